Context: an optimization exercise on an open-source flow, tuned for small area and a short achievable clock period. The choices shown serve that exercise and are no tape-out recipe.
RTL that was checked went through simulation tests only; none was proved equivalent to the original.
The runs stand in the order in which they began. Some may have run side by side, so a run need not build on the results above it, and the first need not be the original design.
The series may have gaps, and a smaller design here may also do less where the tests do not look.
Function not checked in runs 7 to 15, 30 and 31: the RTL went through the layout flow alone.
No activity file was given, so power comes from the tool's default toggle rates.

[flow/run.sh]
#!/bin/bash
# synth_recipe.tcl (not shown) runs the flow's synth.tcl, then flattens the netlist and writes it again
# the make line also repeats each setting of config.mk as NAME=value (left out here)
make -C /OpenROAD-flow-scripts/flow DESIGN_CONFIG=/design/flow/config.mk WORK_HOME=/design/flow/orfs CLKGATE_MAP_FILE= SYNTH_SCRIPT=/design/flow/synth_recipe.tcl finish
[flow/config.mk]
export PLATFORM = sky130hd
export DESIGN_NAME = spn_cu
export DESIGN_NICKNAME = spn_cu
export VERILOG_FILES = /design/flow/design.v
export SDC_FILE = /design/flow/constraint.sdc
export NUM_CORES = 4
export LEC_CHECK = 0
export CAP_MARGIN = 20
export CORE_MARGIN = 2
export CORE_UTILIZATION = 40
export PLACE_DENSITY = 0.6
export SLEW_MARGIN = 20
[flow/constraint.sdc]
create_clock -name core_clock -period 5.5 [get_ports {clk}]
set_input_delay 1.1000 -clock core_clock [delete_from_list [all_inputs] [get_ports {clk}]]
set_output_delay 1.1000 -clock core_clock [all_outputs]
set_load 0.01 [all_outputs]
[flow/design.v]
module spn_cu (
    input  logic        clk,
    input  logic        reset,            
    input  logic [1:0]  opcode,           
    input  logic [15:0] data_in,          
    input  logic [31:0] secret_key,       
    output logic [15:0] data_out,         
    output logic [1:0]  valid             
);
    typedef enum logic [2:0] {
        IDLE        = 3'b000,
        PROCESS     = 3'b001,
        DONE        = 3'b010,
        ERROR       = 3'b011
    } state_t;
    state_t current_state, next_state;
    logic [15:0] data_reg, result_reg;
    logic [1:0]  operation_reg;
    logic [31:0] key_reg;
    logic [1:0]  round_counter;
    logic        processing;
    function logic [3:0] sbox(input logic [3:0] x);
        case (x)
            4'h0: sbox = 4'hA; 4'h1: sbox = 4'h5; 4'h2: sbox = 4'h8; 4'h3: sbox = 4'h2;
            4'h4: sbox = 4'h6; 4'h5: sbox = 4'hC; 4'h6: sbox = 4'h4; 4'h7: sbox = 4'h3;
            4'h8: sbox = 4'h1; 4'h9: sbox = 4'h0; 4'hA: sbox = 4'hB; 4'hB: sbox = 4'h9;
            4'hC: sbox = 4'hF; 4'hD: sbox = 4'hD; 4'hE: sbox = 4'h7; default: sbox = 4'hE;
        endcase
    endfunction
    function logic [3:0] inv_sbox(input logic [3:0] x);
        case (x)
            4'h0: inv_sbox = 4'h9; 4'h1: inv_sbox = 4'h8; 4'h2: inv_sbox = 4'h3; 4'h3: inv_sbox = 4'h7;
            4'h4: inv_sbox = 4'h6; 4'h5: inv_sbox = 4'h1; 4'h6: inv_sbox = 4'h4; 4'h7: inv_sbox = 4'hE;
            4'h8: inv_sbox = 4'h2; 4'h9: inv_sbox = 4'hB; 4'hA: inv_sbox = 4'h0; 4'hB: inv_sbox = 4'hA;
            4'hC: inv_sbox = 4'h5; 4'hD: inv_sbox = 4'hD; 4'hE: inv_sbox = 4'hF; default: inv_sbox = 4'hC;
        endcase
    endfunction
    function logic [15:0] get_round_key(input logic [31:0] key, input logic [1:0] round_num);
        case (round_num)
            2'b00: get_round_key = {key[7:0], key[23:16]};       
            2'b01: get_round_key = key[15:0];                    
            2'b10: get_round_key = {key[7:0], key[31:24]};       
            default: get_round_key = 16'h0000;
        endcase
    endfunction
    function logic [15:0] apply_sbox(input logic [15:0] data_in);
        apply_sbox = {sbox(data_in[15:12]), sbox(data_in[11:8]), 
                     sbox(data_in[7:4]), sbox(data_in[3:0])};
    endfunction
    function logic [15:0] apply_inv_sbox(input logic [15:0] data_in);
        apply_inv_sbox = {inv_sbox(data_in[15:12]), inv_sbox(data_in[11:8]), 
                         inv_sbox(data_in[7:4]), inv_sbox(data_in[3:0])};
    endfunction
    function logic [15:0] apply_pbox(input logic [15:0] data_in);
        apply_pbox = {data_in[13:0], data_in[15:14]};   
    endfunction
    function logic [15:0] apply_inv_pbox(input logic [15:0] data_in);
        apply_inv_pbox = {data_in[1:0], data_in[15:2]};   
    endfunction
    function logic [15:0] encrypt_round(input logic [15:0] data, input logic [31:0] key, input logic [1:0] round_num);
        logic [15:0] temp_data;
        logic [15:0] round_key;
        round_key = get_round_key(key, round_num);
        temp_data = data ^ round_key;            
        temp_data = apply_sbox(temp_data);       
        if (round_num != 2'b10) begin           
            temp_data = apply_pbox(temp_data);   
        end
        encrypt_round = temp_data;
    endfunction
    function logic [15:0] decrypt_round(input logic [15:0] data, input logic [31:0] key, input logic [1:0] round_num);
        logic [15:0] temp_data;
        logic [15:0] round_key;
        temp_data = data;
        case (round_num)
            2'b10: begin   
                round_key = get_round_key(key, 2'b10);
                temp_data = apply_inv_sbox(temp_data);
                temp_data = temp_data ^ round_key;
            end
            2'b01: begin   
                round_key = get_round_key(key, 2'b01);
                temp_data = apply_inv_pbox(temp_data);
                temp_data = apply_inv_sbox(temp_data);
                temp_data = temp_data ^ round_key;
            end
            2'b00: begin   
                round_key = get_round_key(key, 2'b00);
                temp_data = apply_inv_pbox(temp_data);
                temp_data = apply_inv_sbox(temp_data);
                temp_data = temp_data ^ round_key;
            end
        endcase
        decrypt_round = temp_data;
    endfunction
    function logic [15:0] full_encrypt(input logic [15:0] plaintext, input logic [31:0] key);
        logic [15:0] temp_data;
        temp_data = plaintext;
        temp_data = encrypt_round(temp_data, key, 2'b00);   
        temp_data = encrypt_round(temp_data, key, 2'b01);   
        temp_data = encrypt_round(temp_data, key, 2'b10);   
        full_encrypt = temp_data;
    endfunction
    function logic [15:0] full_decrypt(input logic [15:0] ciphertext, input logic [31:0] key);
        logic [15:0] temp_data;
        temp_data = ciphertext;
        temp_data = decrypt_round(temp_data, key, 2'b10);   
        temp_data = decrypt_round(temp_data, key, 2'b01);   
        temp_data = decrypt_round(temp_data, key, 2'b00);   
        full_decrypt = temp_data;
    endfunction
    always_ff @(posedge clk or posedge reset) begin
        if (reset) begin
            current_state <= IDLE;
            data_reg <= 16'h0000;
            result_reg <= 16'h0000;
            operation_reg <= 2'b00;
            key_reg <= 32'h00000000;
            round_counter <= 2'b00;
            processing <= 1'b0;
        end else begin
            current_state <= next_state;
            case (current_state)
                IDLE: begin
                    if (opcode == 2'b01 || opcode == 2'b10) begin
                        data_reg <= data_in;
                        operation_reg <= opcode;
                        key_reg <= secret_key;
                        round_counter <= 2'b00;
                        processing <= 1'b1;
                    end
                end
                PROCESS: begin
                    if (operation_reg == 2'b01) begin
                        result_reg <= full_encrypt(data_reg, key_reg);
                    end else begin
                        result_reg <= full_decrypt(data_reg, key_reg);
                    end
                    processing <= 1'b0;
                end
                DONE: begin
                end
                ERROR: begin
                end
                default: begin
                end
            endcase
        end
    end
    always_comb begin
        case (current_state)
            IDLE: begin
                data_out = 16'h0000;
                if (opcode == 2'b11) begin
                    valid = 2'b11;   
                end else begin
                    valid = 2'b00;   
                end
            end
            PROCESS: begin
                data_out = 16'h0000;
                valid = 2'b00;
            end
            DONE: begin
                data_out = result_reg;
                valid = (operation_reg == 2'b01) ? 2'b01 : 2'b10;
            end
            ERROR: begin
                data_out = 16'h0000;
                valid = 2'b11;
            end
            default: begin
                data_out = 16'h0000;
                valid = 2'b00;
            end
        endcase
    end
    always_comb begin
        next_state = current_state;
        case (current_state)
            IDLE: begin
                if (opcode == 2'b01 || opcode == 2'b10) begin
                    next_state = PROCESS;
                end else if (opcode == 2'b11) begin
                    next_state = ERROR;
                end
            end
            PROCESS: begin
                next_state = DONE;
            end
            DONE: begin
                next_state = IDLE;
            end
            ERROR: begin
                next_state = IDLE;
            end
            default: begin
                next_state = IDLE;
            end
        endcase
    end
endmodule
==> key figures, run 1 <==
Critical path
  – Flop2flop setup slack: a little over 900 ps
  – CP required: 5730 ps
  – WS Path Type: reg -> reg
  – Worst Path Buf+Inv: 4
  – CP Capture Type: flip-flop
  – CP startpoint kind: flip-flop
  – CP most frequent cell: inv_1
  – Crit path max-delay family: multiplexers
  – Crit-path cells: inv_1 -> ha_1 -> inv_1 -> mux4_2 -> xnor2_1 -> inv_1 -> ha_1 -> mux4_2 -> xnor2_2 -> inv_1 -> ha_1 -> mux4_2 -> xnor2_1 -> a221o_1
  – Crit path DAT: slightly below 5000 ps
  – CP max stage delay: 540 ps
  – CP Max Fanout: 9
  – CP max-delay cell: xnor2_1

Synth
  – Syn Inst Count: 950
  – Synth area leader: dfrtp_1
  – Mapped cell area: slightly below 9000 um^2
  – Seq/Total Area, Yosys: around 20%
  – Top-area cell type share of the netlist area: 19.6%
  – Avg Synthesized Cell Area: 9.16 um^2
  – Main area contributors after synthesis: dfrtp_1 20%, ha_1 15%, mux2i_1 9.0%, mux2_2 7.1%, xnor2_1 3.8%
  – Post-Synth Simple-Gate Area: approximately 16%
  – Post-synth EDFFs: 0
  – Post-Synth Adder-Cell Area: 15.4%
  – Synth cell types: between 90 and 100
  – Largest family of logic cells by synthesized area: multiplexers
  – Async SR Flop Fraction: 100%
  – Top_reg_cell synth: dfrtp_1
  – Post-Synth XOR/XNOR Area: between 8 and 9%
  – Compound-Gate Fraction of Synth Area: 15.8%
  – Syn_nets: between 1000 and 1500
  – Register bit total from synthesis: between 60 and 70
  – Yosys Warn Count: 1
  – Post-synthesis mux area share: approximately a fifth

Die
  – Die H: around 150 um
  – Num ports: 70
  – Num rows: 53
  – Core ar.: 21200 um^2
  – Die W: about 150 um
  – Starting Density: about two fifths
  – Die ar.: 22900 um^2

Job
  – Max-cap violations: 0

Clock tree
  – Hold Buf Count CTS: 0
  – Worst-skew pair later-pin latency: 340 ps
  – Num CTS Buffers: 9
  – PostCTS Resize Cnt: 0
  – Clk pin slew, worst setup/hold paths: approximately 60 ps
  – Htree depth: 3
  – CTS tree: yes
  – Clk sink count: 68
  – CTS root buf: clkbuf_16
  – Post-CTS setup buffer count: 0
  – CTS max path bufs: 2

Hold path
  – Hold Crit Class: reg -> reg

Global route
  – Initial antenna violation count: 0
  – First-pass GRT wire length: approximately 37 mm
  – Total gr overflow: 0
  – All-Layer GR Usage: 20.4%
  – Pin count of the biggest net entering global routing: 42
  – Vias in the first global route: just under 7000

Layout
  – Commonest non-fill, non-tap cells in the layout: 106 x ha_1, 79 x inv_1, 78 x mux2i_1
  – Finished Core Util: a little under half
  – Reg area: between 1500 and 2000 um^2
  – Max FFs per register: 32
  – Multi-input logic area: around 6500 um^2
  – Commonest non-fill, non-tap cell in the layout: ha_1
  – P&R area growth vs syn: 13.6%
  – # fillers: 2031
  – Antenna Cells: 0
  – Layout cells sized above 1: approximately 14%
  – Final nets: 1155

Route
  – Routed Antenna Nets: 0
  – # DRC: 0
  – Routed len/inst: roughly 18 um
  – Routed vias/inst: ~5.6
  – Drt first-iter violations: about 390
  – TritonRoute pass-1 iters: 4
  – WL final: between 20 and 25 mm
  – Via count: roughly 7000

STA
  – Final setup fails: 0
  – Max Clock Skew: approximately 8.1 ps
  – Fin crit share: between 80% and 90%
  – Rel. slew slack: between 40% and 50%
  – Worst Tran Pin Value: around 860 ps
  – Post-layout min period: about 4600 ps
  – Unrepaired setup endpoints after global routing: false
  – WHS: between 400 and 500 ps
  – Final hold violation count: 0
  – Setup_tns: 0 ps
  – Max frequency: 218 MHz
  – Final Max Tran Viols: 0

Placed design
  – Placer Congestion: around 0.86
  – PortBufs: between 60 and 70
  – Post-DP HPWL: 17.2 mm

Run status
  – Status: finished clean
[tightest hold or removal path, cell delays in order (launching register included)]
cell	delay (ps)
dfrtp_1	340
nand2_1	40
o21ai_0	60
[logic make-up (layout without fill, tap and decap cells)]
family | Yosys count | in the layout
simple gates | 247 | 247
compound gates | 187 | 187
mux | 144 | 144
buf+inv | 126 | 178
fa+ha+maj | 107 | 107
xor+xnor | 71 | 71
flops | 68 | 68
[synthesized netlist by cell type (13+ instances only)]
cell type and number:
mux2i_1 78, nand2b_1 16, ha_1 106, o21ai_0 41
a21oi_1 26, nor3_1 15, nand2_1 46, xor2_1 21
clkbuf_1 17, nand3_1 22, inv_1 80, and2_1 26
o211ai_1 19, mux2_2 55, xnor2_1 38, dfrtp_1 68
nor2_1 38, buf_2 13
[area by class of cell]
| type | count | area share (%) |
|---|---|---|
| Timing Repair Buffer | 76 | 7.52 |
| Multi-Input combinational cell | 756 | 65.5 |
| Clock inverter | 7 | 0.734 |
| Inverter | 86 | 3.28 |
| Clock buffer | 9 | 2.28 |
| Tap cell | 275 | 3.48 |
| Sequential cell | 68 | 17.2 |
[final timing paths]
kind / startpoint / endpoint / cells after the start
min in group asynchronous: reset / key_reg[21]$_DFFE_PP0P_ / 2
max in group asynchronous: reset / current_state[0]$_DFFE_PP0P_ / 3
worst min register to register: result_reg[6]$_DFFE_PP0P_ / result_reg[6]$_DFFE_PP0P_ / 2
worst min-delay path: result_reg[6]$_DFFE_PP0P_ / result_reg[6]$_DFFE_PP0P_ / 2
worst max-delay path: data_reg[0]$_DFFE_PP0P_ / result_reg[1]$_DFFE_PP0P_ / 14
worst max register to register: data_reg[0]$_DFFE_PP0P_ / result_reg[1]$_DFFE_PP0P_ / 14
[metrics by stage]
step	setup WS, ps	cell area (um^2)	instances
floorplan	1370	8700	950
global placement	1080	9580	1261
detailed placement	958	9580	1261
CTS	956	9880	1277
global route	635	9880	1277
finish	911	9880	1277
[metal layers]
layer / vias to the layer above / global-route usage, % / share of wire (%)
li1: 3509 / - / -
met1: 3476 / 28.4 / 49
met2: 120 / 33.9 / 47
met3: 18 / 2.57 / 3.1
met4: 0 / 4.30 / 1.1
met5: - / 0 / 0
Power of run 1 is left out: the tool's default activity adds up to more than one toggle a clock period on the data nets, which glitch-free logic cannot reach.
==> run 2, diff against run 1 <==
==> flow/design.v (replaced) <==
module spn_cu (
    input  logic        clk,
    input  logic        reset,            
    input  logic [1:0]  opcode,           
    input  logic [15:0] data_in,          
    input  logic [31:0] secret_key,       
    output logic [15:0] data_out,         
    output logic [1:0]  valid             
);
    localparam logic [15:0] S0 = 16'h7d82, S1 = 16'hd499, S2 = 16'hf072, S3 = 16'hbc25;
    localparam logic [15:0] I0 = 16'h722d, I1 = 16'h4b9c, I2 = 16'hf0d8, I3 = 16'hea83;
    function automatic logic [3:0] sbox(input logic [3:0] x);
        sbox = {S3[x], S2[x], S1[x], S0[x]};
    endfunction
    function automatic logic [3:0] inv_sbox(input logic [3:0] x);
        inv_sbox = {I3[x], I2[x], I1[x], I0[x]};
    endfunction
    function automatic logic [15:0] s16(input logic [15:0] x);
        s16 = {sbox(x[15:12]), sbox(x[11:8]), sbox(x[7:4]), sbox(x[3:0])};
    endfunction
    function automatic logic [15:0] si16(input logic [15:0] x);
        si16 = {inv_sbox(x[15:12]), inv_sbox(x[11:8]), inv_sbox(x[7:4]), inv_sbox(x[3:0])};
    endfunction
    logic [1:0]  v;
    logic        p;
    logic [15:0] d_reg, k_reg;
    logic [7:0]  x_reg;
    logic        idle, done, err_in, enc;
    logic [15:0] x, rk, u;
    assign idle   = (v == 2'b00);
    assign done   = !p && (v[0] ^ v[1]);
    assign err_in = idle && (opcode == 2'b11);
    assign enc    = idle ? opcode[0] : v[0];
    assign x  = idle ? data_in : d_reg;
    assign rk = idle ? {secret_key[7:0], opcode[0] ? secret_key[23:16] : secret_key[31:24]}
                     : k_reg;
    assign u  = enc ? s16(x ^ rk) : (si16(x) ^ rk);
    always_ff @(posedge clk or posedge reset) begin
        if (reset) begin
            v <= 2'b00;
            p <= 1'b0;
        end else begin
            v <= idle ? opcode : (p ? v : 2'b00);
            p <= idle && (opcode[0] ^ opcode[1]);
        end
    end
    always_ff @(posedge clk) begin
        d_reg <= enc ? {u[13:0], u[15:14]} : {u[1:0], u[15:2]};
        k_reg <= idle ? secret_key[15:0] : {k_reg[7:0], x_reg};
        x_reg <= opcode[0] ? secret_key[31:24] : secret_key[23:16];
    end
    assign data_out = done ? u : 16'h0000;
    assign valid    = (p ? 2'b00 : v) | {err_in, err_in};
endmodule
==> key figures, run 2 <==
Die
  – Num rows: 37
  – Core ar.: 10300 um^2
  – Num ports: 70
  – Die ar.: about 12000 um^2
  – Die H: between 100 and 150 um
  – Starting Density: a little over 40%
  – Die W: about 110 um

Synth
  – Yosys Warn Count: 1
  – Seq/Total Area, Yosys: 20.5%
  – Synth area leader: dfxtp_1
  – Top_reg_cell synth: dfxtp_1
  – Post-Synth XOR/XNOR Area: under 10%
  – Main area contributors after synthesis: dfxtp_1 19%, ha_1 14%, mux2i_1 11%, mux2_2 9.5%, xnor2_1 5.8%
  – Post-synth EDFFs: 0
  – Top-area cell type share of the netlist area: 18.8%
  – Async SR Flop Fraction: about 7.0%
  – Avg Synthesized Cell Area: between 9 and 10 um^2
  – Compound-Gate Fraction of Synth Area: between 10% and 20%
  – Syn Inst Count: between 400 and 500
  – Post-Synth Adder-Cell Area: 13.8%
  – Post-synthesis mux area share: between 20% and 30%
  – Post-Synth Simple-Gate Area: 10.5%
  – Register bit total from synthesis: 43
  – Mapped cell area: ~4300 um^2
  – Synth cell types: between 50 and 60
  – Most common cell in the netlist: ha_1
  – Syn_nets: roughly 560
  – Synth cell count leaders: 47 x ha_1, 46 x mux2i_1, 41 x nand2_1
  – Largest family of logic cells by synthesized area: multiplexers

Layout
  – P&R area growth vs syn: 21.5%
  – Finished Core Util: 50.2%
  – Layout cells sized above 1: ~16%
  – Commonest non-fill, non-tap cells in the layout: 69 x clkdlybuf4s50_1, 46 x mux2i_1, 46 x ha_1
  – Antenna Cells: 0
  – Fin area: ~5200 um^2
  – Final Non-Filler Cells: roughly 670
  – Commonest non-fill, non-tap cell in the layout: clkdlybuf4s50_1
  – Final nets: 631

Placed design
  – Placed insts: 661
  – Post-DP Area: 5090 um^2
  – Post-DP HPWL: 8.63 mm
  – Placer Congestion: 0.879
  – PortBufs: 69

STA
  – Unrepaired setup endpoints after global routing: false
  – Final Max Tran Viols: 0
  – Post-layout min period: around 5300 ps
  – Max frequency: about 190 MHz
  – Final setup fails: 0
  – Setup_tns: 0 ps
  – Max Clock Skew: approximately 2.7 ps
  – Final hold violation count: 0
  – Fin crit share: 96.0%
  – Rel. slew slack: 48.8%
  – Worst Tran Pin Value: between 700 and 800 ps

Clock tree
  – Num CTS Buffers: 5
  – Hold Buf Count CTS: 0
  – CTS max path bufs: 2
  – Clk sink count: 43
  – Post-CTS setup buffer count: 0
  – Clk pin slew, worst setup/hold paths: approximately 90 ps
  – PostCTS Resize Cnt: 0
  – Htree depth: 2
  – CTS tree: yes
  – Worst-skew pair later-pin latency: between 200 and 300 ps
  – CTS root buf: clkbuf_8

Route
  – Routed Antenna Nets: 0
  – TritonRoute pass-1 iters: 4
  – Routed vias/inst: slightly above 5
  – # DRC: 0
  – Routed len/inst: 16.0 um
  – Via count: roughly 3400
  – Drt first-iter violations: ~120
  – WL final: between 10 and 15 mm

Critical path
  – Crit path DAT: around 4200 ps
  – Worst R2R End: d_reg[9]$_DFF_P_
  – CP Capture Type: output port
  – Worst Reg2Reg Path Length in Cells: 11
  – CP startpoint kind: flip-flop
  – RR Startpoint: v[0]$_DFFE_PP0P_
  – CP Max Fanout: 19
  – Flop2flop setup slack: 1950 ps
  – WS Path Type: reg -> out
  – CP endpoint: data_out[11]
  – Worst Setup SP: v[0]$_DFFE_PP0P_
  – CP required: 4400 ps

Global route
  – Initial antenna violation count: 0
  – Total gr overflow: 0
  – All-Layer GR Usage: 19.0%
  – Vias in the first global route: roughly 3500
  – Pin count of the biggest net entering global routing: 21
  – First-pass GRT wire length: 17.3 mm

Hold path
  – Hold Crit Class: reg -> reg

Job
  – Max-cap violations: 0

Run status
  – Status: finished clean
run 2: changes by cell type in the layout (fill, tap and decap cells not counted), moves of 30 or more:
| cell | change |
|---|---|
| dfrtp_1 | -65 |
| dfxtp_1 | +40 |
| ha_1 | -60 |
| inv_1 | -46 |
| mux2i_1 | -32 |
| o21ai_0 | -30 |
run 2: how the worst min path moves through the flow:
stage                        to  slack (ps)  depth (start not counted)              from
5_1_grt        k_reg[3]$_DFF_P_         460                          2  x_reg[3]$_DFF_P_
2_1_floorplan  k_reg[3]$_DFF_P_         420                          2  x_reg[3]$_DFF_P_
3_5_place_dp   k_reg[3]$_DFF_P_         440                          2  x_reg[3]$_DFF_P_
6_report       k_reg[3]$_DFF_P_         450                          2  x_reg[3]$_DFF_P_
3_3_place_gp   k_reg[3]$_DFF_P_         430                          2  x_reg[3]$_DFF_P_
4_1_cts        k_reg[3]$_DFF_P_         450                          2  x_reg[3]$_DFF_P_
run 2: stage by stage:
step                hold WS, ps  setup slack, ps
finish                      445              222
global route                457             53.0
CTS                         452              241
detailed placement          440              256
global placement            426              338
floorplan                   415             1370
run 2: critical path, stage by stage (launching register included):
cell and delay, ps:
dfrtp_1 420, inv_1 150, ha_2 550, buf_4 380, mux2_2 430, inv_1 130
ha_1 170, nor2_1 50, a211oi_1 330, nor3_1 100, o21ai_0 510, a21oi_1 150
clkdlybuf4s50_1 510
run 2: metal layers:
layer | wire, um | global-route usage [%] | vias to the layer above
li1 | - | - | 1746
met1 | 5090 | 25.5 | 1603
met2 | 4960 | 32.1 | 76
met3 | 496 | 3.03 | 12
met4 | 160 | 4.45 | 0
met5 | 0 | 0 | -
run 2: logic make-up after synthesis:
group | Yosys count
and+or+nand+nor | 103
muxes | 98
AOI/OAI and AO/OA | 78
buffers and inverters | 50
adders and majority gates | 47
DFF | 43
xor gates and xnor gates | 39
run 2: final cells by class:
cell class / count / area [um^2]
clock inverter: 2 / 12.5
tap: 136 / 170
fill: 969 / 5140
timing repair buffer: 82 / 788
inverter: 35 / 131
multi-input combinational: 365 / 3130
clock buffer: 6 / 72.6
sequential: 43 / 876
Power of run 2 is not shown: the default activity estimate is doubtful for this run.
==> run 3, diff against run 2 <==
--- a/flow/config.mk
+++ b/flow/config.mk
@@ -9,4 +9,5 @@
 export CORE_MARGIN = 2
 export CORE_UTILIZATION = 40
 export PLACE_DENSITY = 0.6
+export SETUP_SLACK_MARGIN = 2.0
 export SLEW_MARGIN = 20
==> key figures, run 3 <==
STA
  – Worst Tran Pin Value: 985 ps
  – Fin worst setup slack: 1250 ps
  – Final setup fails: 0
  – Fin crit share: between 70 and 80%
  – Post-layout min period: roughly 4300 ps
  – Rel. slew slack: roughly a third
  – Setup_tns: 0 ps
  – Max frequency: 235 MHz
  – WHS: approximately 440 ps
  – Max Clock Skew: 11.1 ps
  – Final Max Tran Viols: 0
  – Unrepaired setup endpoints after global routing: true
  – Final hold violation count: 0

Synth
  – Top-area cell type share of the netlist area: between 10% and 20%
  – Syn_nets: 557
  – Top_reg_cell synth: dfxtp_1
  – Yosys Warn Count: 1
  – Syn Inst Count: 458
  – Register bit total from synthesis: 43
  – Synth cell count leaders: 47 x ha_1, 46 x mux2i_1, 41 x nand2_1
  – Async SR Flop Fraction: under 10%
  – Most common cell in the netlist: ha_1
  – Mapped cell area: about 4300 um^2
  – Seq/Total Area, Yosys: about a fifth
  – Main area contributors after synthesis: dfxtp_1 19%, ha_1 14%, mux2i_1 11%, mux2_2 9.5%, xnor2_1 5.8%
  – Avg Synthesized Cell Area: between 9 and 10 um^2
  – Post-synth EDFFs: 0
  – Synth cell types: between 50 and 60
  – Synth area leader: dfxtp_1

Layout
  – Commonest non-fill, non-tap cells in the layout: 89 x buf_4, 40 x dfxtp_1, 34 x nand2_1
  – Final nets: between 700 and 800
  – Layout cells sized above 1: 50.2%
  – Multi-input logic area: 3960 um^2
  – Antenna Cells: 0
  – Reg area: 876 um^2
  – Commonest non-fill, non-tap cell in the layout: buf_4
  – # fillers: between 700 and 800
  – P&R area growth vs syn: 62.5%

Clock tree
  – CTS max path bufs: 2
  – Clk sink count: 43
  – Clk pin slew, worst setup/hold paths: ~100 ps
  – CTS tree: yes
  – CTS root buf: clkbuf_8
  – Worst-skew pair later-pin latency: 310 ps
  – Hold Buf Count CTS: 0
  – Htree depth: 2
  – Num CTS Buffers: 5

Global route
  – Met3 Usage GRT: 3.87%
  – Initial antenna violation count: 0
  – Vias in the first global route: 4173
  – GR Util met2: between 40% and 50%
  – All-Layer GR Usage: a little under a quarter
  – GR peak layer: met2
  – Total gr overflow: 0
  – Met1 Use GR: 31.0%
  – First-pass GRT wire length: around 21 mm
  – Pin count of the biggest net entering global routing: 17

Placed design
  – Post-DP HPWL: slightly below 9 mm
  – Setup WS pre-CTS: 369 ps
  – PortBufs: 69
  – Placer Congestion: 0.832

Route
  – Routed Antenna Nets: 0
  – Routed vias/inst: between 5 and 6
  – Drt first-iter violations: 250
  – Via count: between 4000 and 5000
  – # DRC: 0
  – WL final: around 14 mm
  – Routed len/inst: 17.8 um
  – TritonRoute pass-1 iters: 4

Die
  – Core ar.: about 10000 um^2
  – Die ar.: 11500 um^2
  – Num ports: 70
  – Die W: 107 um
  – Num rows: 37
  – Starting Density: between 40% and 50%
  – Die H: roughly 110 um

Critical path
  – Crit path DAT: between 3000 and 4000 ps
  – Worst Reg2Reg Path Length in Cells: 24
  – CP max stage delay: roughly 480 ps
  – CP Max Fanout: 5
  – CP required: approximately 4400 ps
  – CP startpoint kind: input port
  – RR Startpoint: v[0]$_DFFE_PP0P_
  – Worst Path Buf+Inv: 4
  – Crit-path cells: buf_8 -> buf_12 -> mux2_4 -> mux2i_4 -> xnor2_2 -> inv_2 -> ha_4 -> mux4_2 -> nand2_2 -> a21oi_2 -> buf_2
  – CP max-delay cell: mux4_2
  – CP Capture Type: output port
  – Worst R2R End: d_reg[13]$_DFF_P_
  – WS Path Type: in -> out
  – Crit path max-delay family: multiplexers
  – Flop2flop setup slack: 1860 ps
  – Worst Setup SP: opcode[0]
  – Critical path depth: 11

Hold path
  – Worst Min Path Start: x_reg[3]$_DFF_P_
  – Hold Crit Class: reg -> reg
  – WHS Path Cells: 2
  – WHS Endpoint: k_reg[3]$_DFF_P_

Job
  – Max-cap violations: 0

Run status
  – Status: finished clean
[run 3: cell counts after synthesis]
Identical to the previous run, type by type.
[run 3: kinds of logic after synthesis]
group	count (synthesis)	synth area share, %
AND/OR/NAND/NOR	103	10.5
flip-flops	43	20.5
AO/OA/AOI/OAI	78	12.9
XOR/XNOR	39	8.54
buffers and inverters	50	6.13
adder cells (fa/ha/maj)	47	13.8
multiplexers	98	27.6
[run 3: worst max path at each step]
stage	slack, ps	endpoint
after floorplan	1570	data_out[7]
after global placement	400	data_out[0]
after detailed placement	370	data_out[0]
after CTS	1290	data_out[7]
after global routing	1200	data_out[0]
final	1250	data_out[0]
[run 3: worst register-to-register path, stage by stage, from the launching register on]
cell,delay (ps)
dfrtp_1,400
inv_2,130
ha_4,200
buf_12,160
inv_12,90
mux2_4,370
inv_6,90
ha_4,130
mux2i_1,60
mux2i_1,190
nand2_1,130
buf_4,180
buf_4,120
buf_4,120
buf_4,120
buf_4,120
buf_4,120
buf_4,120
buf_4,120
buf_4,120
buf_4,120
buf_4,120
buf_4,120
buf_6,110
nand2_4,50
[run 3: cell type report]
cell class | instances | area share [%]
multi-input combinational | 366 | 57.1
timing repair buffer | 183 | 24.0
sequential | 43 | 12.6
tap | 136 | 2.46
inverter | 35 | 2.33
clock buffer | 6 | 1.19
clock inverter | 2 | 0.235
[run 3: layer usage]
layer	part of all wire, %	vias up
met5	0	-
met4	2.5	0
met3	5.2	26
met2	49	122
met1	44	1995
li1	-	1950
[run 3: timing repair]
item / 4_1_cts / 5_1_grt
buffers inserted: 88 / 14
gates resized for setup: 278 / 39
hold endpoints to repair: 0 / 0
gates cloned: 3 / 1
setup endpoints to repair: 18 / 17
pin swaps: 41 / 14
[run 3: metrics by stage]
stage | instances | instance area [um^2] | utilization [%]
after floorplan | 458 | 4430 | -
after global placement | 657 | 5230 | 50.6
after detailed placement | 657 | 5230 | 50.6
after CTS | 756 | 6660 | 64.5
after global routing | 771 | 6930 | 67.1
final | 771 | 6930 | 67.1
Power of run 3 is not shown: the default activity estimate is doubtful for this run.
==> run 4, diff against run 3 <==
--- a/flow/config.mk
+++ b/flow/config.mk
@@ -9,5 +9,5 @@
 export CORE_MARGIN = 2
 export CORE_UTILIZATION = 40
 export PLACE_DENSITY = 0.6
-export SETUP_SLACK_MARGIN = 2.0
+export SETUP_SLACK_MARGIN = 3.0
 export SLEW_MARGIN = 20
==> key figures, run 4 <==
Placed design
  – Post-DP HPWL: 9.33 mm
  – PortBufs: 69
  – Post-DP Area: approximately 5500 um^2
  – Placer Congestion: roughly 0.83

Layout
  – Finished Core Util: 77.5%
  – P&R area growth vs syn: 87.6%
  – Commonest non-fill, non-tap cells in the layout: 117 x buf_4, 62 x buf_6, 40 x dfxtp_1
  – Commonest non-fill, non-tap cell in the layout: buf_4
  – Fin area: roughly 8000 um^2
  – Antenna Cells: 0
  – Final nets: between 800 and 900
  – # fillers: roughly 630
  – Layout cells sized above 1: ~62%

Global route
  – Pin count of the biggest net entering global routing: 18
  – Total gr overflow: 0
  – Vias in the first global route: ~4600
  – All-Layer GR Usage: a little over a quarter
  – Initial antenna violation count: 0
  – First-pass GRT wire length: roughly 24 mm

Route
  – Drt first-iter violations: between 200 and 250
  – Routed vias/inst: between 5 and 6
  – TritonRoute pass-1 iters: 4
  – Routed len/inst: approximately 20 um
  – # DRC: 0
  – WL final: 16.8 mm
  – Via count: 4590
  – Routed Antenna Nets: 0

Synth
  – Avg Synthesized Cell Area: 9.31 um^2
  – Seq/Total Area, Yosys: a little over 20%
  – Async SR Flop Fraction: under 10%
  – Top-area cell type share of the netlist area: 18.8%
  – Yosys Warn Count: 1
  – Mapped cell area: between 4000 and 5000 um^2
  – Most common cell in the netlist: ha_1
  – Syn_nets: 557
  – Main area contributors after synthesis: dfxtp_1 19%, ha_1 14%, mux2i_1 11%, mux2_2 9.5%, xnor2_1 5.8%
  – Post-synth EDFFs: 0
  – Synth cell count leaders: 47 x ha_1, 46 x mux2i_1, 41 x nand2_1
  – Register bit total from synthesis: between 40 and 50
  – Syn Inst Count: about 460
  – Synth area leader: dfxtp_1
  – Top_reg_cell synth: dfxtp_1
  – Synth cell types: 58

Clock tree
  – CTS root buf: clkbuf_8
  – Htree depth: 2
  – CTS tree: yes
  – Clk pin slew, worst setup/hold paths: ~90 ps
  – Worst-skew pair later-pin latency: roughly 320 ps
  – Clk sink count: 43
  – Hold Buf Count CTS: 0
  – Num CTS Buffers: 5
  – CTS max path bufs: 2

STA
  – Final setup fails: 0
  – Unrepaired setup endpoints after global routing: true
  – Max Clock Skew: roughly 12 ps
  – Final Max Tran Viols: 0
  – Setup_tns: 0 ps
  – Rel. slew slack: between 60% and 70%
  – Max frequency: 232 MHz
  – Post-layout min period: approximately 4300 ps
  – Fin crit share: 78.2%
  – Worst Tran Pin Value: approximately 560 ps
  – Final hold violation count: 0
  – WHS: between 400 and 500 ps

Die
  – Die ar.: around 12000 um^2
  – Core ar.: 10300 um^2
  – Num rows: 37
  – Die H: about 110 um
  – Starting Density: around two fifths
  – Die W: ~110 um
  – Num ports: 70

Run status
  – Status: finished clean

Critical path
  – CP required: 4400 ps
  – Crit path DAT: roughly 3200 ps
  – WS Path Type: in -> out
  – CP Max Fanout: 5
  – CP Capture Type: output port
  – CP startpoint kind: input port

Hold path
  – Hold Crit Class: reg -> reg

Job
  – Max-cap violations: 0
## run 4: metrics by stage
| stage | setup slack [ps] | instances |
|---|---|---|
| after CTS | 1330 | 822 |
| after detailed placement | 345 | 661 |
| after floorplan | 1580 | 458 |
| after global routing | 1160 | 850 |
| after global placement | 397 | 661 |
| final | 1200 | 850 |
## run 4: timing repair
| item | CTS | global route |
|---|---|---|
| gates resized for setup | 321 | 55 |
| gates cloned | 1 | 0 |
| setup buffers | 153 | 28 |
| endpoints found under the hold margin | 0 | 0 |
| endpoints found under the setup margin | 34 | 32 |
| pin swaps | 52 | 38 |
## run 4: cell type report
type / instances / area [um^2] / area share (%)
clock buffer: 7 / 97.6 / 1.22
inverter: 35 / 166 / 2.08
multi-input combinational: 365 / 4230 / 52.9
sequential: 43 / 876 / 11.0
tap: 136 / 170 / 2.13
timing repair buffer: 264 / 2450 / 30.7
## run 4: cells by family after synthesis
logic type | Yosys count | synth area share, %
compound gates | 78 | 12.9
xor+xnor | 39 | 8.54
fa+ha+maj | 47 | 13.8
buf+inv | 50 | 6.13
flops | 43 | 20.5
mux | 98 | 27.6
simple gates | 103 | 10.5
## run 4: final timing paths
check	startpoint	end	slack [ps]	cells past startpoint
max	opcode[0]	data_out[4]	1200	12
min	x_reg[5]$_DFF_P_	k_reg[5]$_DFF_P_	460	1
min reg2reg	x_reg[5]$_DFF_P_	k_reg[5]$_DFF_P_	460	1
max in group asynchronous	reset	v[0]$_DFFE_PP0P_	4420	2
max reg2reg	v[0]$_DFFE_PP0P_	d_reg[6]$_DFF_P_	1340	27
min in group asynchronous	reset	p$_DFF_PP0_	960	2
## run 4: routing by layer
metal  vias up  routed length (um)  GRT usage, %
met5         -                   0             0
li1       2113                   -             -
met1      2263                6950          33.7
met3        46                 759          3.57
met4         0                 666          8.35
met2       168                8390          49.9
## run 4: worst max-delay path, cell delays in order
cell,delay [ps]
buf_8,100
buf_6,120
mux2_4,310
mux2i_4,220
xnor2_4,180
clkinv_4,140
buf_6,140
ha_4,140
mux4_2,450
nand2_2,100
a21oi_2,60
buf_2,150
Power of run 4 is not shown: the default activity estimate is doubtful for this run.
==> run 5, diff against run 4 <==
==> flow/flow/run.sh (new file) <==
#!/bin/bash
bash standard.sh "BUFFER_PORTS_ARGS=-buffer_cell sky130_fd_sc_hd__buf_1" finish > standard.log 2>&1
==> flow/standard.sh (new file) <==
#!/bin/bash
# synth_recipe.tcl (not shown) runs the flow's synth.tcl, then flattens the netlist and writes it again
# the make line also repeats each setting of config.mk as NAME=value (left out here)
make -C /OpenROAD-flow-scripts/flow DESIGN_CONFIG=/design/flow/config.mk WORK_HOME=/design/flow/orfs CLKGATE_MAP_FILE= SYNTH_SCRIPT=/design/flow/synth_recipe.tcl "${@:-finish}"
--- a/flow/config.mk
+++ b/flow/config.mk
@@ -9,5 +9,4 @@
 export CORE_MARGIN = 2
 export CORE_UTILIZATION = 40
 export PLACE_DENSITY = 0.6
-export SETUP_SLACK_MARGIN = 3.0
 export SLEW_MARGIN = 20
removed: flow/run.sh
==> key figures, run 5 <==
Clock tree
  – CTS root buf: clkbuf_8
  – Clk pin slew, worst setup/hold paths: around 90 ps
  – PostCTS Resize Cnt: 0
  – Clk sink count: 43
  – Num CTS Buffers: 5
  – Htree depth: 2
  – CTS max path bufs: 2
  – Hold Buf Count CTS: 0
  – Post-CTS setup buffer count: 0
  – CTS tree: yes
  – Worst-skew pair later-pin latency: around 300 ps

Synth
  – Main area contributors after synthesis: dfxtp_1 19%, ha_1 14%, mux2i_1 11%, mux2_2 9.5%, xnor2_1 5.8%
  – Top-area cell type share of the netlist area: between 10% and 20%
  – Mapped cell area: between 4000 and 5000 um^2
  – Seq/Total Area, Yosys: 20.5%
  – Top_reg_cell synth: dfxtp_1
  – Most common cell in the netlist: ha_1
  – Synth cell types: 58
  – Synth area leader: dfxtp_1
  – Syn Inst Count: between 400 and 500
  – Post-Synth Adder-Cell Area: about 14%
  – Syn_nets: around 560
  – Post-synth EDFFs: 0
  – Post-Synth XOR/XNOR Area: roughly 8.5%
  – Post-synthesis mux area share: between 20% and 30%
  – Largest family of logic cells by synthesized area: multiplexers
  – Avg Synthesized Cell Area: 9.31 um^2
  – Compound-Gate Fraction of Synth Area: 12.9%
  – Post-Synth Simple-Gate Area: between 10% and 20%
  – Register bit total from synthesis: between 40 and 50
  – Async SR Flop Fraction: approximately 7.0%
  – Synth cell count leaders: 47 x ha_1, 46 x mux2i_1, 41 x nand2_1
  – Yosys Warn Count: 1

Critical path
  – Worst Reg2Reg Path Length in Cells: 10
  – CP Capture Type: output port
  – RR Startpoint: v[0]$_DFFE_PP0P_
  – CP required: 4400 ps
  – CP Max Fanout: 9
  – Crit-path cells: inv_1 -> ha_2 -> mux2i_1 -> inv_2 -> xnor2_1 -> inv_1 -> ha_1 -> mux4_2 -> nand2_1 -> a31oi_1 -> buf_1
  – Flop2flop setup slack: a little over 2000 ps
  – Crit path DAT: between 3000 and 4000 ps
  – Worst R2R End: d_reg[9]$_DFF_P_
  – CP most frequent cell: inv_1
  – CP max-delay cell: mux2i_1
  – WS Path Type: reg -> out
  – CP startpoint kind: flip-flop
  – CP max stage delay: between 600 and 700 ps

STA
  – Rel. slew slack: between 30% and 40%
  – Setup_tns: 0 ps
  – Final hold violation count: 0
  – Worst Tran Pin Value: approximately 900 ps
  – Final Max Tran Viols: 0
  – Final setup fails: 0
  – Unrepaired setup endpoints after global routing: false
  – Fin crit share: 88.9%
  – Post-layout min period: roughly 5000 ps
  – Max Clock Skew: 5.15 ps
  – Max frequency: a little over 200 MHz

Global route
  – Vias in the first global route: 3300
  – First-pass GRT wire length: 16.6 mm
  – Initial antenna violation count: 0
  – Total gr overflow: 0
  – All-Layer GR Usage: 18.3%
  – Pin count of the biggest net entering global routing: 43

Die
  – Num rows: 37
  – Starting Density: between 40% and 50%
  – Num ports: 70
  – Die ar.: approximately 12000 um^2
  – Die W: ~110 um
  – Die H: ~110 um
  – Core ar.: just over 10000 um^2

Route
  – TritonRoute pass-1 iters: 5
  – WL final: a little over 10 mm
  – Routed vias/inst: 5.21
  – Drt first-iter violations: roughly 140
  – Via count: between 3000 and 4000
  – Routed Antenna Nets: 0
  – Routed len/inst: 15.7 um
  – # DRC: 0

Layout
  – P&R area growth vs syn: 10.6%
  – Layout cells sized above 1: 14.9%
  – Commonest non-fill, non-tap cell in the layout: buf_1
  – Reg area: approximately 880 um^2
  – Commonest non-fill, non-tap cells in the layout: 69 x buf_1, 46 x mux2i_1, 46 x ha_1
  – # fillers: 1003
  – Multi-input logic area: between 3000 and 4000 um^2
  – Antenna Cells: 0
  – Final nets: between 600 and 700

Hold path
  – WHS Endpoint: k_reg[7]$_DFF_P_
  – Hold Crit Class: reg -> reg
  – Worst Min Path Start: x_reg[7]$_DFF_P_
  – WHS Path Cells: 1

Placed design
  – Placer Congestion: roughly 0.89
  – Post-DP HPWL: roughly 8.4 mm
  – PortBufs: slightly below 70

Job
  – Max-cap violations: 0

Run status
  – Status: finished clean
## run 5: layout make-up
class | count | area share, %
multi-input cells | 365 | 66.4
flip-flops and latches | 43 | 18.6
repair buffers | 74 | 6.56
well taps | 136 | 3.61
inverters | 35 | 2.79
clock buffers | 6 | 1.75
clock inverters | 2 | 0.345
## run 5: metrics by stage
step	worst slack (ps)	instances	cell area (um^2)	hold WS, ps	utilization [%]
2_1_floorplan	1370	458	4260	415	-
3_3_place_gp	922	653	4620	425	44.7
3_5_place_dp	834	653	4620	446	44.7
4_1_cts	611	661	4710	468	45.7
5_1_grt	352	661	4710	476	45.7
6_report	610	661	4710	461	45.7
## run 5: layer usage
metal / share of wire [%] / track usage (%) / vias up / wire, um
met1: 47 / 24.6 / 1630 / 4880
met3: 4.0 / 3.15 / 14 / 418
met5: 0 / 0 / - / 0
li1: - / - / 1726 / -
met2: 47 / 30.6 / 74 / 4910
met4: 1.6 / 4.27 / 0 / 170
## run 5: worst max-delay path by stage
stage                             end  cells past startpoint              from
after floorplan           data_out[7]                      9         opcode[0]
after detailed placement  data_out[0]                     11         opcode[0]
after CTS                 data_out[3]                     12  v[0]$_DFFE_PP0P_
after global routing      data_out[7]                     11  v[0]$_DFFE_PP0P_
after global placement    data_out[4]                     11         opcode[0]
final                     data_out[7]                     11  v[0]$_DFFE_PP0P_
## run 5: cell families after synthesis
| logic type | count (synthesis) |
|---|---|
| DFF | 43 |
| buffers and inverters | 50 |
| xor gates and xnor gates | 39 |
| adders and majority gates | 47 |
| muxes | 98 |
| AOI/OAI and AO/OA | 78 |
| and+or+nand+nor | 103 |
## run 5: worst max-delay path: cells and delay by family, from the launching register on
| kind | cells | cell delay (ps) |
|---|---|---|
| multiplexers | 2 | 1060 |
| buffers and inverters | 4 | 650 |
| flip-flops | 1 | 420 |
| adder cells (fa/ha/maj) | 2 | 670 |
| AO/OA/AOI/OAI | 1 | 110 |
| XOR/XNOR | 1 | 480 |
| AND/OR/NAND/NOR | 1 | 100 |
Power of run 5 is not shown: the default activity estimate is doubtful for this run.
==> run 6, diff against run 5 <==
==> flow/flow/run.sh (replaced) <==
#!/bin/bash
bash standard.sh "BUFFER_PORTS_ARGS=-buffer_cell sky130_fd_sc_hd__buf_1" "ADDER_MAP_FILE=" finish > standard.log 2>&1
==> key figures, run 6 <==
Critical path
  – Crit path DAT: between 3000 and 4000 ps
  – Critical path depth: 7
  – Worst Path Buf+Inv: 1
  – WS Path Type: reg -> out
  – Worst Reg2Reg Path Length in Cells: 6
  – RR Startpoint: v[1]$_DFFE_PP0P_
  – Flop2flop setup slack: between 2000 and 3000 ps
  – CP Capture Type: output port
  – CP required: approximately 4400 ps
  – Worst Setup SP: v[1]$_DFFE_PP0P_
  – CP max-delay cell: or2_4
  – CP Max Fanout: 69
  – CP startpoint kind: flip-flop
  – CP endpoint: data_out[13]
  – Worst R2R End: d_reg[9]$_DFF_P_
  – CP max stage delay: between 800 and 900 ps
  – Crit path max-delay family: simple AND/OR/NAND/NOR gates
  – Crit-path cells: or2_4 -> mux2i_4 -> xnor2_1 -> o221ai_2 -> and4bb_2 -> or3_1 -> buf_1

Job
  – Max-cap violations: 0

Placed design
  – Post-DP Area: around 4200 um^2
  – Placer Congestion: 0.831
  – Post-DP HPWL: 8.36 mm
  – PortBufs: between 60 and 70

STA
  – Unrepaired setup endpoints after global routing: false
  – WHS: between 400 and 500 ps
  – Final Max Tran Viols: 0
  – Fin crit share: between 80% and 90%
  – Max frequency: 227 MHz
  – Final setup fails: 0
  – Setup_tns: 0 ps
  – Final hold violation count: 0
  – Max Clock Skew: slightly above 7 ps
  – Rel. slew slack: 29.9%
  – Worst Tran Pin Value: around 1100 ps
  – Post-layout min period: around 4400 ps

Synth
  – Synth cell types: 63
  – Largest family of logic cells by synthesized area: compound AO/OA/AOI/OAI gates
  – Top_reg_cell synth: dfxtp_1
  – Post-synthesis mux area share: between 10% and 20%
  – Most common cell in the netlist: nand2_1
  – Seq/Total Area, Yosys: roughly 23%
  – Syn_nets: roughly 530
  – Async SR Flop Fraction: 6.98%
  – Yosys Warn Count: 1
  – Post-synth EDFFs: 0
  – Synth cell count leaders: 74 x nand2_1, 40 x dfxtp_1, 29 x xnor2_1
  – Syn Inst Count: 475
  – Mapped cell area: approximately 3900 um^2
  – Register bit total from synthesis: 43
  – Synth area leader: dfxtp_1
  – Post-Synth Simple-Gate Area: between 20 and 25%
  – Post-Synth XOR/XNOR Area: between 10% and 20%
  – Main area contributors after synthesis: dfxtp_1 21%, nand2_1 7.2%, mux2i_1 6.7%, xnor2_1 6.6%, xor2_1 5.0%
  – Post-Synth Adder-Cell Area: 0.291%
  – Avg Synthesized Cell Area: slightly above 8 um^2
  – Top-area cell type share of the netlist area: approximately 21%
  – Compound-Gate Fraction of Synth Area: 22.7%

Die
  – Die H: between 100 and 150 um
  – Die W: ~100 um
  – Core ar.: between 9000 and 10000 um^2
  – Num rows: 35
  – Num ports: 70
  – Starting Density: 41.5%
  – Die ar.: ~10000 um^2

Clock tree
  – CTS tree: yes
  – CTS max path bufs: 2
  – PostCTS Resize Cnt: 0
  – Post-CTS setup buffer count: 0
  – Clk sink count: 43
  – Worst-skew pair later-pin latency: 300 ps
  – Num CTS Buffers: 5
  – Htree depth: 2
  – CTS root buf: clkbuf_8
  – Hold Buf Count CTS: 0
  – Clk pin slew, worst setup/hold paths: about 90 ps

Layout
  – Antenna Cells: 0
  – Finished Core Util: roughly 46%
  – # fillers: between 900 and 1000
  – Fin area: 4330 um^2
  – Layout cells sized above 1: ~11%
  – Commonest non-fill, non-tap cells in the layout: 74 x nand2_1, 69 x buf_1, 40 x dfxtp_1
  – P&R area growth vs syn: 11.9%
  – Commonest non-fill, non-tap cell in the layout: nand2_1
  – Final nets: between 500 and 600

Global route
  – All-Layer GR Usage: 20.9%
  – Total gr overflow: 0
  – Vias in the first global route: between 3000 and 4000
  – Pin count of the biggest net entering global routing: 70
  – Initial antenna violation count: 0
  – First-pass GRT wire length: 17.0 mm

Route
  – WL final: ~11 mm
  – Drt first-iter violations: roughly 150
  – Via count: 3663
  – Routed len/inst: 16.2 um
  – Routed Antenna Nets: 0
  – Routed vias/inst: 5.54
  – TritonRoute pass-1 iters: 4
  – # DRC: 0

Run status
  – Status: finished clean

Hold path
  – Hold Crit Class: reg -> reg
## run 6: cell count changes after synthesis, moves of 8 or more
cell     change
buf_2        +9
ha_1        -47
inv_1       -22
mux2_2      -25
mux2i_1     -20
nand2_1     +33
nand3_1     +11
o21ai_0      +8
xor2_1      +14
## run 6: worst min-delay path, cell delays in order (launching register included)
cell and delay [ps]:
dfxtp_1 300, nand2_1 50, nand2_1 40
## run 6: cell families (layout without fill, tap and decap cells)
group                    after synthesis  after routing
AND/OR/NAND/NOR                      169            169
AO/OA/AOI/OAI                        122            122
XOR/XNOR                              51             51
multiplexers                          51             51
flip-flops                            43             43
buffers and inverters                 38             95
adder cells (fa/ha/maj)                1              1
## run 6: cell type report
cell class,instances,area [um^2],share of cell area [%]
tap,129,161,3.73
sequential,43,876,20.2
timing repair buffer,76,312,7.20
clock buffer,5,68.8,1.59
clock inverter,3,67.6,1.56
inverter,11,41.3,0.954
multi-input combinational,394,2800,64.7
## run 6: per-layer routing
metal	wire length (um)	vias up	part of all wire (%)	global-route usage, %
met5	0	-	0	0
met4	137	0	1.3	5.03
met3	513	10	4.8	2.87
met2	4800	99	45	34.5
met1	5280	1735	49	28.9
li1	-	1819	-	-
## run 6: worst min-delay path by stage
stage                     slack (ps)              from               end  cells after the start
after floorplan                  400  x_reg[0]$_DFF_P_  k_reg[0]$_DFF_P_                      2
after global placement           410  x_reg[7]$_DFF_P_  k_reg[7]$_DFF_P_                      2
after detailed placement         410  x_reg[5]$_DFF_P_  k_reg[5]$_DFF_P_                      2
after CTS                        430  x_reg[7]$_DFF_P_  k_reg[7]$_DFF_P_                      2
after global routing             440  x_reg[7]$_DFF_P_  k_reg[7]$_DFF_P_                      2
final                            430  x_reg[4]$_DFF_P_  k_reg[4]$_DFF_P_                      2
## run 6: through the flow
| stage | instances | setup slack (ps) |
|---|---|---|
| 5_1_grt | 661 | 842 |
| 2_1_floorplan | 475 | 1590 |
| 3_5_place_dp | 653 | 1200 |
| 3_3_place_gp | 653 | 1240 |
| 6_report | 661 | 1090 |
| 4_1_cts | 661 | 1080 |
Power of run 6 is not shown: the default activity estimate is doubtful for this run.
==> run 7, diff against run 6 <==
==> flow/design.v (replaced) <==
module spn_cu (
    input  logic        clk,
    input  logic        reset,            
    input  logic [1:0]  opcode,           
    input  logic [15:0] data_in,          
    input  logic [31:0] secret_key,       
    output logic [15:0] data_out,         
    output logic [1:0]  valid             
);
    function automatic logic [3:0] sbox(input logic [3:0] x);
        logic w;
        w = ~(x[1] ^ x[2]);
        sbox[0] = x[3] ^ (x[0] & w);
        sbox[1] = ~(x[0] ^ x[1]) ^ (x[3] & ((~x[0] & ~x[2]) | (x[1] & (x[0] ^ x[2]))));
        sbox[2] = x[2] ^ (x[0] & w & ~x[3]);
        sbox[3] = ~(x[0] ^ (x[2] & ~(x[0] & x[1])) ^ (x[3] & ~(x[0] ^ x[1])));
    endfunction
    function automatic logic [3:0] inv_sbox(input logic [3:0] x);
        inv_sbox[0] = ~(x[2] ^ x[3] ^ (x[0] & ~(x[1] ^ (x[2] & x[3]))));
        inv_sbox[1] = x[1] ^ x[2] ^ x[3] ^ (x[0] & (x[3] ? x[1] : x[2]));
        inv_sbox[2] = x[2] ^ (x[0] & ~x[3] & (x[1] ^ x[2]));
        inv_sbox[3] = (~(x[1] | x[2]) | (x[0] & x[1] & x[2])) ^ (x[3] & ~(x[0] ^ x[1] ^ x[2]));
    endfunction
    function automatic logic [15:0] s16(input logic [15:0] x);
        s16 = {sbox(x[15:12]), sbox(x[11:8]), sbox(x[7:4]), sbox(x[3:0])};
    endfunction
    function automatic logic [15:0] si16(input logic [15:0] x);
        si16 = {inv_sbox(x[15:12]), inv_sbox(x[11:8]), inv_sbox(x[7:4]), inv_sbox(x[3:0])};
    endfunction
    logic        st_idle, st_pe, st_pd, st_de, st_dd, st_err;
    logic [15:0] d_reg, k_reg;
    logic [7:0]  x_reg;
    logic        err_in, enc;
    logic [15:0] x, rk, u_enc, u_dec, u;
    assign err_in = st_idle && (opcode == 2'b11);
    assign enc    = st_idle ? opcode[0] : (st_pe | st_de);
    assign x     = st_idle ? data_in : d_reg;
    assign rk    = st_idle ? {secret_key[7:0], opcode[0] ? secret_key[23:16] : secret_key[31:24]}
                           : k_reg;
    assign u_enc = s16(x ^ rk);
    assign u_dec = si16(x) ^ rk;
    assign u     = enc ? u_enc : u_dec;
    always_ff @(posedge clk or posedge reset) begin
        if (reset) begin
            st_idle <= 1'b1;
            st_pe   <= 1'b0;
            st_pd   <= 1'b0;
            st_de   <= 1'b0;
            st_dd   <= 1'b0;
            st_err  <= 1'b0;
        end else begin
            st_idle <= st_de | st_dd | st_err | (st_idle && opcode == 2'b00);
            st_pe   <= st_idle && opcode == 2'b01;
            st_pd   <= st_idle && opcode == 2'b10;
            st_de   <= st_pe;
            st_dd   <= st_pd;
            st_err  <= err_in;
        end
    end
    always_ff @(posedge clk) begin
        d_reg <= enc ? {u[13:0], u[15:14]} : {u[1:0], u[15:2]};
        k_reg <= st_idle ? secret_key[15:0] : {k_reg[7:0], x_reg};
        x_reg <= opcode[0] ? secret_key[31:24] : secret_key[23:16];
    end
    assign data_out = ({16{st_de}} & u_enc) | ({16{st_dd}} & u_dec);
    assign valid    = {st_dd | st_err | err_in, st_de | st_err | err_in};
endmodule
==> flow/flow/run.sh (replaced) <==
#!/bin/bash
bash standard.sh "BUFFER_PORTS_ARGS=-buffer_cell sky130_fd_sc_hd__buf_1" "ADDER_MAP_FILE=" "SETUP_SLACK_MARGIN=1.0" finish > standard.log 2>&1
==> key figures, run 7 <==
Die
  – Die ar.: 10300 um^2
  – Core ar.: roughly 9000 um^2
  – Num rows: 35
  – Starting Density: between 40% and 50%
  – Die W: 101 um
  – Die H: 101 um
  – Num ports: 70

Pwr
  – Sw Pwr: 1240 uW
  – Clock share of power: 8.3%
  – P_int: roughly 1300 uW
  – Pleak: between 0.0015 and 0.002 uW
  – Sw frac: between 40% and 50%
  – Combinational share of power: between 60% and 70%
  – Maximum vdd ir drop: 0.000228 V
  – Sequential share of power: roughly 22%
  – Power Dens Cells: ~610 nW/um^2

Placed design
  – Setup WS pre-CTS: 1200 ps
  – PortBufs: 69
  – Post-DP HPWL: 7.84 mm
  – Placer Congestion: 0.887

Route
  – # DRC: 0
  – Drt first-iter violations: ~160
  – WL final: 10.0 mm
  – Routed Antenna Nets: 0
  – Routed len/inst: 17.3 um
  – TritonRoute pass-1 iters: 4
  – Via count: roughly 3200
  – Routed vias/inst: about 5.5

Critical path
  – CP most frequent cell: mux2_2
  – CP required: approximately 4400 ps
  – CP Max Fanout: 31
  – CP startpoint kind: flip-flop
  – WS Path Type: reg -> out
  – RR Startpoint: st_idle$_DFF_PP1_
  – CP max-delay cell: dfstp_4
  – Flop2flop setup slack: approximately 2700 ps
  – Crit path DAT: roughly 3200 ps
  – Crit-path cells: buf_4 -> mux2_2 -> mux2_2 -> a22oi_1 -> o31ai_2 -> xnor2_1 -> a32o_1 -> buf_1
  – CP Capture Type: output port
  – Worst R2R End: d_reg[7]$_DFF_P_
  – CP max stage delay: between 800 and 900 ps
  – Worst Reg2Reg Path Length in Cells: 7

Global route
  – Pin count of the biggest net entering global routing: 57
  – Total gr overflow: 0
  – Vias in the first global route: between 3000 and 4000
  – First-pass GRT wire length: 15.5 mm
  – All-Layer GR Usage: approximately a fifth
  – Initial antenna violation count: 0

Layout
  – Antenna Cells: 0
  – Final nets: 517
  – Multi-input logic area: ~2700 um^2
  – P&R area growth vs syn: 10.0%
  – Commonest non-fill, non-tap cells in the layout: 69 x buf_1, 43 x mux2i_1, 41 x mux2_2
  – Reg area: about 960 um^2
  – Layout cells sized above 1: 16.1%
  – Commonest non-fill, non-tap cell in the layout: buf_1
  – # fillers: 901

STA
  – Worst Tran Pin Value: around 800 ps
  – Fin crit share: about four fifths
  – Setup_tns: 0 ps
  – Unrepaired setup endpoints after global routing: false
  – WHS: 356 ps
  – Max Clock Skew: between 7 and 8 ps
  – Post-layout min period: between 4000 and 5000 ps
  – Final Max Tran Viols: 0
  – Final hold violation count: 0
  – Rel. slew slack: 47.6%
  – Fin worst setup slack: approximately 1200 ps
  – Final setup fails: 0
  – Max frequency: roughly 230 MHz

Hold path
  – WHS Path Cells: 0
  – Hold Crit Class: reg -> reg
  – Worst Min Path Start: st_pd$_DFF_PP0_
  – WHS Endpoint: st_dd$_DFF_PP0_

Synth
  – Top-area cell type share of the netlist area: approximately a fifth
  – Yosys Warn Count: 1
  – Avg Synthesized Cell Area: approximately 9.4 um^2
  – Synth cell types: 54
  – Async SR Flop Fraction: a little over an eighth
  – Syn Inst Count: between 400 and 500
  – Syn_nets: 455
  – Synth area leader: dfxtp_1
  – Seq/Total Area, Yosys: 25.1%
  – Post-synth EDFFs: 0
  – Mapped cell area: about 3800 um^2
  – Register bit total from synthesis: 46
  – Top_reg_cell synth: dfxtp_1
  – Most common cell in the netlist: mux2i_1
  – Main area contributors after synthesis: dfxtp_1 21%, mux2_2 12%, mux2i_1 11%, xnor2_1 7.4%, xor2_1 5.8%
  – Synth cell count leaders: 43 x mux2i_1, 41 x mux2_2, 40 x dfxtp_1

Clock tree
  – PostCTS Resize Cnt: 0
  – Worst-skew pair later-pin latency: roughly 300 ps
  – CTS tree: yes
  – Hold Buf Count CTS: 0
  – Num CTS Buffers: 5
  – Post-CTS setup buffer count: 0
  – CTS root buf: clkbuf_8
  – Clk sink count: 46
  – CTS max path bufs: 2
  – Htree depth: 2
  – Clk pin slew, worst setup/hold paths: 90 ps

Job
  – Max-cap violations: 0

Run status
  – Status: finished clean
-- run 7: changes by cell type after synthesis, sizes merged, moves of 10 or more --
| cell | before | now |
|---|---|---|
| mux2 | 14 | 43 |
| nor2 | 27 | 38 |
| o21ai | 22 | 12 |
| nand2 | 74 | 24 |
| mux2i | 37 | 53 |
-- run 7: kinds of logic (layout without fill, tap and decap cells) --
logic type	Yosys count	in the layout	synth area share, %
xor+xnor	58	58	13.6
buf+inv	22	85	4.36
simple gates	96	96	11.3
compound gates	83	83	16.6
mux	96	96	28.5
fa+ha+maj	2	2	0.529
flops	46	46	25.1
-- run 7: worst max path at each step --
stage,depth (start not counted),slack [ps],to,startpoint
after global routing,8,1000,data_out[9],st_idle$_DFF_PP1_
after global placement,9,1250,data_out[7],opcode[0]
final,8,1180,data_out[9],st_idle$_DFF_PP1_
after CTS,8,1160,data_out[9],st_idle$_DFF_PP1_
after floorplan,7,1840,data_out[7],opcode[0]
after detailed placement,9,1200,data_out[7],opcode[0]
-- run 7: power groups by stage --
stage / registers (uW) / logic [uW] / clock network (uW)
2_1_floorplan: 516 / 1450 / 0
3_3_place_gp: 568 / 1740 / 0
3_5_place_dp: 567 / 1760 / 0
4_1_cts: 561 / 1770 / 222
5_1_grt: 571 / 1960 / 232
6_report: 560 / 1780 / 212
-- run 7: critical path: cells and delay by family (launching register included) --
family / cells / cell delay, ps
multiplexers: 2 / 680
XOR/XNOR: 1 / 290
flip-flops: 1 / 890
AO/OA/AOI/OAI: 3 / 530
buffers and inverters: 2 / 510
-- run 7: final cells by class --
class / instances / share of cell area (%)
Sequential cell: 46 / 22.9
Inverter: 4 / 0.360
Tap cell: 111 / 3.33
Clock buffer: 6 / 1.74
Clock inverter: 2 / 0.330
Timing Repair Buffer: 73 / 7.24
Multi-Input combinational cell: 335 / 64.1
-- run 7: routing by layer --
| metal | vias up | wire length, um | track usage [%] |
|---|---|---|---|
| met4 | 0 | 173 | 5.30 |
| met1 | 1497 | 4420 | 26.5 |
| met2 | 93 | 4820 | 32.1 |
| li1 | 1595 | - | - |
| met5 | - | 0 | 0 |
| met3 | 14 | 588 | 2.76 |
-- run 7: metrics by stage --
stage	cells	instance area [um^2]	power, uW	utilization, %
2_1_floorplan	403	3790	1970	-
3_3_place_gp	569	4080	2310	44.4
3_5_place_dp	569	4080	2330	44.4
4_1_cts	577	4170	2560	45.3
5_1_grt	577	4170	2760	45.3
6_report	577	4170	2550	45.3
==> run 8, diff against run 7 <==
==> flow/flow/run.sh (replaced) <==
#!/bin/bash
bash standard.sh "BUFFER_PORTS_ARGS=-buffer_cell sky130_fd_sc_hd__buf_1" "ADDER_MAP_FILE=" finish > standard.log 2>&1
==> key figures, run 8 <==
STA
  – Final hold violation count: 0
  – Final Max Tran Viols: 0
  – Final setup fails: 0
  – Max Clock Skew: around 7.4 ps
  – Fin crit share: between 70% and 80%
  – Max frequency: approximately 230 MHz
  – Worst Tran Pin Value: 787 ps
  – Rel. slew slack: 47.6%
  – Setup_tns: 0 ps
  – Fin worst setup slack: 1180 ps
  – Unrepaired setup endpoints after global routing: false
  – Post-layout min period: about 4300 ps

Global route
  – GR Util met2: about a third
  – First-pass GRT wire length: 15.5 mm
  – All-Layer GR Usage: around a fifth
  – Initial antenna violation count: 0
  – Total gr overflow: 0
  – GR peak layer: met2
  – Met1 Use GR: a little over a quarter
  – Vias in the first global route: 3017
  – Pin count of the biggest net entering global routing: between 50 and 60
  – Met3 Usage GRT: 2.76%

Clock tree
  – Clk pin slew, worst setup/hold paths: 90 ps
  – CTS tree: yes
  – Clk sink count: 46
  – Hold Buf Count CTS: 0
  – CTS root buf: clkbuf_8
  – Worst-skew pair later-pin latency: 300 ps
  – Htree depth: 2
  – PostCTS Resize Cnt: 0
  – Num CTS Buffers: 5
  – CTS max path bufs: 2
  – Post-CTS setup buffer count: 0

Route
  – Drt first-iter violations: ~160
  – Routed Antenna Nets: 0
  – TritonRoute pass-1 iters: 4
  – Routed vias/inst: about 5.5
  – Routed len/inst: 17.3 um
  – WL final: approximately 10 mm
  – # DRC: 0
  – Via count: roughly 3200

Placed design
  – Setup WS pre-CTS: approximately 1200 ps
  – Placed insts: roughly 570
  – PortBufs: 69
  – Post-DP Area: 4080 um^2
  – Post-DP HPWL: 7.84 mm
  – Placer Congestion: between 0.8 and 0.9

Job
  – Max-cap violations: 0

Synth
  – Top_reg_cell synth: dfxtp_1
  – Syn_nets: between 400 and 500
  – Most common cell in the netlist: mux2i_1
  – Synth cell count leaders: 43 x mux2i_1, 41 x mux2_2, 40 x dfxtp_1
  – Post-synth EDFFs: 0
  – Syn Inst Count: roughly 400
  – Avg Synthesized Cell Area: between 9 and 10 um^2
  – Top-area cell type share of the netlist area: 21.2%
  – Synth cell types: 54
  – Seq/Total Area, Yosys: 25.1%
  – Yosys Warn Count: 1
  – Async SR Flop Fraction: a little over an eighth
  – Synth area leader: dfxtp_1
  – Main area contributors after synthesis: dfxtp_1 21%, mux2_2 12%, mux2i_1 11%, xnor2_1 7.4%, xor2_1 5.8%
  – Mapped cell area: around 3800 um^2
  – Register bit total from synthesis: 46

Layout
  – Antenna Cells: 0
  – Reg area: around 960 um^2
  – Final Non-Filler Cells: ~580
  – Fin area: roughly 4200 um^2
  – Layout cells sized above 1: 16.1%
  – Commonest non-fill, non-tap cell in the layout: buf_1
  – # fillers: approximately 900
  – P&R area growth vs syn: 10.0%
  – Multi-input logic area: roughly 2700 um^2
  – Final nets: slightly above 500
  – Commonest non-fill, non-tap cells in the layout: 69 x buf_1, 43 x mux2i_1, 41 x mux2_2

Die
  – Num rows: 35
  – Die ar.: 10300 um^2
  – Core ar.: 9200 um^2
  – Die H: 101 um
  – Num ports: 70
  – Die W: ~100 um
  – Starting Density: between 40% and 50%

Run status
  – Status: finished clean

Critical path
  – CP most frequent cell: mux2_2
  – Crit path DAT: 3220 ps
  – CP Max Fanout: 31
  – CP max-delay cell: dfstp_4
  – CP startpoint kind: flip-flop
  – CP Capture Type: output port
  – Crit-path cells: buf_4 -> mux2_2 -> mux2_2 -> a22oi_1 -> o31ai_2 -> xnor2_1 -> a32o_1 -> buf_1
  – Crit path max-delay family: flip-flops
  – WS Path Type: reg -> out
  – Worst Path Buf+Inv: 2
  – CP required: between 4000 and 5000 ps
  – CP max stage delay: a little under 900 ps

Hold path
  – Hold Crit Class: reg -> reg

Pwr
  – Pleak: approximately 0.0016 uW
  – Maximum vdd ir drop: ~0.00023 V
  – Power Dens Cells: 613 nW/um^2
==> run 8: cell counts in the layout (fill, tap and decap cells not counted) <==
No cell type changed its count.
==> run 8: worst paths after layout <==
check | from | end | slack [ps] | depth (start not counted)
min in group asynchronous | reset | st_err$_DFF_PP0_ | 670 | 2
max in group asynchronous | reset | st_idle$_DFF_PP1_ | 4560 | 2
min | st_pd$_DFF_PP0_ | st_dd$_DFF_PP0_ | 360 | 0
min reg2reg | st_pd$_DFF_PP0_ | st_dd$_DFF_PP0_ | 360 | 0
max | st_idle$_DFF_PP1_ | data_out[9] | 1180 | 8
max reg2reg | st_idle$_DFF_PP1_ | d_reg[7]$_DFF_P_ | 2680 | 7
==> run 8: metrics by stage <==
stage / hold slack, ps / util [%] / power, uW
floorplan: 331 / - / 1970
global placement: 334 / 44.4 / 2310
detailed placement: 338 / 44.4 / 2330
CTS: 358 / 45.3 / 2560
global route: 362 / 45.3 / 2760
finish: 356 / 45.3 / 2550
==> run 8: area by class of cell <==
type,instances,area share (%)
tap,111,3.33
clock buffer,6,1.74
multi-input combinational,335,64.1
clock inverter,2,0.330
sequential,46,22.9
timing repair buffer,73,7.24
inverter,4,0.360
==> run 8: kinds of logic after synthesis <==
logic type / count (synthesis) / synth area share [%]
simple gates: 96 / 11.3
fa+ha+maj: 2 / 0.529
mux: 96 / 28.5
xor+xnor: 58 / 13.6
flops: 46 / 25.1
buf+inv: 22 / 4.36
compound gates: 83 / 16.6
==> run 8: per-layer routing <==
layer	vias to the layer above	wire (um)
met5	-	0
met4	0	173
met3	14	588
met2	93	4820
met1	1497	4420
li1	1595	-
==> run 8: report_power, final <==
| group | switching (uW) | internal (uW) |
|---|---|---|
| Combinational | 1010 | 775 |
| Clock | 122 | 90.0 |
| Sequential | 114 | 446 |
==> run 8: worst reg2reg max path, cell delays in order, from the launching register on <==
cell and delay [ps]:
dfstp_4 890, buf_4 360, mux2_2 420, mux2_2 270, a22oi_1 210, o31ai_2 110
xnor2_1 190, mux2_2 280
==> run 9, diff against run 8 <==
--- a/flow/design.v
+++ b/flow/design.v
@@ -30,16 +30,16 @@
     logic        st_idle, st_pe, st_pd, st_de, st_dd, st_err;
     logic [15:0] d_reg, k_reg;
     logic [7:0]  x_reg;
-    logic        err_in, enc;
-    logic [15:0] x, rk, u_enc, u_dec, u;
+    logic        err_in, go_e, go_d;
+    logic [15:0] x, rk, u_enc, u_dec;
     assign err_in = st_idle && (opcode == 2'b11);
-    assign enc    = st_idle ? opcode[0] : (st_pe | st_de);
-    assign x     = st_idle ? data_in : d_reg;
-    assign rk    = st_idle ? {secret_key[7:0], opcode[0] ? secret_key[23:16] : secret_key[31:24]}
-                           : k_reg;
+    assign go_e   = (st_idle && opcode == 2'b01) || st_pe;
+    assign go_d   = (st_idle && opcode == 2'b10) || st_pd;
+    assign x     = d_reg | ({16{st_idle}} & data_in);
+    assign rk    = k_reg | ({16{st_idle}} &
+                   {secret_key[7:0], opcode[0] ? secret_key[23:16] : secret_key[31:24]});
     assign u_enc = s16(x ^ rk);
     assign u_dec = si16(x) ^ rk;
-    assign u     = enc ? u_enc : u_dec;
     always_ff @(posedge clk or posedge reset) begin
         if (reset) begin
             st_idle <= 1'b1;
@@ -48,6 +48,8 @@
             st_de   <= 1'b0;
             st_dd   <= 1'b0;
             st_err  <= 1'b0;
+            d_reg   <= 16'h0000;
+            k_reg   <= 16'h0000;
         end else begin
             st_idle <= st_de | st_dd | st_err | (st_idle && opcode == 2'b00);
             st_pe   <= st_idle && opcode == 2'b01;
@@ -55,11 +57,17 @@
             st_de   <= st_pe;
             st_dd   <= st_pd;
             st_err  <= err_in;
+            d_reg   <= ({16{go_e}} & {u_enc[13:0], u_enc[15:14]})
+                     | ({16{go_d}} & {u_dec[1:0], u_dec[15:2]});
+            if (st_idle)
+                k_reg <= (opcode[0] ^ opcode[1]) ? secret_key[15:0] : 16'h0000;
+            else if (st_pe || st_pd)
+                k_reg <= {k_reg[7:0], x_reg};
+            else
+                k_reg <= 16'h0000;
         end
     end
     always_ff @(posedge clk) begin
-        d_reg <= enc ? {u[13:0], u[15:14]} : {u[1:0], u[15:2]};
-        k_reg <= st_idle ? secret_key[15:0] : {k_reg[7:0], x_reg};
         x_reg <= opcode[0] ? secret_key[31:24] : secret_key[23:16];
     end
     assign data_out = ({16{st_de}} & u_enc) | ({16{st_dd}} & u_dec);
==> flow/flow/run.sh (replaced) <==
#!/bin/bash
set -u
here=$(pwd)
sed "s#SYNTH_SCRIPT=[^ ]*#SYNTH_SCRIPT=$here/flow/my_synth.tcl#" standard.sh > my_standard.sh
export MY_ABC_SCRIPT=$here/flow/abc.scr
export FLOW_SYNTH_TCL=$here/synth_recipe.tcl
extra=()
if [[ -f flow/make_args ]]; then mapfile -t extra < flow/make_args; fi
bash my_standard.sh "BUFFER_PORTS_ARGS=-buffer_cell sky130_fd_sc_hd__buf_1" "ADDER_MAP_FILE=" "${extra[@]}" finish > standard.log 2>&1
==> flow/flow/abc.scr (new file) <==
strash; &get -n; &fraig -x; &put; scorr; dc2; strash; &get -n; &dch -f; &nf; &put
==> flow/flow/my_synth.tcl (new file) <==
# Run the standard flow's synthesis script, but map with the ABC script in MY_ABC_SCRIPT.
proc abc {args} {
  set i [lsearch -exact $args -script]
  if { $i >= 0 } { lset args [expr {$i + 1}] $::env(MY_ABC_SCRIPT) }
  yosys abc {*}$args
}
source $::env(FLOW_SYNTH_TCL)
==> key figures, run 9 <==
Route
  – Drt first-iter violations: ~210
  – Via count: between 3000 and 4000
  – Routed Antenna Nets: 0
  – # DRC: 0
  – Routed vias/inst: between 5 and 6
  – WL final: ~9.1 mm
  – TritonRoute pass-1 iters: 6
  – Routed len/inst: between 15 and 20 um

Synth
  – Post-synth EDFFs: 0
  – Yosys Warn Count: 1
  – Most common cell in the netlist: a21oi_1
  – Register bit total from synthesis: 46
  – Synth cell types: 43
  – Synth area leader: dfrtp_1
  – Seq/Total Area, Yosys: a little over a third
  – Syn Inst Count: approximately 350
  – Top-area cell type share of the netlist area: 29.6%
  – Async SR Flop Fraction: a little over 80%
  – Synth cell count leaders: 38 x a21oi_1, 37 x dfrtp_1, 32 x nand2_1
  – Top_reg_cell synth: dfrtp_1
  – Avg Synthesized Cell Area: around 8.8 um^2
  – Mapped cell area: between 3000 and 4000 um^2
  – Main area contributors after synthesis: dfrtp_1 30%, xnor2_1 6.4%, xor2_1 6.4%, a21oi_1 6.1%, dfxtp_1 5.1%
  – Syn_nets: 406

STA
  – Worst Tran Pin Value: around 800 ps
  – Final Max Tran Viols: 0
  – Setup_tns: 0 ps
  – Final hold violation count: 0
  – Final setup fails: 0
  – Max Clock Skew: about 9 ps
  – Post-layout min period: ~4700 ps
  – Fin worst setup slack: approximately 820 ps
  – Rel. slew slack: between 40% and 50%
  – Unrepaired setup endpoints after global routing: false
  – Fin crit share: between 80 and 90%
  – Max frequency: around 210 MHz

Die
  – Die W: 92.4 um
  – Die H: just over 90 um
  – Core ar.: 7650 um^2
  – Num rows: 32
  – Num ports: 70
  – Starting Density: 40.9%
  – Die ar.: 8540 um^2

Critical path
  – WS Path Type: in -> out
  – CP required: roughly 4400 ps
  – CP Capture Type: output port
  – CP Max Fanout: 15
  – Crit-path cells: buf_1 -> nor2b_1 -> a221o_1 -> xnor2_1 -> xor2_1 -> a21boi_0 -> o31ai_1 -> buf_1
  – Crit path DAT: ~3600 ps
  – CP max stage delay: roughly 480 ps
  – CP most frequent cell: buf_1
  – CP max-delay cell: buf_1
  – CP startpoint kind: input port

Placed design
  – PortBufs: 69
  – Placer Congestion: roughly 0.89
  – Post-DP HPWL: 6.86 mm
  – Placed insts: 530
  – Setup WS pre-CTS: between 800 and 900 ps
  – Post-DP Area: 3550 um^2

Clock tree
  – PostCTS Resize Cnt: 0
  – Num CTS Buffers: 5
  – Post-CTS setup buffer count: 0
  – Hold Buf Count CTS: 0
  – CTS root buf: clkbuf_8
  – CTS max path bufs: 2
  – Htree depth: 2
  – Clk sink count: 46
  – Clk pin slew, worst setup/hold paths: about 90 ps
  – CTS tree: yes
  – Worst-skew pair later-pin latency: between 300 and 400 ps

Layout
  – P&R area growth vs syn: 16.5%
  – Final Non-Filler Cells: between 500 and 600
  – # fillers: 779
  – Final nets: between 400 and 500
  – Antenna Cells: 0
  – Fin area: approximately 3600 um^2
  – Commonest non-fill, non-tap cells in the layout: 69 x buf_1, 38 x a21oi_1, 37 x dfrtp_1
  – Commonest non-fill, non-tap cell in the layout: buf_1
  – Layout cells sized above 1: under 10%

Run status
  – Status: finished clean

Global route
  – Vias in the first global route: between 2000 and 3000
  – Total gr overflow: 0
  – First-pass GRT wire length: around 14 mm
  – Initial antenna violation count: 0
  – Pin count of the biggest net entering global routing: 39
  – All-Layer GR Usage: around 21%

Pwr
  – Overall Power: between 1500 and 2000 uW
  – Maximum vdd ir drop: ~0.00015 V
  – Power Dens Cells: between 400 and 500 nW/um^2
  – Pleak: around 0.0014 uW

Job
  – Max-cap violations: 0

Hold path
  – Hold Crit Class: reg -> reg
[run 9: changes by cell type after synthesis, moves of 20 or more]
| cell | change |
|---|---|
| a21oi_1 | +24 |
| dfrtp_1 | +32 |
| dfxtp_1 | -32 |
| mux2_2 | -41 |
| mux2i_1 | -38 |
| nor2_1 | -20 |
[run 9: kinds of logic (layout without fill, tap and decap cells)]
group / Yosys count / count (layout) / synth area share [%]
mux: 13 / 13 / 4.48
buf+inv: 15 / 97 / 1.80
flops: 46 / 46 / 35.6
compound gates: 137 / 137 / 29.6
xor+xnor: 46 / 46 / 12.9
simple gates: 97 / 97 / 15.7
[run 9: layout make-up]
| class | instances | area, um^2 | share of cell area (%) |
|---|---|---|---|
| clock buffer | 7 | 86.3 | 2.37 |
| sequential | 46 | 1110 | 30.5 |
| multi-input combinational | 293 | 1960 | 53.7 |
| clock inverter | 1 | 5.00 | 0.137 |
| tap | 102 | 128 | 3.51 |
| inverter | 15 | 56.3 | 1.55 |
| timing repair buffer | 74 | 297 | 8.14 |
[run 9: path summary, 6_finish.rpt]
check / startpoint / end / slack (ps) / cells after the start
max in group asynchronous: reset / st_idle$_DFF_PP1_ / 4250 / 3
worst max-delay path: opcode[0] / data_out[7] / 820 / 8
min in group asynchronous: reset / k_reg[6]$_DFF_PP0_ / 870 / 3
worst min register to register: st_pd$_DFF_PP0_ / st_dd$_DFF_PP0_ / 450 / 0
worst max register to register: st_idle$_DFF_PP1_ / d_reg[9]$_DFF_PP0_ / 2520 / 7
worst min-delay path: st_pd$_DFF_PP0_ / st_dd$_DFF_PP0_ / 450 / 0
[run 9: metal layers]
layer,track usage (%),wire length (um)
met1,30.4,4170
met3,3.34,553
met2,34.4,4250
met5,0,0
met4,4.98,105
[run 9: worst max-delay path: cells and delay by family]
kind	cells	cell delay, ps
XOR/XNOR	2	700
AO/OA/AOI/OAI	3	880
buffers and inverters	2	670
AND/OR/NAND/NOR	1	230
[run 9: report_power, final]
group	internal (uW)	switching [uW]	total, uW
Clock	102	120	222
Combinational	418	699	1120
Sequential	393	37.2	430
[run 9: metrics by stage]
stage          utilization (%)  hold slack [ps]
2_1_floorplan                -              402
3_3_place_gp              46.4              420
3_5_place_dp              46.4              430
4_1_cts                   47.6              440
5_1_grt                   47.6              451
6_report                  47.6              446
==> run 10, diff against run 9 <==
==> flow/flow/abc.scr (replaced) <==
strash; &get -n; &fraig -x; &put; scorr; dc2; strash; &get -n; &dch -f; &nf -R 1000 -C 32; &put
==> key figures, run 10 <==
Run status
  – Status: finished clean

Pwr
  – Sw Pwr: ~840 uW
  – Pleak: 0.00131 uW
  – Maximum vdd ir drop: about 0.00017 V
  – Combinational share of power: a little under two thirds
  – Sequential share of power: around a quarter
  – Power Dens Cells: 519 nW/um^2
  – Sw frac: 48.0%
  – P_int: 912 uW
  – Clock share of power: roughly 12%

Die
  – Starting Density: 41.8%
  – Num rows: 30
  – Die H: approximately 89 um
  – Num ports: 70
  – Core ar.: approximately 7000 um^2
  – Die W: about 89 um
  – Die ar.: around 7900 um^2

Clock tree
  – Hold Buf Count CTS: 0
  – Num CTS Buffers: 5
  – Clk sink count: between 40 and 50
  – CTS tree: yes
  – Clk pin slew, worst setup/hold paths: around 90 ps
  – Post-CTS setup buffer count: 0
  – PostCTS Resize Cnt: 0
  – Htree depth: 2
  – CTS max path bufs: 2
  – Worst-skew pair later-pin latency: approximately 300 ps
  – CTS root buf: clkbuf_8

Global route
  – Initial antenna violation count: 0
  – Total gr overflow: 0
  – All-Layer GR Usage: 20.9%
  – Vias in the first global route: 2528
  – First-pass GRT wire length: between 10 and 15 mm
  – Pin count of the biggest net entering global routing: 39

Synth
  – Synth cell count leaders: 39 x a21oi_1, 39 x o22ai_1, 37 x dfrtp_1
  – Syn Inst Count: between 300 and 400
  – Avg Synthesized Cell Area: slightly below 9 um^2
  – Seq/Total Area, Yosys: between 30% and 40%
  – Synth area leader: dfrtp_1
  – Main area contributors after synthesis: dfrtp_1 32%, xnor2_1 11%, o22ai_1 8.4%, a21oi_1 6.8%, xor2_1 5.8%
  – Top_reg_cell synth: dfrtp_1
  – Yosys Warn Count: 1
  – Syn_nets: about 380
  – Top-area cell type share of the netlist area: around a third
  – Register bit total from synthesis: 46
  – Mapped cell area: just under 3000 um^2
  – Async SR Flop Fraction: 82.6%
  – Synth cell types: 30
  – Post-synth EDFFs: 0

STA
  – Worst Tran Pin Value: 1080 ps
  – Fin crit share: between 80% and 90%
  – Rel. slew slack: around 28%
  – Post-layout min period: 4590 ps
  – Unrepaired setup endpoints after global routing: false
  – Max frequency: approximately 220 MHz
  – Final setup fails: 0
  – Setup_tns: 0 ps
  – Max Clock Skew: roughly 11 ps
  – Final Max Tran Viols: 0
  – Final hold violation count: 0

Route
  – Routed vias/inst: around 5.4
  – TritonRoute pass-1 iters: 4
  – Via count: about 2800
  – Routed len/inst: between 15 and 20 um
  – Drt first-iter violations: approximately 130
  – Routed Antenna Nets: 0
  – # DRC: 0
  – WL final: 8.02 mm

Critical path
  – Worst R2R End: d_reg[4]$_DFF_PP0_
  – Worst Reg2Reg Path Length in Cells: 8
  – Crit-path cells: buf_1 -> nor2b_1 -> a221o_1 -> xnor2_1 -> a21oi_1 -> o21ai_0 -> nor2_1 -> xnor2_1 -> o22ai_1 -> buf_1
  – Crit path DAT: 3490 ps
  – Flop2flop setup slack: 2580 ps
  – CP required: 4400 ps
  – CP startpoint kind: input port
  – CP Capture Type: output port
  – CP max-delay cell: buf_1
  – WS Path Type: in -> out
  – RR Startpoint: st_idle$_DFF_PP1_
  – CP max stage delay: around 440 ps
  – CP Max Fanout: 12

Layout
  – Commonest non-fill, non-tap cell in the layout: buf_1
  – P&R area growth vs syn: 17.0%
  – Antenna Cells: 0
  – Commonest non-fill, non-tap cells in the layout: 69 x buf_1, 39 x o22ai_1, 39 x a21oi_1
  – Layout cells sized above 1: approximately 3.2%
  – Final nets: 462
  – Finished Core Util: 49.0%

Hold path
  – WHS Path Cells: 0
  – Worst Min Path Start: st_pe$_DFF_PP0_
  – WHS Endpoint: st_de$_DFF_PP0_
  – Hold Crit Class: reg -> reg

Placed design
  – Post-DP HPWL: around 6.2 mm
  – PortBufs: between 60 and 70
  – Placer Congestion: about 0.92

Job
  – Max-cap violations: 0
==> run 10: cell types whose count changed in the layout (fill, tap and decap cells not counted), sizes merged, moves of 5 or more <==
cell,previous run,this run
o22ai,18,39
a22o,16,0
xnor2,23,35
or2,9,1
o2bb2ai,6,0
a221o,3,8
a31oi,8,3
==> run 10: how the worst max path moves through the flow <==
stage	startpoint	end
2_1_floorplan	opcode[0]	data_out[2]
3_3_place_gp	opcode[0]	data_out[2]
3_5_place_dp	opcode[0]	data_out[6]
4_1_cts	opcode[0]	data_out[6]
5_1_grt	opcode[0]	data_out[2]
6_report	opcode[0]	data_out[2]
==> run 10: kinds of logic after synthesis <==
family                 share of synthesized area, %
multiplexers                                   3.81
AO/OA/AOI/OAI                                  26.9
flip-flops                                     38.5
AND/OR/NAND/NOR                                12.1
buffers and inverters                          2.34
XOR/XNOR                                       16.4
==> run 10: layout make-up <==
cell class | instances | area, um^2
Fill cell | 734 | 3520
Multi-Input combinational cell | 267 | 1710
Sequential cell | 46 | 1110
Timing Repair Buffer | 72 | 282
Tap cell | 96 | 120
Clock buffer | 5 | 68.8
Inverter | 18 | 67.6
Clock inverter | 3 | 18.8
==> run 10: worst max-delay path, delay by kind of cell <==
kind / cells / cell delay, ps
AO/OA/AOI/OAI: 4 / 810
XOR/XNOR: 2 / 580
buffers and inverters: 2 / 590
AND/OR/NAND/NOR: 2 / 390
==> run 10: layer usage <==
layer  wire length [um]  GRT usage, %  vias to the layer above
met1               3880          30.8                     1295
met2               3640          31.9                       84
met5                  0             0                        -
li1                   -             -                     1373
met4                 89          5.97                        0
met3                403          3.05                        9
==> run 10: power groups by stage <==
stage | clock [uW] | combinational (uW) | sequential (uW)
floorplan | 0 | 858 | 434
global placement | 0 | 1090 | 434
detailed placement | 0 | 1110 | 435
CTS | 216 | 1110 | 428
global route | 233 | 1250 | 432
finish | 212 | 1120 | 427
==> run 10: metrics by stage <==
step                      area (um^2)  instances  total power, uW  hold slack, ps  setup slack, ps
after floorplan                  2890        331             1290             389             1660
after global placement           3290        499             1520             400             1010
after detailed placement         3290        499             1540             412              911
after CTS                        3380        507             1750             434              915
after global routing             3380        507             1910             464              603
final                            3380        507             1750             448              915
==> run 11, diff against run 10 <==
--- a/flow/design.v
+++ b/flow/design.v
@@ -30,16 +30,16 @@
     logic        st_idle, st_pe, st_pd, st_de, st_dd, st_err;
     logic [15:0] d_reg, k_reg;
     logic [7:0]  x_reg;
-    logic        err_in, go_e, go_d;
-    logic [15:0] x, rk, u_enc, u_dec;
+    logic        err_in;
+    logic [15:0] rk_a, a_enc, a_dec, b_enc, b_dec, a_next, b_next;
     assign err_in = st_idle && (opcode == 2'b11);
-    assign go_e   = (st_idle && opcode == 2'b01) || st_pe;
-    assign go_d   = (st_idle && opcode == 2'b10) || st_pd;
-    assign x     = d_reg | ({16{st_idle}} & data_in);
-    assign rk    = k_reg | ({16{st_idle}} &
-                   {secret_key[7:0], opcode[0] ? secret_key[23:16] : secret_key[31:24]});
-    assign u_enc = s16(x ^ rk);
-    assign u_dec = si16(x) ^ rk;
+    assign rk_a  = {secret_key[7:0], opcode[0] ? secret_key[23:16] : secret_key[31:24]};
+    assign a_enc = s16(data_in ^ rk_a);
+    assign a_dec = si16(data_in) ^ rk_a;
+    assign a_next = opcode[0] ? {a_enc[13:0], a_enc[15:14]} : {a_dec[1:0], a_dec[15:2]};
+    assign b_enc = s16(d_reg ^ k_reg);
+    assign b_dec = si16(d_reg) ^ k_reg;
+    assign b_next = st_pe ? {b_enc[13:0], b_enc[15:14]} : {b_dec[1:0], b_dec[15:2]};
     always_ff @(posedge clk or posedge reset) begin
         if (reset) begin
             st_idle <= 1'b1;
@@ -48,8 +48,6 @@
             st_de   <= 1'b0;
             st_dd   <= 1'b0;
             st_err  <= 1'b0;
-            d_reg   <= 16'h0000;
-            k_reg   <= 16'h0000;
         end else begin
             st_idle <= st_de | st_dd | st_err | (st_idle && opcode == 2'b00);
             st_pe   <= st_idle && opcode == 2'b01;
@@ -57,19 +55,13 @@
             st_de   <= st_pe;
             st_dd   <= st_pd;
             st_err  <= err_in;
-            d_reg   <= ({16{go_e}} & {u_enc[13:0], u_enc[15:14]})
-                     | ({16{go_d}} & {u_dec[1:0], u_dec[15:2]});
-            if (st_idle)
-                k_reg <= (opcode[0] ^ opcode[1]) ? secret_key[15:0] : 16'h0000;
-            else if (st_pe || st_pd)
-                k_reg <= {k_reg[7:0], x_reg};
-            else
-                k_reg <= 16'h0000;
         end
     end
     always_ff @(posedge clk) begin
+        d_reg <= st_idle ? a_next : b_next;
+        k_reg <= st_idle ? secret_key[15:0] : {k_reg[7:0], x_reg};
         x_reg <= opcode[0] ? secret_key[31:24] : secret_key[23:16];
     end
-    assign data_out = ({16{st_de}} & u_enc) | ({16{st_dd}} & u_dec);
+    assign data_out = ({16{st_de}} & b_enc) | ({16{st_dd}} & b_dec);
     assign valid    = {st_dd | st_err | err_in, st_de | st_err | err_in};
 endmodule
==> flow/flow/abc.scr (replaced) <==
strash; &get -n; &fraig -x; &put; scorr; dc2; strash; &get -n; &dch -f; &nf; &put
==> key figures, run 11 <==
Die
  – Die ar.: 10500 um^2
  – Num ports: 70
  – Core ar.: 9330 um^2
  – Starting Density: 41.7%
  – Die H: about 100 um
  – Num rows: 35
  – Die W: 103 um

STA
  – Fin crit share: approximately 64%
  – Final Max Tran Viols: 0
  – Unrepaired setup endpoints after global routing: false
  – Setup_tns: 0 ps
  – Post-layout min period: between 3000 and 4000 ps
  – Final hold violation count: 0
  – Final setup fails: 0
  – Max Clock Skew: slightly above 7 ps
  – Rel. slew slack: between 40% and 50%
  – Max frequency: around 280 MHz
  – Worst Tran Pin Value: a little under 900 ps

Synth
  – Post-synthesis mux area share: around an eighth
  – Register bit total from synthesis: 46
  – Post-Synth Simple-Gate Area: 14.3%
  – Main area contributors after synthesis: dfxtp_1 21%, xnor2_1 16%, xor2_1 8.6%, mux2_1 7.2%, o21ai_0 6.2%
  – Post-Synth XOR/XNOR Area: 24.6%
  – Yosys Warn Count: 1
  – Most common cell in the netlist: xnor2_1
  – Largest family of logic cells by synthesized area: XOR/XNOR gates
  – Post-synth EDFFs: 0
  – Synth area leader: dfxtp_1
  – Top_reg_cell synth: dfxtp_1
  – Syn Inst Count: 473
  – Top-area cell type share of the netlist area: between 20% and 30%
  – Async SR Flop Fraction: 13.0%
  – Syn_nets: around 530
  – Compound-Gate Fraction of Synth Area: 22.2%
  – Synth cell types: 38
  – Avg Synthesized Cell Area: 8.22 um^2
  – Mapped cell area: around 3900 um^2
  – Synth cell count leaders: 71 x xnor2_1, 48 x o21ai_0, 40 x dfxtp_1
  – Seq/Total Area, Yosys: 24.5%
  – Post-Synth Adder-Cell Area: 0%

Layout
  – Layout cells sized above 1: ~1.8%
  – Final nets: ~600
  – # fillers: about 970
  – Antenna Cells: 0
  – Fin area: approximately 4400 um^2
  – Commonest non-fill, non-tap cell in the layout: xnor2_1
  – Commonest non-fill, non-tap cells in the layout: 71 x xnor2_1, 68 x buf_1, 48 x o21ai_0
  – P&R area growth vs syn: 13.4%

Global route
  – Vias in the first global route: between 3000 and 4000
  – Initial antenna violation count: 0
  – All-Layer GR Usage: 20.0%
  – First-pass GRT wire length: between 15 and 20 mm
  – Total gr overflow: 0
  – Pin count of the biggest net entering global routing: 41

Critical path
  – CP startpoint kind: input port
  – CP required: 4400 ps
  – Crit path max-delay family: simple AND/OR/NAND/NOR gates
  – Crit-path cells: clkbuf_2 -> and3_1 -> or3_1 -> buf_1
  – CP max stage delay: between 400 and 500 ps
  – WS Path Type: in -> out
  – CP Capture Type: output port
  – CP Max Fanout: 40
  – Crit path DAT: between 2000 and 2500 ps
  – CP max-delay cell: clkbuf_2
  – Worst Path Buf+Inv: 2

Clock tree
  – PostCTS Resize Cnt: 0
  – Htree depth: 2
  – Num CTS Buffers: 5
  – Worst-skew pair later-pin latency: ~300 ps
  – Clk pin slew, worst setup/hold paths: around 90 ps
  – Hold Buf Count CTS: 0
  – Clk sink count: between 40 and 50
  – CTS max path bufs: 2
  – CTS root buf: clkbuf_8
  – CTS tree: yes
  – Post-CTS setup buffer count: 0

Hold path
  – Hold Crit Class: reg -> reg

Run status
  – Status: finished clean

Job
  – Max-cap violations: 0

Pwr
  – Sw Pwr: approximately 1100 uW
  – Maximum vdd ir drop: around 0.0002 V
  – Combinational share of power: around 63%
  – Clock share of power: about a tenth
  – Sw frac: 49.6%
  – P_int: around 1200 uW
  – Sequential share of power: roughly 28%
  – Power Dens Cells: around 520 nW/um^2
  – Pleak: between 0.0015 and 0.002 uW

Placed design
  – PortBufs: 69
  – Post-DP Area: 4320 um^2
  – Post-DP HPWL: about 8.2 mm
  – Placer Congestion: approximately 0.9

Route
  – WL final: about 10 mm
  – TritonRoute pass-1 iters: 5
  – Drt first-iter violations: around 140
  – Routed vias/inst: about 5.4
  – # DRC: 0
  – Routed Antenna Nets: 0
  – Via count: 3670
  – Routed len/inst: ~15 um
-- run 11: stage by stage --
stage                     hold WS, ps  setup WS, ps  std cells  utilization, %  power (uW)
after global routing              369          1880        680            47.2        2480
after CTS                         355          1970        680            47.2        2290
after global placement            337          1900        672            46.3        2030
after floorplan                   331          2750        473               -        1680
final                             354          1980        680            47.2        2290
after detailed placement          335          1840        672            46.3        2070
-- run 11: path summary, 6_finish.rpt --
path | slack (ps) | startpoint | cells after the start | end
worst min-delay path | 350 | st_pd$_DFF_PP0_ | 0 | st_dd$_DFF_PP0_
min in group asynchronous | 640 | reset | 2 | st_err$_DFF_PP0_
worst max-delay path | 1980 | opcode[0] | 4 | valid[0]
worst min register to register | 350 | st_pd$_DFF_PP0_ | 0 | st_dd$_DFF_PP0_
max in group asynchronous | 4640 | reset | 2 | st_idle$_DFF_PP1_
worst max register to register | 3170 | st_idle$_DFF_PP1_ | 3 | d_reg[8]$_DFF_P_
-- run 11: worst register-to-register path, stage by stage (launching register included) --
cell and delay, ps:
dfstp_2 1040, clkinv_1 710, a221o_1 450, o21ai_0 70
-- run 11: cell type report --
cell class	count	area (um^2)	area share, %
clock buffer	7	86.3	1.96
sequential	46	952	21.6
multi-input combinational	413	2880	65.4
tap	129	161	3.66
inverter	14	52.6	1.19
timing repair buffer	70	268	6.08
clock inverter	1	5.00	0.114
-- run 11: logic make-up (layout without fill, tap and decap cells) --
family / after synthesis / in the layout
compound gates: 138 / 138
simple gates: 118 / 118
xor+xnor: 109 / 109
mux: 48 / 48
flops: 46 / 46
buf+inv: 14 / 92
-- run 11: per-layer routing --
layer  routed length, um  part of all wire, %  GRT usage (%)  up-vias
met5                   0                    0              0        -
met4                 149                  1.5           4.72        0
met3                 502                  4.9           2.58       13
met2                4720                   46           32.4      112
met1                4880                   48           28.3     1700
li1                    -                    -              -     1845
-- run 11: power groups by stage --
stage | combinational, uW | sequential [uW] | clock, uW
finish | 1440 | 635 | 218
global route | 1590 | 658 | 236
floorplan | 1100 | 581 | 0
CTS | 1430 | 633 | 222
detailed placement | 1430 | 642 | 0
global placement | 1400 | 635 | 0
==> run 12, diff against run 11 <==
==> flow/flow/abc.scr (replaced) <==
strash; &get -n; &fraig -x; &put; scorr; dc2; strash; &get -n; &dch -f; &nf -R 1000 -C 32; &put
==> key figures, run 12 <==
Placed design
  – Placed insts: 678
  – Post-DP HPWL: between 8 and 9 mm
  – Placer Congestion: about 0.85
  – Post-DP Area: ~4300 um^2
  – PortBufs: ~70

Synth
  – Yosys Warn Count: 1
  – Syn Inst Count: approximately 480
  – Seq/Total Area, Yosys: 24.6%
  – Main area contributors after synthesis: dfxtp_1 21%, xnor2_1 13%, xor2_1 10%, mux2_1 7.0%, o21ai_0 6.5%
  – Async SR Flop Fraction: 13.0%
  – Synth cell count leaders: 59 x xnor2_1, 50 x o21ai_0, 48 x nor2_1
  – Most common cell in the netlist: xnor2_1
  – Post-synth EDFFs: 0
  – Syn_nets: 531
  – Top-area cell type share of the netlist area: between 20% and 30%
  – Synth area leader: dfxtp_1
  – Synth cell types: 41
  – Mapped cell area: around 3900 um^2
  – Register bit total from synthesis: 46
  – Avg Synthesized Cell Area: between 8 and 9 um^2
  – Top_reg_cell synth: dfxtp_1

Route
  – Routed Antenna Nets: 0
  – Routed vias/inst: about 5.3
  – Drt first-iter violations: ~110
  – # DRC: 0
  – Routed len/inst: around 15 um
  – Via count: ~3700
  – WL final: ~10 mm
  – TritonRoute pass-1 iters: 5

Critical path
  – Crit path DAT: around 2400 ps
  – Worst R2R End: d_reg[8]$_DFF_P_
  – CP max-delay cell: clkbuf_2
  – Crit-path cells: clkbuf_2 -> and3_1 -> or3_1 -> buf_1
  – CP Capture Type: output port
  – CP max stage delay: 480 ps
  – CP Max Fanout: 40
  – WS Path Type: in -> out
  – RR Startpoint: st_idle$_DFF_PP1_
  – Flop2flop setup slack: between 3000 and 4000 ps
  – CP required: between 4000 and 5000 ps
  – CP startpoint kind: input port
  – Worst Reg2Reg Path Length in Cells: 3

Die
  – Die H: around 100 um
  – Die W: 102 um
  – Num rows: 35
  – Num ports: 70
  – Starting Density: around 42%
  – Die ar.: 10500 um^2
  – Core ar.: roughly 9300 um^2

Layout
  – Final Non-Filler Cells: approximately 690
  – Layout cells sized above 1: 1.97%
  – Antenna Cells: 0
  – P&R area growth vs syn: 14.6%
  – Final nets: just over 600
  – Commonest non-fill, non-tap cells in the layout: 68 x buf_1, 59 x xnor2_1, 50 x o21ai_0
  – Commonest non-fill, non-tap cell in the layout: buf_1
  – # fillers: between 900 and 1000
  – Fin area: 4440 um^2

STA
  – Fin crit share: 63.6%
  – Rel. slew slack: between 40% and 50%
  – Final hold violation count: 0
  – Setup_tns: 0 ps
  – Final setup fails: 0
  – Post-layout min period: between 3000 and 4000 ps
  – Unrepaired setup endpoints after global routing: false
  – Max frequency: roughly 290 MHz
  – Max Clock Skew: roughly 7.4 ps
  – Worst Tran Pin Value: 872 ps
  – WHS: about 360 ps
  – Final Max Tran Viols: 0

Clock tree
  – PostCTS Resize Cnt: 0
  – Clk pin slew, worst setup/hold paths: roughly 90 ps
  – Htree depth: 2
  – Post-CTS setup buffer count: 0
  – CTS max path bufs: 2
  – Hold Buf Count CTS: 0
  – CTS tree: yes
  – Num CTS Buffers: 5
  – Worst-skew pair later-pin latency: roughly 300 ps
  – CTS root buf: clkbuf_8
  – Clk sink count: 46

Global route
  – Total gr overflow: 0
  – Initial antenna violation count: 0
  – Vias in the first global route: approximately 3400
  – All-Layer GR Usage: about a fifth
  – Pin count of the biggest net entering global routing: 41
  – First-pass GRT wire length: between 15 and 20 mm

Pwr
  – Maximum vdd ir drop: between 0.00015 and 0.0002 V
  – Power Dens Cells: about 530 nW/um^2
  – Overall Power: between 2000 and 2500 uW
  – Pleak: around 0.0016 uW

Hold path
  – WHS Endpoint: st_dd$_DFF_PP0_
  – Worst Min Path Start: st_pd$_DFF_PP0_
  – WHS Path Cells: 0
  – Hold Crit Class: reg -> reg

Run status
  – Status: finished clean

Job
  – Max-cap violations: 0
run 12: cell types whose count changed after synthesis, sizes merged, moves of 3 or more:
cell	before	now
mux2i	23	16
nor2	37	48
xnor2	71	59
xor2	38	46
a31oi	4	1
nand2	38	41
o31ai	2	6
run 12: worst max-delay path, delay by kind of cell:
| kind | cells | cell delay (ps) |
|---|---|---|
| AND/OR/NAND/NOR | 2 | 660 |
| buffers and inverters | 2 | 620 |
run 12: stage by stage:
step	util, %	setup slack (ps)
detailed placement	46.1	1860
global placement	46.1	1910
global route	47.6	1880
CTS	47.6	2000
finish	47.6	2000
floorplan	-	2780
run 12: worst max-delay path by stage:
| stage | from | to | slack, ps | cells past startpoint |
|---|---|---|---|---|
| CTS | opcode[0] | valid[0] | 2000 | 4 |
| floorplan | opcode[0] | d_reg[7]$_DFF_P_ | 2780 | 8 |
| detailed placement | opcode[0] | d_reg[7]$_DFF_P_ | 1860 | 9 |
| global placement | opcode[0] | d_reg[7]$_DFF_P_ | 1910 | 9 |
| global route | opcode[0] | valid[0] | 1880 | 4 |
| finish | opcode[0] | valid[0] | 2000 | 4 |
run 12: kinds of logic (layout without fill, tap and decap cells):
family	after synthesis	after routing	synth area share (%)
buf+inv	12	90	1.16
flops	46	46	24.6
compound gates	144	144	23.6
xor+xnor	105	105	23.7
mux	40	40	11.1
simple gates	132	132	15.9
run 12: area by class of cell:
class	count	area (um^2)	share of cell area (%)
clock buffers	5	68.8	1.55
clock inverters	3	68.8	1.55
inverters	12	45.0	1.01
multi-input cells	421	2880	64.8
flip-flops and latches	46	952	21.4
well taps	129	161	3.63
repair buffers	70	268	6.03
run 12: routing by layer:
metal | share of wire, % | global-route usage [%] | up-vias | wire (um)
li1 | - | - | 1870 | -
met1 | 45 | 27.8 | 1683 | 4680
met2 | 49 | 34.9 | 107 | 5070
met3 | 4.9 | 2.39 | 7 | 509
met4 | 0.84 | 4.00 | 0 | 87
met5 | 0 | 0 | - | 0
run 12: power by group:
part           internal [uW]  switching (uW)  total, uW
Combinational            601             817       1420
Sequential               441             186        627
Clock                    182             124        306
==> run 13, diff against run 12 <==
==> flow/flow/abc.scr (replaced) <==
strash; &get -n; &fraig -x; &put; scorr; dc2; strash; &get -n; &dch -f; &nf; &put
==> flow/flow/make_args (new file) <==
SETUP_SLACK_MARGIN=2.5
==> key figures, run 13 <==
Run status
  – Status: finished clean

Clock tree
  – CTS root buf: clkbuf_8
  – Worst-skew pair later-pin latency: 300 ps
  – Hold Buf Count CTS: 0
  – Clk pin slew, worst setup/hold paths: roughly 90 ps
  – Htree depth: 2
  – CTS max path bufs: 2
  – Clk sink count: between 40 and 50
  – Num CTS Buffers: 5
  – CTS tree: yes

Critical path
  – CP Max Fanout: 20
  – CP max stage delay: ~300 ps
  – CP startpoint kind: input port
  – CP required: approximately 4400 ps
  – WS Path Type: in -> out
  – Worst Reg2Reg Path Length in Cells: 3
  – CP Capture Type: output port
  – Crit path DAT: about 1900 ps
  – CP max-delay cell: or3_1
  – Crit-path cells: clkbuf_16 -> and3_4 -> or3_1 -> clkbuf_2

Synth
  – Synth cell types: 38
  – Top_reg_cell synth: dfxtp_1
  – Synth area leader: dfxtp_1
  – Top-area cell type share of the netlist area: approximately a fifth
  – Register bit total from synthesis: between 40 and 50
  – Seq/Total Area, Yosys: 24.5%
  – Mapped cell area: slightly below 4000 um^2
  – Syn_nets: 525
  – Main area contributors after synthesis: dfxtp_1 21%, xnor2_1 16%, xor2_1 8.6%, mux2_1 7.2%, o21ai_0 6.2%
  – Post-synth EDFFs: 0
  – Avg Synthesized Cell Area: between 8 and 9 um^2
  – Yosys Warn Count: 1
  – Most common cell in the netlist: xnor2_1
  – Syn Inst Count: 473
  – Async SR Flop Fraction: 13.0%
  – Synth cell count leaders: 71 x xnor2_1, 48 x o21ai_0, 40 x dfxtp_1

Die
  – Die H: a little over 100 um
  – Die ar.: 10500 um^2
  – Num ports: 70
  – Die W: 103 um
  – Core ar.: between 9000 and 10000 um^2
  – Num rows: 35
  – Starting Density: a little over two fifths

Layout
  – Reg area: 1000 um^2
  – Commonest non-fill, non-tap cells in the layout: 64 x buf_1, 62 x xnor2_1, 42 x o21ai_0
  – Multi-input logic area: roughly 3100 um^2
  – Finished Core Util: 52.5%
  – Final nets: 623
  – Layout cells sized above 1: 15.0%
  – Fin area: between 4000 and 5000 um^2
  – # fillers: 928
  – Commonest non-fill, non-tap cell in the layout: buf_1
  – Antenna Cells: 0
  – P&R area growth vs syn: 26.0%

Hold path
  – Hold Crit Class: reg -> reg
  – WHS Path Cells: 0

Placed design
  – Placer Congestion: 0.899
  – Post-DP HPWL: 8.18 mm
  – Post-DP Area: approximately 4300 um^2
  – PortBufs: slightly below 70
  – Setup WS pre-CTS: 1840 ps

Route
  – WL final: about 11 mm
  – Routed vias/inst: ~5.4
  – Routed len/inst: roughly 15 um
  – # DRC: 0
  – Routed Antenna Nets: 0
  – Via count: about 3800
  – TritonRoute pass-1 iters: 5
  – Drt first-iter violations: around 140

STA
  – Final hold violation count: 0
  – Setup_tns: 0 ps
  – Unrepaired setup endpoints after global routing: true
  – Max Clock Skew: 5.64 ps
  – Rel. slew slack: between 40% and 50%
  – Fin worst setup slack: between 2000 and 3000 ps
  – Worst Tran Pin Value: 769 ps
  – Final Max Tran Viols: 0
  – Fin crit share: about 54%
  – Max frequency: between 300 and 400 MHz
  – Final setup fails: 0
  – Post-layout min period: ~3000 ps

Pwr
  – Power Dens Cells: roughly 570 nW/um^2
  – Maximum vdd ir drop: 0.000290 V
  – Pleak: about 0.0018 uW
  – Overall Power: approximately 2800 uW

Global route
  – Initial antenna violation count: 0
  – Pin count of the biggest net entering global routing: 38
  – All-Layer GR Usage: between 20% and 30%
  – Vias in the first global route: 3381
  – Total gr overflow: 0
  – First-pass GRT wire length: between 15 and 20 mm

Job
  – Max-cap violations: 0
run 13: final cells by class:
class                      instances  area share (%)
tap                              129            3.30
inverter                          14            1.07
multi-input combinational        413            64.0
clock inverter                     1           0.102
timing repair buffer              91            9.32
clock buffer                       7            1.76
sequential                        46            20.5
run 13: routing by layer:
| metal | GRT usage [%] | share of wire [%] | vias to the layer above |
|---|---|---|---|
| met5 | 0 | 0 | - |
| met1 | 28.7 | 46 | 1748 |
| li1 | - | - | 1882 |
| met2 | 33.6 | 47 | 119 |
| met3 | 3.19 | 4.9 | 18 |
| met4 | 5.95 | 1.9 | 0 |
run 13: metrics by stage:
step	instances	hold slack (ps)
final	701	354
after global routing	701	369
after CTS	689	355
after detailed placement	672	335
after global placement	672	337
after floorplan	473	331
run 13: logic make-up (layout without fill, tap and decap cells):
kind of cell / after synthesis / after routing / synth area share, %
compound gates: 138 / 138 / 22.2
simple gates: 118 / 118 / 14.3
buf+inv: 14 / 113 / 1.35
flops: 46 / 46 / 24.5
xor+xnor: 109 / 109 / 24.6
mux: 48 / 48 / 13.2
run 13: critical path, delay by kind of cell:
| kind | cells | cell delay, ps |
|---|---|---|
| and+or+nand+nor | 2 | 460 |
| buffers and inverters | 2 | 300 |
run 13: worst paths after layout:
path,from,endpoint,slack (ps)
hold / removal,st_pd$_DFF_PP0_,st_dd$_DFF_PP0_,350
setup reg to reg,st_idle$_DFF_PP1_,d_reg[8]$_DFF_P_,3450
hold reg to reg,st_pd$_DFF_PP0_,st_dd$_DFF_PP0_,350
setup / recovery,opcode[0],valid[0],2520
min in group asynchronous,reset,st_err$_DFF_PP0_,640
max in group asynchronous,reset,st_idle$_DFF_PP1_,4640
run 13: power breakdown:
part / leakage (uW) / internal, uW / switching [uW]
clock: 0.0000482 / 102 / 117
combinational: 0.00131 / 922 / 929
sequential: 0.000420 / 471 / 239
run 13: repair_timing:
action,4_1_cts,5_1_grt
setup buffers,8,12
gates cloned,1,0
endpoints found under the hold margin,0,0
gates resized for setup,34,49
endpoints found under the setup margin,22,18
pin swaps,7,17
==> run 14, diff against run 13 <==
==> flow/flow/make_args (replaced) <==
SETUP_SLACK_MARGIN=3.0
==> key figures, run 14 <==
STA
  – Max frequency: around 340 MHz
  – Unrepaired setup endpoints after global routing: true
  – Fin crit share: 54.0%
  – Fin worst setup slack: 2530 ps
  – Rel. slew slack: a little under half
  – Final setup fails: 0
  – Worst Tran Pin Value: approximately 820 ps
  – Max Clock Skew: ~11 ps
  – Setup_tns: 0 ps
  – Final Max Tran Viols: 0
  – Final hold violation count: 0
  – Post-layout min period: a little under 3000 ps

Die
  – Die ar.: around 11000 um^2
  – Die H: a little over 100 um
  – Die W: 103 um
  – Core ar.: about 9300 um^2
  – Num ports: 70
  – Num rows: 35
  – Starting Density: between 40% and 50%

Route
  – TritonRoute pass-1 iters: 5
  – Drt first-iter violations: 157
  – # DRC: 0
  – Via count: 3985
  – Routed Antenna Nets: 0
  – Routed vias/inst: 5.38
  – WL final: ~13 mm
  – Routed len/inst: about 17 um

Global route
  – Met1 Use GR: a little under 30%
  – All-Layer GR Usage: a little under a quarter
  – First-pass GRT wire length: ~19 mm
  – Total gr overflow: 0
  – GR Util met2: between 40% and 50%
  – Initial antenna violation count: 0
  – Vias in the first global route: 3809
  – Pin count of the biggest net entering global routing: 38
  – Met3 Usage GRT: 3.73%
  – GR peak layer: met2

Layout
  – P&R area growth vs syn: 52.7%
  – Antenna Cells: 0
  – Final nets: 664
  – # fillers: slightly below 800
  – Multi-input logic area: between 3000 and 4000 um^2
  – Reg area: 1040 um^2
  – Commonest non-fill, non-tap cells in the layout: 47 x buf_1, 47 x buf_4, 42 x xnor2_1
  – Layout cells sized above 1: 35.5%

Pwr
  – Power Dens Cells: ~600 nW/um^2
  – Overall Power: approximately 3600 uW
  – Pleak: approximately 0.0023 uW
  – Maximum vdd ir drop: around 0.00032 V

Placed design
  – Setup WS pre-CTS: 1870 ps
  – Post-DP HPWL: about 8 mm
  – Placer Congestion: a little under 0.9
  – PortBufs: roughly 70

Critical path
  – CP Max Fanout: 4
  – Crit path DAT: 1870 ps
  – Worst Setup SP: opcode[1]
  – CP max-delay cell: or3_4
  – Crit-path cells: buf_4 -> and3_4 -> or3_4 -> buf_6
  – CP max stage delay: approximately 320 ps
  – CP required: ~4400 ps
  – CP startpoint kind: input port
  – WS Path Type: in -> out
  – CP Capture Type: output port
  – RR Startpoint: st_idle$_DFF_PP1_

Synth
  – Avg Synthesized Cell Area: between 8 and 9 um^2
  – Yosys Warn Count: 1
  – Largest family of logic cells by synthesized area: XOR/XNOR gates
  – Post-synthesis mux area share: between 10% and 20%
  – Top-area cell type share of the netlist area: around a fifth
  – Mapped cell area: 3890 um^2
  – Syn_nets: between 500 and 600
  – Post-synth EDFFs: 0
  – Synth area leader: dfxtp_1
  – Syn Inst Count: about 470
  – Synth cell types: 38
  – Most common cell in the netlist: xnor2_1
  – Register bit total from synthesis: between 40 and 50
  – Synth cell count leaders: 71 x xnor2_1, 48 x o21ai_0, 40 x dfxtp_1
  – Main area contributors after synthesis: dfxtp_1 21%, xnor2_1 16%, xor2_1 8.6%, mux2_1 7.2%, o21ai_0 6.2%
  – Seq/Total Area, Yosys: between 20% and 30%
  – Post-Synth Adder-Cell Area: 0%
  – Post-Synth XOR/XNOR Area: 24.6%
  – Compound-Gate Fraction of Synth Area: between 20% and 30%
  – Post-Synth Simple-Gate Area: 14.3%
  – Top_reg_cell synth: dfxtp_1
  – Async SR Flop Fraction: 13.0%

Job
  – Max-cap violations: 0

Clock tree
  – CTS max path bufs: 2
  – Clk sink count: 46
  – CTS tree: yes
  – Worst-skew pair later-pin latency: 300 ps
  – Clk pin slew, worst setup/hold paths: ~90 ps
  – Htree depth: 2
  – Hold Buf Count CTS: 0
  – Num CTS Buffers: 5
  – CTS root buf: clkbuf_8

Hold path
  – Hold Crit Class: reg -> reg
  – Worst Min Path Start: st_pd$_DFF_PP0_

Run status
  – Status: finished clean
[run 14: cell counts after synthesis]
No cell type changed its count.
[run 14: per-stage QoR]
| step | utilization (%) | hold WS [ps] | instance area, um^2 | cells |
|---|---|---|---|---|
| after floorplan | - | 331 | 3950 | 473 |
| after global placement | 47.0 | 332 | 4380 | 672 |
| after detailed placement | 47.0 | 339 | 4380 | 672 |
| after CTS | 58.8 | 358 | 5490 | 725 |
| after global routing | 63.6 | 366 | 5930 | 741 |
| final | 63.6 | 356 | 5930 | 741 |
[run 14: final cells by class]
| class | instances | area share (%) |
|---|---|---|
| flip-flops and latches | 46 | 17.5 |
| multi-input cells | 413 | 62.5 |
| well taps | 129 | 2.72 |
| clock buffers | 7 | 1.46 |
| inverters | 14 | 0.886 |
| repair buffers | 132 | 14.8 |
[run 14: routing by layer]
layer  routed length, um  share of wire (%)
met5                   0                  0
met4                 194                1.6
met3                 855                6.8
met2                6350                 51
met1                5110                 41
[run 14: critical path: cells and delay by family]
kind	cells	cell delay, ps
buf+inv	2	260
simple gates	2	510
[run 14: repair_timing]
item	CTS	global route
endpoints found under the setup margin	28	30
resized for setup	172	67
cloned	2	0
buffers inserted	44	16
pin swaps	35	31
[run 14: cell families (layout without fill, tap and decap cells)]
logic type	after synthesis	count (layout)
compound gates	138	138
xor+xnor	109	109
buf+inv	14	153
flops	46	46
mux	48	48
simple gates	118	118
[run 14: power breakdown]
part           internal [uW]  switching (uW)
clock network            100             113
registers                488             255
logic                   1390            1240
total                   1980            1600
[run 14: worst paths after layout]
kind                                     endpoint  slack, ps  depth (start not counted)
max in group asynchronous       st_idle$_DFF_PP1_       4630                          2
worst max register to register   d_reg[8]$_DFF_P_       3460                          3
worst min-delay path              st_dd$_DFF_PP0_        360                          0
min in group asynchronous         st_de$_DFF_PP0_        640                          2
worst max-delay path                     valid[0]       2530                          4
worst min register to register    st_dd$_DFF_PP0_        360                          0
==> run 15, diff against run 14 <==
==> flow/design.v: back to that of run 9 <==
==> flow/flow/abc.scr (replaced) <==
strash; &get -n; &fraig -x; &put; scorr; dc2; strash; &get -n; &dch -f; &nf -R 1000 -C 32; &put
==> flow/flow/make_args (replaced) <==
SETUP_SLACK_MARGIN=1.8
==> key figures, run 15 <==
Run status
  – Status: finished clean

Global route
  – Initial antenna violation count: 0
  – Pin count of the biggest net entering global routing: 40
  – GR peak layer: met2
  – Vias in the first global route: roughly 3000
  – GR Util met2: ~42%
  – First-pass GRT wire length: around 15 mm
  – Met1 Use GR: roughly a third
  – All-Layer GR Usage: between 20% and 30%
  – Met3 Usage GRT: approximately 4.1%
  – Total gr overflow: 0

Layout
  – Layout cells sized above 1: between 20% and 30%
  – Antenna Cells: 0
  – # fillers: ~600
  – Commonest non-fill, non-tap cell in the layout: buf_1
  – P&R area growth vs syn: 46.8%
  – Final nets: approximately 510
  – Commonest non-fill, non-tap cells in the layout: 57 x buf_1, 44 x buf_4, 37 x o22ai_1, 37 x dfrtp_1, 32 x nand2_1
  – Finished Core Util: between 60% and 70%
  – Final Non-Filler Cells: 551

Synth
  – Mapped cell area: 2890 um^2
  – Syn_nets: roughly 380
  – Largest family of logic cells by synthesized area: compound AO/OA/AOI/OAI gates
  – Avg Synthesized Cell Area: just under 9 um^2
  – Post-Synth Simple-Gate Area: around 12%
  – Post-synth EDFFs: 0
  – Post-Synth Adder-Cell Area: 0%
  – Synth cell count leaders: 39 x a21oi_1, 39 x o22ai_1, 37 x dfrtp_1
  – Top_reg_cell synth: dfrtp_1
  – Compound-Gate Fraction of Synth Area: 26.9%
  – Yosys Warn Count: 1
  – Synth cell types: 30
  – Top-area cell type share of the netlist area: 32.0%
  – Register bit total from synthesis: 46
  – Post-Synth XOR/XNOR Area: between 10% and 20%
  – Async SR Flop Fraction: about 83%
  – Main area contributors after synthesis: dfrtp_1 32%, xnor2_1 11%, o22ai_1 8.4%, a21oi_1 6.8%, xor2_1 5.8%
  – Post-synthesis mux area share: 3.81%
  – Synth area leader: dfrtp_1
  – Seq/Total Area, Yosys: about two fifths
  – Syn Inst Count: around 330

Clock tree
  – Clk sink count: 46
  – CTS max path bufs: 2
  – CTS root buf: clkbuf_8
  – Htree depth: 2
  – CTS tree: yes
  – Worst-skew pair later-pin latency: roughly 300 ps
  – Num CTS Buffers: 5
  – Clk pin slew, worst setup/hold paths: around 90 ps
  – Hold Buf Count CTS: 0

Critical path
  – Worst Path Buf+Inv: 3
  – CP max-delay cell: a221o_1
  – CP Capture Type: output port
  – WS Path Type: in -> out
  – CP Max Fanout: 5
  – Crit-path cells: buf_6 -> buf_6 -> and2_4 -> a221o_1 -> xnor2_2 -> nor2_2 -> nand3b_1 -> xnor2_2 -> o22ai_1 -> buf_2
  – Crit path DAT: approximately 3000 ps
  – CP startpoint kind: input port
  – CP required: between 4000 and 5000 ps
  – Crit path max-delay family: compound AO/OA/AOI/OAI gates
  – CP max stage delay: about 410 ps

Placed design
  – Placer Congestion: slightly above 0.9
  – Post-DP HPWL: 6.33 mm
  – PortBufs: 69
  – Placed insts: between 500 and 600

Pwr
  – Power Dens Cells: 583 nW/um^2
  – Pleak: approximately 0.0017 uW
  – Maximum vdd ir drop: between 0.00015 and 0.0002 V

Route
  – # DRC: 0
  – Routed vias/inst: ~5.7
  – Routed Antenna Nets: 0
  – Via count: around 3100
  – TritonRoute pass-1 iters: 5
  – Drt first-iter violations: between 200 and 300
  – Routed len/inst: ~18 um
  – WL final: between 9 and 10 mm

STA
  – Setup_tns: 0 ps
  – Max frequency: roughly 240 MHz
  – Post-layout min period: a little over 4000 ps
  – Final Max Tran Viols: 0
  – Max Clock Skew: roughly 6.6 ps
  – Rel. slew slack: roughly 48%
  – Worst Tran Pin Value: ~780 ps
  – Unrepaired setup endpoints after global routing: true
  – Fin crit share: about three quarters
  – Final hold violation count: 0
  – Final setup fails: 0

Die
  – Starting Density: a little over two fifths
  – Die H: between 80 and 90 um
  – Die ar.: between 7000 and 8000 um^2
  – Num ports: 70
  – Num rows: 30
  – Core ar.: about 6900 um^2
  – Die W: roughly 89 um

Job
  – Max-cap violations: 0

Hold path
  – Hold Crit Class: reg -> reg
[run 15: cell types whose count changed after synthesis, moves of 21 or more]
cell,delta
dfrtp_1,+32
dfxtp_1,-32
mux2i_1,-21
o21ai_0,-31
o22ai_1,+34
xnor2_1,-36
[run 15: layout make-up]
type	instances	area, um^2	share of cell area, %
Clock inverter	2	37.5	0.885
Inverter	18	67.6	1.59
Sequential cell	46	1120	26.3
Tap cell	96	120	2.83
Clock buffer	6	72.6	1.71
Multi-Input combinational cell	268	2190	51.5
Timing Repair Buffer	115	642	15.1
[run 15: worst min-delay path, cell delays in order, from the launching register on]
cell	delay, ps
dfxtp_1	310
clkinv_1	40
o32ai_1	70
[run 15: worst paths after layout]
path | start | to | slack [ps] | cells past startpoint
max in group asynchronous | reset | st_idle$_DFF_PP1_ | 4250 | 3
worst min-delay path | x_reg[3]$_DFF_P_ | k_reg[3]$_DFF_PP0_ | 450 | 2
worst max register to register | st_idle$_DFF_PP1_ | d_reg[4]$_DFF_PP0_ | 2570 | 12
worst max-delay path | opcode[0] | data_out[3] | 1400 | 10
worst min register to register | x_reg[3]$_DFF_P_ | k_reg[3]$_DFF_PP0_ | 450 | 2
min in group asynchronous | reset | k_reg[3]$_DFF_PP0_ | 890 | 3
[run 15: metrics by stage]
step	worst slack (ps)	power, uW	area [um^2]	hold slack (ps)
floorplan	1820	1320	2940	389
global placement	1270	1570	3370	428
detailed placement	1230	1580	3370	432
CTS	1510	2170	3840	455
global route	1330	2620	4240	472
finish	1400	2470	4240	451
[run 15: timing repair]
action,in CTS,in global routing
cloned,1,0
setup endpoints to repair,16,16
setup buffers,25,15
pin swaps,25,26
resized for setup,44,52
[run 15: cells by family after synthesis]
| logic type | after synthesis |
|---|---|
| compound gates | 125 |
| simple gates | 78 |
| xor+xnor | 54 |
| flops | 46 |
| buf+inv | 18 |
| mux | 10 |
[run 15: report_power, final]
part / switching, uW / internal (uW) / total, uW
clock: 121 / 136 / 257
sequential: 36.4 / 397 / 433
combinational: 940 / 842 / 1780
[run 15: routing by layer]
layer	wire length [um]	vias up
met2	4740	146
met4	318	0
li1	-	1464
met1	4250	1494
met3	531	34
met5	0	-
==> run 16, diff against run 15 <==
==> flow/design.v (replaced) <==
module spn_cu (
    input  logic        clk,
    input  logic        reset,            
    input  logic [1:0]  opcode,           
    input  logic [15:0] data_in,          
    input  logic [31:0] secret_key,       
    output logic [15:0] data_out,         
    output logic [1:0]  valid             
);
    function automatic logic [3:0] sbox(input logic [3:0] x);
        logic w;
        w = ~(x[1] ^ x[2]);
        sbox[0] = x[3] ^ (x[0] & w);
        sbox[1] = ~(x[0] ^ x[1]) ^ (x[3] & ((~x[0] & ~x[2]) | (x[1] & (x[0] ^ x[2]))));
        sbox[2] = x[2] ^ (x[0] & w & ~x[3]);
        sbox[3] = ~(x[0] ^ (x[2] & ~(x[0] & x[1])) ^ (x[3] & ~(x[0] ^ x[1])));
    endfunction
    function automatic logic [3:0] inv_sbox(input logic [3:0] x);
        inv_sbox[0] = ~(x[2] ^ x[3] ^ (x[0] & ~(x[1] ^ (x[2] & x[3]))));
        inv_sbox[1] = x[1] ^ x[2] ^ x[3] ^ (x[0] & (x[3] ? x[1] : x[2]));
        inv_sbox[2] = x[2] ^ (x[0] & ~x[3] & (x[1] ^ x[2]));
        inv_sbox[3] = (~(x[1] | x[2]) | (x[0] & x[1] & x[2])) ^ (x[3] & ~(x[0] ^ x[1] ^ x[2]));
    endfunction
    function automatic logic [15:0] s16(input logic [15:0] x);
        s16 = {sbox(x[15:12]), sbox(x[11:8]), sbox(x[7:4]), sbox(x[3:0])};
    endfunction
    function automatic logic [15:0] si16(input logic [15:0] x);
        si16 = {inv_sbox(x[15:12]), inv_sbox(x[11:8]), inv_sbox(x[7:4]), inv_sbox(x[3:0])};
    endfunction
    logic        st_idle, st_pe, st_pd, st_de, st_dd;
    logic [1:0]  vo;
    logic [15:0] d_reg, k_reg;
    logic [7:0]  x_reg;
    logic        err_in;
    logic [15:0] rk_a, a_enc, a_dec, b_enc, b_dec, a_next, b_next;
    assign err_in = st_idle && (opcode == 2'b11);
    assign st_de  = vo[0] && !vo[1];
    assign st_dd  = vo[1] && !vo[0];
    assign rk_a  = {secret_key[7:0], opcode[1] ? secret_key[31:24] : secret_key[23:16]};
    assign a_enc = s16(data_in ^ rk_a);
    assign a_dec = si16(data_in) ^ rk_a;
    assign a_next = opcode[0] ? {a_enc[13:0], a_enc[15:14]} : {a_dec[1:0], a_dec[15:2]};
    assign b_enc = s16(d_reg ^ k_reg);
    assign b_dec = si16(d_reg) ^ k_reg;
    assign b_next = st_pe ? {b_enc[13:0], b_enc[15:14]} : {b_dec[1:0], b_dec[15:2]};
    always_ff @(posedge clk or posedge reset) begin
        if (reset) begin
            st_idle <= 1'b1;
            st_pe   <= 1'b0;
            st_pd   <= 1'b0;
            vo      <= 2'b00;
        end else begin
            st_idle <= vo[0] | vo[1] | (st_idle && opcode == 2'b00);
            st_pe   <= st_idle && opcode == 2'b01;
            st_pd   <= st_idle && opcode == 2'b10;
            vo      <= {st_pd | err_in, st_pe | err_in};
        end
    end
    always_ff @(posedge clk) begin
        d_reg <= st_idle ? a_next : b_next;
        k_reg <= st_idle ? secret_key[15:0] : {k_reg[7:0], x_reg};
        x_reg <= opcode[0] ? secret_key[31:24] : secret_key[23:16];
    end
    assign data_out = ({16{st_de}} & b_enc) | ({16{st_dd}} & b_dec);
    assign valid    = vo | {err_in, err_in};
endmodule
==> flow/flow/abc.scr (replaced) <==
strash; &get -n; &fraig -x; &put; scorr; dc2; strash; &get -n; &dch -f; &nf; &put
==> flow/flow/make_args (replaced) <==
SETUP_SLACK_MARGIN=2.5
==> key figures, run 16 <==
Run status
  – Status: finished clean

Die
  – Die W: ~100 um
  – Num ports: 70
  – Core ar.: slightly above 9000 um^2
  – Die ar.: around 10000 um^2
  – Num rows: 35
  – Die H: around 100 um
  – Starting Density: approximately two fifths

Clock tree
  – CTS tree: yes
  – CTS root buf: clkbuf_8
  – Htree depth: 2
  – Clk sink count: between 40 and 50
  – Num CTS Buffers: 5
  – CTS max path bufs: 2
  – Clk pin slew, worst setup/hold paths: about 80 ps
  – Worst-skew pair later-pin latency: around 300 ps

Critical path
  – CP max stage delay: 370 ps
  – CP required: 4400 ps
  – Flop2flop setup slack: 3560 ps
  – CP max-delay cell: dfxtp_2
  – WS Path Type: reg -> out
  – Worst Setup SP: d_reg[12]$_DFF_P_
  – Worst Reg2Reg Path Length in Cells: 3
  – Crit-path cells: xnor2_2 -> nor2_1 -> or2_1 -> a21oi_2 -> xnor2_1 -> o22ai_1 -> clkbuf_2
  – Crit path DAT: about 1900 ps
  – Crit path max-delay family: XOR/XNOR gates
  – Worst R2R End: d_reg[8]$_DFF_P_
  – Worst Path Buf+Inv: 1
  – CP startpoint kind: flip-flop
  – CP Max Fanout: 6
  – CP Capture Type: output port
  – RR Startpoint: st_pe$_DFF_PP0_

STA
  – Worst Tran Pin Value: roughly 650 ps
  – Final setup fails: 0
  – Final Max Tran Viols: 0
  – Setup_tns: 0 ps
  – Final hold violation count: 0
  – Post-layout min period: between 2000 and 3000 ps
  – Unrepaired setup endpoints after global routing: true
  – Max frequency: 335 MHz
  – Fin crit share: roughly 54%
  – WHS: 453 ps
  – Rel. slew slack: between 50% and 60%
  – Max Clock Skew: 6.77 ps

Hold path
  – Worst Min Path Start: st_pd$_DFF_PP0_
  – WHS Path Cells: 1
  – WHS Endpoint: vo[1]$_DFF_PP0_
  – Hold Crit Class: reg -> reg

Synth
  – Synth area leader: dfxtp_1
  – Most common cell in the netlist: xnor2_1
  – Seq/Total Area, Yosys: ~24%
  – Synth cell types: 39
  – Avg Synthesized Cell Area: 8.01 um^2
  – Async SR Flop Fraction: between 10 and 15%
  – Post-synth EDFFs: 0
  – Synth cell count leaders: 68 x xnor2_1, 45 x nand2_1, 40 x a21oi_1, 40 x dfxtp_1, 40 x o21ai_0
  – Syn Inst Count: between 400 and 500
  – Main area contributors after synthesis: dfxtp_1 21%, xnor2_1 16%, xor2_1 8.3%, mux2_1 7.7%, a21oi_1 5.2%
  – Top_reg_cell synth: dfxtp_1
  – Register bit total from synthesis: 45
  – Top-area cell type share of the netlist area: 21.0%
  – Syn_nets: between 500 and 600
  – Mapped cell area: 3820 um^2
  – Yosys Warn Count: 1

Route
  – WL final: roughly 11 mm
  – Routed Antenna Nets: 0
  – Via count: around 3800
  – TritonRoute pass-1 iters: 4
  – Routed len/inst: between 15 and 20 um
  – Drt first-iter violations: between 100 and 150
  – # DRC: 0
  – Routed vias/inst: 5.45

Pwr
  – Combinational share of power: 66.1%
  – Sw Pwr: between 1000 and 1500 uW
  – P_int: between 1000 and 1500 uW
  – Sw frac: between 40% and 50%
  – Clock share of power: a little under 8%
  – Pleak: 0.00164 uW
  – Sequential share of power: approximately a quarter
  – Maximum vdd ir drop: ~0.0003 V
  – Power Dens Cells: ~580 nW/um^2

Global route
  – Pin count of the biggest net entering global routing: between 40 and 50
  – Initial antenna violation count: 0
  – All-Layer GR Usage: 20.3%
  – Total gr overflow: 0
  – Vias in the first global route: 3415
  – First-pass GRT wire length: roughly 16 mm

Layout
  – Commonest non-fill, non-tap cell in the layout: xnor2_1
  – Finished Core Util: between 50% and 60%
  – Final nets: 612
  – # fillers: 922
  – Antenna Cells: 0
  – P&R area growth vs syn: 23.0%
  – Fin area: roughly 4700 um^2
  – Layout cells sized above 1: 11.9%
  – Commonest non-fill, non-tap cells in the layout: 64 x xnor2_1, 63 x buf_1, 45 x nand2_1

Placed design
  – Placer Congestion: around 0.84
  – Post-DP HPWL: roughly 8 mm
  – PortBufs: slightly below 70
  – Post-DP Area: around 4200 um^2

Job
  – Max-cap violations: 0
run 16: changes by cell type after synthesis, sizes merged, moves of 17 or more:
cell,previous run,this run
o22ai,39,17
dfrtp,37,4
dfxtp,8,40
xnor2,35,68
o21ai,17,40
mux2,8,26
xor2,19,36
run 16: kinds of logic after synthesis:
| family | share of synthesized area, % |
|---|---|
| AOI/OAI and AO/OA | 24.1 |
| muxes | 10.8 |
| DFF | 24.3 |
| and+or+nand+nor | 14.6 |
| adders and majority gates | 0.524 |
| xor gates and xnor gates | 23.8 |
| buffers and inverters | 1.87 |
run 16: worst reg2reg max path, delay by kind of cell, from the launching register on:
family                 cells  cell delay [ps]
buffers and inverters      1              550
DFF                        1              690
AOI/OAI and AO/OA          2              620
run 16: worst max-delay path by stage:
stage | end | slack (ps) | depth (start not counted)
floorplan | data_out[6] | 2930 | 5
global placement | valid[1] | 2160 | 4
detailed placement | d_reg[8]$_DFF_P_ | 2080 | 8
CTS | valid[1] | 2500 | 5
global route | data_out[13] | 2430 | 7
finish | data_out[13] | 2510 | 7
run 16: timing repair:
item	CTS	global route
pin swaps	2	6
hold buffers	0	0
gates cloned	0	1
setup endpoints to repair	18	18
setup buffers	3	2
gates resized for setup	31	48
run 16: routing by layer:
metal	up-vias	track usage (%)	share of wire [%]
met2	103	34.8	49
met5	-	0	0
met3	13	2.97	5.1
li1	1869	-	-
met4	0	6.86	1.8
met1	1776	25.9	44
run 16: power by group through the flow:
stage | clock (uW) | combinational (uW) | sequential [uW]
after floorplan | 0 | 1200 | 575
after global placement | 0 | 1530 | 625
after detailed placement | 0 | 1560 | 629
after CTS | 218 | 1640 | 652
after global routing | 227 | 1950 | 729
final | 212 | 1790 | 705
run 16: cell type report:
cell class              instances  area [um^2]  share of cell area, %
clock buffers                   8         90.1                   1.92
well taps                     129          161                   3.43
flip-flops and latches         45          976                   20.8
inverters                      19         71.3                   1.52
repair buffers                 76          352                   7.48
multi-input cells             413         3050                   64.9
run 16: per-stage QoR:
step	total power [uW]	worst slack, ps	instances
4_1_cts	2510	2500	687
2_1_floorplan	1770	2930	477
5_1_grt	2900	2430	690
6_report	2700	2510	690
3_5_place_dp	2180	2080	676
3_3_place_gp	2160	2160	676
==> run 17, diff against run 16 <==
==> flow/flow/make_args (replaced) <==
SETUP_SLACK_MARGIN=2.5
CTS_CLUSTER_SIZE=100
CTS_CLUSTER_DIAMETER=500
==> key figures, run 17 <==
Clock tree
  – CTS max path bufs: 2
  – Num CTS Buffers: 5
  – Clk pin slew, worst setup/hold paths: 80 ps
  – Clk sink count: 45
  – Htree depth: 2
  – CTS root buf: clkbuf_8
  – Worst-skew pair later-pin latency: 300 ps
  – CTS tree: yes

Synth
  – Main area contributors after synthesis: dfxtp_1 21%, xnor2_1 16%, xor2_1 8.3%, mux2_1 7.7%, a21oi_1 5.2%
  – Syn Inst Count: ~480
  – Seq/Total Area, Yosys: 24.3%
  – Yosys Warn Count: 1
  – Top-area cell type share of the netlist area: roughly a fifth
  – Most common cell in the netlist: xnor2_1
  – Register bit total from synthesis: 45
  – Synth cell count leaders: 68 x xnor2_1, 45 x nand2_1, 40 x a21oi_1, 40 x dfxtp_1, 40 x o21ai_0
  – Post-synth EDFFs: 0
  – Synth area leader: dfxtp_1
  – Synth cell types: 39
  – Async SR Flop Fraction: approximately 11%
  – Syn_nets: 529
  – Mapped cell area: roughly 3800 um^2
  – Avg Synthesized Cell Area: 8.01 um^2
  – Top_reg_cell synth: dfxtp_1

Layout
  – # fillers: between 900 and 1000
  – P&R area growth vs syn: 23.0%
  – Commonest non-fill, non-tap cell in the layout: xnor2_1
  – Multi-input logic area: roughly 3000 um^2
  – Layout cells sized above 1: approximately an eighth
  – Final nets: slightly above 600
  – Reg area: 976 um^2
  – Antenna Cells: 0
  – Commonest non-fill, non-tap cells in the layout: 64 x xnor2_1, 63 x buf_1, 45 x nand2_1

Global route
  – Initial antenna violation count: 0
  – Vias in the first global route: 3415
  – All-Layer GR Usage: around a fifth
  – Total gr overflow: 0
  – Pin count of the biggest net entering global routing: 45
  – First-pass GRT wire length: 16.4 mm

Critical path
  – RR Startpoint: st_pe$_DFF_PP0_
  – Flop2flop setup slack: about 3600 ps
  – Worst Path Buf+Inv: 1
  – Critical path depth: 7
  – Worst Setup SP: d_reg[12]$_DFF_P_
  – CP startpoint kind: flip-flop
  – Crit path DAT: 1890 ps
  – CP required: between 4000 and 5000 ps
  – CP max-delay cell: dfxtp_2
  – Crit path max-delay family: XOR/XNOR gates
  – CP Capture Type: output port
  – Worst Reg2Reg Path Length in Cells: 3
  – Worst R2R End: d_reg[8]$_DFF_P_
  – Crit-path cells: xnor2_2 -> nor2_1 -> or2_1 -> a21oi_2 -> xnor2_1 -> o22ai_1 -> clkbuf_2
  – CP Max Fanout: 6
  – CP endpoint: data_out[13]
  – CP max stage delay: between 300 and 400 ps
  – WS Path Type: reg -> out

Die
  – Starting Density: about two fifths
  – Core ar.: 9240 um^2
  – Die H: ~100 um
  – Die W: just over 100 um
  – Num ports: 70
  – Num rows: 35
  – Die ar.: 10300 um^2

Placed design
  – PortBufs: 69
  – Post-DP HPWL: 8.17 mm
  – Placer Congestion: ~0.84
  – Setup WS pre-CTS: ~2100 ps

Route
  – Routed Antenna Nets: 0
  – # DRC: 0
  – WL final: roughly 11 mm
  – TritonRoute pass-1 iters: 4
  – Via count: 3761
  – Drt first-iter violations: around 130
  – Routed len/inst: around 15 um
  – Routed vias/inst: 5.45

Hold path
  – Hold Crit Class: reg -> reg
  – WHS Path Cells: 1

STA
  – Max frequency: between 300 and 400 MHz
  – Final hold violation count: 0
  – Worst Tran Pin Value: around 650 ps
  – Fin worst setup slack: 2510 ps
  – Max Clock Skew: roughly 6.8 ps
  – Unrepaired setup endpoints after global routing: true
  – Final Max Tran Viols: 0
  – Rel. slew slack: 56.7%
  – Fin crit share: around 54%
  – Final setup fails: 0
  – Post-layout min period: 2990 ps
  – Setup_tns: 0 ps

Pwr
  – Pleak: around 0.0016 uW
  – Power Dens Cells: 576 nW/um^2
  – Maximum vdd ir drop: just under 0.0003 V

Run status
  – Status: finished clean

Job
  – Max-cap violations: 0
## run 17: cell counts after synthesis
Identical to the previous run, type by type.
## run 17: cells by family (layout without fill, tap and decap cells)
kind of cell	Yosys count	in the layout	share of synthesized area [%]
flip-flops	45	45	24.3
adder cells (fa/ha/maj)	2	2	0.524
AO/OA/AOI/OAI	149	149	24.1
multiplexers	38	38	10.8
AND/OR/NAND/NOR	120	120	14.6
buffers and inverters	19	103	1.87
XOR/XNOR	104	104	23.8
## run 17: what timing repair did
| item | in CTS | in global routing |
|---|---|---|
| hold buffers | 0 | 0 |
| pin swaps | 2 | 6 |
| gates cloned | 0 | 1 |
| buffers inserted | 3 | 2 |
| gates resized for setup | 31 | 48 |
| setup endpoints to repair | 18 | 18 |
## run 17: cell type report
class / count / area share, %
inverters: 19 / 1.52
well taps: 129 / 3.43
flip-flops and latches: 45 / 20.8
clock buffers: 8 / 1.92
multi-input cells: 413 / 64.9
repair buffers: 76 / 7.48
## run 17: routing by layer
layer,GRT usage (%),vias to the layer above,wire length (um)
li1,-,1869,-
met1,25.9,1776,4680
met2,34.8,103,5200
met3,2.97,13,542
met4,6.86,0,192
met5,0,-,0
## run 17: power breakdown
group,switching [uW],internal (uW),leakage (uW)
registers,242,463,0.000404
clock network,110,103,0.0000455
logic,969,818,0.00119
total,1320,1380,0.00164
## run 17: per-stage QoR
step                utilization [%]  hold slack, ps  cells  cell area (um^2)  total power (uW)
CTS                            48.5             455    687              4480              2510
global placement               46.0             424    676              4250              2160
floorplan                         -             408    477              3820              1770
global route                   50.9             481    690              4700              2900
detailed placement             46.0             435    676              4250              2180
finish                         50.9             453    690              4700              2700
## run 17: worst min-delay path by stage
stage | endpoint | from | slack (ps)
after detailed placement | vo[1]$_DFF_PP0_ | st_pd$_DFF_PP0_ | 430
after global routing | k_reg[2]$_DFF_P_ | x_reg[2]$_DFF_P_ | 480
final | vo[1]$_DFF_PP0_ | st_pd$_DFF_PP0_ | 450
after CTS | vo[1]$_DFF_PP0_ | st_pd$_DFF_PP0_ | 450
after floorplan | vo[1]$_DFF_PP0_ | st_pd$_DFF_PP0_ | 410
after global placement | vo[1]$_DFF_PP0_ | st_pd$_DFF_PP0_ | 420
## run 17: worst reg2reg max path: stages (launching register included)
cell	delay, ps
dfrtp_1	690
clkinv_1	550
o211ai_1	410
a21boi_0	210
==> run 18, diff against run 17 <==
==> flow/flow/make_args (replaced) <==
SETUP_SLACK_MARGIN=2.2
==> key figures, run 18 <==
Run status
  – Status: finished clean

Die
  – Num ports: 70
  – Starting Density: 41.3%
  – Die H: 102 um
  – Die ar.: between 10000 and 15000 um^2
  – Num rows: 35
  – Die W: 102 um
  – Core ar.: 9240 um^2

Layout
  – Commonest non-fill, non-tap cell in the layout: buf_1
  – Layout cells sized above 1: 2.88%
  – # fillers: 943
  – Commonest non-fill, non-tap cells in the layout: 68 x buf_1, 66 x xnor2_1, 45 x nand2_1
  – Final nets: roughly 610
  – Final Non-Filler Cells: about 680
  – P&R area growth vs syn: 15.0%
  – Antenna Cells: 0

Hold path
  – WHS Path Cells: 1
  – Worst Min Path Start: st_pd$_DFF_PP0_
  – Hold Crit Class: reg -> reg
  – WHS Endpoint: vo[1]$_DFF_PP0_

Placed design
  – PortBufs: slightly below 70
  – Post-DP HPWL: ~8.2 mm
  – Placer Congestion: 0.840
  – Placed insts: 676

Critical path
  – CP Max Fanout: 7
  – Crit path max-delay family: compound AO/OA/AOI/OAI gates
  – Worst Path Buf+Inv: 1
  – Flop2flop setup slack: about 3400 ps
  – Crit-path cells: xor2_2 -> o21ai_1 -> o31ai_1 -> o31ai_1 -> o22ai_1 -> buf_1
  – RR Startpoint: st_idle$_DFF_PP1_
  – CP Capture Type: output port
  – CP required: 4400 ps
  – CP max-delay cell: dfxtp_1
  – CP startpoint kind: flip-flop
  – CP most frequent cell: o31ai_1
  – CP max stage delay: about 480 ps
  – Worst Reg2Reg Path Length in Cells: 3
  – WS Path Type: reg -> out
  – Crit path DAT: slightly above 2000 ps
  – Worst R2R End: d_reg[8]$_DFF_P_

STA
  – Max Clock Skew: approximately 4.5 ps
  – Post-layout min period: 3150 ps
  – WHS: 457 ps
  – Max frequency: 317 MHz
  – Final setup fails: 0
  – Fin crit share: between 50 and 60%
  – Final hold violation count: 0
  – Unrepaired setup endpoints after global routing: true
  – Setup_tns: 0 ps
  – Final Max Tran Viols: 0
  – Worst Tran Pin Value: slightly below 900 ps
  – Rel. slew slack: between 40% and 50%

Route
  – # DRC: 0
  – TritonRoute pass-1 iters: 4
  – Via count: between 3000 and 4000
  – WL final: about 10 mm
  – Routed len/inst: about 15 um
  – Routed vias/inst: 5.38
  – Drt first-iter violations: 125
  – Routed Antenna Nets: 0

Synth
  – Top_reg_cell synth: dfxtp_1
  – Synth cell count leaders: 68 x xnor2_1, 45 x nand2_1, 40 x a21oi_1, 40 x dfxtp_1, 40 x o21ai_0
  – Synth cell types: 39
  – Syn_nets: 529
  – Yosys Warn Count: 1
  – Top-area cell type share of the netlist area: 21.0%
  – Async SR Flop Fraction: between 10% and 20%
  – Post-synth EDFFs: 0
  – Syn Inst Count: 477
  – Most common cell in the netlist: xnor2_1
  – Main area contributors after synthesis: dfxtp_1 21%, xnor2_1 16%, xor2_1 8.3%, mux2_1 7.7%, a21oi_1 5.2%
  – Avg Synthesized Cell Area: 8.01 um^2
  – Seq/Total Area, Yosys: between 20 and 25%
  – Register bit total from synthesis: 45
  – Synth area leader: dfxtp_1
  – Mapped cell area: ~3800 um^2

Global route
  – All-Layer GR Usage: about 20%
  – Pin count of the biggest net entering global routing: 45
  – Initial antenna violation count: 0
  – Vias in the first global route: 3379
  – Total gr overflow: 0
  – First-pass GRT wire length: 16.3 mm

Clock tree
  – CTS tree: yes
  – Post-CTS setup buffer count: 0
  – Worst-skew pair later-pin latency: ~300 ps
  – Htree depth: 2
  – Clk sink count: 45
  – Num CTS Buffers: 5
  – PostCTS Resize Cnt: 2
  – CTS root buf: clkbuf_8
  – Clk pin slew, worst setup/hold paths: roughly 80 ps
  – CTS max path bufs: 2
  – Hold Buf Count CTS: 0

Pwr
  – Maximum vdd ir drop: ~0.00028 V
  – Power Dens Cells: 559 nW/um^2
  – Pleak: roughly 0.0015 uW

Job
  – Max-cap violations: 0
==> run 18: layout make-up <==
type                    instances  area (um^2)  share of cell area (%)
multi-input cells             413         2870                    65.4
flip-flops and latches         45          927                    21.1
repair buffers                 70          268                    6.10
well taps                     129          161                    3.68
clock buffers                   8         90.1                    2.05
inverters                      19         71.3                    1.62
==> run 18: cells by family (layout without fill, tap and decap cells) <==
group,count (synthesis),in the layout,share of synthesized area (%)
fa+ha+maj,2,2,0.524
flops,45,45,24.3
compound gates,149,149,24.1
buf+inv,19,97,1.87
xor+xnor,104,104,23.8
mux,38,38,10.8
simple gates,120,120,14.6
==> run 18: per-stage QoR <==
step                total power [uW]  utilization (%)  area, um^2  worst slack, ps
floorplan                       1770                -        3820             2930
global placement                2160             46.0        4250             2160
detailed placement              2180             46.0        4250             2080
CTS                             2410             47.0        4350             2260
global route                    2650             47.5        4390             2200
finish                          2450             47.5        4390             2350
==> run 18: per-layer routing <==
layer  track usage, %  vias to the layer above  part of all wire, %
met4             6.86                        0                  1.9
met2             34.1                       88                   48
met5                0                        -                    0
met1             26.1                     1718                   44
met3             2.97                       14                  5.6
li1                 -                     1862                    -
==> run 18: worst max path at each step <==
stage | from | end | cells after the start
2_1_floorplan | d_reg[5]$_DFF_P_ | data_out[6] | 5
3_3_place_gp | opcode[1] | valid[1] | 4
3_5_place_dp | opcode[1] | d_reg[8]$_DFF_P_ | 8
4_1_cts | d_reg[5]$_DFF_P_ | data_out[6] | 6
5_1_grt | d_reg[9]$_DFF_P_ | data_out[11] | 6
6_report | d_reg[1]$_DFF_P_ | data_out[2] | 6
==> run 18: where the power goes <==
group	switching, uW	total [uW]	internal [uW]
sequential	199	633	434
combinational	923	1610	686
clock	110	213	103
total	1230	2450	1220
==> run 19, diff against run 18 <==
==> flow/flow/make_args (replaced) <==
SETUP_SLACK_MARGIN=2.5
CORE_UTILIZATION=65
PLACE_DENSITY=0.8
==> key figures, run 19 <==
Clock tree
  – Htree depth: 2
  – CTS tree: yes
  – CTS max path bufs: 2
  – Clk sink count: 45
  – CTS root buf: clkbuf_8
  – Num CTS Buffers: 5
  – Hold Buf Count CTS: 0
  – Clk pin slew, worst setup/hold paths: 90 ps
  – Worst-skew pair later-pin latency: 310 ps

Synth
  – Async SR Flop Fraction: 11.1%
  – Top-area cell type share of the netlist area: between 20% and 30%
  – Syn Inst Count: 477
  – Register bit total from synthesis: 45
  – Mapped cell area: between 3000 and 4000 um^2
  – Avg Synthesized Cell Area: roughly 8 um^2
  – Synth cell types: 39
  – Synth cell count leaders: 68 x xnor2_1, 45 x nand2_1, 40 x a21oi_1, 40 x dfxtp_1, 40 x o21ai_0
  – Most common cell in the netlist: xnor2_1
  – Syn_nets: 529
  – Post-synth EDFFs: 0
  – Top_reg_cell synth: dfxtp_1
  – Yosys Warn Count: 1
  – Seq/Total Area, Yosys: 24.3%
  – Synth area leader: dfxtp_1
  – Main area contributors after synthesis: dfxtp_1 21%, xnor2_1 16%, xor2_1 8.3%, mux2_1 7.7%, a21oi_1 5.2%

STA
  – Final hold violation count: 0
  – Max Clock Skew: ~8.3 ps
  – Setup_tns: 0 ps
  – Worst Tran Pin Value: 700 ps
  – Post-layout min period: approximately 3100 ps
  – Final Max Tran Viols: 0
  – Final setup fails: 0
  – Max frequency: 325 MHz
  – Rel. slew slack: a little over half
  – Fin crit share: between 50 and 60%
  – Unrepaired setup endpoints after global routing: true

Critical path
  – CP Capture Type: output port
  – CP required: 4400 ps
  – CP Max Fanout: 6
  – WS Path Type: reg -> out
  – CP startpoint kind: flip-flop
  – Crit path DAT: 1980 ps

Layout
  – # fillers: 363
  – Multi-input logic area: approximately 3100 um^2
  – Finished Core Util: ~84%
  – Final nets: between 600 and 700
  – Reg area: about 980 um^2
  – Layout cells sized above 1: approximately an eighth
  – Antenna Cells: 0
  – Commonest non-fill, non-tap cell in the layout: buf_1
  – P&R area growth vs syn: 23.2%
  – Commonest non-fill, non-tap cells in the layout: 65 x buf_1, 60 x xnor2_1, 45 x nand2_1

Global route
  – Pin count of the biggest net entering global routing: between 40 and 50
  – First-pass GRT wire length: between 15 and 20 mm
  – All-Layer GR Usage: approximately a third
  – Initial antenna violation count: 0
  – Vias in the first global route: around 3500
  – Total gr overflow: 0

Pwr
  – Pleak: between 0.0015 and 0.002 uW
  – Maximum vdd ir drop: between 0.0004 and 0.0005 V
  – Power Dens Cells: between 600 and 700 nW/um^2

Job
  – Max-cap violations: 0

Die
  – Die ar.: around 6500 um^2
  – Core ar.: 5610 um^2
  – Die W: 80.7 um
  – Num ports: 70
  – Die H: between 80 and 90 um
  – Num rows: 27
  – Starting Density: between 60% and 70%

Route
  – WL final: between 10 and 15 mm
  – Drt first-iter violations: around 290
  – # DRC: 0
  – TritonRoute pass-1 iters: 7
  – Routed len/inst: 18.0 um
  – Routed vias/inst: 6.36
  – Via count: about 4000
  – Routed Antenna Nets: 0

Placed design
  – Post-DP HPWL: between 7 and 8 mm
  – Placer Congestion: 0.919
  – PortBufs: 69

Hold path
  – Hold Crit Class: reg -> reg

Run status
  – Status: finished clean
## run 19: where the power goes
group | internal, uW | switching [uW]
logic | 816 | 1010
clock network | 183 | 127
registers | 464 | 262
total | 1460 | 1400
## run 19: metal layers
metal | track usage [%] | part of all wire [%]
met3 | 6.18 | 6.9
met5 | 0 | 0
met2 | 58.0 | 50
met1 | 41.3 | 40
met4 | 12.7 | 3.3
## run 19: worst paths after layout
path,end,slack [ps],cells after the start,start
max in group asynchronous,st_idle$_DFF_PP1_,4660,2,reset
max,data_out[2],2420,6,k_reg[2]$_DFF_P_
min in group asynchronous,vo[1]$_DFF_PP0_,620,2,reset
max reg2reg,d_reg[8]$_DFF_P_,3480,3,st_pe$_DFF_PP0_
min,k_reg[4]$_DFF_P_,450,1,x_reg[4]$_DFF_P_
min reg2reg,k_reg[4]$_DFF_P_,450,1,x_reg[4]$_DFF_P_
## run 19: logic make-up after synthesis
logic type	Yosys count	synth area share, %
AOI/OAI and AO/OA	149	24.1
and+or+nand+nor	120	14.6
xor gates and xnor gates	104	23.8
DFF	45	24.3
muxes	38	10.8
buffers and inverters	19	1.87
adders and majority gates	2	0.524
## run 19: critical path, cell delays in order (launching register included)
cell and delay [ps]:
dfxtp_1 380, xnor2_2 360, o21ai_2 140, o31ai_1 290
o31ai_1 170, o22ai_1 150, buf_1 190
## run 19: what timing repair did
item,CTS,global route
buffers inserted,1,1
pin swaps,2,6
endpoints found under the setup margin,18,18
gates resized for setup,28,60
gates cloned,0,1
## run 19: per-stage QoR
stage | power, uW | instance area, um^2 | instances | hold WS [ps] | setup slack [ps]
4_1_cts | 2540 | 4440 | 628 | 451 | 2500
2_1_floorplan | 1770 | 3820 | 477 | 408 | 2930
3_5_place_dp | 2140 | 4180 | 619 | 422 | 2100
5_1_grt | 3020 | 4710 | 630 | 472 | 2370
6_report | 2860 | 4710 | 630 | 454 | 2420
3_3_place_gp | 2100 | 4180 | 619 | 418 | 2170
## run 19: final cells by class
| class | instances | share of cell area, % |
|---|---|---|
| clock buffer | 5 | 1.46 |
| clock inverter | 3 | 1.46 |
| inverter | 19 | 1.52 |
| multi-input combinational | 413 | 65.9 |
| sequential | 45 | 20.8 |
| tap | 72 | 1.91 |
| timing repair buffer | 73 | 6.94 |
==> run 20, diff against run 19 <==
==> flow/flow/make_args (replaced) <==
SETUP_SLACK_MARGIN=2.0
==> key figures, run 20 <==
Run status
  – Status: finished clean

Layout
  – Finished Core Util: 46.9%
  – P&R area growth vs syn: 13.6%
  – Fin area: 4340 um^2
  – Final nets: 606
  – Commonest non-fill, non-tap cell in the layout: buf_1
  – Commonest non-fill, non-tap cells in the layout: 69 x buf_1, 68 x xnor2_1, 45 x nand2_1
  – Layout cells sized above 1: about 1.4%
  – Antenna Cells: 0
  – # fillers: 947
  – Multi-input logic area: 2820 um^2
  – Reg area: between 900 and 1000 um^2

STA
  – Unrepaired setup endpoints after global routing: false
  – Rel. slew slack: roughly 42%
  – Post-layout min period: around 3300 ps
  – Fin crit share: between 60% and 70%
  – Max Clock Skew: 7.62 ps
  – Final hold violation count: 0
  – Setup_tns: 0 ps
  – Worst Tran Pin Value: roughly 860 ps
  – Max frequency: ~300 MHz
  – Final setup fails: 0
  – Final Max Tran Viols: 0
  – Fin worst setup slack: 2160 ps

Global route
  – Initial antenna violation count: 0
  – Total gr overflow: 0
  – All-Layer GR Usage: a little over 20%
  – First-pass GRT wire length: about 16 mm
  – Pin count of the biggest net entering global routing: 45
  – Vias in the first global route: roughly 3400

Route
  – WL final: 10.2 mm
  – Routed Antenna Nets: 0
  – # DRC: 0
  – Via count: roughly 3700
  – Routed len/inst: 15.0 um
  – Routed vias/inst: roughly 5.4
  – TritonRoute pass-1 iters: 4
  – Drt first-iter violations: between 100 and 150

Synth
  – Seq/Total Area, Yosys: 24.3%
  – Register bit total from synthesis: 45
  – Post-synth EDFFs: 0
  – Largest family of logic cells by synthesized area: compound AO/OA/AOI/OAI gates
  – Post-synthesis mux area share: roughly 11%
  – Syn Inst Count: about 480
  – Post-Synth Adder-Cell Area: less than 1%
  – Synth area leader: dfxtp_1
  – Mapped cell area: around 3800 um^2
  – Top_reg_cell synth: dfxtp_1
  – Avg Synthesized Cell Area: 8.01 um^2
  – Yosys Warn Count: 1
  – Async SR Flop Fraction: 11.1%
  – Syn_nets: 529
  – Most common cell in the netlist: xnor2_1
  – Top-area cell type share of the netlist area: a little over a fifth
  – Main area contributors after synthesis: dfxtp_1 21%, xnor2_1 16%, xor2_1 8.3%, mux2_1 7.7%, a21oi_1 5.2%
  – Synth cell count leaders: 68 x xnor2_1, 45 x nand2_1, 40 x a21oi_1, 40 x dfxtp_1, 40 x o21ai_0
  – Post-Synth Simple-Gate Area: between 10 and 15%
  – Post-Synth XOR/XNOR Area: a little under a quarter
  – Compound-Gate Fraction of Synth Area: roughly 24%
  – Synth cell types: 39

Critical path
  – RR Startpoint: st_idle$_DFF_PP1_
  – CP Max Fanout: 7
  – CP max stage delay: between 400 and 500 ps
  – CP max-delay cell: dfxtp_1
  – Flop2flop setup slack: 3400 ps
  – Worst Reg2Reg Path Length in Cells: 3
  – WS Path Type: reg -> out
  – CP most frequent cell: o31ai_1
  – CP startpoint kind: flip-flop
  – Crit path DAT: 2240 ps
  – CP Capture Type: output port
  – Crit-path cells: xor2_1 -> o21ai_0 -> o31ai_1 -> o31ai_1 -> o22ai_1 -> buf_1
  – Worst R2R End: d_reg[8]$_DFF_P_
  – CP required: 4400 ps

Pwr
  – Sequential share of power: 25.8%
  – Pleak: roughly 0.0015 uW
  – Power Dens Cells: 556 nW/um^2
  – Combinational share of power: roughly two thirds
  – Sw frac: roughly half
  – Clock share of power: under 10%
  – Sw Pwr: between 1000 and 1500 uW
  – Maximum vdd ir drop: 0.000262 V
  – P_int: around 1200 uW

Clock tree
  – Clk pin slew, worst setup/hold paths: 80 ps
  – Clk sink count: 45
  – Worst-skew pair later-pin latency: around 300 ps
  – Post-CTS setup buffer count: 0
  – CTS tree: yes
  – CTS max path bufs: 2
  – Htree depth: 2
  – CTS root buf: clkbuf_8
  – Num CTS Buffers: 5
  – Hold Buf Count CTS: 0
  – PostCTS Resize Cnt: 0

Die
  – Die ar.: roughly 10000 um^2
  – Num ports: 70
  – Die H: between 100 and 150 um
  – Die W: between 100 and 150 um
  – Num rows: 35
  – Starting Density: 41.3%
  – Core ar.: 9240 um^2

Hold path
  – Worst Min Path Start: st_pd$_DFF_PP0_
  – Hold Crit Class: reg -> reg
  – WHS Endpoint: vo[1]$_DFF_PP0_
  – WHS Path Cells: 1

Placed design
  – PortBufs: a little under 70
  – Setup WS pre-CTS: ~2100 ps
  – Post-DP Area: 4250 um^2
  – Post-DP HPWL: approximately 8.2 mm
  – Placer Congestion: 0.840

Job
  – Max-cap violations: 0
## run 20: area by class of cell
type | count | area share, %
Clock buffer | 8 | 2.08
Inverter | 19 | 1.64
Multi-Input combinational cell | 413 | 65.0
Sequential cell | 45 | 21.4
Tap cell | 129 | 3.72
Timing Repair Buffer | 70 | 6.14
## run 20: worst max-delay path: cells and delay by family (launching register included)
kind | cells | cell delay, ps
AO/OA/AOI/OAI | 4 | 900
buffers and inverters | 1 | 190
flip-flops | 1 | 460
XOR/XNOR | 1 | 400
## run 20: routing by layer
layer  share of wire (%)  GRT usage [%]
met5                   0              0
met4                 1.8           6.86
met3                 6.0           2.97
met2                  48           34.1
met1                  45           26.1
## run 20: power groups by stage
stage,Clock (uW),Sequential (uW),Combinational (uW)
floorplan,0,575,1200
global placement,0,625,1530
detailed placement,0,629,1560
CTS,218,621,1570
global route,227,646,1740
finish,212,622,1580
## run 20: cell families (layout without fill, tap and decap cells)
| group | Yosys count | count (layout) |
|---|---|---|
| AOI/OAI and AO/OA | 149 | 149 |
| xor gates and xnor gates | 104 | 104 |
| adders and majority gates | 2 | 2 |
| buffers and inverters | 19 | 97 |
| DFF | 45 | 45 |
| muxes | 38 | 38 |
| and+or+nand+nor | 120 | 120 |
## run 20: stage by stage
stage	cells	hold slack (ps)	total power [uW]
floorplan	477	408	1770
global placement	676	424	2160
detailed placement	676	435	2180
CTS	684	455	2410
global route	684	481	2610
finish	684	455	2410
## run 20: worst max-delay path by stage
stage,to,startpoint,depth (start not counted),slack [ps]
finish,data_out[2],d_reg[1]$_DFF_P_,6,2160
global placement,valid[1],opcode[1],4,2160
detailed placement,d_reg[8]$_DFF_P_,opcode[1],8,2080
CTS,valid[1],opcode[1],4,2140
global route,data_out[11],d_reg[9]$_DFF_P_,6,2000
floorplan,data_out[6],d_reg[5]$_DFF_P_,5,2930
==> run 21, diff against run 20 <==
==> flow/flow/abc.scr (replaced) <==
strash; &get -n; &fraig -x; &put; scorr; dc2; strash; &get -n; &dch -f; &nf -R 1000 -C 32; &put
==> flow/flow/make_args (replaced) <==
SETUP_SLACK_MARGIN=2.2
==> key figures, run 21 <==
Synth
  – Yosys Warn Count: 1
  – Post-Synth Simple-Gate Area: between 10% and 20%
  – Most common cell in the netlist: xnor2_1
  – Top-area cell type share of the netlist area: 21.1%
  – Top_reg_cell synth: dfxtp_1
  – Register bit total from synthesis: 45
  – Main area contributors after synthesis: dfxtp_1 21%, xnor2_1 14%, xor2_1 9.7%, mux2_1 8.0%, a21oi_1 5.3%
  – Synth cell count leaders: 60 x xnor2_1, 50 x nand2_1, 42 x xor2_1
  – Async SR Flop Fraction: between 10 and 15%
  – Synth cell types: 35
  – Synth area leader: dfxtp_1
  – Compound-Gate Fraction of Synth Area: a little under a quarter
  – Seq/Total Area, Yosys: 24.4%
  – Syn Inst Count: roughly 470
  – Avg Synthesized Cell Area: ~8 um^2
  – Post-synthesis mux area share: between 10% and 20%
  – Syn_nets: between 500 and 600
  – Post-Synth XOR/XNOR Area: 23.5%
  – Post-synth EDFFs: 0
  – Post-Synth Adder-Cell Area: 0%
  – Largest family of logic cells by synthesized area: XOR/XNOR gates
  – Mapped cell area: ~3800 um^2

Layout
  – Fin area: ~4400 um^2
  – P&R area growth vs syn: 15.8%
  – # fillers: around 950
  – Antenna Cells: 0
  – Final Non-Filler Cells: just under 700
  – Layout cells sized above 1: 3.26%
  – Commonest non-fill, non-tap cells in the layout: 68 x buf_1, 58 x xnor2_1, 50 x nand2_1
  – Multi-input logic area: 2850 um^2
  – Commonest non-fill, non-tap cell in the layout: buf_1
  – Reg area: approximately 930 um^2
  – Finished Core Util: a little under half
  – Final nets: roughly 600

STA
  – Worst Tran Pin Value: approximately 670 ps
  – Rel. slew slack: 55.2%
  – Fin crit share: between 50% and 60%
  – Setup_tns: 0 ps
  – Final hold violation count: 0
  – Final Max Tran Viols: 0
  – Post-layout min period: 3160 ps
  – Max frequency: approximately 320 MHz
  – Max Clock Skew: approximately 5.8 ps
  – Unrepaired setup endpoints after global routing: true
  – Final setup fails: 0

Global route
  – Pin count of the biggest net entering global routing: 49
  – Total gr overflow: 0
  – First-pass GRT wire length: about 17 mm
  – Vias in the first global route: 3395
  – Initial antenna violation count: 0
  – All-Layer GR Usage: between 20% and 30%

Critical path
  – CP required: 4400 ps
  – WS Path Type: reg -> out
  – CP most frequent cell: o21ai_0
  – Worst Path Buf+Inv: 1
  – CP Max Fanout: 7
  – Crit-path cells: xor2_1 -> o21ai_0 -> o21ai_0 -> xor2_1 -> nand2b_1 -> o21ai_0 -> buf_1
  – CP Capture Type: output port
  – CP max-delay cell: dfxtp_1
  – CP max stage delay: ~470 ps
  – CP startpoint kind: flip-flop
  – Crit path max-delay family: XOR/XNOR gates
  – Crit path DAT: 2060 ps

Route
  – Routed Antenna Nets: 0
  – Via count: about 3600
  – # DRC: 0
  – Drt first-iter violations: approximately 180
  – TritonRoute pass-1 iters: 4
  – Routed vias/inst: about 5.3
  – WL final: around 10 mm
  – Routed len/inst: 15.2 um

Placed design
  – Placed insts: approximately 670
  – PortBufs: 69
  – Post-DP HPWL: between 8 and 9 mm
  – Post-DP Area: 4220 um^2
  – Placer Congestion: 0.826

Hold path
  – Hold Crit Class: reg -> reg

Clock tree
  – CTS max path bufs: 2
  – Num CTS Buffers: 5
  – Clk pin slew, worst setup/hold paths: about 90 ps
  – Clk sink count: 45
  – CTS root buf: clkbuf_8
  – Htree depth: 2
  – Worst-skew pair later-pin latency: roughly 300 ps
  – CTS tree: yes

Job
  – Max-cap violations: 0

Die
  – Num rows: 35
  – Core ar.: between 9000 and 10000 um^2
  – Die ar.: 10300 um^2
  – Num ports: 70
  – Starting Density: between 40% and 50%
  – Die H: 101 um
  – Die W: slightly above 100 um

Pwr
  – Pleak: 0.00158 uW
  – Power Dens Cells: 563 nW/um^2
  – Maximum vdd ir drop: around 0.00020 V
  – Overall Power: around 2500 uW

Run status
  – Status: finished clean
-- run 21: changes by cell type after synthesis, moves of 3 or more --
cell       change
a22o_1         +3
mux2i_1        +5
o2bb2ai_1      -4
nand2_1        +5
nor2_1         +3
xor2_1         +6
xnor2_1        -8
-- run 21: logic make-up (layout without fill, tap and decap cells) --
logic type | after synthesis | count (layout)
xor gates and xnor gates | 102 | 102
muxes | 44 | 44
AOI/OAI and AO/OA | 144 | 144
and+or+nand+nor | 122 | 122
DFF | 45 | 45
buffers and inverters | 17 | 95
-- run 21: metal layers --
metal,vias to the layer above,track usage (%),part of all wire (%)
met5,-,0,0
met4,0,5.30,1.3
met3,8,2.28,4.1
met2,90,33.8,48
met1,1640,28.8,47
li1,1849,-,-
-- run 21: where the power goes --
part / leakage (uW) / switching, uW / internal [uW]
Clock: 0.0000574 / 117 / 148
Sequential: 0.000402 / 204 / 437
Combinational: 0.00112 / 897 / 670
-- run 21: final cells by class --
type | count | area share [%]
Tap cell | 129 | 3.67
Clock inverter | 2 | 0.854
Sequential cell | 45 | 21.2
Multi-Input combinational cell | 412 | 64.8
Clock buffer | 6 | 1.88
Timing Repair Buffer | 70 | 6.09
Inverter | 17 | 1.45
-- run 21: what timing repair did --
action | CTS | global route
endpoints found under the hold margin | 0 | 0
resized for setup | 1 | 9
endpoints found under the setup margin | 2 | 9
setup buffers | 0 | 0
hold buffers | 0 | 0
-- run 21: per-stage QoR --
stage,worst slack (ps),hold slack (ps)
after floorplan,2930,408
after global placement,2120,417
after detailed placement,2110,423
after CTS,2240,441
after global routing,2130,454
final,2340,436
-- run 21: worst paths after layout --
kind | from | endpoint | slack (ps) | cells after the start
worst max-delay path | d_reg[14]$_DFF_P_ | data_out[15] | 2340 | 7
worst min-delay path | st_pd$_DFF_PP0_ | vo[1]$_DFF_PP0_ | 440 | 1
worst max register to register | d_reg[8]$_DFF_P_ | d_reg[13]$_DFF_P_ | 3580 | 6
worst min register to register | st_pd$_DFF_PP0_ | vo[1]$_DFF_PP0_ | 440 | 1
max in group asynchronous | reset | st_idle$_DFF_PP1_ | 4660 | 2
min in group asynchronous | reset | vo[1]$_DFF_PP0_ | 630 | 2
==> run 22, diff against run 21 <==
==> flow/flow/abc.scr (replaced) <==
strash; &get -n; &fraig -x; &put; scorr; dc2; strash; &get -n; &dch -f; &nf; &put
==> flow/flow/make_args (replaced) <==
SETUP_SLACK_MARGIN=2.4
==> key figures, run 22 <==
Global route
  – Vias in the first global route: roughly 3400
  – Total gr overflow: 0
  – Initial antenna violation count: 0
  – All-Layer GR Usage: around a fifth
  – First-pass GRT wire length: roughly 16 mm
  – Pin count of the biggest net entering global routing: 45

Synth
  – Main area contributors after synthesis: dfxtp_1 21%, xnor2_1 16%, xor2_1 8.3%, mux2_1 7.7%, a21oi_1 5.2%
  – Mapped cell area: about 3800 um^2
  – Avg Synthesized Cell Area: ~8.0 um^2
  – Synth area leader: dfxtp_1
  – Most common cell in the netlist: xnor2_1
  – Async SR Flop Fraction: approximately 11%
  – Syn Inst Count: 477
  – Synth cell types: 39
  – Seq/Total Area, Yosys: about a quarter
  – Top-area cell type share of the netlist area: around a fifth
  – Syn_nets: 529
  – Post-synth EDFFs: 0
  – Top_reg_cell synth: dfxtp_1
  – Yosys Warn Count: 1
  – Register bit total from synthesis: 45
  – Synth cell count leaders: 68 x xnor2_1, 45 x nand2_1, 40 x a21oi_1, 40 x dfxtp_1, 40 x o21ai_0

Clock tree
  – CTS tree: yes
  – Num CTS Buffers: 5
  – Htree depth: 2
  – Hold Buf Count CTS: 0
  – Post-CTS setup buffer count: 0
  – CTS max path bufs: 2
  – Clk sink count: 45
  – Worst-skew pair later-pin latency: around 300 ps
  – Clk pin slew, worst setup/hold paths: ~80 ps
  – CTS root buf: clkbuf_8

Layout
  – # fillers: between 900 and 1000
  – Final Non-Filler Cells: approximately 700
  – Commonest non-fill, non-tap cells in the layout: 68 x buf_1, 64 x xnor2_1, 45 x nand2_1
  – Antenna Cells: 0
  – Final nets: between 600 and 700
  – Layout cells sized above 1: between 6 and 7%
  – P&R area growth vs syn: 18.3%
  – Commonest non-fill, non-tap cell in the layout: buf_1

Pwr
  – P_int: about 1300 uW
  – Power Dens Cells: roughly 560 nW/um^2
  – Maximum vdd ir drop: approximately 0.00028 V
  – Overall Power: ~2500 uW
  – Sw Pwr: 1260 uW
  – Clock share of power: ~8.4%
  – Sequential share of power: a little over a quarter
  – Sw frac: between 40% and 50%
  – Combinational share of power: 65.1%
  – Pleak: 0.00157 uW

Critical path
  – Worst R2R End: d_reg[8]$_DFF_P_
  – WS Path Type: reg -> out
  – Critical path depth: 6
  – CP Capture Type: output port
  – CP endpoint: data_out[6]
  – CP required: ~4400 ps
  – Flop2flop setup slack: about 3600 ps
  – CP max-delay cell: dfxtp_1
  – Worst Reg2Reg Path Length in Cells: 3
  – Worst Setup SP: k_reg[4]$_DFF_P_
  – CP startpoint kind: flip-flop
  – Crit path DAT: around 2000 ps
  – CP max stage delay: between 400 and 500 ps
  – Crit-path cells: xor2_1 -> o21ai_2 -> o31ai_1 -> o31ai_1 -> o22ai_1 -> buf_1
  – Crit path max-delay family: compound AO/OA/AOI/OAI gates
  – RR Startpoint: st_pe$_DFF_PP0_
  – Worst Path Buf+Inv: 1
  – CP most frequent cell: o31ai_1
  – CP Max Fanout: 4

Die
  – Num ports: 70
  – Core ar.: between 9000 and 10000 um^2
  – Starting Density: about two fifths
  – Die H: slightly above 100 um
  – Die W: between 100 and 150 um
  – Die ar.: just over 10000 um^2
  – Num rows: 35

Route
  – WL met3: 545 um
  – WL met1: ~4.6 mm
  – # DRC: 0
  – Routed vias/inst: approximately 5.4
  – Via count: 3691
  – Met2 WL: 5.14 mm
  – Routed len/inst: 15.2 um
  – Max layer used: met4
  – TritonRoute pass-1 iters: 4
  – WL final: 10.4 mm
  – Routed Antenna Nets: 0
  – Drt first-iter violations: ~150

Hold path
  – Worst Min Path Start: st_pd$_DFF_PP0_
  – Hold Crit Class: reg -> reg

STA
  – Post-layout min period: between 3000 and 4000 ps
  – Unrepaired setup endpoints after global routing: true
  – Rel. slew slack: 57.5%
  – Setup_tns: 0 ps
  – Max Clock Skew: 4.91 ps
  – Worst Tran Pin Value: ~640 ps
  – Final Max Tran Viols: 0
  – Max frequency: between 300 and 400 MHz
  – Fin crit share: a little under three fifths
  – Final setup fails: 0
  – Final hold violation count: 0

Placed design
  – Placed insts: ~680
  – Placer Congestion: 0.840
  – Post-DP HPWL: 8.17 mm
  – PortBufs: 69

Job
  – Max-cap violations: 0

Run status
  – Status: finished clean
run 22: cell count changes after synthesis, moves of 3 or more:
cell       previous run  this run
a22o_1                7         4
xor2_1               42        36
nor2_1               34        31
mux2i_1              17        12
xnor2_1              60        68
o2bb2ai_1             0         4
nand2_1              50        45
run 22: power groups by stage:
| stage | Clock (uW) | Sequential (uW) | Combinational, uW |
|---|---|---|---|
| after floorplan | 0 | 575 | 1200 |
| after global placement | 0 | 625 | 1530 |
| after detailed placement | 0 | 629 | 1560 |
| after CTS | 218 | 638 | 1600 |
| after global routing | 227 | 693 | 1800 |
| final | 213 | 669 | 1650 |
run 22: layer usage:
| layer | track usage (%) | vias up |
|---|---|---|
| li1 | - | 1851 |
| met1 | 26.1 | 1733 |
| met2 | 34.3 | 96 |
| met5 | 0 | - |
| met3 | 2.97 | 11 |
| met4 | 6.86 | 0 |
run 22: final cells by class:
cell class / count / area [um^2] / share of cell area (%)
Clock buffer: 8 / 90.1 / 1.99
Multi-Input combinational cell: 413 / 2970 / 65.7
Sequential cell: 45 / 947 / 21.0
Tap cell: 129 / 161 / 3.57
Timing Repair Buffer: 70 / 280 / 6.20
Inverter: 19 / 71.3 / 1.58
run 22: logic make-up (layout without fill, tap and decap cells):
kind of cell | Yosys count | in the layout | share of synthesized area (%)
adder cells (fa/ha/maj) | 2 | 2 | 0.524
AND/OR/NAND/NOR | 120 | 120 | 14.6
multiplexers | 38 | 38 | 10.8
XOR/XNOR | 104 | 104 | 23.8
flip-flops | 45 | 45 | 24.3
AO/OA/AOI/OAI | 149 | 149 | 24.1
buffers and inverters | 19 | 97 | 1.87
run 22: per-stage QoR:
stage	util [%]	setup WS, ps	cell area (um^2)	hold slack (ps)
finish	48.9	2450	4520	455
global route	48.9	2370	4520	481
CTS	47.7	2410	4410	455
detailed placement	46.0	2080	4250	435
global placement	46.0	2160	4250	424
floorplan	-	2930	3820	408
run 22: timing repair:
action	in CTS	in global routing
endpoints found under the setup margin	13	17
pin swaps	0	3
resized for setup	17	25
run 22: how the worst min path moves through the flow:
stage,endpoint,slack (ps),depth (start not counted)
6_report,vo[1]$_DFF_PP0_,460,1
5_1_grt,k_reg[2]$_DFF_P_,480,1
4_1_cts,vo[1]$_DFF_PP0_,450,1
3_5_place_dp,vo[1]$_DFF_PP0_,430,1
3_3_place_gp,vo[1]$_DFF_PP0_,420,1
2_1_floorplan,vo[1]$_DFF_PP0_,410,1
run 22: worst reg2reg max path, stage by stage (launching register included):
cell      delay [ps]
dfrtp_1          680
clkinv_1         540
o211ai_1         420
a21boi_0         210
==> run 23, diff against run 22 <==
==> flow/flow/make_args (replaced) <==
SETUP_SLACK_MARGIN=2.3
==> key figures, run 23 <==
STA
  – Worst Tran Pin Value: 650 ps
  – Max Clock Skew: between 6 and 7 ps
  – Final setup fails: 0
  – Max frequency: 323 MHz
  – Final Max Tran Viols: 0
  – Rel. slew slack: a little under three fifths
  – Unrepaired setup endpoints after global routing: true
  – Setup_tns: 0 ps
  – Post-layout min period: around 3100 ps
  – Fin crit share: 56.2%
  – Final hold violation count: 0

Synth
  – Synth cell count leaders: 68 x xnor2_1, 45 x nand2_1, 40 x a21oi_1, 40 x dfxtp_1, 40 x o21ai_0
  – Synth area leader: dfxtp_1
  – Post-synth EDFFs: 0
  – Async SR Flop Fraction: 11.1%
  – Most common cell in the netlist: xnor2_1
  – Register bit total from synthesis: 45
  – Top_reg_cell synth: dfxtp_1
  – Top-area cell type share of the netlist area: 21.0%
  – Mapped cell area: 3820 um^2
  – Syn_nets: roughly 530
  – Seq/Total Area, Yosys: ~24%
  – Main area contributors after synthesis: dfxtp_1 21%, xnor2_1 16%, xor2_1 8.3%, mux2_1 7.7%, a21oi_1 5.2%
  – Synth cell types: 39
  – Avg Synthesized Cell Area: 8.01 um^2
  – Yosys Warn Count: 1
  – Syn Inst Count: around 480

Critical path
  – CP max-delay cell: dfxtp_1
  – CP Max Fanout: 6
  – Crit-path cells: clkinv_1 -> o21ai_0 -> o31a_1 -> xor2_1 -> o22ai_1 -> buf_1
  – Crit path DAT: between 1500 and 2000 ps
  – CP max stage delay: roughly 500 ps
  – CP startpoint kind: flip-flop
  – CP Capture Type: output port
  – CP required: roughly 4400 ps
  – WS Path Type: reg -> out

Global route
  – GR peak layer: met2
  – Met1 Use GR: 26.1%
  – Vias in the first global route: roughly 3400
  – First-pass GRT wire length: 16.4 mm
  – Pin count of the biggest net entering global routing: between 40 and 50
  – All-Layer GR Usage: between 20% and 30%
  – Met3 Usage GRT: 2.97%
  – GR Util met2: about a third
  – Total gr overflow: 0
  – Initial antenna violation count: 0

Placed design
  – PortBufs: 69
  – Placer Congestion: between 0.8 and 0.9
  – Post-DP HPWL: 8.17 mm

Clock tree
  – Hold Buf Count CTS: 0
  – CTS tree: yes
  – Clk pin slew, worst setup/hold paths: about 80 ps
  – CTS root buf: clkbuf_8
  – CTS max path bufs: 2
  – Htree depth: 2
  – Worst-skew pair later-pin latency: about 300 ps
  – Post-CTS setup buffer count: 0
  – Clk sink count: between 40 and 50
  – Num CTS Buffers: 5

Route
  – TritonRoute pass-1 iters: 4
  – Via count: between 3000 and 4000
  – WL final: about 10 mm
  – # DRC: 0
  – Routed len/inst: 15.0 um
  – Routed Antenna Nets: 0
  – Drt first-iter violations: roughly 130
  – Routed vias/inst: 5.46

Pwr
  – Power Dens Cells: approximately 560 nW/um^2
  – Pleak: ~0.0016 uW
  – Maximum vdd ir drop: 0.000273 V

Layout
  – Final nets: 606
  – Commonest non-fill, non-tap cell in the layout: buf_1
  – Layout cells sized above 1: under 10%
  – P&R area growth vs syn: 15.9%
  – Finished Core Util: 47.9%
  – Commonest non-fill, non-tap cells in the layout: 68 x buf_1, 64 x xnor2_1, 45 x nand2_1
  – Antenna Cells: 0

Die
  – Core ar.: ~9000 um^2
  – Die W: around 100 um
  – Num ports: 70
  – Die H: a little over 100 um
  – Die ar.: just over 10000 um^2
  – Starting Density: around two fifths
  – Num rows: 35

Job
  – Max-cap violations: 0

Hold path
  – Hold Crit Class: reg -> reg

Run status
  – Status: finished clean
[run 23: cell counts after synthesis]
Identical to the previous run, type by type.
[run 23: logic make-up (layout without fill, tap and decap cells)]
| family | after synthesis | after routing | synth area share, % |
|---|---|---|---|
| muxes | 38 | 38 | 10.8 |
| DFF | 45 | 45 | 24.3 |
| and+or+nand+nor | 120 | 120 | 14.6 |
| buffers and inverters | 19 | 97 | 1.87 |
| xor gates and xnor gates | 104 | 104 | 23.8 |
| AOI/OAI and AO/OA | 149 | 149 | 24.1 |
| adders and majority gates | 2 | 2 | 0.524 |
[run 23: where the power goes]
group	switching (uW)	internal (uW)
logic	926	696
registers	202	440
clock network	112	103
[run 23: worst paths after layout]
kind	start	end	slack (ps)	cells after the start
max in group asynchronous	reset	st_idle$_DFF_PP1_	4650	2
min in group asynchronous	reset	vo[1]$_DFF_PP0_	630	2
setup / recovery	d_reg[4]$_DFF_P_	data_out[6]	2410	6
setup reg to reg	d_reg[4]$_DFF_P_	d_reg[4]$_DFF_P_	3570	7
hold / removal	st_pd$_DFF_PP0_	vo[1]$_DFF_PP0_	450	1
hold reg to reg	st_pd$_DFF_PP0_	vo[1]$_DFF_PP0_	450	1
[run 23: layer usage]
metal | wire, um | up-vias
met5 | 0 | -
met4 | 185 | 0
met3 | 655 | 14
met2 | 4980 | 114
met1 | 4470 | 1740
li1 | - | 1866
[run 23: final cells by class]
type,instances,area [um^2]
inverters,19,71.3
fillers,940,4810
repair buffers,70,272
flip-flops and latches,45,936
clock buffers,8,90.1
well taps,129,161
multi-input cells,413,2900
[run 23: per-stage QoR]
step / worst slack [ps] / power [uW] / cells / hold slack, ps / instance area [um^2]
after CTS: 2310 / 2420 / 684 / 455 / 4370
after global routing: 2300 / 2670 / 684 / 481 / 4430
after detailed placement: 2080 / 2180 / 676 / 435 / 4250
final: 2410 / 2480 / 684 / 454 / 4430
after global placement: 2160 / 2160 / 676 / 424 / 4250
after floorplan: 2930 / 1770 / 477 / 408 / 3820
[run 23: worst max-delay path, delay by kind of cell, from the launching register on]
| family | cells | cell delay, ps |
|---|---|---|
| compound gates | 3 | 620 |
| flops | 1 | 500 |
| buf+inv | 2 | 340 |
| xor+xnor | 1 | 240 |
[run 23: repair_timing]
| item | 4_1_cts | 5_1_grt |
|---|---|---|
| endpoints found under the setup margin | 7 | 12 |
| gates resized for setup | 6 | 17 |
| pin swaps | 0 | 0 |
==> run 24, diff against run 23 <==
==> flow/flow/make_args (replaced) <==
SETUP_SLACK_MARGIN=2.3
CTS_ARGS=-sink_clustering_enable -repair_clock_nets -buf_list sky130_fd_sc_hd__clkbuf_16 -sink_clustering_size 60 -sink_clustering_max_diameter 500
==> key figures, run 24 <==
Synth
  – Mapped cell area: between 3000 and 4000 um^2
  – Syn_nets: between 500 and 600
  – Post-synthesis mux area share: between 10% and 20%
  – Yosys Warn Count: 1
  – Most common cell in the netlist: xnor2_1
  – Post-Synth XOR/XNOR Area: about a quarter
  – Post-Synth Adder-Cell Area: less than 1%
  – Main area contributors after synthesis: dfxtp_1 21%, xnor2_1 16%, xor2_1 8.3%, mux2_1 7.7%, a21oi_1 5.2%
  – Post-Synth Simple-Gate Area: between 10 and 15%
  – Synth cell count leaders: 68 x xnor2_1, 45 x nand2_1, 40 x a21oi_1, 40 x dfxtp_1, 40 x o21ai_0
  – Synth cell types: 39
  – Async SR Flop Fraction: 11.1%
  – Register bit total from synthesis: 45
  – Compound-Gate Fraction of Synth Area: about 24%
  – Top_reg_cell synth: dfxtp_1
  – Seq/Total Area, Yosys: between 20% and 30%
  – Avg Synthesized Cell Area: 8.01 um^2
  – Syn Inst Count: approximately 480
  – Largest family of logic cells by synthesized area: compound AO/OA/AOI/OAI gates
  – Post-synth EDFFs: 0
  – Top-area cell type share of the netlist area: between 20% and 30%
  – Synth area leader: dfxtp_1

Critical path
  – CP Capture Type: output port
  – Worst R2R End: d_reg[4]$_DFF_P_
  – RR Startpoint: d_reg[4]$_DFF_P_
  – WS Path Type: reg -> out
  – Flop2flop setup slack: about 3600 ps
  – Crit path DAT: roughly 2000 ps
  – CP max stage delay: between 400 and 500 ps
  – CP required: between 4000 and 5000 ps
  – Worst Reg2Reg Path Length in Cells: 7
  – CP max-delay cell: dfxtp_1
  – Crit path max-delay family: compound AO/OA/AOI/OAI gates
  – CP most frequent cell: o31ai_1
  – CP startpoint kind: flip-flop
  – CP Max Fanout: 7
  – Crit-path cells: xor2_2 -> o21ai_1 -> o31ai_1 -> o31ai_1 -> o22ai_1 -> buf_1
  – Worst Path Buf+Inv: 1

STA
  – Final Max Tran Viols: 0
  – Rel. slew slack: between 50% and 60%
  – Final hold violation count: 0
  – WHS: ~450 ps
  – Unrepaired setup endpoints after global routing: false
  – Fin crit share: 57.1%
  – Setup_tns: 0 ps
  – Final setup fails: 0
  – Worst Tran Pin Value: between 600 and 700 ps
  – Post-layout min period: about 3100 ps
  – Max Clock Skew: 5.47 ps
  – Max frequency: around 320 MHz

Global route
  – First-pass GRT wire length: 16.4 mm
  – Vias in the first global route: around 3400
  – Initial antenna violation count: 0
  – Pin count of the biggest net entering global routing: between 40 and 50
  – All-Layer GR Usage: between 20% and 30%
  – Total gr overflow: 0

Die
  – Num rows: 35
  – Core ar.: around 9200 um^2
  – Starting Density: 41.3%
  – Die ar.: 10300 um^2
  – Num ports: 70
  – Die H: 102 um
  – Die W: ~100 um

Run status
  – Status: finished clean

Pwr
  – P_int: between 1000 and 1500 uW
  – Sw Pwr: ~1300 uW
  – Clock share of power: 11.1%
  – Power Dens Cells: between 500 and 600 nW/um^2
  – Sequential share of power: 25.1%
  – Pleak: roughly 0.0016 uW
  – Maximum vdd ir drop: 0.000264 V
  – Combinational share of power: 63.8%
  – Sw frac: 49.1%

Hold path
  – WHS Path Cells: 1
  – WHS Endpoint: vo[1]$_DFF_PP0_
  – Worst Min Path Start: st_pd$_DFF_PP0_
  – Hold Crit Class: reg -> reg

Placed design
  – Placer Congestion: between 0.8 and 0.9
  – PortBufs: about 70
  – Post-DP Area: 4250 um^2
  – Placed insts: between 600 and 700
  – Post-DP HPWL: between 8 and 9 mm

Layout
  – Final nets: slightly above 600
  – Final Non-Filler Cells: roughly 680
  – Layout cells sized above 1: 3.60%
  – Commonest non-fill, non-tap cells in the layout: 68 x buf_1, 64 x xnor2_1, 45 x nand2_1
  – Antenna Cells: 0
  – P&R area growth vs syn: 17.0%
  – Fin area: 4470 um^2
  – Commonest non-fill, non-tap cell in the layout: buf_1

Clock tree
  – Clk sink count: between 40 and 50
  – CTS tree: yes
  – Worst-skew pair later-pin latency: around 280 ps
  – Clk pin slew, worst setup/hold paths: ~60 ps
  – CTS max path bufs: 2
  – CTS root buf: clkbuf_16
  – Post-CTS setup buffer count: 0
  – Num CTS Buffers: 5
  – Htree depth: 2
  – PostCTS Resize Cnt: 5
  – Hold Buf Count CTS: 0

Route
  – Routed vias/inst: 5.42
  – Routed Antenna Nets: 0
  – Drt first-iter violations: 132
  – Routed len/inst: roughly 15 um
  – TritonRoute pass-1 iters: 4
  – Via count: between 3000 and 4000
  – # DRC: 0
  – WL final: roughly 10 mm

Job
  – Max-cap violations: 0
==> run 24: worst max-delay path by stage <==
stage / startpoint / endpoint / slack [ps] / cells past startpoint
2_1_floorplan: d_reg[5]$_DFF_P_ / data_out[6] / 2930 / 5
3_3_place_gp: opcode[1] / valid[1] / 2160 / 4
3_5_place_dp: opcode[1] / d_reg[8]$_DFF_P_ / 2080 / 8
4_1_cts: opcode[0] / valid[1] / 2330 / 5
5_1_grt: d_reg[9]$_DFF_P_ / data_out[10] / 2300 / 6
6_report: d_reg[1]$_DFF_P_ / data_out[2] / 2360 / 6
==> run 24: area by class of cell <==
type,count,area [um^2]
Timing Repair Buffer,70,272
Tap cell,129,161
Sequential cell,45,932
Clock buffer,5,125
Clock inverter,3,11.3
Inverter,19,71.3
Fill cell,930,4770
Multi-Input combinational cell,413,2900
==> run 24: through the flow <==
stage	util (%)	total power, uW	setup slack, ps
6_report	48.4	2550	2360
5_1_grt	48.4	2740	2300
4_1_cts	47.7	2490	2330
3_5_place_dp	46.0	2180	2080
3_3_place_gp	46.0	2160	2160
2_1_floorplan	-	1770	2930
==> run 24: worst reg2reg max path: stages, from the launching register on <==
cell and delay (ps):
dfxtp_1 490, clkinv_1 170, o21ai_0 280, o31a_1 200, xor2_1 240, or2_0 150, o211ai_1 130, a21boi_0 150
==> run 24: cell families (layout without fill, tap and decap cells) <==
kind of cell               Yosys count  after routing
adders and majority gates            2              2
muxes                               38             38
buffers and inverters               19             97
and+or+nand+nor                    120            120
xor gates and xnor gates           104            104
DFF                                 45             45
AOI/OAI and AO/OA                  149            149
==> run 24: per-layer routing <==
layer	up-vias	part of all wire (%)	GRT usage [%]
met2	97	48	34.3
li1	1866	-	-
met4	0	1.9	6.55
met1	1729	45	26.2
met5	-	0	0
met3	15	5.3	2.76
==> run 24: power groups by stage <==
stage	Clock, uW	Sequential [uW]	Combinational, uW
after floorplan	0	575	1200
after CTS	286	627	1570
final	284	639	1630
after detailed placement	0	629	1560
after global placement	0	625	1530
after global routing	297	664	1780
==> run 25, diff against run 24 <==
==> flow/flow/abc.scr (replaced) <==
strash; &get -n; &fraig -x; &put; scorr; dc2; strash; &get -n; &dch -f; &nf -R 1000 -C 32; &put
==> flow/flow/make_args (replaced) <==
SETUP_SLACK_MARGIN=2.3
==> key figures, run 25 <==
Critical path
  – Crit path max-delay family: compound AO/OA/AOI/OAI gates
  – CP max stage delay: between 400 and 500 ps
  – CP Capture Type: output port
  – Crit path DAT: 1970 ps
  – Worst Path Buf+Inv: 2
  – Crit-path cells: clkinv_1 -> o21ai_0 -> o31a_1 -> xor2_1 -> o22ai_1 -> buf_1
  – CP required: about 4400 ps
  – CP max-delay cell: dfxtp_1
  – CP Max Fanout: 5
  – WS Path Type: reg -> out
  – CP startpoint kind: flip-flop

Die
  – Num ports: 70
  – Core ar.: just over 9000 um^2
  – Die ar.: between 10000 and 15000 um^2
  – Die H: 101 um
  – Die W: 101 um
  – Num rows: 35
  – Starting Density: roughly 41%

Synth
  – Synth cell count leaders: 60 x xnor2_1, 50 x nand2_1, 42 x xor2_1
  – Post-synth EDFFs: 0
  – Yosys Warn Count: 1
  – Top-area cell type share of the netlist area: roughly a fifth
  – Register bit total from synthesis: 45
  – Synth cell types: 35
  – Syn_nets: around 530
  – Most common cell in the netlist: xnor2_1
  – Syn Inst Count: between 400 and 500
  – Async SR Flop Fraction: 11.1%
  – Seq/Total Area, Yosys: between 20% and 30%
  – Avg Synthesized Cell Area: around 8.0 um^2
  – Mapped cell area: ~3800 um^2
  – Synth area leader: dfxtp_1
  – Main area contributors after synthesis: dfxtp_1 21%, xnor2_1 14%, xor2_1 9.7%, mux2_1 8.0%, a21oi_1 5.3%
  – Top_reg_cell synth: dfxtp_1

STA
  – Setup_tns: 0 ps
  – Unrepaired setup endpoints after global routing: true
  – Post-layout min period: approximately 3100 ps
  – WHS: roughly 430 ps
  – Fin crit share: between 50 and 60%
  – Max Clock Skew: ~6.9 ps
  – Max frequency: approximately 330 MHz
  – Final hold violation count: 0
  – Final setup fails: 0
  – Rel. slew slack: between 50% and 60%
  – Final Max Tran Viols: 0
  – Worst Tran Pin Value: around 650 ps

Clock tree
  – Clk sink count: 45
  – CTS tree: yes
  – Htree depth: 2
  – Post-CTS setup buffer count: 0
  – CTS max path bufs: 2
  – Worst-skew pair later-pin latency: 300 ps
  – CTS root buf: clkbuf_8
  – Clk pin slew, worst setup/hold paths: ~90 ps
  – Num CTS Buffers: 5

Hold path
  – Hold Crit Class: reg -> reg

Placed design
  – PortBufs: 69
  – Post-DP HPWL: 8.12 mm
  – Placer Congestion: 0.826

Pwr
  – Overall Power: 2510 uW
  – Maximum vdd ir drop: just over 0.0002 V
  – Power Dens Cells: roughly 560 nW/um^2
  – Pleak: 0.00159 uW

Layout
  – P&R area growth vs syn: 17.0%
  – Antenna Cells: 0
  – Layout cells sized above 1: around 4.5%
  – Commonest non-fill, non-tap cell in the layout: buf_1
  – Final nets: 603
  – Commonest non-fill, non-tap cells in the layout: 68 x buf_1, 56 x xnor2_1, 50 x nand2_1

Global route
  – Initial antenna violation count: 0
  – All-Layer GR Usage: between 20% and 30%
  – Total gr overflow: 0
  – Pin count of the biggest net entering global routing: between 40 and 50
  – First-pass GRT wire length: ~17 mm
  – Vias in the first global route: ~3400

Route
  – # DRC: 0
  – WL final: about 10 mm
  – Routed len/inst: about 15 um
  – Drt first-iter violations: 158
  – Routed vias/inst: around 5.2
  – TritonRoute pass-1 iters: 4
  – Via count: 3568
  – Routed Antenna Nets: 0

Job
  – Max-cap violations: 0

Run status
  – Status: finished clean
## run 25: cell count changes after synthesis, sizes merged, moves of 3 or more
| cell | delta |
|---|---|
| a22o | +3 |
| mux2i | +5 |
| nand2 | +5 |
| nor2 | +3 |
| o2bb2ai | -4 |
| xnor2 | -8 |
| xor2 | +6 |
## run 25: power breakdown
| group | total [uW] | switching (uW) | leakage [uW] | internal [uW] |
|---|---|---|---|---|
| clock | 266 | 119 | 0.0000574 | 148 |
| sequential | 650 | 212 | 0.000402 | 438 |
| combinational | 1590 | 901 | 0.00114 | 688 |
## run 25: cell type report
cell class / count / area, um^2
inverter: 17 / 63.8
tap: 129 / 161
timing repair buffer: 70 / 272
fill: 946 / 4800
multi-input combinational: 412 / 2890
sequential: 45 / 933
clock buffer: 6 / 82.6
clock inverter: 2 / 37.5
## run 25: worst register-to-register path, stage by stage, from the launching register on
cell	delay [ps]
dfrtp_1	740
clkinv_1	540
mux2i_1	230
mux2_1	280
## run 25: kinds of logic after synthesis
group / share of synthesized area, %
flops: 24.4
buf+inv: 1.68
xor+xnor: 23.5
simple gates: 14.6
mux: 12.5
compound gates: 23.2
## run 25: path summary, 6_finish.rpt
path                             startpoint                 to  slack [ps]  depth (start not counted)
max                        d_reg[8]$_DFF_P_       data_out[10]        2430                          6
min                         st_pd$_DFF_PP0_    vo[1]$_DFF_PP0_         430                          1
max reg2reg                 st_pe$_DFF_PP0_  d_reg[13]$_DFF_P_        3590                          3
min reg2reg                 st_pd$_DFF_PP0_    vo[1]$_DFF_PP0_         430                          1
max in group asynchronous             reset  st_idle$_DFF_PP1_        4660                          2
min in group asynchronous             reset    vo[1]$_DFF_PP0_         630                          2
## run 25: layer usage
layer  up-vias  part of all wire [%]  global-route usage (%)
li1       1844                     -                       -
met1      1624                    46                    28.6
met2        85                    47                    33.8
met3        15                   4.4                    2.28
met4         0                   2.2                    5.72
met5         -                     0                       0
## run 25: per-stage QoR
step	cell area (um^2)	std cells	setup slack, ps	utilization, %
floorplan	3790	474	2930	-
global placement	4220	673	2120	45.7
detailed placement	4220	673	2110	45.7
CTS	4360	681	2330	47.1
global route	4440	681	2250	48.1
finish	4440	681	2430	48.1
## run 25: what timing repair did
| item | 4_1_cts | 5_1_grt |
|---|---|---|
| gates resized for setup | 4 | 18 |
| hold buffers | 0 | 0 |
| endpoints found under the setup margin | 4 | 14 |
==> run 26, diff against run 25 <==
==> flow/flow/abc.scr (replaced) <==
&get -n
&st
&dch
&nf
&st
&syn2
&if -g -K 6
&synch2
&nf
&st
&syn2
&if -g -K 6
&synch2
&nf
&st
&syn2
&if -g -K 6
&synch2
&nf
&st
&syn2
&if -g -K 6
&synch2
&nf
&st
&syn2
&if -g -K 6
&synch2
&nf
&put
buffer -c
topo
stime -c
upsize -c
dnsize -c
==> key figures, run 26 <==
Run status
  – Status: finished clean

Clock tree
  – Worst-skew pair later-pin latency: around 300 ps
  – CTS tree: yes
  – Clk pin slew, worst setup/hold paths: about 90 ps
  – Clk sink count: 45
  – Num CTS Buffers: 5
  – CTS max path bufs: 2
  – CTS root buf: clkbuf_8
  – Htree depth: 2
  – Hold Buf Count CTS: 0

Synth
  – Yosys Warn Count: 1
  – Compound-Gate Fraction of Synth Area: between 10% and 20%
  – Syn_nets: 595
  – Post-synthesis mux area share: between 10% and 20%
  – Synth cell count leaders: 53 x nor2_1, 45 x xnor2_1, 42 x xor2_1
  – Mapped cell area: roughly 4400 um^2
  – Post-synth EDFFs: 0
  – Top_reg_cell synth: dfxtp_1
  – Syn Inst Count: between 500 and 600
  – Post-Synth XOR/XNOR Area: between 10% and 20%
  – Top-area cell type share of the netlist area: between 10% and 20%
  – Post-Synth Simple-Gate Area: around 18%
  – Async SR Flop Fraction: 11.1%
  – Synth area leader: dfxtp_1
  – Synth cell types: 62
  – Seq/Total Area, Yosys: approximately a fifth
  – Most common cell in the netlist: nor2_1
  – Largest family of logic cells by synthesized area: compound AO/OA/AOI/OAI gates
  – Register bit total from synthesis: 45
  – Avg Synthesized Cell Area: 8.10 um^2
  – Main area contributors after synthesis: dfxtp_1 18%, xnor2_1 9.0%, xor2_1 8.4%, mux2_2 7.9%, mux2i_1 5.7%
  – Post-Synth Adder-Cell Area: less than 1%

STA
  – Setup_tns: 0 ps
  – Max Clock Skew: 5.51 ps
  – Fin crit share: 57.3%
  – Max frequency: approximately 320 MHz
  – Final hold violation count: 0
  – Post-layout min period: roughly 3100 ps
  – Final setup fails: 0
  – Final Max Tran Viols: 0
  – Rel. slew slack: between 50% and 60%
  – Worst Tran Pin Value: approximately 630 ps
  – Unrepaired setup endpoints after global routing: true
  – Fin worst setup slack: ~2400 ps

Route
  – Via count: about 4000
  – Routed vias/inst: 5.57
  – Routed len/inst: ~16 um
  – TritonRoute pass-1 iters: 5
  – WL final: between 10 and 15 mm
  – Routed Antenna Nets: 0
  – # DRC: 0
  – Drt first-iter violations: around 340

Die
  – Die W: 109 um
  – Num rows: 38
  – Die H: 109 um
  – Num ports: 70
  – Die ar.: roughly 12000 um^2
  – Starting Density: between 40% and 50%
  – Core ar.: around 11000 um^2

Placed design
  – PortBufs: 69
  – Placer Congestion: between 0.8 and 0.9
  – Post-DP HPWL: 9.18 mm
  – Setup WS pre-CTS: between 1500 and 2000 ps

Layout
  – Commonest non-fill, non-tap cell in the layout: buf_1
  – Layout cells sized above 1: approximately 14%
  – Antenna Cells: 0
  – Final nets: approximately 630
  – P&R area growth vs syn: 11.0%
  – Commonest non-fill, non-tap cells in the layout: 68 x buf_1, 53 x nor2_1, 40 x xnor2_1

Global route
  – Total gr overflow: 0
  – Vias in the first global route: roughly 3700
  – First-pass GRT wire length: around 19 mm
  – All-Layer GR Usage: between 20% and 30%
  – Pin count of the biggest net entering global routing: 39
  – Initial antenna violation count: 0

Critical path
  – CP Capture Type: output port
  – Crit path DAT: between 2000 and 2500 ps
  – CP Max Fanout: 6
  – CP startpoint kind: flip-flop
  – WS Path Type: reg -> out
  – CP required: roughly 4400 ps

Hold path
  – Hold Crit Class: reg -> reg

Pwr
  – Power Dens Cells: around 540 nW/um^2
  – Maximum vdd ir drop: ~0.00033 V
  – Pleak: 0.00185 uW

Job
  – Max-cap violations: 0
==> run 26: cell types whose count changed after synthesis, moves of 14 or more <==
cell,before,now
mux2_2,0,31
mux2_1,27,1
nand2_1,50,25
buf_2,0,19
nor2_1,34,53
clkbuf_1,0,16
clkinv_1,17,1
o21ai_0,39,24
xnor2_1,60,45
a21oi_1,40,26
nor3_1,1,15
==> run 26: metrics by stage <==
step | util [%] | instances | hold slack (ps) | instance area [um^2] | power, uW
after global routing | 45.3 | 723 | 467 | 4880 | 2820
after floorplan | - | 543 | 408 | 4400 | 1880
after CTS | 44.3 | 721 | 433 | 4780 | 2500
final | 45.3 | 723 | 433 | 4880 | 2620
after global placement | 43.2 | 713 | 412 | 4660 | 2220
after detailed placement | 43.2 | 713 | 418 | 4660 | 2250
==> run 26: cell type report <==
| type | instances | area [um^2] |
|---|---|---|
| Multi-Input combinational cell | 448 | 3340 |
| Inverter | 10 | 37.5 |
| Clock buffer | 7 | 96.3 |
| Fill cell | 1057 | 5910 |
| Sequential cell | 45 | 945 |
| Clock inverter | 1 | 5.00 |
| Timing Repair Buffer | 72 | 283 |
| Tap cell | 140 | 175 |
==> run 26: path summary, 6_finish.rpt <==
path,slack [ps],startpoint,to,depth (start not counted)
worst min-delay path,430,st_pd$_DFF_PP0_,vo[1]$_DFF_PP0_,1
max in group asynchronous,4590,reset,st_idle$_DFF_PP1_,2
min in group asynchronous,660,reset,vo[1]$_DFF_PP0_,2
worst max-delay path,2350,d_reg[4]$_DFF_P_,data_out[7],6
worst max register to register,3410,st_pe$_DFF_PP0_,d_reg[6]$_DFF_P_,5
worst min register to register,430,st_pd$_DFF_PP0_,vo[1]$_DFF_PP0_,1
==> run 26: where the power goes <==
group	internal, uW	leakage, uW	total (uW)	switching, uW
Sequential	445	0.000401	707	262
Combinational	747	0.00140	1680	930
Clock	114	0.0000542	233	119
Total	1310	0.00185	2620	1310
==> run 26: layer usage <==
layer	wire [um]	vias up	global-route usage [%]
met2	5480	130	33.2
met3	591	20	1.85
met1	5370	1887	27.7
met4	293	0	6.59
li1	-	1993	-
met5	0	-	0
==> run 26: logic make-up after synthesis <==
family,count (synthesis)
AND/OR/NAND/NOR,160
flip-flops,45
multiplexers,62
buffers and inverters,50
AO/OA/AOI/OAI,132
XOR/XNOR,93
adder cells (fa/ha/maj),1
==> run 26: repair_timing <==
| item | in CTS | in global routing |
|---|---|---|
| gates resized for setup | 8 | 20 |
| endpoints found under the setup margin | 5 | 14 |
| setup buffers | 0 | 2 |
==> run 26: critical path, stage by stage (launching register included) <==
cell and delay [ps]:
dfxtp_1 480, xnor2_2 200, nand2b_1 190, a21boi_0 280, a221oi_2 120, o22ai_1 280
buf_1 190
==> run 27, diff against run 26 <==
==> flow/flow/abc.scr (replaced) <==
strash; &get -n; &fraig -x; &put; scorr; dc2; strash; &get -n; &dch -f; &nf -R 1000 -C 32; &put
==> flow/flow/make_args (replaced) <==
SETUP_SLACK_MARGIN=2.3
GPL_TIMING_DRIVEN=1
==> key figures, run 27 <==
Critical path
  – Worst Reg2Reg Path Length in Cells: 3
  – Flop2flop setup slack: 3590 ps
  – Worst R2R End: d_reg[13]$_DFF_P_
  – CP required: about 4400 ps
  – Crit path DAT: between 1500 and 2000 ps
  – CP Max Fanout: 5
  – CP startpoint kind: flip-flop
  – CP Capture Type: output port
  – WS Path Type: reg -> out
  – RR Startpoint: st_pe$_DFF_PP0_

Layout
  – P&R area growth vs syn: 17.0%
  – Multi-input logic area: 2890 um^2
  – Layout cells sized above 1: between 4 and 5%
  – Finished Core Util: between 40 and 50%
  – Commonest non-fill, non-tap cell in the layout: buf_1
  – # fillers: 946
  – Commonest non-fill, non-tap cells in the layout: 68 x buf_1, 56 x xnor2_1, 50 x nand2_1
  – Reg area: a little over 900 um^2
  – Final Non-Filler Cells: between 600 and 700
  – Final nets: between 600 and 700
  – Antenna Cells: 0

Clock tree
  – Worst-skew pair later-pin latency: 300 ps
  – Num CTS Buffers: 5
  – Clk pin slew, worst setup/hold paths: around 90 ps
  – Htree depth: 2
  – Hold Buf Count CTS: 0
  – CTS max path bufs: 2
  – CTS root buf: clkbuf_8
  – CTS tree: yes
  – Clk sink count: 45

Hold path
  – WHS Endpoint: vo[1]$_DFF_PP0_
  – WHS Path Cells: 1
  – Hold Crit Class: reg -> reg
  – Worst Min Path Start: st_pd$_DFF_PP0_

Placed design
  – PortBufs: slightly below 70
  – Post-DP HPWL: between 8 and 9 mm
  – Placer Congestion: just over 0.8
  – Placed insts: approximately 670

Synth
  – Post-Synth Adder-Cell Area: 0%
  – Compound-Gate Fraction of Synth Area: 23.2%
  – Most common cell in the netlist: xnor2_1
  – Main area contributors after synthesis: dfxtp_1 21%, xnor2_1 14%, xor2_1 9.7%, mux2_1 8.0%, a21oi_1 5.3%
  – Top_reg_cell synth: dfxtp_1
  – Post-Synth Simple-Gate Area: 14.6%
  – Mapped cell area: between 3000 and 4000 um^2
  – Synth cell count leaders: 60 x xnor2_1, 50 x nand2_1, 42 x xor2_1
  – Syn Inst Count: 474
  – Register bit total from synthesis: between 40 and 50
  – Synth cell types: 35
  – Top-area cell type share of the netlist area: a little over a fifth
  – Largest family of logic cells by synthesized area: XOR/XNOR gates
  – Syn_nets: 526
  – Post-Synth XOR/XNOR Area: between 20% and 30%
  – Seq/Total Area, Yosys: between 20% and 30%
  – Synth area leader: dfxtp_1
  – Yosys Warn Count: 1
  – Post-synthesis mux area share: between 10 and 15%
  – Post-synth EDFFs: 0
  – Avg Synthesized Cell Area: between 8 and 9 um^2
  – Async SR Flop Fraction: between 10% and 20%

STA
  – Max frequency: 326 MHz
  – Post-layout min period: between 3000 and 4000 ps
  – Rel. slew slack: 56.6%
  – Fin crit share: 55.7%
  – Final hold violation count: 0
  – Worst Tran Pin Value: roughly 650 ps
  – Unrepaired setup endpoints after global routing: true
  – Setup_tns: 0 ps
  – Final setup fails: 0
  – Final Max Tran Viols: 0
  – Max Clock Skew: just under 7 ps
  – WHS: roughly 430 ps

Global route
  – All-Layer GR Usage: between 20 and 25%
  – Vias in the first global route: approximately 3400
  – Initial antenna violation count: 0
  – Pin count of the biggest net entering global routing: 49
  – First-pass GRT wire length: about 17 mm
  – Total gr overflow: 0

Route
  – TritonRoute pass-1 iters: 4
  – Routed len/inst: 15.1 um
  – Drt first-iter violations: around 160
  – # DRC: 0
  – Routed Antenna Nets: 0
  – WL final: 10.3 mm
  – Routed vias/inst: approximately 5.2
  – Via count: between 3000 and 4000

Die
  – Die W: about 100 um
  – Starting Density: roughly two fifths
  – Num ports: 70
  – Die ar.: 10300 um^2
  – Core ar.: about 9200 um^2
  – Num rows: 35
  – Die H: ~100 um

Run status
  – Status: finished clean

Job
  – Max-cap violations: 0

Pwr
  – Maximum vdd ir drop: between 0.0002 and 0.00025 V
  – Overall Power: between 2000 and 3000 uW
  – Pleak: ~0.0016 uW
  – Power Dens Cells: between 500 and 600 nW/um^2
-- run 27: cell count changes in the layout (fill, tap and decap cells not counted), moves of 16 or more --
cell / previous run / this run
nand2_1: 25 / 50
xnor2_1: 40 / 56
clkinv_1: 1 / 17
mux2_1: 1 / 27
mux2_2: 31 / 0
nor2_1: 53 / 34
-- run 27: where the power goes --
| part | switching [uW] | internal (uW) |
|---|---|---|
| logic | 901 | 688 |
| clock network | 119 | 148 |
| registers | 212 | 438 |
-- run 27: per-stage QoR --
stage	cell area [um^2]	worst slack [ps]
after detailed placement	4220	2110
after CTS	4360	2330
final	4440	2430
after global routing	4440	2250
after global placement	4220	2120
after floorplan	3790	2930
-- run 27: metal layers --
| metal | track usage (%) | share of wire [%] | routed length, um |
|---|---|---|---|
| met1 | 28.6 | 46 | 4760 |
| met2 | 33.8 | 47 | 4840 |
| met3 | 2.28 | 4.4 | 455 |
| met4 | 5.72 | 2.2 | 224 |
| met5 | 0 | 0 | 0 |
-- run 27: cell families (layout without fill, tap and decap cells) --
kind of cell / after synthesis / in the layout
compound gates: 144 / 144
flops: 45 / 45
simple gates: 122 / 122
xor+xnor: 102 / 102
buf+inv: 17 / 95
mux: 44 / 44
-- run 27: worst max-delay path, cell delays in order (launching register included) --
cell and delay, ps:
dfxtp_1 490, clkinv_1 150, o21ai_0 290, o31a_1 210, xor2_1 230, o22ai_1 120, buf_1 170
-- run 27: worst max path at each step --
stage                               to  cells after the start               from  slack [ps]
after floorplan           data_out[10]                      5   d_reg[9]$_DFF_P_        2930
after global placement        valid[1]                      4          opcode[1]        2120
after detailed placement      valid[0]                      4          opcode[1]        2110
after CTS                 data_out[15]                      8  d_reg[13]$_DFF_P_        2330
after global routing      data_out[10]                      6   d_reg[8]$_DFF_P_        2250
final                     data_out[10]                      6   d_reg[8]$_DFF_P_        2430
-- run 27: final cells by class --
cell class	instances	share of cell area, %
Tap cell	129	3.63
Sequential cell	45	21.0
Timing Repair Buffer	70	6.11
Multi-Input combinational cell	412	65.1
Clock buffer	6	1.86
Clock inverter	2	0.845
Inverter	17	1.44
-- run 27: what timing repair did --
item / in CTS / in global routing
endpoints found under the setup margin: 4 / 14
buffers inserted: 0 / 0
resized for setup: 4 / 18
==> run 28, diff against run 27 <==
==> flow/flow/abc.scr (replaced) <==
strash; &get -n; &fraig -x; &put; scorr; dc2; strash; &get -n; &synch2; &nf -R 1000; &put
==> flow/flow/make_args (replaced) <==
SETUP_SLACK_MARGIN=2.3
==> key figures, run 28 <==
Critical path
  – RR Startpoint: st_idle$_DFF_PP1_
  – Worst Setup SP: d_reg[10]$_DFF_P_
  – WS Path Type: reg -> out
  – CP Max Fanout: 5
  – Crit path DAT: roughly 2000 ps
  – Crit-path cells: xor2_2 -> clkinv_1 -> o21ai_0 -> xor2_1 -> o22ai_1 -> buf_1
  – CP max stage delay: between 400 and 500 ps
  – CP startpoint kind: flip-flop
  – CP required: 4400 ps
  – CP max-delay cell: dfxtp_1
  – CP Capture Type: output port

Placed design
  – Setup WS pre-CTS: 2010 ps
  – Placer Congestion: between 0.8 and 0.9
  – PortBufs: between 60 and 70
  – Post-DP HPWL: 7.92 mm
  – Placed insts: 672

Synth
  – Mapped cell area: between 3000 and 4000 um^2
  – Seq/Total Area, Yosys: roughly 24%
  – Synth cell count leaders: 58 x xnor2_1, 45 x xor2_1, 44 x nand2_1
  – Main area contributors after synthesis: dfxtp_1 21%, xnor2_1 13%, xor2_1 10%, mux2_1 8.8%, mux2i_1 7.3%
  – Top_reg_cell synth: dfxtp_1
  – Async SR Flop Fraction: between 10% and 20%
  – Syn Inst Count: approximately 470
  – Avg Synthesized Cell Area: approximately 8.1 um^2
  – Register bit total from synthesis: between 40 and 50
  – Top-area cell type share of the netlist area: a little over a fifth
  – Yosys Warn Count: 1
  – Synth area leader: dfxtp_1
  – Post-synth EDFFs: 0
  – Most common cell in the netlist: xnor2_1
  – Syn_nets: ~530
  – Synth cell types: 33

Global route
  – Total gr overflow: 0
  – Met3 Usage GRT: under 10%
  – All-Layer GR Usage: about a fifth
  – GR Util met2: 31.3%
  – Initial antenna violation count: 0
  – Pin count of the biggest net entering global routing: 45
  – Met1 Use GR: a little over a quarter
  – First-pass GRT wire length: 15.8 mm
  – GR peak layer: met2
  – Vias in the first global route: about 3300

Layout
  – Commonest non-fill, non-tap cells in the layout: 67 x buf_1, 56 x xnor2_1, 44 x nand2_1
  – Reg area: 935 um^2
  – Final Non-Filler Cells: just under 700
  – Final nets: ~600
  – P&R area growth vs syn: 16.1%
  – Commonest non-fill, non-tap cell in the layout: buf_1
  – Layout cells sized above 1: 3.99%
  – Multi-input logic area: slightly below 3000 um^2
  – # fillers: 965
  – Antenna Cells: 0

Route
  – Drt first-iter violations: roughly 190
  – Routed len/inst: between 10 and 15 um
  – Routed vias/inst: 5.25
  – TritonRoute pass-1 iters: 4
  – Via count: about 3600
  – Routed Antenna Nets: 0
  – # DRC: 0
  – WL final: 9.91 mm

Clock tree
  – PostCTS Resize Cnt: 4
  – Worst-skew pair later-pin latency: slightly below 300 ps
  – Htree depth: 2
  – Num CTS Buffers: 5
  – CTS max path bufs: 2
  – CTS root buf: clkbuf_8
  – CTS tree: yes
  – Clk pin slew, worst setup/hold paths: roughly 90 ps
  – Hold Buf Count CTS: 0
  – Post-CTS setup buffer count: 0
  – Clk sink count: 45

Die
  – Starting Density: ~41%
  – Core ar.: roughly 9300 um^2
  – Die H: 102 um
  – Num ports: 70
  – Die ar.: roughly 10000 um^2
  – Num rows: 35
  – Die W: between 100 and 150 um

STA
  – Final Max Tran Viols: 0
  – Post-layout min period: 3100 ps
  – Unrepaired setup endpoints after global routing: true
  – Fin worst setup slack: 2400 ps
  – Max frequency: approximately 320 MHz
  – Final setup fails: 0
  – Final hold violation count: 0
  – Setup_tns: 0 ps
  – Max Clock Skew: roughly 2.6 ps
  – Rel. slew slack: between 40% and 50%
  – Fin crit share: a little under three fifths
  – WHS: 435 ps
  – Worst Tran Pin Value: slightly above 800 ps

Hold path
  – Worst Min Path Start: st_pd$_DFF_PP0_
  – Hold Crit Class: reg -> reg

Pwr
  – Maximum vdd ir drop: 0.000181 V
  – Power Dens Cells: approximately 560 nW/um^2
  – Pleak: about 0.0016 uW

Run status
  – Status: finished clean

Job
  – Max-cap violations: 0
-- run 28: cell count changes in the layout (fill, tap and decap cells not counted), moves of 6 or more --
cell      change
mux2i_1      +11
nor3_1       +10
o211ai_1      +7
a22o_1        -6
nand2_1       -6
nand3_1       +6
-- run 28: critical path, delay by kind of cell, from the launching register on --
family	cells	cell delay, ps
XOR/XNOR	2	560
AO/OA/AOI/OAI	2	360
buffers and inverters	2	320
flip-flops	1	460
-- run 28: where the power goes --
part,internal [uW],switching (uW)
logic,685,921
clock network,148,117
registers,440,197
-- run 28: final timing paths --
check                                          to  slack, ps  cells past startpoint
worst max-delay path                 data_out[11]       2400                      6
worst min-delay path              vo[1]$_DFF_PP0_        440                      1
worst max register to register   d_reg[4]$_DFF_P_       3560                      3
worst min register to register    vo[1]$_DFF_PP0_        440                      1
max in group asynchronous       st_idle$_DFF_PP1_       4650                      2
min in group asynchronous         st_pd$_DFF_PP0_        630                      2
-- run 28: kinds of logic after synthesis --
| group | Yosys count | share of synthesized area [%] |
|---|---|---|
| AO/OA/AOI/OAI | 124 | 19.1 |
| XOR/XNOR | 103 | 23.5 |
| buffers and inverters | 16 | 1.57 |
| flip-flops | 45 | 24.2 |
| multiplexers | 58 | 16.1 |
| AND/OR/NAND/NOR | 128 | 15.5 |
-- run 28: layout make-up --
cell class	instances	area share [%]
Inverter	16	1.35
Tap cell	129	3.62
Clock buffer	6	1.85
Clock inverter	2	0.843
Sequential cell	45	21.0
Timing Repair Buffer	69	6.01
Multi-Input combinational cell	413	65.3
-- run 28: metrics by stage --
stage / instance area, um^2 / utilization, % / power, uW
2_1_floorplan: 3840 / - / 1760
3_3_place_gp: 4260 / 45.9 / 2160
3_5_place_dp: 4260 / 45.9 / 2190
4_1_cts: 4400 / 47.4 / 2460
5_1_grt: 4450 / 48.0 / 2710
6_report: 4450 / 48.0 / 2510
-- run 28: layer usage --
metal	vias up	share of wire [%]	wire, um
li1	1827	-	-
met1	1627	46	4570
met2	104	46	4580
met3	11	6.1	600
met4	0	1.6	161
met5	-	0	0
==> run 29, diff against run 28 <==
==> flow/flow/abc.scr (replaced) <==
strash; &get -n; &fraig -x; &put; scorr; dc2; strash; &get -n; &dch -f; &nf -R 1000 -C 32; &put
==> flow/flow/make_args (replaced) <==
SETUP_SLACK_MARGIN=2.4
==> key figures, run 29 <==
Die
  – Die W: 101 um
  – Num ports: 70
  – Die ar.: roughly 10000 um^2
  – Starting Density: between 40% and 50%
  – Num rows: 35
  – Core ar.: slightly above 9000 um^2
  – Die H: 101 um

Global route
  – Total gr overflow: 0
  – GR Util met2: about a third
  – Met3 Usage GRT: around 2.3%
  – Initial antenna violation count: 0
  – Pin count of the biggest net entering global routing: 49
  – GR peak layer: met2
  – Met1 Use GR: between 20% and 30%
  – Vias in the first global route: 3412
  – All-Layer GR Usage: around a fifth
  – First-pass GRT wire length: 16.8 mm

Synth
  – Yosys Warn Count: 1
  – Post-synth EDFFs: 0
  – Synth area leader: dfxtp_1
  – Register bit total from synthesis: between 40 and 50
  – Mapped cell area: approximately 3800 um^2
  – Synth cell types: 35
  – Avg Synthesized Cell Area: 8.01 um^2
  – Seq/Total Area, Yosys: between 20% and 30%
  – Synth cell count leaders: 60 x xnor2_1, 50 x nand2_1, 42 x xor2_1
  – Async SR Flop Fraction: 11.1%
  – Most common cell in the netlist: xnor2_1
  – Top_reg_cell synth: dfxtp_1
  – Top-area cell type share of the netlist area: between 20% and 30%
  – Syn Inst Count: 474
  – Syn_nets: between 500 and 600
  – Main area contributors after synthesis: dfxtp_1 21%, xnor2_1 14%, xor2_1 9.7%, mux2_1 8.0%, a21oi_1 5.3%

Route
  – TritonRoute pass-1 iters: 5
  – Drt first-iter violations: 157
  – Via count: approximately 3600
  – Routed len/inst: roughly 15 um
  – WL final: just over 10 mm
  – Routed vias/inst: 5.30
  – Routed Antenna Nets: 0
  – # DRC: 0

Layout
  – P&R area growth vs syn: 19.7%
  – Layout cells sized above 1: under 10%
  – Commonest non-fill, non-tap cell in the layout: buf_1
  – Finished Core Util: about half
  – Antenna Cells: 0
  – Final nets: 605
  – Commonest non-fill, non-tap cells in the layout: 68 x buf_1, 56 x xnor2_1, 50 x nand2_1

Clock tree
  – Hold Buf Count CTS: 0
  – Htree depth: 2
  – Clk pin slew, worst setup/hold paths: approximately 90 ps
  – Num CTS Buffers: 5
  – CTS max path bufs: 2
  – Clk sink count: 45
  – Worst-skew pair later-pin latency: approximately 300 ps
  – CTS tree: yes
  – CTS root buf: clkbuf_8

Critical path
  – CP most frequent cell: xnor2_1
  – CP required: roughly 4400 ps
  – Crit path DAT: 1900 ps
  – WS Path Type: reg -> out
  – Crit-path cells: xor2_2 -> xnor2_1 -> nand2b_1 -> xnor2_1 -> o22ai_1 -> buf_1
  – RR Startpoint: st_pe$_DFF_PP0_
  – CP startpoint kind: flip-flop
  – CP max-delay cell: dfxtp_1
  – Worst Setup SP: k_reg[5]$_DFF_P_
  – Worst Path Buf+Inv: 1
  – CP Capture Type: output port
  – Crit path max-delay family: XOR/XNOR gates
  – CP max stage delay: between 400 and 500 ps
  – CP Max Fanout: 4

Pwr
  – Power Dens Cells: 567 nW/um^2
  – Pleak: 0.00162 uW
  – Maximum vdd ir drop: between 0.00015 and 0.0002 V

STA
  – Max Clock Skew: 5.28 ps
  – Setup_tns: 0 ps
  – Max frequency: roughly 330 MHz
  – Post-layout min period: roughly 3000 ps
  – Final setup fails: 0
  – Fin worst setup slack: about 2500 ps
  – Unrepaired setup endpoints after global routing: false
  – Worst Tran Pin Value: ~650 ps
  – Fin crit share: between 50% and 60%
  – Final hold violation count: 0
  – Final Max Tran Viols: 0
  – Rel. slew slack: between 50% and 60%

Run status
  – Status: finished clean

Job
  – Max-cap violations: 0

Hold path
  – Hold Crit Class: reg -> reg
  – Worst Min Path Start: st_pd$_DFF_PP0_

Placed design
  – Setup WS pre-CTS: about 2100 ps
  – Placer Congestion: between 0.8 and 0.9
  – Post-DP HPWL: around 8.1 mm
  – PortBufs: 69
==> run 29: per-stage QoR <==
step | hold slack, ps | power (uW) | std cells | area (um^2)
final | 433 | 2580 | 683 | 4540
after global routing | 457 | 2800 | 683 | 4540
after CTS | 441 | 2470 | 681 | 4390
after detailed placement | 423 | 2170 | 673 | 4220
after global placement | 417 | 2130 | 673 | 4220
after floorplan | 408 | 1760 | 474 | 3790
==> run 29: layer usage <==
metal / wire length [um] / share of wire [%] / vias up
met1: 4710 / 45 / 1661
met3: 488 / 4.7 / 13
li1: - / - / 1849
met4: 189 / 1.8 / 0
met5: 0 / 0 / -
met2: 4970 / 48 / 94
==> run 29: layout make-up <==
type | instances | area (um^2)
inverters | 17 | 63.8
fillers | 933 | 4700
multi-input cells | 412 | 2950
clock inverters | 2 | 37.5
clock buffers | 6 | 82.6
repair buffers | 72 | 295
flip-flops and latches | 45 | 953
well taps | 129 | 161
==> run 29: logic make-up (layout without fill, tap and decap cells) <==
kind of cell / count (synthesis) / after routing / synth area share (%)
buffers and inverters: 17 / 97 / 1.68
XOR/XNOR: 102 / 102 / 23.5
multiplexers: 44 / 44 / 12.5
AND/OR/NAND/NOR: 122 / 122 / 14.6
AO/OA/AOI/OAI: 144 / 144 / 23.2
flip-flops: 45 / 45 / 24.4
==> run 29: path summary, 6_finish.rpt <==
path | endpoint | slack [ps] | depth (start not counted)
max in group asynchronous | st_idle$_DFF_PP1_ | 4660 | 2
min in group asynchronous | vo[1]$_DFF_PP0_ | 630 | 2
max | data_out[7] | 2500 | 6
min | vo[1]$_DFF_PP0_ | 430 | 1
min reg2reg | vo[1]$_DFF_PP0_ | 430 | 1
max reg2reg | d_reg[13]$_DFF_P_ | 3600 | 3
==> run 29: what timing repair did <==
| action | 4_1_cts | 5_1_grt |
|---|---|---|
| resized for setup | 11 | 37 |
| setup buffers | 0 | 2 |
| gates cloned | 0 | 0 |
| endpoints found under the setup margin | 12 | 18 |
| pin swaps | 0 | 1 |
==> run 29: power breakdown <==
part	leakage [uW]	switching (uW)	internal (uW)
combinational	0.00116	915	720
sequential	0.000403	224	451
clock	0.0000574	117	148
==> run 30, diff against run 29 <==
--- a/flow/design.v
+++ b/flow/design.v
@@ -36,10 +36,10 @@
     assign err_in = st_idle && (opcode == 2'b11);
     assign st_de  = vo[0] && !vo[1];
     assign st_dd  = vo[1] && !vo[0];
-    assign rk_a  = {secret_key[7:0], opcode[1] ? secret_key[31:24] : secret_key[23:16]};
+    assign rk_a  = {secret_key[7:0], opcode[0] ? secret_key[23:16] : secret_key[31:24]};
     assign a_enc = s16(data_in ^ rk_a);
     assign a_dec = si16(data_in) ^ rk_a;
-    assign a_next = opcode[0] ? {a_enc[13:0], a_enc[15:14]} : {a_dec[1:0], a_dec[15:2]};
+    assign a_next = opcode[1] ? {a_dec[1:0], a_dec[15:2]} : {a_enc[13:0], a_enc[15:14]};
     assign b_enc = s16(d_reg ^ k_reg);
     assign b_dec = si16(d_reg) ^ k_reg;
     assign b_next = st_pe ? {b_enc[13:0], b_enc[15:14]} : {b_dec[1:0], b_dec[15:2]};
==> flow/flow/make_args (replaced) <==
SETUP_SLACK_MARGIN=2.5
==> key figures, run 30 <==
Clock tree
  – CTS max path bufs: 2
  – Clk pin slew, worst setup/hold paths: approximately 80 ps
  – Clk sink count: 45
  – Htree depth: 2
  – Num CTS Buffers: 5
  – Hold Buf Count CTS: 0
  – CTS root buf: clkbuf_8
  – Worst-skew pair later-pin latency: approximately 300 ps
  – CTS tree: yes

Layout
  – Commonest non-fill, non-tap cell in the layout: buf_1
  – Commonest non-fill, non-tap cells in the layout: 64 x buf_1, 55 x nand2_1, 54 x xnor2_1
  – Final nets: approximately 620
  – P&R area growth vs syn: 22.8%
  – Antenna Cells: 0
  – Multi-input logic area: between 3000 and 4000 um^2
  – # fillers: between 900 and 1000
  – Reg area: 975 um^2
  – Layout cells sized above 1: between 10% and 20%

Synth
  – Post-synth EDFFs: 0
  – Seq/Total Area, Yosys: roughly 24%
  – Register bit total from synthesis: 45
  – Synth area leader: dfxtp_1
  – Syn Inst Count: 480
  – Async SR Flop Fraction: 11.1%
  – Yosys Warn Count: 1
  – Avg Synthesized Cell Area: just under 8 um^2
  – Syn_nets: roughly 530
  – Main area contributors after synthesis: dfxtp_1 21%, xnor2_1 13%, xor2_1 9.5%, mux2_1 8.0%, o21ai_0 6.9%
  – Top_reg_cell synth: dfxtp_1
  – Mapped cell area: between 3000 and 4000 um^2
  – Synth cell types: 34
  – Most common cell in the netlist: xnor2_1
  – Top-area cell type share of the netlist area: 21.1%
  – Synth cell count leaders: 58 x xnor2_1, 55 x nand2_1, 52 x o21ai_0

Critical path
  – Worst R2R End: d_reg[4]$_DFF_P_
  – Crit-path cells: xor2_4 -> o21ai_2 -> o31ai_1 -> o31ai_1 -> o22ai_1 -> clkbuf_2
  – CP Capture Type: output port
  – Crit path max-delay family: compound AO/OA/AOI/OAI gates
  – CP most frequent cell: o31ai_1
  – Flop2flop setup slack: ~3700 ps
  – Crit path DAT: 1820 ps
  – CP max-delay cell: dfxtp_4
  – Worst Path Buf+Inv: 1
  – Worst Reg2Reg Path Length in Cells: 6
  – CP Max Fanout: 7
  – RR Startpoint: d_reg[4]$_DFF_P_
  – WS Path Type: reg -> out
  – CP required: roughly 4400 ps
  – CP startpoint kind: flip-flop
  – CP max stage delay: between 400 and 500 ps

STA
  – Rel. slew slack: a little under three fifths
  – Final hold violation count: 0
  – Final setup fails: 0
  – Post-layout min period: 2920 ps
  – Max frequency: 342 MHz
  – Worst Tran Pin Value: ~640 ps
  – Unrepaired setup endpoints after global routing: true
  – Max Clock Skew: 6.18 ps
  – Fin crit share: between 50% and 60%
  – Setup_tns: 0 ps
  – WHS: between 400 and 500 ps
  – Final Max Tran Viols: 0

Hold path
  – WHS Path Cells: 1
  – Worst Min Path Start: st_pd$_DFF_PP0_
  – Hold Crit Class: reg -> reg
  – WHS Endpoint: vo[1]$_DFF_PP0_

Global route
  – Vias in the first global route: about 3300
  – First-pass GRT wire length: around 16 mm
  – Initial antenna violation count: 0
  – Pin count of the biggest net entering global routing: 52
  – All-Layer GR Usage: approximately 20%
  – Total gr overflow: 0

Die
  – Core ar.: 9200 um^2
  – Die W: 101 um
  – Num ports: 70
  – Starting Density: between 40% and 50%
  – Die ar.: roughly 10000 um^2
  – Die H: approximately 100 um
  – Num rows: 35

Route
  – Via count: 3658
  – Routed len/inst: approximately 15 um
  – TritonRoute pass-1 iters: 4
  – Drt first-iter violations: between 150 and 200
  – Routed Antenna Nets: 0
  – # DRC: 0
  – Routed vias/inst: 5.37
  – WL final: roughly 10 mm

Run status
  – Status: finished clean

Pwr
  – Maximum vdd ir drop: about 0.00022 V
  – Power Dens Cells: 569 nW/um^2
  – Pleak: approximately 0.0017 uW

Placed design
  – Post-DP HPWL: between 7 and 8 mm
  – Placer Congestion: 0.889
  – PortBufs: roughly 70

Job
  – Max-cap violations: 0
[run 30: cell types whose count changed after synthesis, sizes merged, moves of 3 or more]
cell / previous run / this run
a21oi: 40 / 37
and2: 0 / 3
and3b: 1 / 4
nand2: 50 / 55
nor2: 34 / 37
nor2b: 10 / 7
nor3: 1 / 4
o21a: 1 / 4
o21ai: 39 / 52
o221ai: 3 / 0
o31ai: 6 / 2
or2: 4 / 0
[run 30: routing by layer]
layer | wire, um | share of wire [%] | global-route usage (%) | vias to the layer above
li1 | - | - | - | 1884
met1 | 4530 | 45 | 25.6 | 1688
met4 | 89 | 0.88 | 4.05 | 0
met5 | 0 | 0 | 0 | -
met3 | 499 | 4.9 | 3.31 | 6
met2 | 4960 | 49 | 34.3 | 80
[run 30: worst reg2reg max path: stages (launching register included)]
cell and delay, ps:
dfxtp_4 410, clkinv_1 120, o21ai_1 220, o31a_1 190
xor2_1 270, mux2i_1 150, mux2_1 310
[run 30: area by class of cell]
type,count,area share [%]
clock buffers,7,1.64
clock inverters,1,0.108
inverters,15,1.21
multi-input cells,420,64.8
flip-flops and latches,45,20.9
well taps,111,2.98
repair buffers,82,8.28
[run 30: where the power goes]
part / internal, uW / switching, uW
Sequential: 463 / 240
Clock: 89.3 / 113
Combinational: 812 / 932
Total: 1360 / 1280
[run 30: what timing repair did]
| item | CTS | global route |
|---|---|---|
| resized for setup | 28 | 49 |
| pin swaps | 2 | 7 |
| setup endpoints to repair | 17 | 18 |
| setup buffers | 5 | 6 |
[run 30: cell families (layout without fill, tap and decap cells)]
| kind of cell | count (synthesis) | in the layout | synth area share, % |
|---|---|---|---|
| and+or+nand+nor | 131 | 131 | 15.6 |
| DFF | 45 | 45 | 24.5 |
| buffers and inverters | 15 | 105 | 1.49 |
| AOI/OAI and AO/OA | 148 | 148 | 23.5 |
| xor gates and xnor gates | 99 | 99 | 22.9 |
| muxes | 42 | 42 | 12.0 |
[run 30: worst max path at each step]
stage	start	endpoint	slack [ps]	cells past startpoint
after floorplan	opcode[0]	d_reg[4]$_DFF_P_	2830	8
after global placement	opcode[0]	d_reg[4]$_DFF_P_	1740	9
after detailed placement	opcode[0]	d_reg[8]$_DFF_P_	2040	10
after CTS	d_reg[1]$_DFF_P_	data_out[2]	2450	6
after global routing	d_reg[5]$_DFF_P_	data_out[6]	2460	7
final	d_reg[1]$_DFF_P_	data_out[2]	2580	6
[run 30: per-stage QoR]
step	instance area [um^2]	power [uW]	setup slack, ps	util [%]	std cells
finish	4650	2650	2580	50.6	681
floorplan	3790	1750	2830	-	480
global route	4650	2860	2460	50.6	681
CTS	4430	2460	2450	48.2	675
global placement	4200	2110	1740	45.6	661
detailed placement	4210	2140	2040	45.7	662
==> run 31, diff against run 30 <==
==> flow/flow/make_args (replaced) <==
SETUP_SLACK_MARGIN=2.3
==> key figures, run 31 <==
Synth
  – Largest family of logic cells by synthesized area: compound AO/OA/AOI/OAI gates
  – Synth area leader: dfxtp_1
  – Mapped cell area: about 3800 um^2
  – Synth cell types: 34
  – Synth cell count leaders: 58 x xnor2_1, 55 x nand2_1, 52 x o21ai_0
  – Post-synthesis mux area share: between 10% and 20%
  – Yosys Warn Count: 1
  – Most common cell in the netlist: xnor2_1
  – Post-Synth Adder-Cell Area: 0%
  – Main area contributors after synthesis: dfxtp_1 21%, xnor2_1 13%, xor2_1 9.5%, mux2_1 8.0%, o21ai_0 6.9%
  – Register bit total from synthesis: 45
  – Post-Synth XOR/XNOR Area: between 20% and 30%
  – Avg Synthesized Cell Area: roughly 8 um^2
  – Post-synth EDFFs: 0
  – Syn Inst Count: 480
  – Seq/Total Area, Yosys: between 20% and 30%
  – Syn_nets: roughly 530
  – Post-Synth Simple-Gate Area: around 16%
  – Async SR Flop Fraction: 11.1%
  – Top_reg_cell synth: dfxtp_1
  – Top-area cell type share of the netlist area: a little over a fifth
  – Compound-Gate Fraction of Synth Area: about a quarter

Pwr
  – Pleak: 0.00159 uW
  – Maximum vdd ir drop: about 0.00017 V
  – Power Dens Cells: between 500 and 600 nW/um^2

Clock tree
  – Worst-skew pair later-pin latency: 300 ps
  – CTS max path bufs: 2
  – Clk pin slew, worst setup/hold paths: around 90 ps
  – Hold Buf Count CTS: 0
  – CTS tree: yes
  – Htree depth: 2
  – CTS root buf: clkbuf_8
  – Clk sink count: between 40 and 50
  – Num CTS Buffers: 5

Placed design
  – Placer Congestion: 0.889
  – Post-DP HPWL: between 7 and 8 mm
  – PortBufs: 69
  – Setup WS pre-CTS: ~2000 ps

STA
  – Unrepaired setup endpoints after global routing: true
  – Setup_tns: 0 ps
  – Final Max Tran Viols: 0
  – Rel. slew slack: 57.1%
  – Final hold violation count: 0
  – Post-layout min period: approximately 3200 ps
  – Max frequency: between 300 and 400 MHz
  – Final setup fails: 0
  – Fin crit share: 57.4%
  – Fin worst setup slack: between 2000 and 2500 ps
  – Max Clock Skew: 7.92 ps
  – Worst Tran Pin Value: approximately 640 ps

Global route
  – Pin count of the biggest net entering global routing: 52
  – All-Layer GR Usage: between 15 and 20%
  – Total gr overflow: 0
  – Initial antenna violation count: 0
  – Vias in the first global route: around 3200
  – First-pass GRT wire length: 15.7 mm

Route
  – Drt first-iter violations: 139
  – Routed Antenna Nets: 0
  – TritonRoute pass-1 iters: 4
  – # DRC: 0
  – Routed len/inst: 14.5 um
  – WL final: roughly 10 mm
  – Routed vias/inst: approximately 5.4
  – Via count: 3595

Die
  – Num rows: 35
  – Die W: approximately 100 um
  – Die H: approximately 100 um
  – Num ports: 70
  – Starting Density: about two fifths
  – Core ar.: just over 9000 um^2
  – Die ar.: just over 10000 um^2

Critical path
  – CP startpoint kind: flip-flop
  – CP Max Fanout: 7
  – Worst R2R End: d_reg[8]$_DFF_P_
  – RR Startpoint: d_reg[5]$_DFF_P_
  – WS Path Type: reg -> out
  – Worst Reg2Reg Path Length in Cells: 8
  – CP endpoint: data_out[6]
  – Flop2flop setup slack: approximately 3500 ps
  – CP required: 4400 ps
  – CP Capture Type: output port
  – Worst Setup SP: d_reg[5]$_DFF_P_
  – Crit path DAT: a little over 2000 ps

Layout
  – # fillers: ~940
  – Antenna Cells: 0
  – Commonest non-fill, non-tap cells in the layout: 68 x buf_1, 56 x xnor2_1, 55 x nand2_1
  – P&R area growth vs syn: 15.4%
  – Final nets: just over 600
  – Layout cells sized above 1: under 10%
  – Commonest non-fill, non-tap cell in the layout: buf_1
  – Reg area: around 940 um^2
  – Finished Core Util: 47.6%
  – Multi-input logic area: a little under 3000 um^2

Job
  – Max-cap violations: 0

Run status
  – Status: finished clean

Hold path
  – Hold Crit Class: reg -> reg
[run 31: cell types whose count changed in the layout (fill, tap and decap cells not counted), sizes merged]
| cell | change |
|---|---|
| buf | -8 |
| clkbuf | -3 |
| clkinv | +1 |
| inv | -1 |
[run 31: per-stage QoR]
step	power (uW)	hold slack, ps	std cells	cell area [um^2]
after floorplan	1750	408	480	3790
after global placement	2110	417	661	4200
after detailed placement	2140	421	662	4210
after CTS	2360	445	670	4310
after global routing	2610	457	670	4370
final	2400	443	670	4370
[run 31: logic make-up after synthesis]
family                 after synthesis
flip-flops                          45
XOR/XNOR                            99
AO/OA/AOI/OAI                      148
AND/OR/NAND/NOR                    131
buffers and inverters               15
multiplexers                        42
[run 31: worst min-delay path by stage]
stage,start,to,cells after the start
2_1_floorplan,st_pd$_DFF_PP0_,vo[1]$_DFF_PP0_,1
3_3_place_gp,st_pd$_DFF_PP0_,vo[1]$_DFF_PP0_,1
3_5_place_dp,st_pd$_DFF_PP0_,vo[1]$_DFF_PP0_,1
4_1_cts,st_pd$_DFF_PP0_,vo[1]$_DFF_PP0_,1
5_1_grt,st_pd$_DFF_PP0_,vo[1]$_DFF_PP0_,1
6_report,st_pd$_DFF_PP0_,vo[1]$_DFF_PP0_,1
[run 31: layer usage]
metal	track usage (%)	wire, um
met5	0	0
met3	3.24	560
met4	4.05	89
met1	25.4	4470
met2	33.4	4590
[run 31: repair_timing]
item,4_1_cts,5_1_grt
endpoints found under the setup margin,7,8
pin swaps,0,2
buffers inserted,0,0
resized for setup,6,12
[run 31: final cells by class]
type                       instances  share of cell area [%]
sequential                        45                    21.4
clock inverter                     1                   0.114
clock buffer                       7                    1.74
timing repair buffer              71                    6.38
multi-input combinational        420                    65.9
tap                              111                    3.18
inverter                          15                    1.29
[run 31: critical path, stage by stage, from the launching register on]
cell	delay [ps]
dfxtp_1	500
xor2_2	240
o21ai_0	140
a21oi_1	200
nor2b_1	180
xor2_1	190
o22ai_1	130
buf_1	170
[run 31: power breakdown]
part | internal (uW) | leakage, uW | total, uW | switching [uW]
Combinational | 671 | 0.00115 | 1540 | 873
Clock | 89.4 | 0.0000422 | 204 | 115
Sequential | 442 | 0.000402 | 650 | 208
==> run 32, diff against run 31 <==
--- a/flow/design.v
+++ b/flow/design.v
@@ -36,10 +36,10 @@
     assign err_in = st_idle && (opcode == 2'b11);
     assign st_de  = vo[0] && !vo[1];
     assign st_dd  = vo[1] && !vo[0];
-    assign rk_a  = {secret_key[7:0], opcode[0] ? secret_key[23:16] : secret_key[31:24]};
+    assign rk_a  = {secret_key[7:0], opcode[1] ? secret_key[31:24] : secret_key[23:16]};
     assign a_enc = s16(data_in ^ rk_a);
     assign a_dec = si16(data_in) ^ rk_a;
-    assign a_next = opcode[1] ? {a_dec[1:0], a_dec[15:2]} : {a_enc[13:0], a_enc[15:14]};
+    assign a_next = opcode[0] ? {a_enc[13:0], a_enc[15:14]} : {a_dec[1:0], a_dec[15:2]};
     assign b_enc = s16(d_reg ^ k_reg);
     assign b_dec = si16(d_reg) ^ k_reg;
     assign b_next = st_pe ? {b_enc[13:0], b_enc[15:14]} : {b_dec[1:0], b_dec[15:2]};
==> flow/flow/make_args (replaced) <==
SETUP_SLACK_MARGIN=2.3
CORE_UTILIZATION=50
PLACE_DENSITY=0.7
==> key figures, run 32 <==
Synth
  – Mapped cell area: between 3000 and 4000 um^2
  – Post-Synth Simple-Gate Area: between 10% and 20%
  – Most common cell in the netlist: xnor2_1
  – Top-area cell type share of the netlist area: 21.1%
  – Largest family of logic cells by synthesized area: XOR/XNOR gates
  – Post-synth EDFFs: 0
  – Main area contributors after synthesis: dfxtp_1 21%, xnor2_1 14%, xor2_1 9.7%, mux2_1 8.0%, a21oi_1 5.3%
  – Top_reg_cell synth: dfxtp_1
  – Synth cell count leaders: 60 x xnor2_1, 50 x nand2_1, 42 x xor2_1
  – Yosys Warn Count: 1
  – Compound-Gate Fraction of Synth Area: 23.2%
  – Seq/Total Area, Yosys: 24.4%
  – Post-synthesis mux area share: between 10% and 20%
  – Synth cell types: 35
  – Post-Synth XOR/XNOR Area: 23.5%
  – Register bit total from synthesis: 45
  – Synth area leader: dfxtp_1
  – Syn Inst Count: between 400 and 500
  – Syn_nets: between 500 and 600
  – Post-Synth Adder-Cell Area: 0%
  – Async SR Flop Fraction: 11.1%
  – Avg Synthesized Cell Area: about 8.0 um^2

STA
  – Rel. slew slack: 57.5%
  – Fin worst setup slack: between 2000 and 2500 ps
  – Final hold violation count: 0
  – Max Clock Skew: ~6.5 ps
  – Post-layout min period: about 3100 ps
  – Final setup fails: 0
  – Worst Tran Pin Value: about 640 ps
  – Fin crit share: a little under three fifths
  – Max frequency: between 300 and 400 MHz
  – Final Max Tran Viols: 0
  – Unrepaired setup endpoints after global routing: true
  – WHS: approximately 440 ps
  – Setup_tns: 0 ps

Critical path
  – RR Startpoint: st_pe$_DFF_PP0_
  – Flop2flop setup slack: about 3700 ps
  – Worst R2R End: d_reg[13]$_DFF_P_
  – Crit path DAT: ~2000 ps
  – Worst Reg2Reg Path Length in Cells: 3
  – CP Capture Type: output port
  – CP required: 4400 ps
  – Worst Setup SP: d_reg[7]$_DFF_P_
  – CP Max Fanout: 9
  – CP startpoint kind: flip-flop
  – Crit-path cells: xor2_1 -> nand2b_1 -> xnor2_1 -> o22ai_1 -> buf_1
  – WS Path Type: reg -> out
  – CP max stage delay: 490 ps
  – CP max-delay cell: dfxtp_1

Layout
  – P&R area growth vs syn: 14.5%
  – Antenna Cells: 0
  – Commonest non-fill, non-tap cells in the layout: 68 x buf_1, 57 x xnor2_1, 50 x nand2_1
  – Multi-input logic area: 2870 um^2
  – Final nets: about 600
  – Final Non-Filler Cells: around 650
  – Reg area: about 930 um^2
  – # fillers: 727
  – Finished Core Util: approximately three fifths
  – Commonest non-fill, non-tap cell in the layout: buf_1
  – Layout cells sized above 1: under 10%

Global route
  – Initial antenna violation count: 0
  – All-Layer GR Usage: between 20% and 30%
  – Total gr overflow: 0
  – Vias in the first global route: between 3000 and 4000
  – Pin count of the biggest net entering global routing: 49
  – First-pass GRT wire length: around 16 mm

Pwr
  – Pleak: 0.00157 uW
  – Maximum vdd ir drop: approximately 0.00016 V
  – Power Dens Cells: roughly 560 nW/um^2

Placed design
  – Placer Congestion: approximately 0.92
  – Post-DP HPWL: about 7.6 mm
  – Placed insts: between 600 and 700
  – PortBufs: 69
  – Setup WS pre-CTS: 2110 ps

Clock tree
  – Clk pin slew, worst setup/hold paths: approximately 80 ps
  – CTS root buf: clkbuf_8
  – Num CTS Buffers: 5
  – CTS tree: yes
  – Htree depth: 2
  – Worst-skew pair later-pin latency: approximately 300 ps
  – Clk sink count: 45
  – Post-CTS setup buffer count: 0
  – CTS max path bufs: 2

Run status
  – Status: finished clean

Route
  – Via count: 3641
  – # DRC: 0
  – Routed len/inst: approximately 15 um
  – Drt first-iter violations: 241
  – Routed vias/inst: 5.59
  – WL final: just under 10 mm
  – TritonRoute pass-1 iters: 5
  – Routed Antenna Nets: 0

Die
  – Num rows: 31
  – Die ar.: 8300 um^2
  – Die W: ~91 um
  – Core ar.: around 7300 um^2
  – Die H: between 90 and 100 um
  – Starting Density: a little over half
  – Num ports: 70

Job
  – Max-cap violations: 0

Hold path
  – Hold Crit Class: reg -> reg
  – Worst Min Path Start: st_pd$_DFF_PP0_
  – WHS Endpoint: vo[1]$_DFF_PP0_
  – WHS Path Cells: 1
==> run 32: cell types whose count changed after synthesis, sizes merged, moves of 4 or more <==
| cell | delta |
|---|---|
| o31ai | +4 |
| or2 | +4 |
| nand2 | -5 |
| o21ai | -13 |
==> run 32: where the power goes <==
part | switching, uW | internal [uW] | total (uW)
Sequential | 209 | 438 | 647
Clock | 111 | 90.0 | 201
Combinational | 897 | 678 | 1570
==> run 32: repair_timing <==
item                       CTS  global route
setup endpoints to repair    4            16
pin swaps                    0             0
gates resized for setup      2            15
hold buffers                 0             0
==> run 32: metal layers <==
metal	vias to the layer above	GRT usage, %	part of all wire [%]
li1	1848	-	-
met1	1673	31.5	45
met2	104	39.0	48
met3	16	3.40	5.4
met4	0	6.19	1.8
met5	-	0	0
==> run 32: worst max path at each step <==
stage	to	slack, ps	cells after the start
after global routing	data_out[15]	2250	8
final	data_out[7]	2400	5
after CTS	data_out[11]	2310	6
after global placement	valid[0]	2150	4
after detailed placement	d_reg[9]$_DFF_P_	2110	9
after floorplan	data_out[10]	2930	5
==> run 32: worst max-delay path, delay by kind of cell (launching register included) <==
kind | cells | cell delay (ps)
compound gates | 1 | 150
xor+xnor | 2 | 730
flops | 1 | 490
buf+inv | 1 | 180
simple gates | 1 | 150
==> run 32: area by class of cell <==
class	count	share of cell area (%)
well taps	99	2.85
multi-input cells	412	66.1
clock buffers	7	1.76
inverters	17	1.47
repair buffers	70	6.16
clock inverters	1	0.173
flip-flops and latches	45	21.5
==> run 32: through the flow <==
stage                     power [uW]  cell area [um^2]
after CTS                       2370              4280
final                           2420              4340
after detailed placement        2150              4190
after floorplan                 1760              3790
after global routing            2620              4340
after global placement          2120              4190
==> run 32: logic make-up after synthesis <==
kind of cell | after synthesis
xor gates and xnor gates | 102
and+or+nand+nor | 122
muxes | 44
DFF | 45
buffers and inverters | 17
AOI/OAI and AO/OA | 144
==> run 33, diff against run 32 <==
==> flow/flow/make_args (replaced) <==
SETUP_SLACK_MARGIN=2.3
CORE_UTILIZATION=30
PLACE_DENSITY=0.5
==> key figures, run 33 <==
Run status
  – Status: finished clean

Critical path
  – CP startpoint kind: flip-flop
  – CP Max Fanout: 6
  – Worst R2R End: d_reg[13]$_DFF_P_
  – Crit-path cells: xor2_2 -> nor2_1 -> or2_0 -> a21oi_1 -> xnor2_1 -> o22ai_1 -> buf_1
  – Crit path max-delay family: flip-flops
  – Worst Reg2Reg Path Length in Cells: 3
  – CP max-delay cell: dfxtp_1
  – Critical path depth: 7
  – CP max stage delay: approximately 450 ps
  – CP required: about 4400 ps
  – Crit path DAT: about 2000 ps
  – Flop2flop setup slack: approximately 3600 ps
  – Worst Path Buf+Inv: 1
  – RR Startpoint: st_pe$_DFF_PP0_
  – WS Path Type: reg -> out
  – CP Capture Type: output port

STA
  – Max frequency: roughly 330 MHz
  – Setup_tns: 0 ps
  – Worst Tran Pin Value: just under 700 ps
  – Post-layout min period: between 3000 and 4000 ps
  – Final setup fails: 0
  – Final Max Tran Viols: 0
  – Rel. slew slack: around 55%
  – Unrepaired setup endpoints after global routing: true
  – Final hold violation count: 0
  – Max Clock Skew: ~2.1 ps
  – Fin crit share: 55.9%

Route
  – WL final: 11.0 mm
  – Via count: roughly 3600
  – Drt first-iter violations: about 160
  – Routed len/inst: between 15 and 20 um
  – Routed Antenna Nets: 0
  – TritonRoute pass-1 iters: 4
  – # DRC: 0
  – Routed vias/inst: ~5.0

Synth
  – Most common cell in the netlist: xnor2_1
  – Mapped cell area: roughly 3800 um^2
  – Top_reg_cell synth: dfxtp_1
  – Syn Inst Count: approximately 470
  – Seq/Total Area, Yosys: between 20% and 30%
  – Async SR Flop Fraction: between 10 and 15%
  – Synth area leader: dfxtp_1
  – Post-synth EDFFs: 0
  – Top-area cell type share of the netlist area: about a fifth
  – Synth cell types: 35
  – Syn_nets: 526
  – Register bit total from synthesis: 45
  – Main area contributors after synthesis: dfxtp_1 21%, xnor2_1 14%, xor2_1 9.7%, mux2_1 8.0%, a21oi_1 5.3%
  – Yosys Warn Count: 1
  – Synth cell count leaders: 60 x xnor2_1, 50 x nand2_1, 42 x xor2_1
  – Avg Synthesized Cell Area: approximately 8.0 um^2

Die
  – Core ar.: ~12000 um^2
  – Num ports: 70
  – Die ar.: 13600 um^2
  – Die W: 116 um
  – Die H: 116 um
  – Starting Density: around 30%
  – Num rows: about 40

Global route
  – Vias in the first global route: approximately 3500
  – Initial antenna violation count: 0
  – GR peak layer: met2
  – Met1 Use GR: a little under a quarter
  – Pin count of the biggest net entering global routing: 49
  – GR Util met2: roughly 29%
  – First-pass GRT wire length: about 18 mm
  – All-Layer GR Usage: approximately 17%
  – Total gr overflow: 0
  – Met3 Usage GRT: around 2.1%

Clock tree
  – Clk pin slew, worst setup/hold paths: approximately 60 ps
  – CTS tree: yes
  – Num CTS Buffers: 5
  – Clk sink count: 45
  – Hold Buf Count CTS: 0
  – CTS max path bufs: 2
  – CTS root buf: clkbuf_16
  – Htree depth: 2
  – Worst-skew pair later-pin latency: 280 ps

Hold path
  – Hold Crit Class: reg -> reg
  – WHS Path Cells: 1
  – WHS Endpoint: vo[1]$_DFF_PP0_
  – Worst Min Path Start: st_pd$_DFF_PP0_

Layout
  – P&R area growth vs syn: 19.7%
  – Multi-input logic area: 2900 um^2
  – # fillers: ~1300
  – Final nets: approximately 600
  – Final Non-Filler Cells: between 700 and 800
  – Layout cells sized above 1: ~4.2%
  – Commonest non-fill, non-tap cells in the layout: 68 x buf_1, 57 x xnor2_1, 50 x nand2_1
  – Reg area: just over 900 um^2
  – Antenna Cells: 0
  – Commonest non-fill, non-tap cell in the layout: buf_1

Job
  – Max-cap violations: 0

Pwr
  – Pleak: between 0.0015 and 0.002 uW
  – Power Dens Cells: 567 nW/um^2
  – Maximum vdd ir drop: about 0.00017 V

Placed design
  – Placed insts: 716
  – Placer Congestion: between 0.8 and 0.9
  – PortBufs: 69
  – Post-DP HPWL: 8.90 mm
[run 33: where the power goes]
group          switching [uW]  internal [uW]
clock                     123            192
sequential                220            438
combinational             914            690
[run 33: per-layer routing]
layer / up-vias / routed length (um)
li1: 1840 / -
met1: 1664 / 5290
met2: 80 / 5100
met3: 10 / 477
met4: 0 / 144
met5: - / 0
[run 33: repair_timing]
item                       CTS  global route
setup endpoints to repair    5            14
resized for setup            5            18
setup buffers                0             0
[run 33: worst max-delay path by stage]
stage / from / endpoint / slack, ps
floorplan: d_reg[9]$_DFF_P_ / data_out[10] / 2930
global placement: opcode[1] / valid[1] / 2090
detailed placement: opcode[1] / valid[1] / 2070
CTS: d_reg[13]$_DFF_P_ / data_out[15] / 2310
global route: d_reg[13]$_DFF_P_ / data_out[15] / 2280
finish: d_reg[13]$_DFF_P_ / data_out[13] / 2420
[run 33: logic make-up after synthesis]
kind of cell | count (synthesis) | synth area share (%)
compound gates | 144 | 23.2
xor+xnor | 102 | 23.5
buf+inv | 17 | 1.68
flops | 45 | 24.4
mux | 44 | 12.5
simple gates | 122 | 14.6
[run 33: area by class of cell]
type                       count  share of cell area [%]
timing repair buffer          70                    5.98
sequential                    45                    20.5
clock inverter                 1                   0.110
clock buffer                   7                    3.36
multi-input combinational    412                    63.9
inverter                      17                    1.40
tap                          172                    4.74
[run 33: per-stage QoR]
stage                     worst slack (ps)  area (um^2)  power, uW  hold WS, ps  utilization, %
after floorplan                       2930         3790       1760          408               -
after global placement                2090         4280       2170          418            34.3
after detailed placement              2070         4280       2190          429            34.3
after CTS                             2310         4450       2530          446            35.7
after global routing                  2280         4540       2810          458            36.4
final                                 2420         4540       2580          436            36.4
[run 33: worst reg2reg max path, cell delays in order, from the launching register on]
cell and delay (ps):
dfrtp_1 740, clkinv_1 520, mux2i_1 230, mux2_1 280

[separate check: timing with driven ports]
The flow's constraints put no driver on any port. The routed layouts listed below were extracted and timed again, unchanged, in two steps. Step 1 sets driving cells, clkbuf_16 on the clock port and buf_2 on the other inputs (assumed; they add their load-dependent delay and slew). Step 2 times the ports against the registers' clock, not the clock port: input delays grow and output delays shrink by t, the midpoint of the rising clock arrivals with the driver on. Slacks: no drivers / after step 1 / after step 2; pairs: no drivers / after step 1.
run | shift t [ns] | setup WS [ns] | worst setup path at the end | worst register clock-pin slew, ns
run 1 | 0.385 | 0.911 / 0.911 / 0.911 | register to register | 0.06 / 0.06
run 2 | 0.325 | 0.222 / 0.189 / 0.216 | input to output | 0.09 / 0.09
run 3 | 0.340 | 1.249 / 1.211 / 1.211 | input to output | 0.10 / 0.10
run 4 | 0.340 | 1.198 / 1.161 / 0.876 | input to register | 0.10 / 0.10
run 5 | 0.325 | 0.610 / 0.581 / 0.811 | input to output | 0.09 / 0.09
run 6 | 0.330 | 1.090 / 1.056 / 1.197 | input to output | 0.09 / 0.09
run 7 | 0.327 | 1.179 / 1.151 / 1.175 | input to output | 0.09 / 0.09
run 8 | 0.327 | 1.179 / 1.151 / 1.175 | input to output | 0.09 / 0.09
run 9 | 0.337 | 0.820 / 0.796 / 0.796 | input to output | 0.09 / 0.09
run 10 | 0.326 | 0.915 / 0.892 / 0.892 | input to output | 0.10 / 0.10
run 11 | 0.330 | 1.985 / 1.964 / 1.859 | input to register | 0.09 / 0.09
run 12 | 0.327 | 2.001 / 1.980 / 1.843 | input to register | 0.09 / 0.09
run 13 | 0.329 | 2.519 / 2.444 / 2.332 | input to register | 0.09 / 0.09
run 14 | 0.327 | 2.532 / 2.476 / 2.431 | input to register | 0.09 / 0.09
run 15 | 0.322 | 1.397 / 1.366 / 1.366 | input to output | 0.09 / 0.09
run 16 | 0.328 | 2.512 / 2.481 / 2.454 | input to register | 0.08 / 0.08
run 17 | 0.328 | 2.512 / 2.481 / 2.454 | input to register | 0.08 / 0.08
run 18 | 0.327 | 2.346 / 2.315 / 2.336 | input to output | 0.08 / 0.08
run 19 | 0.337 | 2.423 / 2.392 / 2.495 | input to register | 0.09 / 0.09
run 20 | 0.327 | 2.159 / 2.128 / 2.071 | input to register | 0.08 / 0.08
run 21 | 0.329 | 2.341 / 2.310 / 2.347 | input to output | 0.09 / 0.09
run 22 | 0.331 | 2.448 / 2.417 / 2.391 | input to register | 0.08 / 0.08
run 23 | 0.329 | 2.409 / 2.378 / 2.391 | input to register | 0.09 / 0.09
run 24 | 0.316 | 2.360 / 2.323 / 2.402 | input to register | 0.06 / 0.06
run 25 | 0.329 | 2.435 / 2.403 / 2.432 | input to output | 0.09 / 0.09
run 26 | 0.337 | 2.350 / 2.314 / 2.394 | input to output | 0.09 / 0.09
run 27 | 0.329 | 2.435 / 2.403 / 2.432 | input to output | 0.09 / 0.09
run 28 | 0.325 | 2.403 / 2.372 / 2.484 | input to output | 0.09 / 0.09
run 29 | 0.328 | 2.504 / 2.472 / 2.438 | input to register | 0.09 / 0.09
run 30 | 0.331 | 2.580 / 2.550 / 2.391 | input to register | 0.08 / 0.08
run 31 | 0.330 | 2.341 / 2.312 / 2.293 | input to register | 0.09 / 0.09
run 32 | 0.323 | 2.402 / 2.374 / 2.388 | input to output | 0.08 / 0.08
run 33 | 0.320 | 2.424 / 2.384 / 2.404 | input to output | 0.06 / 0.06
After both steps every run listed still meets setup and hold. For run 4, which loses most, drivers alone change the setup slack by -0.037 ns; drivers and shift together by -0.322 ns.
